This is an optimization exercise on Yosys and OpenROAD, whose aim is small area, a short achievable clock period and few clock cycles per item, not a production implementation. At most, simulation tests tie the RTL to the original design; equivalence was not proved. The runs stand in the order in which they began. Some may have run side by side, so a run need not build on the results above it, and the first need not be the original design. Not every run is shown, and edits may drop behaviour that the tests do not exercise. For run 1, only the layout was checked, not whether the RTL still works.

===== config.mk =====
export PLATFORM = sky130hd
export DESIGN_NAME = kuznechik
export DESIGN_NICKNAME = kuznechik
export VERILOG_FILES = /design/flow/design.v
export SDC_FILE = /design/flow/constraint.sdc
export NUM_CORES = 4
export LEC_CHECK = 0
export CAP_MARGIN = 20
export CELL_PAD_IN_SITES_DETAIL_PLACEMENT = 1
export CELL_PAD_IN_SITES_GLOBAL_PLACEMENT = 2
export CORE_MARGIN = 2
export CORE_UTILIZATION = 25
export PLACE_DENSITY = 0.35
export SETUP_SLACK_MARGIN = 4
export SLEW_MARGIN = 20
export TNS_END_PERCENT = 100

===== constraint.sdc =====
create_clock -name core_clock -period 10.0 [get_ports {clk_i}]
set_input_delay 2.0000 -clock core_clock [delete_from_list [all_inputs] [get_ports {clk_i}]]
set_output_delay 2.0000 -clock core_clock [all_outputs]
set_load 0.01 [all_outputs]

===== design.v =====
module kuznechik(
    input  wire          clk_i,
    input  wire          resetn_i,
    input  wire          request_i,
    input  wire          ack_i,
    input  wire  [127:0] data_i,
    output reg           busy_o,
    output reg           valid_o,
    output wire  [127:0] data_o
);
  function automatic [7:0] sb(input [7:0] a);
    case (a)
      8'd0: sb = 8'hfc;
      8'd1: sb = 8'hee;
      8'd2: sb = 8'hdd;
      8'd3: sb = 8'h11;
      8'd4: sb = 8'hcf;
      8'd5: sb = 8'h6e;
      8'd6: sb = 8'h31;
      8'd7: sb = 8'h16;
      8'd8: sb = 8'hfb;
      8'd9: sb = 8'hc4;
      8'd10: sb = 8'hfa;
      8'd11: sb = 8'hda;
      8'd12: sb = 8'h23;
      8'd13: sb = 8'hc5;
      8'd14: sb = 8'h04;
      8'd15: sb = 8'h4d;
      8'd16: sb = 8'he9;
      8'd17: sb = 8'h77;
      8'd18: sb = 8'hf0;
      8'd19: sb = 8'hdb;
      8'd20: sb = 8'h93;
      8'd21: sb = 8'h2e;
      8'd22: sb = 8'h99;
      8'd23: sb = 8'hba;
      8'd24: sb = 8'h17;
      8'd25: sb = 8'h36;
      8'd26: sb = 8'hf1;
      8'd27: sb = 8'hbb;
      8'd28: sb = 8'h14;
      8'd29: sb = 8'hcd;
      8'd30: sb = 8'h5f;
      8'd31: sb = 8'hc1;
      8'd32: sb = 8'hf9;
      8'd33: sb = 8'h18;
      8'd34: sb = 8'h65;
      8'd35: sb = 8'h5a;
      8'd36: sb = 8'he2;
      8'd37: sb = 8'h5c;
      8'd38: sb = 8'hef;
      8'd39: sb = 8'h21;
      8'd40: sb = 8'h81;
      8'd41: sb = 8'h1c;
      8'd42: sb = 8'h3c;
      8'd43: sb = 8'h42;
      8'd44: sb = 8'h8b;
      8'd45: sb = 8'h01;
      8'd46: sb = 8'h8e;
      8'd47: sb = 8'h4f;
      8'd48: sb = 8'h05;
      8'd49: sb = 8'h84;
      8'd50: sb = 8'h02;
      8'd51: sb = 8'hae;
      8'd52: sb = 8'he3;
      8'd53: sb = 8'h6a;
      8'd54: sb = 8'h8f;
      8'd55: sb = 8'ha0;
      8'd56: sb = 8'h06;
      8'd57: sb = 8'h0b;
      8'd58: sb = 8'hed;
      8'd59: sb = 8'h98;
      8'd60: sb = 8'h7f;
      8'd61: sb = 8'hd4;
      8'd62: sb = 8'hd3;
      8'd63: sb = 8'h1f;
      8'd64: sb = 8'heb;
      8'd65: sb = 8'h34;
      8'd66: sb = 8'h2c;
      8'd67: sb = 8'h51;
      8'd68: sb = 8'hea;
      8'd69: sb = 8'hc8;
      8'd70: sb = 8'h48;
      8'd71: sb = 8'hab;
      8'd72: sb = 8'hf2;
      8'd73: sb = 8'h2a;
      8'd74: sb = 8'h68;
      8'd75: sb = 8'ha2;
      8'd76: sb = 8'hfd;
      8'd77: sb = 8'h3a;
      8'd78: sb = 8'hce;
      8'd79: sb = 8'hcc;
      8'd80: sb = 8'hb5;
      8'd81: sb = 8'h70;
      8'd82: sb = 8'h0e;
      8'd83: sb = 8'h56;
      8'd84: sb = 8'h08;
      8'd85: sb = 8'h0c;
      8'd86: sb = 8'h76;
      8'd87: sb = 8'h12;
      8'd88: sb = 8'hbf;
      8'd89: sb = 8'h72;
      8'd90: sb = 8'h13;
      8'd91: sb = 8'h47;
      8'd92: sb = 8'h9c;
      8'd93: sb = 8'hb7;
      8'd94: sb = 8'h5d;
      8'd95: sb = 8'h87;
      8'd96: sb = 8'h15;
      8'd97: sb = 8'ha1;
      8'd98: sb = 8'h96;
      8'd99: sb = 8'h29;
      8'd100: sb = 8'h10;
      8'd101: sb = 8'h7b;
      8'd102: sb = 8'h9a;
      8'd103: sb = 8'hc7;
      8'd104: sb = 8'hf3;
      8'd105: sb = 8'h91;
      8'd106: sb = 8'h78;
      8'd107: sb = 8'h6f;
      8'd108: sb = 8'h9d;
      8'd109: sb = 8'h9e;
      8'd110: sb = 8'hb2;
      8'd111: sb = 8'hb1;
      8'd112: sb = 8'h32;
      8'd113: sb = 8'h75;
      8'd114: sb = 8'h19;
      8'd115: sb = 8'h3d;
      8'd116: sb = 8'hff;
      8'd117: sb = 8'h35;
      8'd118: sb = 8'h8a;
      8'd119: sb = 8'h7e;
      8'd120: sb = 8'h6d;
      8'd121: sb = 8'h54;
      8'd122: sb = 8'hc6;
      8'd123: sb = 8'h80;
      8'd124: sb = 8'hc3;
      8'd125: sb = 8'hbd;
      8'd126: sb = 8'h0d;
      8'd127: sb = 8'h57;
      8'd128: sb = 8'hdf;
      8'd129: sb = 8'hf5;
      8'd130: sb = 8'h24;
      8'd131: sb = 8'ha9;
      8'd132: sb = 8'h3e;
      8'd133: sb = 8'ha8;
      8'd134: sb = 8'h43;
      8'd135: sb = 8'hc9;
      8'd136: sb = 8'hd7;
      8'd137: sb = 8'h79;
      8'd138: sb = 8'hd6;
      8'd139: sb = 8'hf6;
      8'd140: sb = 8'h7c;
      8'd141: sb = 8'h22;
      8'd142: sb = 8'hb9;
      8'd143: sb = 8'h03;
      8'd144: sb = 8'he0;
      8'd145: sb = 8'h0f;
      8'd146: sb = 8'hec;
      8'd147: sb = 8'hde;
      8'd148: sb = 8'h7a;
      8'd149: sb = 8'h94;
      8'd150: sb = 8'hb0;
      8'd151: sb = 8'hbc;
      8'd152: sb = 8'hdc;
      8'd153: sb = 8'he8;
      8'd154: sb = 8'h28;
      8'd155: sb = 8'h50;
      8'd156: sb = 8'h4e;
      8'd157: sb = 8'h33;
      8'd158: sb = 8'h0a;
      8'd159: sb = 8'h4a;
      8'd160: sb = 8'ha7;
      8'd161: sb = 8'h97;
      8'd162: sb = 8'h60;
      8'd163: sb = 8'h73;
      8'd164: sb = 8'h1e;
      8'd165: sb = 8'h00;
      8'd166: sb = 8'h62;
      8'd167: sb = 8'h44;
      8'd168: sb = 8'h1a;
      8'd169: sb = 8'hb8;
      8'd170: sb = 8'h38;
      8'd171: sb = 8'h82;
      8'd172: sb = 8'h64;
      8'd173: sb = 8'h9f;
      8'd174: sb = 8'h26;
      8'd175: sb = 8'h41;
      8'd176: sb = 8'had;
      8'd177: sb = 8'h45;
      8'd178: sb = 8'h46;
      8'd179: sb = 8'h92;
      8'd180: sb = 8'h27;
      8'd181: sb = 8'h5e;
      8'd182: sb = 8'h55;
      8'd183: sb = 8'h2f;
      8'd184: sb = 8'h8c;
      8'd185: sb = 8'ha3;
      8'd186: sb = 8'ha5;
      8'd187: sb = 8'h7d;
      8'd188: sb = 8'h69;
      8'd189: sb = 8'hd5;
      8'd190: sb = 8'h95;
      8'd191: sb = 8'h3b;
      8'd192: sb = 8'h07;
      8'd193: sb = 8'h58;
      8'd194: sb = 8'hb3;
      8'd195: sb = 8'h40;
      8'd196: sb = 8'h86;
      8'd197: sb = 8'hac;
      8'd198: sb = 8'h1d;
      8'd199: sb = 8'hf7;
      8'd200: sb = 8'h30;
      8'd201: sb = 8'h37;
      8'd202: sb = 8'h6b;
      8'd203: sb = 8'he4;
      8'd204: sb = 8'h88;
      8'd205: sb = 8'hd9;
      8'd206: sb = 8'he7;
      8'd207: sb = 8'h89;
      8'd208: sb = 8'he1;
      8'd209: sb = 8'h1b;
      8'd210: sb = 8'h83;
      8'd211: sb = 8'h49;
      8'd212: sb = 8'h4c;
      8'd213: sb = 8'h3f;
      8'd214: sb = 8'hf8;
      8'd215: sb = 8'hfe;
      8'd216: sb = 8'h8d;
      8'd217: sb = 8'h53;
      8'd218: sb = 8'haa;
      8'd219: sb = 8'h90;
      8'd220: sb = 8'hca;
      8'd221: sb = 8'hd8;
      8'd222: sb = 8'h85;
      8'd223: sb = 8'h61;
      8'd224: sb = 8'h20;
      8'd225: sb = 8'h71;
      8'd226: sb = 8'h67;
      8'd227: sb = 8'ha4;
      8'd228: sb = 8'h2d;
      8'd229: sb = 8'h2b;
      8'd230: sb = 8'h09;
      8'd231: sb = 8'h5b;
      8'd232: sb = 8'hcb;
      8'd233: sb = 8'h9b;
      8'd234: sb = 8'h25;
      8'd235: sb = 8'hd0;
      8'd236: sb = 8'hbe;
      8'd237: sb = 8'he5;
      8'd238: sb = 8'h6c;
      8'd239: sb = 8'h52;
      8'd240: sb = 8'h59;
      8'd241: sb = 8'ha6;
      8'd242: sb = 8'h74;
      8'd243: sb = 8'hd2;
      8'd244: sb = 8'he6;
      8'd245: sb = 8'hf4;
      8'd246: sb = 8'hb4;
      8'd247: sb = 8'hc0;
      8'd248: sb = 8'hd1;
      8'd249: sb = 8'h66;
      8'd250: sb = 8'haf;
      8'd251: sb = 8'hc2;
      8'd252: sb = 8'h39;
      8'd253: sb = 8'h4b;
      8'd254: sb = 8'h63;
      8'd255: sb = 8'hb6;
    endcase
  endfunction
  reg  [127:0] s;
  reg  [3:0]   rc;
  reg  [127:0] rk;
  always_comb begin
    case (rc)
      4'd1: rk = 128'hfedcba98765432100123456789abcdef;
      4'd2: rk = 128'hdb31485315694343228d6aef8cc78c44;
      4'd3: rk = 128'h3d4553d8e9cfec6815ebadc40a9ffd04;
      4'd4: rk = 128'h57646468c44a5e28d3e59246f429f1ac;
      4'd5: rk = 128'hbd079435165c6432b532e82834da581b;
      4'd6: rk = 128'h51e640757e8745de705727265a0098b1;
      4'd7: rk = 128'h5a7925017b9fdd3ed72a91a22286f984;
      4'd8: rk = 128'hbb44e25378c73123a5f32f73cdb6e517;
      default: rk = 128'hfedcba98765432100123456789abcdef;
    endcase
  end
  wire [127:0] ls;
  kuz_lin u_lin (.a(s), .y(ls));
  wire [127:0] x  = busy_o ? (ls ^ rk) : (data_i ^ 128'h8899aabbccddeeff0011223344556677);
  wire [127:0] sx;
  genvar gi;
  generate
    for (gi = 0; gi < 16; gi = gi + 1) begin : g_sbox
      assign sx[gi*8 +: 8] = sb(x[gi*8 +: 8]);
    end
  endgenerate
  assign data_o = ls ^ 128'h72e9dd7416bcf45b755dbaa88e4a4043;
  always_ff @(posedge clk_i or negedge resetn_i) begin
    if (!resetn_i) begin
      busy_o  <= 1'b0;
      valid_o <= 1'b0;
      rc      <= 4'd0;
    end else if (!busy_o) begin
      if (request_i) begin
        busy_o  <= 1'b1;
        valid_o <= 1'b0;
        rc      <= 4'd1;
      end else if (ack_i) begin
        valid_o <= 1'b0;
      end
    end else begin
      rc <= rc + 4'd1;
      if (rc == 4'd8) begin
        busy_o  <= 1'b0;
        valid_o <= 1'b1;
      end
    end
  end
  always_ff @(posedge clk_i) begin
    if (busy_o | request_i)
      s <= sx;
  end
endmodule
module kuz_lin(input wire [127:0] a, output wire [127:0] y);
  wire [2875:0] t;
  assign t[0] = a[15] ^ a[64];
  assign t[1] = a[28] ^ a[105];
  assign t[2] = a[29] ^ a[106];
  assign t[3] = a[10] ^ a[110];
  assign t[4] = a[45] ^ a[48];
  assign t[5] = a[14] ^ a[68];
  assign t[6] = a[71] ^ a[108];
  assign t[7] = a[25] ^ a[118];
  assign t[8] = a[13] ^ a[117];
  assign t[9] = a[27] ^ a[40];
  assign t[10] = a[1] ^ a[72];
  assign t[11] = a[2] ^ a[50];
  assign t[12] = a[30] ^ a[43];
  assign t[13] = a[51] ^ a[109];
  assign t[14] = a[66] ^ a[81];
  assign t[15] = a[41] ^ a[122];
  assign t[16] = a[31] ^ a[107];
  assign t[17] = a[49] ^ a[121];
  assign t[18] = a[26] ^ a[119];
  assign t[19] = a[83] ^ a[100];
  assign t[20] = a[65] ^ a[79];
  assign t[21] = a[24] ^ a[104];
  assign t[22] = a[44] ^ a[125];
  assign t[23] = a[73] ^ a[74];
  assign t[24] = a[61] ^ a[111];
  assign t[25] = a[23] ^ a[84];
  assign t[26] = a[62] ^ a[103];
  assign t[27] = a[67] ^ a[69];
  assign t[28] = a[22] ^ a[86];
  assign t[29] = a[70] ^ a[115];
  assign t[30] = a[21] ^ a[85];
  assign t[31] = a[113] ^ a[123];
  assign t[32] = a[116] ^ a[120];
  assign t[33] = a[89] ^ a[124];
  assign t[34] = a[52] ^ a[126];
  assign t[35] = a[18] ^ a[82];
  assign t[36] = a[7] ^ a[8];
  assign t[37] = a[46] ^ a[112];
  assign t[38] = a[76] ^ a[98];
  assign t[39] = a[53] ^ a[54];
  assign t[40] = a[12] ^ a[63];
  assign t[41] = a[0] ^ a[96];
  assign t[42] = a[75] ^ a[97];
  assign t[43] = a[11] ^ a[78];
  assign t[44] = a[5] ^ a[55];
  assign t[45] = a[101] ^ a[102];
  assign t[46] = a[42] ^ a[59];
  assign t[47] = a[20] ^ a[47];
  assign t[48] = a[87] ^ a[127];
  assign t[49] = a[4] ^ a[99];
  assign t[50] = a[6] ^ a[37];
  assign t[51] = a[3] ^ a[9];
  assign t[52] = a[32] ^ a[34];
  assign t[53] = a[88] ^ t[2];
  assign t[54] = a[57] ^ a[94];
  assign t[55] = a[39] ^ a[91];
  assign t[56] = a[16] ^ a[80];
  assign t[57] = a[17] ^ a[77];
  assign t[58] = a[56] ^ a[60];
  assign t[59] = a[58] ^ a[114];
  assign t[60] = a[36] ^ a[38];
  assign t[61] = a[33] ^ a[92];
  assign t[62] = a[95] ^ t[21];
  assign t[63] = a[19] ^ a[90];
  assign t[64] = a[35] ^ t[7];
  assign t[65] = t[0] ^ t[4];
  assign t[66] = t[9] ^ t[16];
  assign t[67] = a[93] ^ t[6];
  assign t[68] = t[1] ^ t[5];
  assign t[69] = t[3] ^ t[11];
  assign t[70] = t[10] ^ t[20];
  assign t[71] = t[12] ^ t[17];
  assign t[72] = t[24] ^ t[26];
  assign t[73] = t[23] ^ t[31];
  assign t[74] = t[13] ^ t[28];
  assign t[75] = t[22] ^ t[36];
  assign t[76] = a[121] ^ t[8];
  assign t[77] = t[14] ^ t[42];
  assign t[78] = t[15] ^ t[43];
  assign t[79] = a[33] ^ t[25];
  assign t[80] = t[18] ^ t[45];
  assign t[81] = t[19] ^ t[34];
  assign t[82] = t[33] ^ t[35];
  assign t[83] = a[95] ^ t[39];
  assign t[84] = a[71] ^ a[93];
  assign t[85] = t[38] ^ t[51];
  assign t[86] = t[27] ^ t[32];
  assign t[87] = a[59] ^ t[37];
  assign t[88] = a[108] ^ t[30];
  assign t[89] = a[44] ^ a[92];
  assign t[90] = t[29] ^ t[46];
  assign t[91] = t[9] ^ t[50];
  assign t[92] = t[8] ^ t[41];
  assign t[93] = a[104] ^ t[56];
  assign t[94] = t[48] ^ t[61];
  assign t[95] = a[22] ^ t[44];
  assign t[96] = a[74] ^ t[40];
  assign t[97] = a[14] ^ t[1];
  assign t[98] = a[67] ^ a[82];
  assign t[99] = a[19] ^ t[3];
  assign t[100] = a[32] ^ a[91];
  assign t[101] = a[29] ^ a[99];
  assign t[102] = a[60] ^ a[124];
  assign t[103] = a[48] ^ a[66];
  assign t[104] = a[3] ^ a[52];
  assign t[105] = a[119] ^ t[55];
  assign t[106] = a[27] ^ a[49];
  assign t[107] = a[78] ^ t[14];
  assign t[108] = a[122] ^ t[22];
  assign t[109] = a[100] ^ t[49];
  assign t[110] = a[75] ^ a[109];
  assign t[111] = a[118] ^ t[47];
  assign t[112] = a[94] ^ a[106];
  assign t[113] = a[12] ^ t[5];
  assign t[114] = a[76] ^ a[120];
  assign t[115] = a[113] ^ t[52];
  assign t[116] = a[51] ^ a[85];
  assign t[117] = a[31] ^ t[53];
  assign t[118] = a[88] ^ t[60];
  assign t[119] = a[9] ^ a[28];
  assign t[120] = a[64] ^ t[30];
  assign t[121] = a[6] ^ a[62];
  assign t[122] = a[61] ^ a[102];
  assign t[123] = a[46] ^ a[65];
  assign t[124] = a[54] ^ t[15];
  assign t[125] = a[87] ^ t[10];
  assign t[126] = a[26] ^ t[0];
  assign t[127] = a[7] ^ t[69];
  assign t[128] = a[5] ^ t[7];
  assign t[129] = a[38] ^ t[57];
  assign t[130] = a[72] ^ a[112];
  assign t[131] = a[37] ^ a[82];
  assign t[132] = a[69] ^ a[73];
  assign t[133] = t[23] ^ t[41];
  assign t[134] = a[86] ^ t[58];
  assign t[135] = a[125] ^ t[27];
  assign t[136] = a[96] ^ t[54];
  assign t[137] = a[30] ^ a[55];
  assign t[138] = a[103] ^ a[111];
  assign t[139] = a[11] ^ a[42];
  assign t[140] = a[23] ^ a[97];
  assign t[141] = a[35] ^ a[80];
  assign t[142] = a[68] ^ a[110];
  assign t[143] = a[58] ^ a[77];
  assign t[144] = a[53] ^ a[114];
  assign t[145] = a[117] ^ t[18];
  assign t[146] = a[4] ^ a[56];
  assign t[147] = a[25] ^ a[50];
  assign t[148] = a[84] ^ a[101];
  assign t[149] = a[39] ^ a[90];
  assign t[150] = a[41] ^ t[17];
  assign t[151] = t[6] ^ t[11];
  assign t[152] = a[21] ^ t[13];
  assign t[153] = a[36] ^ t[33];
  assign t[154] = a[123] ^ t[4];
  assign t[155] = a[80] ^ a[127];
  assign t[156] = t[32] ^ t[68];
  assign t[157] = a[13] ^ a[47];
  assign t[158] = a[43] ^ a[70];
  assign t[159] = a[40] ^ t[59];
  assign t[160] = a[29] ^ t[25];
  assign t[161] = a[63] ^ t[64];
  assign t[162] = a[76] ^ t[70];
  assign t[163] = a[126] ^ t[20];
  assign t[164] = a[17] ^ t[28];
  assign t[165] = a[85] ^ t[49];
  assign t[166] = a[107] ^ t[29];
  assign t[167] = a[19] ^ a[98];
  assign t[168] = t[31] ^ t[52];
  assign t[169] = a[24] ^ t[24];
  assign t[170] = a[1] ^ t[63];
  assign t[171] = a[8] ^ a[115];
  assign t[172] = a[0] ^ a[79];
  assign t[173] = a[10] ^ a[18];
  assign t[174] = a[2] ^ a[34];
  assign t[175] = a[45] ^ t[67];
  assign t[176] = a[116] ^ t[27];
  assign t[177] = t[12] ^ t[40];
  assign t[178] = a[15] ^ a[26];
  assign t[179] = a[53] ^ t[46];
  assign t[180] = a[103] ^ t[2];
  assign t[181] = a[20] ^ a[68];
  assign t[182] = t[37] ^ t[77];
  assign t[183] = a[113] ^ t[62];
  assign t[184] = t[36] ^ t[66];
  assign t[185] = a[89] ^ t[55];
  assign t[186] = t[19] ^ t[49];
  assign t[187] = a[83] ^ a[92];
  assign t[188] = a[81] ^ t[71];
  assign t[189] = t[16] ^ t[39];
  assign t[190] = a[111] ^ t[26];
  assign t[191] = a[110] ^ t[75];
  assign t[192] = a[101] ^ t[48];
  assign t[193] = t[42] ^ t[85];
  assign t[194] = a[30] ^ a[57];
  assign t[195] = a[16] ^ a[79];
  assign t[196] = a[105] ^ a[122];
  assign t[197] = t[0] ^ t[29];
  assign t[198] = a[116] ^ t[24];
  assign t[199] = a[87] ^ t[15];
  assign t[200] = a[3] ^ t[35];
  assign t[201] = a[41] ^ t[6];
  assign t[202] = t[11] ^ t[88];
  assign t[203] = a[52] ^ t[47];
  assign t[204] = a[0] ^ t[44];
  assign t[205] = t[50] ^ t[63];
  assign t[206] = a[60] ^ t[20];
  assign t[207] = a[0] ^ t[25];
  assign t[208] = t[14] ^ t[58];
  assign t[209] = a[27] ^ t[38];
  assign t[210] = t[70] ^ t[98];
  assign t[211] = a[70] ^ a[107];
  assign t[212] = a[25] ^ t[51];
  assign t[213] = t[17] ^ t[47];
  assign t[214] = a[91] ^ a[97];
  assign t[215] = a[54] ^ a[65];
  assign t[216] = a[112] ^ t[53];
  assign t[217] = a[90] ^ t[5];
  assign t[218] = a[117] ^ t[43];
  assign t[219] = a[69] ^ a[125];
  assign t[220] = a[127] ^ t[59];
  assign t[221] = t[34] ^ t[57];
  assign t[222] = a[13] ^ t[80];
  assign t[223] = t[13] ^ t[73];
  assign t[224] = a[102] ^ t[104];
  assign t[225] = a[84] ^ a[103];
  assign t[226] = t[10] ^ t[81];
  assign t[227] = a[45] ^ a[126];
  assign t[228] = a[119] ^ t[22];
  assign t[229] = a[88] ^ t[72];
  assign t[230] = a[86] ^ t[84];
  assign t[231] = t[48] ^ t[161];
  assign t[232] = a[35] ^ a[39];
  assign t[233] = a[38] ^ t[91];
  assign t[234] = a[93] ^ t[101];
  assign t[235] = a[74] ^ a[95];
  assign t[236] = a[2] ^ a[14];
  assign t[237] = t[33] ^ t[62];
  assign t[238] = a[20] ^ a[114];
  assign t[239] = a[23] ^ a[87];
  assign t[240] = a[22] ^ a[101];
  assign t[241] = t[66] ^ t[94];
  assign t[242] = a[47] ^ t[74];
  assign t[243] = a[11] ^ t[15];
  assign t[244] = a[5] ^ t[97];
  assign t[245] = t[39] ^ t[45];
  assign t[246] = a[56] ^ a[78];
  assign t[247] = a[36] ^ t[54];
  assign t[248] = a[96] ^ t[8];
  assign t[249] = a[15] ^ t[4];
  assign t[250] = a[18] ^ t[1];
  assign t[251] = t[69] ^ t[117];
  assign t[252] = a[61] ^ t[107];
  assign t[253] = a[8] ^ t[23];
  assign t[254] = a[51] ^ t[21];
  assign t[255] = a[6] ^ t[68];
  assign t[256] = a[100] ^ t[0];
  assign t[257] = t[12] ^ t[89];
  assign t[258] = a[55] ^ t[7];
  assign t[259] = a[66] ^ t[40];
  assign t[260] = a[94] ^ t[83];
  assign t[261] = a[49] ^ t[56];
  assign t[262] = a[9] ^ t[21];
  assign t[263] = a[94] ^ t[111];
  assign t[264] = a[92] ^ t[25];
  assign t[265] = t[19] ^ t[65];
  assign t[266] = a[15] ^ t[79];
  assign t[267] = a[42] ^ a[58];
  assign t[268] = a[12] ^ t[64];
  assign t[269] = a[48] ^ t[41];
  assign t[270] = a[104] ^ t[31];
  assign t[271] = a[115] ^ t[30];
  assign t[272] = a[70] ^ t[16];
  assign t[273] = a[50] ^ t[76];
  assign t[274] = a[20] ^ a[72];
  assign t[275] = a[16] ^ a[24];
  assign t[276] = a[81] ^ t[65];
  assign t[277] = a[46] ^ t[44];
  assign t[278] = a[57] ^ t[46];
  assign t[279] = a[32] ^ a[120];
  assign t[280] = a[95] ^ t[73];
  assign t[281] = a[36] ^ a[44];
  assign t[282] = a[78] ^ a[117];
  assign t[283] = a[83] ^ a[126];
  assign t[284] = a[89] ^ a[105];
  assign t[285] = a[93] ^ a[123];
  assign t[286] = a[62] ^ a[89];
  assign t[287] = t[3] ^ t[102];
  assign t[288] = a[114] ^ a[120];
  assign t[289] = a[109] ^ a[118];
  assign t[290] = t[60] ^ t[144];
  assign t[291] = a[33] ^ t[112];
  assign t[292] = a[5] ^ a[77];
  assign t[293] = a[43] ^ t[79];
  assign t[294] = a[13] ^ a[28];
  assign t[295] = a[1] ^ a[17];
  assign t[296] = a[124] ^ t[146];
  assign t[297] = a[31] ^ t[35];
  assign t[298] = t[2] ^ t[121];
  assign t[299] = a[118] ^ t[28];
  assign t[300] = a[15] ^ t[32];
  assign t[301] = a[75] ^ t[8];
  assign t[302] = a[73] ^ t[88];
  assign t[303] = a[10] ^ a[55];
  assign t[304] = a[37] ^ t[32];
  assign t[305] = a[34] ^ t[18];
  assign t[306] = a[75] ^ t[10];
  assign t[307] = a[63] ^ t[57];
  assign t[308] = t[80] ^ t[147];
  assign t[309] = a[67] ^ t[125];
  assign t[310] = a[37] ^ a[88];
  assign t[311] = a[11] ^ t[76];
  assign t[312] = a[7] ^ a[61];
  assign t[313] = a[12] ^ t[13];
  assign t[314] = a[22] ^ t[12];
  assign t[315] = a[127] ^ t[78];
  assign t[316] = a[52] ^ t[59];
  assign t[317] = a[60] ^ t[108];
  assign t[318] = a[72] ^ t[37];
  assign t[319] = a[3] ^ t[30];
  assign t[320] = t[53] ^ t[249];
  assign t[321] = a[54] ^ t[44];
  assign t[322] = a[125] ^ t[36];
  assign t[323] = a[9] ^ t[71];
  assign t[324] = t[38] ^ t[81];
  assign t[325] = t[31] ^ t[72];
  assign t[326] = a[90] ^ t[105];
  assign t[327] = a[43] ^ t[118];
  assign t[328] = a[6] ^ t[0];
  assign t[329] = a[67] ^ t[45];
  assign t[330] = t[50] ^ t[149];
  assign t[331] = a[112] ^ t[34];
  assign t[332] = t[1] ^ t[14];
  assign t[333] = a[63] ^ t[65];
  assign t[334] = a[53] ^ t[62];
  assign t[335] = a[83] ^ t[145];
  assign t[336] = a[99] ^ t[135];
  assign t[337] = a[14] ^ t[67];
  assign t[338] = a[1] ^ t[82];
  assign t[339] = a[35] ^ t[51];
  assign t[340] = a[50] ^ t[92];
  assign t[341] = a[45] ^ a[64];
  assign t[342] = a[51] ^ t[82];
  assign t[343] = t[100] ^ t[236];
  assign t[344] = t[35] ^ t[106];
  assign t[345] = t[82] ^ t[126];
  assign t[346] = a[19] ^ a[21];
  assign t[347] = a[121] ^ t[157];
  assign t[348] = a[41] ^ t[95];
  assign t[349] = a[80] ^ t[237];
  assign t[350] = a[39] ^ t[116];
  assign t[351] = a[69] ^ a[116];
  assign t[352] = a[59] ^ a[98];
  assign t[353] = a[115] ^ t[51];
  assign t[354] = a[71] ^ a[91];
  assign t[355] = a[46] ^ t[139];
  assign t[356] = a[108] ^ t[87];
  assign t[357] = t[55] ^ t[153];
  assign t[358] = a[24] ^ a[115];
  assign t[359] = t[17] ^ t[90];
  assign t[360] = a[10] ^ a[61];
  assign t[361] = t[109] ^ t[152];
  assign t[362] = t[99] ^ t[114];
  assign t[363] = a[18] ^ t[90];
  assign t[364] = a[29] ^ a[127];
  assign t[365] = a[28] ^ t[174];
  assign t[366] = a[17] ^ t[155];
  assign t[367] = a[47] ^ t[142];
  assign t[368] = a[74] ^ t[233];
  assign t[369] = t[96] ^ t[154];
  assign t[370] = a[38] ^ t[124];
  assign t[371] = a[31] ^ a[40];
  assign t[372] = a[21] ^ t[151];
  assign t[373] = t[9] ^ t[128];
  assign t[374] = a[51] ^ t[181];
  assign t[375] = a[9] ^ a[109];
  assign t[376] = a[121] ^ t[171];
  assign t[377] = a[102] ^ t[19];
  assign t[378] = a[77] ^ t[86];
  assign t[379] = t[2] ^ t[6];
  assign t[380] = a[36] ^ t[18];
  assign t[381] = t[37] ^ t[39];
  assign t[382] = t[93] ^ t[117];
  assign t[383] = a[58] ^ t[28];
  assign t[384] = t[79] ^ t[83];
  assign t[385] = t[113] ^ t[197];
  assign t[386] = a[4] ^ t[27];
  assign t[387] = a[4] ^ t[42];
  assign t[388] = a[87] ^ t[21];
  assign t[389] = a[88] ^ t[119];
  assign t[390] = t[57] ^ t[139];
  assign t[391] = a[97] ^ t[49];
  assign t[392] = a[12] ^ t[114];
  assign t[393] = t[47] ^ t[56];
  assign t[394] = a[26] ^ t[7];
  assign t[395] = a[107] ^ t[36];
  assign t[396] = a[111] ^ t[61];
  assign t[397] = a[119] ^ t[38];
  assign t[398] = a[27] ^ t[115];
  assign t[399] = a[8] ^ t[3];
  assign t[400] = a[73] ^ t[60];
  assign t[401] = a[123] ^ t[12];
  assign t[402] = t[26] ^ t[66];
  assign t[403] = t[54] ^ t[144];
  assign t[404] = t[40] ^ t[59];
  assign t[405] = t[99] ^ t[192];
  assign t[406] = a[40] ^ t[25];
  assign t[407] = t[68] ^ t[148];
  assign t[408] = a[111] ^ t[91];
  assign t[409] = a[48] ^ t[7];
  assign t[410] = a[64] ^ t[129];
  assign t[411] = a[86] ^ t[52];
  assign t[412] = a[34] ^ t[4];
  assign t[413] = a[7] ^ a[66];
  assign t[414] = t[20] ^ t[28];
  assign t[415] = a[96] ^ t[112];
  assign t[416] = t[74] ^ t[89];
  assign t[417] = a[99] ^ t[211];
  assign t[418] = t[43] ^ t[102];
  assign t[419] = a[31] ^ t[61];
  assign t[420] = a[94] ^ t[43];
  assign t[421] = a[58] ^ t[64];
  assign t[422] = a[30] ^ a[72];
  assign t[423] = a[122] ^ t[19];
  assign t[424] = t[103] ^ t[330];
  assign t[425] = a[48] ^ t[134];
  assign t[426] = a[75] ^ t[84];
  assign t[427] = a[59] ^ t[135];
  assign t[428] = a[46] ^ t[20];
  assign t[429] = a[54] ^ t[78];
  assign t[430] = t[87] ^ t[129];
  assign t[431] = t[123] ^ t[124];
  assign t[432] = a[39] ^ t[58];
  assign t[433] = t[58] ^ t[73];
  assign t[434] = a[57] ^ t[122];
  assign t[435] = a[49] ^ t[110];
  assign t[436] = a[23] ^ t[172];
  assign t[437] = a[45] ^ t[140];
  assign t[438] = a[26] ^ t[131];
  assign t[439] = a[112] ^ t[52];
  assign t[440] = t[120] ^ t[195];
  assign t[441] = a[62] ^ t[232];
  assign t[442] = a[36] ^ a[76];
  assign t[443] = t[38] ^ t[168];
  assign t[444] = a[110] ^ t[119];
  assign t[445] = t[164] ^ t[261];
  assign t[446] = a[114] ^ t[130];
  assign t[447] = a[81] ^ t[216];
  assign t[448] = a[25] ^ t[242];
  assign t[449] = t[42] ^ t[268];
  assign t[450] = t[109] ^ t[132];
  assign t[451] = t[158] ^ t[303];
  assign t[452] = a[81] ^ t[85];
  assign t[453] = t[4] ^ t[127];
  assign t[454] = t[46] ^ t[125];
  assign t[455] = a[63] ^ a[100];
  assign t[456] = a[71] ^ t[136];
  assign t[457] = t[103] ^ t[159];
  assign t[458] = a[84] ^ t[34];
  assign t[459] = a[110] ^ t[16];
  assign t[460] = a[92] ^ t[86];
  assign t[461] = t[40] ^ t[240];
  assign t[462] = a[25] ^ t[187];
  assign t[463] = t[251] ^ t[264];
  assign t[464] = t[37] ^ t[260];
  assign t[465] = a[18] ^ t[126];
  assign t[466] = t[63] ^ t[162];
  assign t[467] = a[47] ^ t[201];
  assign t[468] = t[90] ^ t[122];
  assign t[469] = t[35] ^ t[286];
  assign t[470] = a[48] ^ t[116];
  assign t[471] = a[106] ^ t[110];
  assign t[472] = t[160] ^ t[179];
  assign t[473] = a[58] ^ t[109];
  assign t[474] = t[56] ^ t[136];
  assign t[475] = a[123] ^ t[53];
  assign t[476] = t[133] ^ t[145];
  assign t[477] = a[2] ^ t[212];
  assign t[478] = a[98] ^ t[306];
  assign t[479] = a[30] ^ t[6];
  assign t[480] = a[107] ^ t[414];
  assign t[481] = a[10] ^ t[76];
  assign t[482] = a[71] ^ t[143];
  assign t[483] = a[87] ^ t[93];
  assign t[484] = a[116] ^ a[127];
  assign t[485] = a[42] ^ t[231];
  assign t[486] = t[98] ^ t[166];
  assign t[487] = a[97] ^ t[45];
  assign t[488] = a[84] ^ t[320];
  assign t[489] = t[110] ^ t[130];
  assign t[490] = a[54] ^ t[127];
  assign t[491] = a[8] ^ t[151];
  assign t[492] = t[104] ^ t[332];
  assign t[493] = a[42] ^ t[235];
  assign t[494] = t[1] ^ t[106];
  assign t[495] = t[75] ^ t[222];
  assign t[496] = a[62] ^ a[108];
  assign t[497] = a[98] ^ a[109];
  assign t[498] = t[193] ^ t[248];
  assign t[499] = t[131] ^ t[160];
  assign t[500] = a[49] ^ a[126];
  assign t[501] = a[69] ^ t[206];
  assign t[502] = a[3] ^ t[77];
  assign t[503] = a[105] ^ t[155];
  assign t[504] = a[32] ^ t[87];
  assign t[505] = a[57] ^ t[128];
  assign t[506] = a[79] ^ t[74];
  assign t[507] = a[85] ^ t[467];
  assign t[508] = a[23] ^ t[121];
  assign t[509] = t[53] ^ t[406];
  assign t[510] = t[54] ^ t[132];
  assign t[511] = t[162] ^ t[205];
  assign t[512] = a[16] ^ a[68];
  assign t[513] = t[165] ^ t[214];
  assign t[514] = t[95] ^ t[185];
  assign t[515] = t[50] ^ t[366];
  assign t[516] = t[26] ^ t[107];
  assign t[517] = t[247] ^ t[300];
  assign t[518] = a[43] ^ t[238];
  assign t[519] = a[4] ^ t[171];
  assign t[520] = a[79] ^ t[226];
  assign t[521] = t[40] ^ t[225];
  assign t[522] = t[134] ^ t[191];
  assign t[523] = t[62] ^ t[113];
  assign t[524] = t[188] ^ t[234];
  assign t[525] = a[117] ^ t[183];
  assign t[526] = t[137] ^ t[289];
  assign t[527] = a[99] ^ t[270];
  assign t[528] = t[167] ^ t[189];
  assign t[529] = a[52] ^ a[83];
  assign t[530] = t[75] ^ t[215];
  assign t[531] = a[104] ^ t[141];
  assign t[532] = a[56] ^ a[86];
  assign t[533] = t[138] ^ t[184];
  assign t[534] = t[182] ^ t[375];
  assign t[535] = a[14] ^ a[65];
  assign t[536] = t[86] ^ t[193];
  assign t[537] = t[70] ^ t[223];
  assign t[538] = t[148] ^ t[203];
  assign t[539] = t[29] ^ t[170];
  assign t[540] = t[100] ^ t[210];
  assign t[541] = t[14] ^ t[150];
  assign t[542] = t[78] ^ t[217];
  assign t[543] = t[34] ^ t[45];
  assign t[544] = a[108] ^ t[81];
  assign t[545] = t[165] ^ t[345];
  assign t[546] = a[114] ^ t[41];
  assign t[547] = a[13] ^ t[133];
  assign t[548] = a[41] ^ t[29];
  assign t[549] = a[27] ^ t[26];
  assign t[550] = t[39] ^ t[55];
  assign t[551] = t[94] ^ t[154];
  assign t[552] = t[18] ^ t[452];
  assign t[553] = t[29] ^ t[263];
  assign t[554] = a[45] ^ t[153];
  assign t[555] = t[91] ^ t[178];
  assign t[556] = a[19] ^ t[19];
  assign t[557] = t[31] ^ t[136];
  assign t[558] = a[127] ^ t[67];
  assign t[559] = t[18] ^ t[123];
  assign t[560] = a[93] ^ t[33];
  assign t[561] = a[102] ^ t[63];
  assign t[562] = a[19] ^ t[16];
  assign t[563] = t[43] ^ t[156];
  assign t[564] = a[31] ^ t[5];
  assign t[565] = a[78] ^ t[38];
  assign t[566] = t[3] ^ t[32];
  assign t[567] = a[85] ^ t[0];
  assign t[568] = a[60] ^ t[62];
  assign t[569] = a[66] ^ t[487];
  assign t[570] = t[13] ^ t[54];
  assign t[571] = a[45] ^ a[90];
  assign t[572] = a[105] ^ t[8];
  assign t[573] = a[38] ^ t[267];
  assign t[574] = a[32] ^ t[84];
  assign t[575] = t[190] ^ t[511];
  assign t[576] = a[43] ^ t[120];
  assign t[577] = t[67] ^ t[362];
  assign t[578] = a[70] ^ t[61];
  assign t[579] = a[107] ^ t[96];
  assign t[580] = a[69] ^ t[11];
  assign t[581] = a[12] ^ t[86];
  assign t[582] = t[208] ^ t[420];
  assign t[583] = t[71] ^ t[141];
  assign t[584] = t[97] ^ t[271];
  assign t[585] = t[194] ^ t[371];
  assign t[586] = a[84] ^ t[10];
  assign t[587] = a[16] ^ a[113];
  assign t[588] = a[4] ^ t[259];
  assign t[589] = a[34] ^ t[15];
  assign t[590] = t[107] ^ t[245];
  assign t[591] = a[91] ^ t[56];
  assign t[592] = t[27] ^ t[103];
  assign t[593] = a[11] ^ t[24];
  assign t[594] = a[3] ^ t[80];
  assign t[595] = t[155] ^ t[291];
  assign t[596] = a[44] ^ t[58];
  assign t[597] = a[55] ^ t[86];
  assign t[598] = a[18] ^ t[53];
  assign t[599] = t[16] ^ t[287];
  assign t[600] = t[22] ^ t[72];
  assign t[601] = a[124] ^ t[328];
  assign t[602] = a[105] ^ t[187];
  assign t[603] = a[110] ^ t[18];
  assign t[604] = a[35] ^ t[47];
  assign t[605] = a[40] ^ t[399];
  assign t[606] = a[5] ^ t[105];
  assign t[607] = a[17] ^ t[477];
  assign t[608] = a[97] ^ t[11];
  assign t[609] = a[27] ^ t[93];
  assign t[610] = a[103] ^ t[89];
  assign t[611] = t[48] ^ t[168];
  assign t[612] = t[217] ^ t[372];
  assign t[613] = t[176] ^ t[293];
  assign t[614] = t[62] ^ t[181];
  assign t[615] = a[90] ^ t[43];
  assign t[616] = a[7] ^ t[77];
  assign t[617] = a[17] ^ t[133];
  assign t[618] = t[145] ^ t[369];
  assign t[619] = a[108] ^ t[108];
  assign t[620] = t[34] ^ t[301];
  assign t[621] = t[230] ^ t[297];
  assign t[622] = a[51] ^ t[26];
  assign t[623] = a[11] ^ t[92];
  assign t[624] = t[72] ^ t[152];
  assign t[625] = a[74] ^ t[36];
  assign t[626] = t[105] ^ t[288];
  assign t[627] = a[120] ^ t[72];
  assign t[628] = t[99] ^ t[242];
  assign t[629] = a[74] ^ t[192];
  assign t[630] = a[105] ^ t[84];
  assign t[631] = a[7] ^ t[30];
  assign t[632] = a[77] ^ t[102];
  assign t[633] = a[13] ^ t[69];
  assign t[634] = t[71] ^ t[114];
  assign t[635] = t[24] ^ t[69];
  assign t[636] = t[64] ^ t[199];
  assign t[637] = a[37] ^ t[196];
  assign t[638] = a[56] ^ a[94];
  assign t[639] = t[167] ^ t[204];
  assign t[640] = t[106] ^ t[277];
  assign t[641] = t[175] ^ t[419];
  assign t[642] = a[100] ^ t[147];
  assign t[643] = t[197] ^ t[585];
  assign t[644] = t[100] ^ t[196];
  assign t[645] = a[73] ^ t[221];
  assign t[646] = t[122] ^ t[180];
  assign t[647] = a[20] ^ t[80];
  assign t[648] = t[430] ^ t[523];
  assign t[649] = a[5] ^ t[274];
  assign t[650] = t[3] ^ t[146];
  assign t[651] = t[55] ^ t[127];
  assign t[652] = a[76] ^ t[0];
  assign t[653] = a[50] ^ t[163];
  assign t[654] = a[22] ^ t[213];
  assign t[655] = a[18] ^ t[280];
  assign t[656] = a[72] ^ t[76];
  assign t[657] = a[57] ^ t[159];
  assign t[658] = a[100] ^ t[23];
  assign t[659] = a[101] ^ a[119];
  assign t[660] = a[64] ^ t[118];
  assign t[661] = a[6] ^ a[68];
  assign t[662] = a[90] ^ t[218];
  assign t[663] = t[313] ^ t[357];
  assign t[664] = a[26] ^ t[104];
  assign t[665] = a[73] ^ t[49];
  assign t[666] = t[108] ^ t[137];
  assign t[667] = a[66] ^ t[177];
  assign t[668] = a[37] ^ t[59];
  assign t[669] = t[285] ^ t[441];
  assign t[670] = t[31] ^ t[170];
  assign t[671] = a[24] ^ a[42];
  assign t[672] = t[159] ^ t[224];
  assign t[673] = t[273] ^ t[522];
  assign t[674] = a[120] ^ t[33];
  assign t[675] = t[217] ^ t[450];
  assign t[676] = t[47] ^ t[137];
  assign t[677] = t[200] ^ t[207];
  assign t[678] = a[9] ^ t[52];
  assign t[679] = t[342] ^ t[352];
  assign t[680] = a[70] ^ t[26];
  assign t[681] = t[118] ^ t[680];
  assign t[682] = t[89] ^ t[305];
  assign t[683] = t[169] ^ t[187];
  assign t[684] = a[55] ^ t[54];
  assign t[685] = t[266] ^ t[338];
  assign t[686] = a[127] ^ t[97];
  assign t[687] = t[253] ^ t[359];
  assign t[688] = a[113] ^ t[206];
  assign t[689] = t[34] ^ t[48];
  assign t[690] = a[2] ^ t[4];
  assign t[691] = t[1] ^ t[340];
  assign t[692] = a[11] ^ t[71];
  assign t[693] = t[158] ^ t[173];
  assign t[694] = a[56] ^ t[312];
  assign t[695] = t[44] ^ t[521];
  assign t[696] = a[1] ^ t[41];
  assign t[697] = a[63] ^ t[95];
  assign t[698] = t[10] ^ t[198];
  assign t[699] = t[128] ^ t[440];
  assign t[700] = a[23] ^ t[88];
  assign t[701] = a[125] ^ t[287];
  assign t[702] = t[257] ^ t[473];
  assign t[703] = t[24] ^ t[232];
  assign t[704] = t[166] ^ t[509];
  assign t[705] = a[27] ^ t[370];
  assign t[706] = a[32] ^ t[335];
  assign t[707] = a[44] ^ t[65];
  assign t[708] = t[78] ^ t[310];
  assign t[709] = t[220] ^ t[246];
  assign t[710] = t[78] ^ t[255];
  assign t[711] = a[67] ^ t[318];
  assign t[712] = a[22] ^ t[143];
  assign t[713] = t[37] ^ t[275];
  assign t[714] = a[113] ^ t[122];
  assign t[715] = t[5] ^ t[111];
  assign t[716] = a[112] ^ t[403];
  assign t[717] = a[91] ^ t[426];
  assign t[718] = t[156] ^ t[323];
  assign t[719] = t[57] ^ t[83];
  assign t[720] = a[43] ^ t[202];
  assign t[721] = t[95] ^ t[175];
  assign t[722] = t[93] ^ t[106];
  assign t[723] = a[92] ^ t[52];
  assign t[724] = a[82] ^ t[42];
  assign t[725] = a[58] ^ t[368];
  assign t[726] = a[65] ^ t[61];
  assign t[727] = a[61] ^ t[496];
  assign t[728] = t[169] ^ t[219];
  assign t[729] = t[400] ^ t[588];
  assign t[730] = t[35] ^ t[418];
  assign t[731] = a[88] ^ t[186];
  assign t[732] = t[178] ^ t[243];
  assign t[733] = t[174] ^ t[532];
  assign t[734] = t[114] ^ t[115];
  assign t[735] = a[72] ^ t[361];
  assign t[736] = a[88] ^ t[94];
  assign t[737] = t[33] ^ t[156];
  assign t[738] = t[45] ^ t[446];
  assign t[739] = t[2] ^ t[138];
  assign t[740] = t[182] ^ t[307];
  assign t[741] = a[33] ^ t[149];
  assign t[742] = a[73] ^ t[226];
  assign t[743] = t[130] ^ t[212];
  assign t[744] = t[141] ^ t[254];
  assign t[745] = a[122] ^ t[77];
  assign t[746] = a[89] ^ t[157];
  assign t[747] = t[560] ^ t[664];
  assign t[748] = a[62] ^ t[318];
  assign t[749] = a[66] ^ t[228];
  assign t[750] = t[464] ^ t[520];
  assign t[751] = a[80] ^ a[106];
  assign t[752] = t[46] ^ t[158];
  assign t[753] = a[51] ^ t[140];
  assign t[754] = t[143] ^ t[442];
  assign t[755] = t[323] ^ t[663];
  assign t[756] = a[104] ^ a[121];
  assign t[757] = t[229] ^ t[672];
  assign t[758] = a[1] ^ t[429];
  assign t[759] = t[296] ^ t[378];
  assign t[760] = t[92] ^ t[243];
  assign t[761] = a[64] ^ t[334];
  assign t[762] = t[409] ^ t[410];
  assign t[763] = t[8] ^ t[535];
  assign t[764] = a[123] ^ t[140];
  assign t[765] = a[93] ^ t[75];
  assign t[766] = t[98] ^ t[121];
  assign t[767] = t[138] ^ t[299];
  assign t[768] = t[211] ^ t[391];
  assign t[769] = a[50] ^ t[348];
  assign t[770] = t[252] ^ t[607];
  assign t[771] = t[283] ^ t[354];
  assign t[772] = a[116] ^ t[102];
  assign t[773] = a[9] ^ a[20];
  assign t[774] = a[38] ^ a[50];
  assign t[775] = t[344] ^ t[752];
  assign t[776] = a[118] ^ t[455];
  assign t[777] = a[32] ^ t[372];
  assign t[778] = t[12] ^ t[101];
  assign t[779] = t[74] ^ t[131];
  assign t[780] = a[6] ^ t[527];
  assign t[781] = t[222] ^ t[349];
  assign t[782] = t[64] ^ t[142];
  assign t[783] = t[123] ^ t[290];
  assign t[784] = t[468] ^ t[478];
  assign t[785] = t[28] ^ t[78];
  assign t[786] = t[150] ^ t[676];
  assign t[787] = a[11] ^ t[786];
  assign t[788] = t[239] ^ t[476];
  assign t[789] = t[219] ^ t[296];
  assign t[790] = a[27] ^ t[94];
  assign t[791] = t[44] ^ t[512];
  assign t[792] = a[34] ^ t[105];
  assign t[793] = t[32] ^ t[65];
  assign t[794] = t[79] ^ t[466];
  assign t[795] = t[103] ^ t[347];
  assign t[796] = t[140] ^ t[379];
  assign t[797] = t[60] ^ t[278];
  assign t[798] = t[184] ^ t[374];
  assign t[799] = t[244] ^ t[315];
  assign t[800] = t[373] ^ t[503];
  assign t[801] = a[87] ^ a[95];
  assign t[802] = a[16] ^ t[89];
  assign t[803] = t[19] ^ t[284];
  assign t[804] = t[50] ^ t[348];
  assign t[805] = a[71] ^ t[14];
  assign t[806] = t[66] ^ t[83];
  assign t[807] = a[112] ^ t[351];
  assign t[808] = a[102] ^ t[390];
  assign t[809] = a[102] ^ t[120];
  assign t[810] = t[281] ^ t[671];
  assign t[811] = t[70] ^ t[256];
  assign t[812] = t[117] ^ t[555];
  assign t[813] = t[258] ^ t[495];
  assign t[814] = a[85] ^ t[435];
  assign t[815] = t[121] ^ t[329];
  assign t[816] = t[352] ^ t[513];
  assign t[817] = a[95] ^ t[256];
  assign t[818] = t[190] ^ t[336];
  assign t[819] = a[10] ^ t[319];
  assign t[820] = t[115] ^ t[333];
  assign t[821] = t[132] ^ t[517];
  assign t[822] = t[411] ^ t[494];
  assign t[823] = t[37] ^ t[170];
  assign t[824] = t[283] ^ t[454];
  assign t[825] = t[134] ^ t[339];
  assign t[826] = a[24] ^ a[88];
  assign t[827] = t[402] ^ t[741];
  assign t[828] = t[17] ^ t[239];
  assign t[829] = a[31] ^ t[173];
  assign t[830] = t[85] ^ t[88];
  assign t[831] = t[125] ^ t[358];
  assign t[832] = t[285] ^ t[593];
  assign t[833] = a[0] ^ t[447];
  assign t[834] = t[66] ^ t[388];
  assign t[835] = t[259] ^ t[327];
  assign t[836] = t[292] ^ t[368];
  assign t[837] = a[81] ^ t[311];
  assign t[838] = t[492] ^ t[518];
  assign t[839] = t[329] ^ t[350];
  assign t[840] = t[363] ^ t[369];
  assign t[841] = a[126] ^ t[327];
  assign t[842] = t[415] ^ t[458];
  assign t[843] = t[216] ^ t[679];
  assign t[844] = t[292] ^ t[423];
  assign t[845] = t[214] ^ t[264];
  assign t[846] = t[113] ^ t[199];
  assign t[847] = t[483] ^ t[536];
  assign t[848] = t[279] ^ t[828];
  assign t[849] = t[96] ^ t[164];
  assign t[850] = a[91] ^ t[286];
  assign t[851] = t[474] ^ t[484];
  assign t[852] = a[8] ^ t[186];
  assign t[853] = a[123] ^ t[119];
  assign t[854] = a[44] ^ t[163];
  assign t[855] = a[56] ^ t[198];
  assign t[856] = t[298] ^ t[855];
  assign t[857] = t[163] ^ t[337];
  assign t[858] = a[68] ^ t[428];
  assign t[859] = a[118] ^ t[357];
  assign t[860] = a[38] ^ t[401];
  assign t[861] = t[231] ^ t[384];
  assign t[862] = a[46] ^ t[389];
  assign t[863] = t[13] ^ t[279];
  assign t[864] = t[150] ^ t[451];
  assign t[865] = t[195] ^ t[738];
  assign t[866] = a[61] ^ t[668];
  assign t[867] = t[202] ^ t[360];
  assign t[868] = t[241] ^ t[255];
  assign t[869] = t[183] ^ t[656];
  assign t[870] = t[209] ^ t[486];
  assign t[871] = a[65] ^ a[97];
  assign t[872] = a[32] ^ t[871];
  assign t[873] = a[77] ^ t[324];
  assign t[874] = a[4] ^ t[272];
  assign t[875] = t[204] ^ t[730];
  assign t[876] = t[18] ^ t[189];
  assign t[877] = a[90] ^ t[269];
  assign t[878] = t[85] ^ t[317];
  assign t[879] = t[101] ^ t[135];
  assign t[880] = t[120] ^ t[146];
  assign t[881] = t[254] ^ t[417];
  assign t[882] = t[60] ^ t[227];
  assign t[883] = t[144] ^ t[504];
  assign t[884] = t[157] ^ t[177];
  assign t[885] = t[119] ^ t[165];
  assign t[886] = t[12] ^ t[83];
  assign t[887] = a[80] ^ t[383];
  assign t[888] = t[188] ^ t[338];
  assign t[889] = t[139] ^ t[304];
  assign t[890] = t[205] ^ t[263];
  assign t[891] = t[162] ^ t[412];
  assign t[892] = t[416] ^ t[431];
  assign t[893] = a[30] ^ t[557];
  assign t[894] = t[111] ^ t[138];
  assign t[895] = t[221] ^ t[308];
  assign t[896] = t[385] ^ t[459];
  assign t[897] = a[25] ^ a[120];
  assign t[898] = t[624] ^ t[662];
  assign t[899] = t[267] ^ t[508];
  assign t[900] = t[142] ^ t[515];
  assign t[901] = t[50] ^ t[173];
  assign t[902] = a[116] ^ t[112];
  assign t[903] = a[21] ^ t[683];
  assign t[904] = t[110] ^ t[709];
  assign t[905] = a[106] ^ t[627];
  assign t[906] = t[36] ^ t[341];
  assign t[907] = a[52] ^ t[346];
  assign t[908] = t[200] ^ t[321];
  assign t[909] = t[87] ^ t[148];
  assign t[910] = t[238] ^ t[547];
  assign t[911] = t[480] ^ t[497];
  assign t[912] = t[269] ^ t[335];
  assign t[913] = t[233] ^ t[265];
  assign t[914] = t[173] ^ t[851];
  assign t[915] = a[14] ^ t[392];
  assign t[916] = t[191] ^ t[526];
  assign t[917] = t[126] ^ t[219];
  assign t[918] = a[37] ^ a[116];
  assign t[919] = t[274] ^ t[638];
  assign t[920] = t[918] ^ t[68];
  assign t[921] = t[180] ^ t[185];
  assign t[922] = t[197] ^ t[207];
  assign t[923] = t[258] ^ t[262];
  assign t[924] = t[380] ^ t[919];
  assign t[925] = t[188] ^ t[405];
  assign t[926] = t[544] ^ t[920];
  assign t[927] = t[921] ^ t[922];
  assign t[928] = t[923] ^ t[924];
  assign t[929] = t[892] ^ t[925];
  assign t[930] = t[926] ^ t[927];
  assign t[931] = t[928] ^ t[929];
  assign t[932] = t[930] ^ t[931];
  assign t[933] = a[47] ^ a[50];
  assign t[934] = a[51] ^ a[82];
  assign t[935] = a[117] ^ t[5];
  assign t[936] = t[933] ^ t[934];
  assign t[937] = t[120] ^ t[185];
  assign t[938] = t[355] ^ t[377];
  assign t[939] = t[510] ^ t[853];
  assign t[940] = t[935] ^ t[936];
  assign t[941] = t[175] ^ t[539];
  assign t[942] = t[541] ^ t[767];
  assign t[943] = t[806] ^ t[937];
  assign t[944] = t[938] ^ t[939];
  assign t[945] = t[940] ^ t[841];
  assign t[946] = t[941] ^ t[942];
  assign t[947] = t[943] ^ t[944];
  assign t[948] = t[945] ^ t[946];
  assign t[949] = t[947] ^ t[948];
  assign t[950] = a[15] ^ a[28];
  assign t[951] = a[103] ^ t[267];
  assign t[952] = t[529] ^ t[950];
  assign t[953] = t[451] ^ t[951];
  assign t[954] = t[952] ^ t[237];
  assign t[955] = t[263] ^ t[326];
  assign t[956] = t[491] ^ t[499];
  assign t[957] = t[581] ^ t[629];
  assign t[958] = t[953] ^ t[892];
  assign t[959] = t[954] ^ t[955];
  assign t[960] = t[956] ^ t[957];
  assign t[961] = t[958] ^ t[959];
  assign t[962] = t[960] ^ t[961];
  assign t[963] = a[52] ^ a[55];
  assign t[964] = a[70] ^ t[13];
  assign t[965] = t[571] ^ t[801];
  assign t[966] = t[963] ^ t[212];
  assign t[967] = t[367] ^ t[602];
  assign t[968] = t[964] ^ t[965];
  assign t[969] = t[311] ^ t[472];
  assign t[970] = t[717] ^ t[749];
  assign t[971] = t[809] ^ t[860];
  assign t[972] = t[966] ^ t[967];
  assign t[973] = t[968] ^ t[969];
  assign t[974] = t[970] ^ t[971];
  assign t[975] = t[972] ^ t[973];
  assign t[976] = t[974] ^ t[975];
  assign t[977] = a[8] ^ a[26];
  assign t[978] = a[31] ^ a[85];
  assign t[979] = a[122] ^ t[123];
  assign t[980] = t[341] ^ t[977];
  assign t[981] = t[978] ^ t[257];
  assign t[982] = t[287] ^ t[386];
  assign t[983] = t[550] ^ t[574];
  assign t[984] = t[979] ^ t[980];
  assign t[985] = t[767] ^ t[842];
  assign t[986] = t[915] ^ t[981];
  assign t[987] = t[982] ^ t[983];
  assign t[988] = t[984] ^ t[985];
  assign t[989] = t[986] ^ t[987];
  assign t[990] = t[988] ^ t[989];
  assign t[991] = a[9] ^ a[65];
  assign t[992] = a[77] ^ a[86];
  assign t[993] = t[991] ^ t[992];
  assign t[994] = t[272] ^ t[347];
  assign t[995] = t[437] ^ t[567];
  assign t[996] = t[791] ^ t[993];
  assign t[997] = t[749] ^ t[790];
  assign t[998] = t[832] ^ t[994];
  assign t[999] = t[995] ^ t[996];
  assign t[1000] = t[464] ^ t[997];
  assign t[1001] = t[998] ^ t[999];
  assign t[1002] = t[1000] ^ t[1001];
  assign t[1003] = a[95] ^ a[113];
  assign t[1004] = t[7] ^ t[167];
  assign t[1005] = t[240] ^ t[1003];
  assign t[1006] = t[176] ^ t[203];
  assign t[1007] = t[548] ^ t[630];
  assign t[1008] = t[1004] ^ t[1005];
  assign t[1009] = t[265] ^ t[509];
  assign t[1010] = t[516] ^ t[682];
  assign t[1011] = t[1006] ^ t[1007];
  assign t[1012] = t[1008] ^ t[900];
  assign t[1013] = t[1009] ^ t[1010];
  assign t[1014] = t[1011] ^ t[755];
  assign t[1015] = t[1012] ^ t[1013];
  assign t[1016] = t[1014] ^ t[1015];
  assign t[1017] = a[55] ^ a[80];
  assign t[1018] = t[35] ^ t[288];
  assign t[1019] = t[1017] ^ t[67];
  assign t[1020] = t[262] ^ t[550];
  assign t[1021] = t[561] ^ t[1018];
  assign t[1022] = t[265] ^ t[273];
  assign t[1023] = t[506] ^ t[584];
  assign t[1024] = t[879] ^ t[1019];
  assign t[1025] = t[1020] ^ t[1021];
  assign t[1026] = t[533] ^ t[841];
  assign t[1027] = t[1022] ^ t[1023];
  assign t[1028] = t[1024] ^ t[1025];
  assign t[1029] = t[485] ^ t[1026];
  assign t[1030] = t[1027] ^ t[1028];
  assign t[1031] = t[1029] ^ t[1030];
  assign t[1032] = a[9] ^ a[94];
  assign t[1033] = t[8] ^ t[38];
  assign t[1034] = t[141] ^ t[1032];
  assign t[1035] = t[299] ^ t[331];
  assign t[1036] = t[396] ^ t[561];
  assign t[1037] = t[753] ^ t[772];
  assign t[1038] = t[1033] ^ t[1034];
  assign t[1039] = t[359] ^ t[732];
  assign t[1040] = t[765] ^ t[1035];
  assign t[1041] = t[1036] ^ t[1037];
  assign t[1042] = t[1038] ^ t[251];
  assign t[1043] = t[540] ^ t[1039];
  assign t[1044] = t[1040] ^ t[1041];
  assign t[1045] = t[725] ^ t[1042];
  assign t[1046] = t[1043] ^ t[1044];
  assign t[1047] = t[1045] ^ t[1046];
  assign t[1048] = a[20] ^ a[39];
  assign t[1049] = a[44] ^ a[53];
  assign t[1050] = a[83] ^ a[96];
  assign t[1051] = a[99] ^ t[28];
  assign t[1052] = t[48] ^ t[98];
  assign t[1053] = t[294] ^ t[1048];
  assign t[1054] = t[1049] ^ t[1050];
  assign t[1055] = t[305] ^ t[482];
  assign t[1056] = t[1051] ^ t[1052];
  assign t[1057] = t[1053] ^ t[1054];
  assign t[1058] = t[280] ^ t[502];
  assign t[1059] = t[554] ^ t[583];
  assign t[1060] = t[646] ^ t[1055];
  assign t[1061] = t[1056] ^ t[1057];
  assign t[1062] = t[511] ^ t[896];
  assign t[1063] = t[1058] ^ t[1059];
  assign t[1064] = t[1060] ^ t[1061];
  assign t[1065] = t[1062] ^ t[1063];
  assign t[1066] = t[1064] ^ t[1065];
  assign t[1067] = a[35] ^ t[422];
  assign t[1068] = t[87] ^ t[118];
  assign t[1069] = t[190] ^ t[565];
  assign t[1070] = t[591] ^ t[1067];
  assign t[1071] = t[265] ^ t[499];
  assign t[1072] = t[530] ^ t[745];
  assign t[1073] = t[834] ^ t[1068];
  assign t[1074] = t[1069] ^ t[1070];
  assign t[1075] = t[612] ^ t[759];
  assign t[1076] = t[910] ^ t[1071];
  assign t[1077] = t[1072] ^ t[1073];
  assign t[1078] = t[1074] ^ t[1075];
  assign t[1079] = t[1076] ^ t[1077];
  assign t[1080] = t[1078] ^ t[1079];
  assign t[1081] = a[16] ^ a[47];
  assign t[1082] = a[60] ^ t[131];
  assign t[1083] = t[227] ^ t[282];
  assign t[1084] = t[1081] ^ t[118];
  assign t[1085] = t[150] ^ t[462];
  assign t[1086] = t[1082] ^ t[1083];
  assign t[1087] = t[336] ^ t[407];
  assign t[1088] = t[514] ^ t[643];
  assign t[1089] = t[830] ^ t[1084];
  assign t[1090] = t[1085] ^ t[1086];
  assign t[1091] = t[537] ^ t[740];
  assign t[1092] = t[1087] ^ t[1088];
  assign t[1093] = t[1089] ^ t[1090];
  assign t[1094] = t[1091] ^ t[1092];
  assign t[1095] = t[1093] ^ t[1094];
  assign t[1096] = a[42] ^ a[47];
  assign t[1097] = a[70] ^ t[15];
  assign t[1098] = t[1096] ^ t[93];
  assign t[1099] = t[129] ^ t[133];
  assign t[1100] = t[176] ^ t[299];
  assign t[1101] = t[574] ^ t[714];
  assign t[1102] = t[1097] ^ t[324];
  assign t[1103] = t[424] ^ t[858];
  assign t[1104] = t[1098] ^ t[1099];
  assign t[1105] = t[1100] ^ t[1101];
  assign t[1106] = t[545] ^ t[904];
  assign t[1107] = t[1102] ^ t[1103];
  assign t[1108] = t[1104] ^ t[1105];
  assign t[1109] = t[463] ^ t[1106];
  assign t[1110] = t[1107] ^ t[1108];
  assign t[1111] = t[1109] ^ t[1110];
  assign t[1112] = t[129] ^ t[218];
  assign t[1113] = t[230] ^ t[367];
  assign t[1114] = t[395] ^ t[401];
  assign t[1115] = t[470] ^ t[803];
  assign t[1116] = t[363] ^ t[502];
  assign t[1117] = t[606] ^ t[629];
  assign t[1118] = t[716] ^ t[722];
  assign t[1119] = t[1112] ^ t[1113];
  assign t[1120] = t[1114] ^ t[1115];
  assign t[1121] = t[818] ^ t[1116];
  assign t[1122] = t[1117] ^ t[1118];
  assign t[1123] = t[1119] ^ t[1120];
  assign t[1124] = t[794] ^ t[1121];
  assign t[1125] = t[1122] ^ t[1123];
  assign t[1126] = t[1124] ^ t[1125];
  assign t[1127] = a[29] ^ t[141];
  assign t[1128] = t[215] ^ t[67];
  assign t[1129] = t[76] ^ t[129];
  assign t[1130] = t[250] ^ t[350];
  assign t[1131] = t[461] ^ t[650];
  assign t[1132] = t[658] ^ t[1127];
  assign t[1133] = t[293] ^ t[398];
  assign t[1134] = t[454] ^ t[614];
  assign t[1135] = t[616] ^ t[708];
  assign t[1136] = t[917] ^ t[1128];
  assign t[1137] = t[1129] ^ t[1130];
  assign t[1138] = t[1131] ^ t[1132];
  assign t[1139] = t[1133] ^ t[1134];
  assign t[1140] = t[1135] ^ t[1136];
  assign t[1141] = t[1137] ^ t[1138];
  assign t[1142] = t[1139] ^ t[1140];
  assign t[1143] = t[1141] ^ t[1142];
  assign t[1144] = a[1] ^ a[31];
  assign t[1145] = a[59] ^ a[101];
  assign t[1146] = t[132] ^ t[147];
  assign t[1147] = t[282] ^ t[285];
  assign t[1148] = t[1144] ^ t[1145];
  assign t[1149] = t[77] ^ t[322];
  assign t[1150] = t[566] ^ t[723];
  assign t[1151] = t[1146] ^ t[1147];
  assign t[1152] = t[1148] ^ t[465];
  assign t[1153] = t[584] ^ t[657];
  assign t[1154] = t[877] ^ t[1149];
  assign t[1155] = t[1150] ^ t[1151];
  assign t[1156] = t[804] ^ t[1152];
  assign t[1157] = t[1153] ^ t[1154];
  assign t[1158] = t[1155] ^ t[755];
  assign t[1159] = t[1156] ^ t[1157];
  assign t[1160] = t[1158] ^ t[1159];
  assign t[1161] = t[21] ^ t[227];
  assign t[1162] = t[192] ^ t[291];
  assign t[1163] = t[350] ^ t[469];
  assign t[1164] = t[763] ^ t[1161];
  assign t[1165] = t[634] ^ t[635];
  assign t[1166] = t[670] ^ t[731];
  assign t[1167] = t[1162] ^ t[1163];
  assign t[1168] = t[1164] ^ t[449];
  assign t[1169] = t[883] ^ t[1165];
  assign t[1170] = t[1166] ^ t[1167];
  assign t[1171] = t[836] ^ t[1168];
  assign t[1172] = t[1169] ^ t[1170];
  assign t[1173] = t[1171] ^ t[1172];
  assign t[1174] = a[15] ^ a[65];
  assign t[1175] = t[122] ^ t[281];
  assign t[1176] = t[413] ^ t[1174];
  assign t[1177] = t[200] ^ t[604];
  assign t[1178] = t[1175] ^ t[1176];
  assign t[1179] = t[599] ^ t[708];
  assign t[1180] = t[822] ^ t[831];
  assign t[1181] = t[842] ^ t[886];
  assign t[1182] = t[1177] ^ t[1178];
  assign t[1183] = t[618] ^ t[816];
  assign t[1184] = t[1179] ^ t[1180];
  assign t[1185] = t[1181] ^ t[1182];
  assign t[1186] = t[1183] ^ t[1184];
  assign t[1187] = t[1185] ^ t[1186];
  assign t[1188] = a[60] ^ a[66];
  assign t[1189] = a[67] ^ a[86];
  assign t[1190] = t[172] ^ t[294];
  assign t[1191] = t[1188] ^ t[1189];
  assign t[1192] = t[53] ^ t[400];
  assign t[1193] = t[1190] ^ t[1191];
  assign t[1194] = t[202] ^ t[528];
  assign t[1195] = t[551] ^ t[600];
  assign t[1196] = t[640] ^ t[852];
  assign t[1197] = t[889] ^ t[1192];
  assign t[1198] = t[1193] ^ t[349];
  assign t[1199] = t[449] ^ t[1194];
  assign t[1200] = t[1195] ^ t[1196];
  assign t[1201] = t[1197] ^ t[1198];
  assign t[1202] = t[1199] ^ t[1200];
  assign t[1203] = t[1201] ^ t[1202];
  assign t[1204] = a[125] ^ t[47];
  assign t[1205] = t[74] ^ t[85];
  assign t[1206] = t[248] ^ t[305];
  assign t[1207] = t[321] ^ t[330];
  assign t[1208] = t[642] ^ t[674];
  assign t[1209] = t[713] ^ t[727];
  assign t[1210] = t[882] ^ t[1204];
  assign t[1211] = t[309] ^ t[407];
  assign t[1212] = t[579] ^ t[1205];
  assign t[1213] = t[1206] ^ t[1207];
  assign t[1214] = t[1208] ^ t[1209];
  assign t[1215] = t[1210] ^ t[524];
  assign t[1216] = t[1211] ^ t[1212];
  assign t[1217] = t[1213] ^ t[1214];
  assign t[1218] = t[1215] ^ t[1216];
  assign t[1219] = t[1217] ^ t[1218];
  assign t[1220] = a[113] ^ t[21];
  assign t[1221] = t[638] ^ t[129];
  assign t[1222] = t[347] ^ t[543];
  assign t[1223] = t[724] ^ t[863];
  assign t[1224] = t[1220] ^ t[666];
  assign t[1225] = t[700] ^ t[748];
  assign t[1226] = t[1221] ^ t[1222];
  assign t[1227] = t[1223] ^ t[231];
  assign t[1228] = t[651] ^ t[675];
  assign t[1229] = t[812] ^ t[1224];
  assign t[1230] = t[1225] ^ t[1226];
  assign t[1231] = t[1227] ^ t[1228];
  assign t[1232] = t[1229] ^ t[1230];
  assign t[1233] = t[1231] ^ t[1232];
  assign t[1234] = a[56] ^ a[69];
  assign t[1235] = a[110] ^ t[194];
  assign t[1236] = t[756] ^ t[1234];
  assign t[1237] = t[185] ^ t[290];
  assign t[1238] = t[578] ^ t[1235];
  assign t[1239] = t[1236] ^ t[324];
  assign t[1240] = t[333] ^ t[594];
  assign t[1241] = t[1237] ^ t[1238];
  assign t[1242] = t[448] ^ t[533];
  assign t[1243] = t[655] ^ t[799];
  assign t[1244] = t[1239] ^ t[1240];
  assign t[1245] = t[1241] ^ t[1242];
  assign t[1246] = t[1243] ^ t[1244];
  assign t[1247] = t[1245] ^ t[1246];
  assign t[1248] = a[8] ^ t[12];
  assign t[1249] = t[26] ^ t[116];
  assign t[1250] = t[160] ^ t[262];
  assign t[1251] = t[608] ^ t[1248];
  assign t[1252] = t[1249] ^ t[244];
  assign t[1253] = t[345] ^ t[370];
  assign t[1254] = t[421] ^ t[468];
  assign t[1255] = t[474] ^ t[481];
  assign t[1256] = t[734] ^ t[1250];
  assign t[1257] = t[1251] ^ t[520];
  assign t[1258] = t[641] ^ t[1252];
  assign t[1259] = t[1253] ^ t[1254];
  assign t[1260] = t[1255] ^ t[1256];
  assign t[1261] = t[1257] ^ t[1258];
  assign t[1262] = t[1259] ^ t[1260];
  assign t[1263] = t[1261] ^ t[1262];
  assign t[1264] = a[29] ^ t[23];
  assign t[1265] = t[284] ^ t[295];
  assign t[1266] = t[801] ^ t[115];
  assign t[1267] = t[118] ^ t[169];
  assign t[1268] = t[331] ^ t[435];
  assign t[1269] = t[603] ^ t[1264];
  assign t[1270] = t[1265] ^ t[276];
  assign t[1271] = t[340] ^ t[473];
  assign t[1272] = t[621] ^ t[695];
  assign t[1273] = t[889] ^ t[1266];
  assign t[1274] = t[1267] ^ t[1268];
  assign t[1275] = t[1269] ^ t[878];
  assign t[1276] = t[1270] ^ t[1271];
  assign t[1277] = t[1272] ^ t[1273];
  assign t[1278] = t[1274] ^ t[1275];
  assign t[1279] = t[1276] ^ t[1277];
  assign t[1280] = t[1278] ^ t[1279];
  assign t[1281] = a[20] ^ a[61];
  assign t[1282] = t[246] ^ t[1281];
  assign t[1283] = t[92] ^ t[164];
  assign t[1284] = t[417] ^ t[494];
  assign t[1285] = t[1282] ^ t[182];
  assign t[1286] = t[210] ^ t[736];
  assign t[1287] = t[747] ^ t[899];
  assign t[1288] = t[1283] ^ t[1284];
  assign t[1289] = t[820] ^ t[916];
  assign t[1290] = t[1285] ^ t[1286];
  assign t[1291] = t[1287] ^ t[1288];
  assign t[1292] = t[1289] ^ t[1290];
  assign t[1293] = t[1291] ^ t[1292];
  assign t[1294] = a[48] ^ t[81];
  assign t[1295] = t[164] ^ t[169];
  assign t[1296] = t[179] ^ t[257];
  assign t[1297] = t[272] ^ t[572];
  assign t[1298] = t[604] ^ t[665];
  assign t[1299] = t[684] ^ t[598];
  assign t[1300] = t[601] ^ t[1294];
  assign t[1301] = t[1295] ^ t[1296];
  assign t[1302] = t[1297] ^ t[1298];
  assign t[1303] = t[552] ^ t[612];
  assign t[1304] = t[904] ^ t[1299];
  assign t[1305] = t[1300] ^ t[1301];
  assign t[1306] = t[1302] ^ t[1303];
  assign t[1307] = t[1304] ^ t[1305];
  assign t[1308] = t[1306] ^ t[1307];
  assign t[1309] = a[49] ^ a[59];
  assign t[1310] = a[74] ^ a[115];
  assign t[1311] = t[751] ^ t[1309];
  assign t[1312] = t[1310] ^ t[65];
  assign t[1313] = t[75] ^ t[314];
  assign t[1314] = t[754] ^ t[850];
  assign t[1315] = t[1311] ^ t[337];
  assign t[1316] = t[405] ^ t[501];
  assign t[1317] = t[505] ^ t[677];
  assign t[1318] = t[806] ^ t[1312];
  assign t[1319] = t[1313] ^ t[1314];
  assign t[1320] = t[735] ^ t[1315];
  assign t[1321] = t[1316] ^ t[1317];
  assign t[1322] = t[1318] ^ t[1319];
  assign t[1323] = t[1320] ^ t[1321];
  assign t[1324] = t[1322] ^ t[1323];
  assign t[1325] = a[8] ^ a[23];
  assign t[1326] = t[41] ^ t[143];
  assign t[1327] = t[215] ^ t[1325];
  assign t[1328] = t[198] ^ t[205];
  assign t[1329] = t[444] ^ t[802];
  assign t[1330] = t[1326] ^ t[1327];
  assign t[1331] = t[333] ^ t[356];
  assign t[1332] = t[582] ^ t[647];
  assign t[1333] = t[814] ^ t[874];
  assign t[1334] = t[1328] ^ t[1329];
  assign t[1335] = t[1330] ^ t[742];
  assign t[1336] = t[769] ^ t[1331];
  assign t[1337] = t[1332] ^ t[1333];
  assign t[1338] = t[1334] ^ t[1335];
  assign t[1339] = t[1336] ^ t[1337];
  assign t[1340] = t[1338] ^ t[1339];
  assign t[1341] = a[6] ^ a[9];
  assign t[1342] = a[38] ^ a[57];
  assign t[1343] = t[282] ^ t[1341];
  assign t[1344] = t[1342] ^ t[134];
  assign t[1345] = t[152] ^ t[392];
  assign t[1346] = t[393] ^ t[1343];
  assign t[1347] = t[183] ^ t[229];
  assign t[1348] = t[472] ^ t[558];
  assign t[1349] = t[569] ^ t[617];
  assign t[1350] = t[640] ^ t[1344];
  assign t[1351] = t[1345] ^ t[1346];
  assign t[1352] = t[453] ^ t[540];
  assign t[1353] = t[1347] ^ t[1348];
  assign t[1354] = t[1349] ^ t[1350];
  assign t[1355] = t[1351] ^ t[1352];
  assign t[1356] = t[1353] ^ t[1354];
  assign t[1357] = t[1355] ^ t[1356];
  assign t[1358] = a[22] ^ a[83];
  assign t[1359] = a[98] ^ t[23];
  assign t[1360] = t[61] ^ t[661];
  assign t[1361] = t[1358] ^ t[250];
  assign t[1362] = t[409] ^ t[432];
  assign t[1363] = t[570] ^ t[746];
  assign t[1364] = t[1359] ^ t[1360];
  assign t[1365] = t[309] ^ t[440];
  assign t[1366] = t[692] ^ t[1361];
  assign t[1367] = t[1362] ^ t[1363];
  assign t[1368] = t[1364] ^ t[490];
  assign t[1369] = t[740] ^ t[757];
  assign t[1370] = t[1365] ^ t[1366];
  assign t[1371] = t[1367] ^ t[1368];
  assign t[1372] = t[1369] ^ t[1370];
  assign t[1373] = t[1371] ^ t[1372];
  assign t[1374] = t[14] ^ t[23];
  assign t[1375] = t[194] ^ t[195];
  assign t[1376] = t[313] ^ t[397];
  assign t[1377] = t[608] ^ t[1374];
  assign t[1378] = t[1375] ^ t[334];
  assign t[1379] = t[363] ^ t[760];
  assign t[1380] = t[789] ^ t[823];
  assign t[1381] = t[894] ^ t[1376];
  assign t[1382] = t[1377] ^ t[488];
  assign t[1383] = t[868] ^ t[1378];
  assign t[1384] = t[1379] ^ t[1380];
  assign t[1385] = t[1381] ^ t[1382];
  assign t[1386] = t[1383] ^ t[1384];
  assign t[1387] = t[1385] ^ t[1386];
  assign t[1388] = a[57] ^ t[41];
  assign t[1389] = t[167] ^ t[201];
  assign t[1390] = t[321] ^ t[343];
  assign t[1391] = t[508] ^ t[632];
  assign t[1392] = t[807] ^ t[1388];
  assign t[1393] = t[252] ^ t[576];
  assign t[1394] = t[790] ^ t[854];
  assign t[1395] = t[1389] ^ t[1390];
  assign t[1396] = t[1391] ^ t[1392];
  assign t[1397] = t[382] ^ t[448];
  assign t[1398] = t[618] ^ t[1393];
  assign t[1399] = t[1394] ^ t[1395];
  assign t[1400] = t[1396] ^ t[1397];
  assign t[1401] = t[1398] ^ t[1399];
  assign t[1402] = t[1400] ^ t[1401];
  assign t[1403] = a[33] ^ a[47];
  assign t[1404] = a[75] ^ a[79];
  assign t[1405] = a[118] ^ a[121];
  assign t[1406] = a[126] ^ t[54];
  assign t[1407] = t[246] ^ t[292];
  assign t[1408] = t[1403] ^ t[1404];
  assign t[1409] = t[1405] ^ t[80];
  assign t[1410] = t[82] ^ t[165];
  assign t[1411] = t[395] ^ t[446];
  assign t[1412] = t[678] ^ t[1406];
  assign t[1413] = t[1407] ^ t[1408];
  assign t[1414] = t[223] ^ t[728];
  assign t[1415] = t[846] ^ t[1409];
  assign t[1416] = t[1410] ^ t[1411];
  assign t[1417] = t[1412] ^ t[1413];
  assign t[1418] = t[488] ^ t[577];
  assign t[1419] = t[1414] ^ t[1415];
  assign t[1420] = t[1416] ^ t[1417];
  assign t[1421] = t[1418] ^ t[1419];
  assign t[1422] = t[1420] ^ t[1421];
  assign t[1423] = a[6] ^ a[13];
  assign t[1424] = a[26] ^ t[2];
  assign t[1425] = t[48] ^ t[422];
  assign t[1426] = t[571] ^ t[1423];
  assign t[1427] = t[186] ^ t[230];
  assign t[1428] = t[344] ^ t[355];
  assign t[1429] = t[548] ^ t[622];
  assign t[1430] = t[694] ^ t[1424];
  assign t[1431] = t[1425] ^ t[1426];
  assign t[1432] = t[421] ^ t[523];
  assign t[1433] = t[538] ^ t[1427];
  assign t[1434] = t[1428] ^ t[1429];
  assign t[1435] = t[1430] ^ t[1431];
  assign t[1436] = t[1432] ^ t[1433];
  assign t[1437] = t[1434] ^ t[1435];
  assign t[1438] = t[1436] ^ t[1437];
  assign t[1439] = a[52] ^ a[56];
  assign t[1440] = a[84] ^ t[354];
  assign t[1441] = t[1439] ^ t[179];
  assign t[1442] = t[556] ^ t[631];
  assign t[1443] = t[1440] ^ t[244];
  assign t[1444] = t[308] ^ t[748];
  assign t[1445] = t[834] ^ t[884];
  assign t[1446] = t[1441] ^ t[1442];
  assign t[1447] = t[821] ^ t[1443];
  assign t[1448] = t[1444] ^ t[1445];
  assign t[1449] = t[1446] ^ t[1447];
  assign t[1450] = t[1448] ^ t[1449];
  assign t[1451] = a[41] ^ a[57];
  assign t[1452] = a[63] ^ a[108];
  assign t[1453] = t[47] ^ t[58];
  assign t[1454] = t[158] ^ t[225];
  assign t[1455] = t[897] ^ t[1451];
  assign t[1456] = t[1452] ^ t[97];
  assign t[1457] = t[245] ^ t[253];
  assign t[1458] = t[383] ^ t[470];
  assign t[1459] = t[802] ^ t[1453];
  assign t[1460] = t[1454] ^ t[1455];
  assign t[1461] = t[1456] ^ t[1457];
  assign t[1462] = t[1458] ^ t[1459];
  assign t[1463] = t[1460] ^ t[812];
  assign t[1464] = t[869] ^ t[1461];
  assign t[1465] = t[1462] ^ t[1463];
  assign t[1466] = t[1464] ^ t[1465];
  assign t[1467] = a[89] ^ a[107];
  assign t[1468] = t[137] ^ t[1467];
  assign t[1469] = t[97] ^ t[230];
  assign t[1470] = t[262] ^ t[278];
  assign t[1471] = t[316] ^ t[394];
  assign t[1472] = t[489] ^ t[631];
  assign t[1473] = t[1468] ^ t[617];
  assign t[1474] = t[646] ^ t[707];
  assign t[1475] = t[848] ^ t[1469];
  assign t[1476] = t[1470] ^ t[1471];
  assign t[1477] = t[1472] ^ t[705];
  assign t[1478] = t[1473] ^ t[1474];
  assign t[1479] = t[1475] ^ t[1476];
  assign t[1480] = t[1477] ^ t[1478];
  assign t[1481] = t[1479] ^ t[1480];
  assign t[1482] = a[55] ^ a[94];
  assign t[1483] = a[96] ^ a[108];
  assign t[1484] = a[122] ^ t[3];
  assign t[1485] = t[42] ^ t[147];
  assign t[1486] = t[1482] ^ t[1483];
  assign t[1487] = t[179] ^ t[250];
  assign t[1488] = t[559] ^ t[1484];
  assign t[1489] = t[1485] ^ t[1486];
  assign t[1490] = t[320] ^ t[433];
  assign t[1491] = t[634] ^ t[831];
  assign t[1492] = t[887] ^ t[1487];
  assign t[1493] = t[1488] ^ t[1489];
  assign t[1494] = t[827] ^ t[1490];
  assign t[1495] = t[1491] ^ t[1492];
  assign t[1496] = t[1493] ^ t[1494];
  assign t[1497] = t[1495] ^ t[1496];
  assign t[1498] = a[79] ^ t[5];
  assign t[1499] = t[45] ^ t[84];
  assign t[1500] = t[227] ^ t[351];
  assign t[1501] = t[177] ^ t[228];
  assign t[1502] = t[261] ^ t[297];
  assign t[1503] = t[1498] ^ t[1499];
  assign t[1504] = t[1500] ^ t[183];
  assign t[1505] = t[266] ^ t[373];
  assign t[1506] = t[582] ^ t[862];
  assign t[1507] = t[1501] ^ t[1502];
  assign t[1508] = t[1503] ^ t[490];
  assign t[1509] = t[816] ^ t[1504];
  assign t[1510] = t[1505] ^ t[1506];
  assign t[1511] = t[1507] ^ t[1508];
  assign t[1512] = t[1509] ^ t[1510];
  assign t[1513] = t[1511] ^ t[1512];
  assign t[1514] = a[40] ^ a[103];
  assign t[1515] = a[124] ^ t[43];
  assign t[1516] = t[57] ^ t[148];
  assign t[1517] = t[279] ^ t[1514];
  assign t[1518] = t[67] ^ t[258];
  assign t[1519] = t[423] ^ t[471];
  assign t[1520] = t[1515] ^ t[1516];
  assign t[1521] = t[1517] ^ t[255];
  assign t[1522] = t[452] ^ t[711];
  assign t[1523] = t[736] ^ t[874];
  assign t[1524] = t[1518] ^ t[1519];
  assign t[1525] = t[1520] ^ t[655];
  assign t[1526] = t[1521] ^ t[1522];
  assign t[1527] = t[1523] ^ t[1524];
  assign t[1528] = t[673] ^ t[1525];
  assign t[1529] = t[1526] ^ t[1527];
  assign t[1530] = t[1528] ^ t[1529];
  assign t[1531] = a[39] ^ a[98];
  assign t[1532] = a[100] ^ a[102];
  assign t[1533] = t[1531] ^ t[1532];
  assign t[1534] = t[65] ^ t[99];
  assign t[1535] = t[247] ^ t[301];
  assign t[1536] = t[316] ^ t[381];
  assign t[1537] = t[386] ^ t[1533];
  assign t[1538] = t[477] ^ t[1534];
  assign t[1539] = t[1535] ^ t[1536];
  assign t[1540] = t[1537] ^ t[507];
  assign t[1541] = t[537] ^ t[868];
  assign t[1542] = t[875] ^ t[905];
  assign t[1543] = t[1538] ^ t[1539];
  assign t[1544] = t[1540] ^ t[1541];
  assign t[1545] = t[1542] ^ t[1543];
  assign t[1546] = t[1544] ^ t[1545];
  assign t[1547] = a[120] ^ t[9];
  assign t[1548] = t[19] ^ t[101];
  assign t[1549] = t[310] ^ t[773];
  assign t[1550] = t[247] ^ t[259];
  assign t[1551] = t[322] ^ t[394];
  assign t[1552] = t[439] ^ t[565];
  assign t[1553] = t[572] ^ t[1547];
  assign t[1554] = t[1548] ^ t[1549];
  assign t[1555] = t[359] ^ t[551];
  assign t[1556] = t[568] ^ t[621];
  assign t[1557] = t[839] ^ t[1550];
  assign t[1558] = t[1551] ^ t[1552];
  assign t[1559] = t[1553] ^ t[1554];
  assign t[1560] = t[1555] ^ t[1556];
  assign t[1561] = t[1557] ^ t[1558];
  assign t[1562] = t[1559] ^ t[1560];
  assign t[1563] = t[1561] ^ t[1562];
  assign t[1564] = a[37] ^ a[99];
  assign t[1565] = t[84] ^ t[143];
  assign t[1566] = t[172] ^ t[225];
  assign t[1567] = t[346] ^ t[360];
  assign t[1568] = t[774] ^ t[1564];
  assign t[1569] = t[81] ^ t[291];
  assign t[1570] = t[1565] ^ t[1566];
  assign t[1571] = t[1567] ^ t[1568];
  assign t[1572] = t[398] ^ t[425];
  assign t[1573] = t[636] ^ t[711];
  assign t[1574] = t[1569] ^ t[1570];
  assign t[1575] = t[1571] ^ t[718];
  assign t[1576] = t[1572] ^ t[1573];
  assign t[1577] = t[1574] ^ t[781];
  assign t[1578] = t[1575] ^ t[1576];
  assign t[1579] = t[1577] ^ t[1578];
  assign t[1580] = a[35] ^ t[46];
  assign t[1581] = t[116] ^ t[360];
  assign t[1582] = t[68] ^ t[93];
  assign t[1583] = t[108] ^ t[218];
  assign t[1584] = t[269] ^ t[290];
  assign t[1585] = t[510] ^ t[586];
  assign t[1586] = t[1580] ^ t[1581];
  assign t[1587] = t[308] ^ t[611];
  assign t[1588] = t[654] ^ t[817];
  assign t[1589] = t[1582] ^ t[1583];
  assign t[1590] = t[1584] ^ t[1585];
  assign t[1591] = t[1586] ^ t[447];
  assign t[1592] = t[827] ^ t[1587];
  assign t[1593] = t[1588] ^ t[1589];
  assign t[1594] = t[1590] ^ t[1591];
  assign t[1595] = t[1592] ^ t[1593];
  assign t[1596] = t[1594] ^ t[1595];
  assign t[1597] = a[11] ^ a[33];
  assign t[1598] = t[59] ^ t[131];
  assign t[1599] = t[178] ^ t[295];
  assign t[1600] = t[1597] ^ t[124];
  assign t[1601] = t[166] ^ t[177];
  assign t[1602] = t[437] ^ t[531];
  assign t[1603] = t[543] ^ t[622];
  assign t[1604] = t[1598] ^ t[1599];
  assign t[1605] = t[202] ^ t[280];
  assign t[1606] = t[501] ^ t[822];
  assign t[1607] = t[1600] ^ t[1601];
  assign t[1608] = t[1602] ^ t[1603];
  assign t[1609] = t[1604] ^ t[859];
  assign t[1610] = t[1605] ^ t[1606];
  assign t[1611] = t[1607] ^ t[1608];
  assign t[1612] = t[833] ^ t[1609];
  assign t[1613] = t[1610] ^ t[1611];
  assign t[1614] = t[1612] ^ t[1613];
  assign t[1615] = a[13] ^ a[46];
  assign t[1616] = a[83] ^ t[137];
  assign t[1617] = t[1615] ^ t[74];
  assign t[1618] = t[82] ^ t[96];
  assign t[1619] = t[168] ^ t[180];
  assign t[1620] = t[228] ^ t[290];
  assign t[1621] = t[304] ^ t[531];
  assign t[1622] = t[1616] ^ t[241];
  assign t[1623] = t[491] ^ t[492];
  assign t[1624] = t[877] ^ t[1617];
  assign t[1625] = t[1618] ^ t[1619];
  assign t[1626] = t[1620] ^ t[1621];
  assign t[1627] = t[784] ^ t[1622];
  assign t[1628] = t[1623] ^ t[1624];
  assign t[1629] = t[1625] ^ t[1626];
  assign t[1630] = t[1627] ^ t[1628];
  assign t[1631] = t[1629] ^ t[1630];
  assign t[1632] = a[25] ^ a[35];
  assign t[1633] = a[68] ^ a[115];
  assign t[1634] = t[1632] ^ t[1633];
  assign t[1635] = t[163] ^ t[277];
  assign t[1636] = t[377] ^ t[567];
  assign t[1637] = t[615] ^ t[1634];
  assign t[1638] = t[443] ^ t[728];
  assign t[1639] = t[845] ^ t[1635];
  assign t[1640] = t[1636] ^ t[1637];
  assign t[1641] = t[524] ^ t[1638];
  assign t[1642] = t[1639] ^ t[1640];
  assign t[1643] = t[725] ^ t[914];
  assign t[1644] = t[1641] ^ t[1642];
  assign t[1645] = t[1643] ^ t[1644];
  assign t[1646] = a[44] ^ a[106];
  assign t[1647] = t[9] ^ t[36];
  assign t[1648] = t[194] ^ t[1646];
  assign t[1649] = t[198] ^ t[204];
  assign t[1650] = t[458] ^ t[644];
  assign t[1651] = t[1647] ^ t[1648];
  assign t[1652] = t[175] ^ t[223];
  assign t[1653] = t[309] ^ t[465];
  assign t[1654] = t[590] ^ t[633];
  assign t[1655] = t[768] ^ t[825];
  assign t[1656] = t[1649] ^ t[1650];
  assign t[1657] = t[1651] ^ t[648];
  assign t[1658] = t[1652] ^ t[1653];
  assign t[1659] = t[1654] ^ t[1655];
  assign t[1660] = t[1656] ^ t[1657];
  assign t[1661] = t[1658] ^ t[1659];
  assign t[1662] = t[1660] ^ t[1661];
  assign t[1663] = t[63] ^ t[181];
  assign t[1664] = t[92] ^ t[322];
  assign t[1665] = t[479] ^ t[637];
  assign t[1666] = t[726] ^ t[863];
  assign t[1667] = t[1663] ^ t[325];
  assign t[1668] = t[450] ^ t[554];
  assign t[1669] = t[819] ^ t[1664];
  assign t[1670] = t[1665] ^ t[1666];
  assign t[1671] = t[704] ^ t[895];
  assign t[1672] = t[1667] ^ t[1668];
  assign t[1673] = t[1669] ^ t[1670];
  assign t[1674] = t[1671] ^ t[1672];
  assign t[1675] = t[1673] ^ t[1674];
  assign t[1676] = a[18] ^ a[66];
  assign t[1677] = a[119] ^ t[1676];
  assign t[1678] = t[99] ^ t[115];
  assign t[1679] = t[133] ^ t[234];
  assign t[1680] = t[307] ^ t[353];
  assign t[1681] = t[564] ^ t[906];
  assign t[1682] = t[1677] ^ t[273];
  assign t[1683] = t[698] ^ t[783];
  assign t[1684] = t[785] ^ t[845];
  assign t[1685] = t[1678] ^ t[1679];
  assign t[1686] = t[1680] ^ t[1681];
  assign t[1687] = t[800] ^ t[1682];
  assign t[1688] = t[1683] ^ t[1684];
  assign t[1689] = t[1685] ^ t[1686];
  assign t[1690] = t[1687] ^ t[1688];
  assign t[1691] = t[1689] ^ t[1690];
  assign t[1692] = a[30] ^ a[40];
  assign t[1693] = a[42] ^ a[114];
  assign t[1694] = t[112] ^ t[167];
  assign t[1695] = t[236] ^ t[1692];
  assign t[1696] = t[1693] ^ t[111];
  assign t[1697] = t[389] ^ t[396];
  assign t[1698] = t[470] ^ t[519];
  assign t[1699] = t[901] ^ t[1694];
  assign t[1700] = t[1695] ^ t[182];
  assign t[1701] = t[429] ^ t[581];
  assign t[1702] = t[669] ^ t[811];
  assign t[1703] = t[1696] ^ t[1697];
  assign t[1704] = t[1698] ^ t[1699];
  assign t[1705] = t[788] ^ t[1700];
  assign t[1706] = t[1701] ^ t[1702];
  assign t[1707] = t[1703] ^ t[1704];
  assign t[1708] = t[1705] ^ t[1706];
  assign t[1709] = t[1707] ^ t[1708];
  assign t[1710] = a[10] ^ t[139];
  assign t[1711] = t[659] ^ t[73];
  assign t[1712] = t[150] ^ t[234];
  assign t[1713] = t[300] ^ t[733];
  assign t[1714] = t[791] ^ t[907];
  assign t[1715] = t[1710] ^ t[184];
  assign t[1716] = t[210] ^ t[237];
  assign t[1717] = t[1711] ^ t[1712];
  assign t[1718] = t[1713] ^ t[1714];
  assign t[1719] = t[498] ^ t[553];
  assign t[1720] = t[835] ^ t[1715];
  assign t[1721] = t[1716] ^ t[1717];
  assign t[1722] = t[1718] ^ t[1719];
  assign t[1723] = t[1720] ^ t[1721];
  assign t[1724] = t[1722] ^ t[1723];
  assign t[1725] = a[20] ^ a[64];
  assign t[1726] = t[1725] ^ t[68];
  assign t[1727] = t[186] ^ t[199];
  assign t[1728] = t[228] ^ t[253];
  assign t[1729] = t[314] ^ t[268];
  assign t[1730] = t[424] ^ t[481];
  assign t[1731] = t[716] ^ t[808];
  assign t[1732] = t[1726] ^ t[1727];
  assign t[1733] = t[1728] ^ t[349];
  assign t[1734] = t[536] ^ t[777];
  assign t[1735] = t[1729] ^ t[1730];
  assign t[1736] = t[1731] ^ t[1732];
  assign t[1737] = t[1733] ^ t[1734];
  assign t[1738] = t[1735] ^ t[1736];
  assign t[1739] = t[1737] ^ t[1738];
  assign t[1740] = a[75] ^ t[17];
  assign t[1741] = t[27] ^ t[143];
  assign t[1742] = t[240] ^ t[92];
  assign t[1743] = t[128] ^ t[180];
  assign t[1744] = t[270] ^ t[493];
  assign t[1745] = t[615] ^ t[644];
  assign t[1746] = t[829] ^ t[882];
  assign t[1747] = t[1740] ^ t[1741];
  assign t[1748] = t[293] ^ t[385];
  assign t[1749] = t[530] ^ t[1742];
  assign t[1750] = t[1743] ^ t[1744];
  assign t[1751] = t[1745] ^ t[1746];
  assign t[1752] = t[1747] ^ t[552];
  assign t[1753] = t[735] ^ t[1748];
  assign t[1754] = t[1749] ^ t[1750];
  assign t[1755] = t[1751] ^ t[1752];
  assign t[1756] = t[1753] ^ t[1754];
  assign t[1757] = t[1755] ^ t[1756];
  assign t[1758] = a[12] ^ a[14];
  assign t[1759] = a[17] ^ t[7];
  assign t[1760] = t[32] ^ t[103];
  assign t[1761] = t[195] ^ t[364];
  assign t[1762] = t[442] ^ t[1758];
  assign t[1763] = t[328] ^ t[353];
  assign t[1764] = t[518] ^ t[586];
  assign t[1765] = t[724] ^ t[1759];
  assign t[1766] = t[1760] ^ t[1761];
  assign t[1767] = t[1762] ^ t[191];
  assign t[1768] = t[356] ^ t[398];
  assign t[1769] = t[514] ^ t[1763];
  assign t[1770] = t[1764] ^ t[1765];
  assign t[1771] = t[1766] ^ t[898];
  assign t[1772] = t[1767] ^ t[1768];
  assign t[1773] = t[1769] ^ t[1770];
  assign t[1774] = t[1771] ^ t[1772];
  assign t[1775] = t[1773] ^ t[1774];
  assign t[1776] = a[61] ^ t[100];
  assign t[1777] = t[151] ^ t[153];
  assign t[1778] = t[176] ^ t[250];
  assign t[1779] = t[328] ^ t[521];
  assign t[1780] = t[556] ^ t[1776];
  assign t[1781] = t[475] ^ t[654];
  assign t[1782] = t[782] ^ t[881];
  assign t[1783] = t[1777] ^ t[1778];
  assign t[1784] = t[1779] ^ t[1780];
  assign t[1785] = t[865] ^ t[878];
  assign t[1786] = t[1781] ^ t[1782];
  assign t[1787] = t[1783] ^ t[1784];
  assign t[1788] = t[1785] ^ t[1786];
  assign t[1789] = t[1787] ^ t[1788];
  assign t[1790] = a[5] ^ a[45];
  assign t[1791] = a[104] ^ t[100];
  assign t[1792] = t[146] ^ t[172];
  assign t[1793] = t[1790] ^ t[366];
  assign t[1794] = t[376] ^ t[489];
  assign t[1795] = t[658] ^ t[1791];
  assign t[1796] = t[1792] ^ t[345];
  assign t[1797] = t[619] ^ t[815];
  assign t[1798] = t[832] ^ t[1793];
  assign t[1799] = t[1794] ^ t[1795];
  assign t[1800] = t[838] ^ t[1796];
  assign t[1801] = t[1797] ^ t[1798];
  assign t[1802] = t[1799] ^ t[463];
  assign t[1803] = t[1800] ^ t[1801];
  assign t[1804] = t[1802] ^ t[1803];
  assign t[1805] = a[17] ^ a[91];
  assign t[1806] = a[103] ^ t[178];
  assign t[1807] = t[484] ^ t[587];
  assign t[1808] = t[756] ^ t[1805];
  assign t[1809] = t[81] ^ t[403];
  assign t[1810] = t[1806] ^ t[1807];
  assign t[1811] = t[1808] ^ t[667];
  assign t[1812] = t[862] ^ t[1809];
  assign t[1813] = t[1810] ^ t[798];
  assign t[1814] = t[867] ^ t[1811];
  assign t[1815] = t[1812] ^ t[794];
  assign t[1816] = t[1813] ^ t[1814];
  assign t[1817] = t[1815] ^ t[1816];
  assign t[1818] = a[29] ^ t[1];
  assign t[1819] = t[174] ^ t[220];
  assign t[1820] = t[353] ^ t[592];
  assign t[1821] = t[829] ^ t[850];
  assign t[1822] = t[1818] ^ t[302];
  assign t[1823] = t[416] ^ t[538];
  assign t[1824] = t[609] ^ t[719];
  assign t[1825] = t[760] ^ t[1819];
  assign t[1826] = t[1820] ^ t[1821];
  assign t[1827] = t[1822] ^ t[1823];
  assign t[1828] = t[1824] ^ t[1825];
  assign t[1829] = t[1826] ^ t[1827];
  assign t[1830] = t[1828] ^ t[1829];
  assign t[1831] = a[35] ^ a[92];
  assign t[1832] = a[93] ^ t[39];
  assign t[1833] = t[63] ^ t[140];
  assign t[1834] = t[1831] ^ t[224];
  assign t[1835] = t[526] ^ t[1832];
  assign t[1836] = t[1833] ^ t[309];
  assign t[1837] = t[445] ^ t[605];
  assign t[1838] = t[880] ^ t[1834];
  assign t[1839] = t[1835] ^ t[563];
  assign t[1840] = t[840] ^ t[1836];
  assign t[1841] = t[1837] ^ t[1838];
  assign t[1842] = t[833] ^ t[1839];
  assign t[1843] = t[1840] ^ t[1841];
  assign t[1844] = t[1842] ^ t[1843];
  assign t[1845] = a[4] ^ a[12];
  assign t[1846] = a[41] ^ a[119];
  assign t[1847] = t[11] ^ t[142];
  assign t[1848] = t[239] ^ t[773];
  assign t[1849] = t[1845] ^ t[1846];
  assign t[1850] = t[164] ^ t[277];
  assign t[1851] = t[739] ^ t[1847];
  assign t[1852] = t[1848] ^ t[1849];
  assign t[1853] = t[528] ^ t[623];
  assign t[1854] = t[688] ^ t[717];
  assign t[1855] = t[1850] ^ t[1851];
  assign t[1856] = t[1852] ^ t[821];
  assign t[1857] = t[888] ^ t[1853];
  assign t[1858] = t[1854] ^ t[1855];
  assign t[1859] = t[1856] ^ t[1857];
  assign t[1860] = t[1858] ^ t[1859];
  assign t[1861] = a[30] ^ a[99];
  assign t[1862] = t[1861] ^ t[125];
  assign t[1863] = t[272] ^ t[493];
  assign t[1864] = t[580] ^ t[753];
  assign t[1865] = t[457] ^ t[481];
  assign t[1866] = t[619] ^ t[908];
  assign t[1867] = t[915] ^ t[1862];
  assign t[1868] = t[1863] ^ t[1864];
  assign t[1869] = t[890] ^ t[903];
  assign t[1870] = t[1865] ^ t[1866];
  assign t[1871] = t[1867] ^ t[1868];
  assign t[1872] = t[1869] ^ t[1870];
  assign t[1873] = t[1871] ^ t[1872];
  assign t[1874] = a[70] ^ a[114];
  assign t[1875] = t[235] ^ t[500];
  assign t[1876] = t[1874] ^ t[99];
  assign t[1877] = t[436] ^ t[805];
  assign t[1878] = t[1875] ^ t[686];
  assign t[1879] = t[1876] ^ t[1877];
  assign t[1880] = t[495] ^ t[762];
  assign t[1881] = t[769] ^ t[903];
  assign t[1882] = t[1878] ^ t[1879];
  assign t[1883] = t[843] ^ t[1880];
  assign t[1884] = t[1881] ^ t[1882];
  assign t[1885] = t[1883] ^ t[1884];
  assign t[1886] = a[42] ^ a[122];
  assign t[1887] = a[126] ^ t[6];
  assign t[1888] = t[63] ^ t[240];
  assign t[1889] = t[1886] ^ t[71];
  assign t[1890] = t[610] ^ t[1887];
  assign t[1891] = t[1888] ^ t[244];
  assign t[1892] = t[599] ^ t[609];
  assign t[1893] = t[626] ^ t[731];
  assign t[1894] = t[1889] ^ t[1890];
  assign t[1895] = t[537] ^ t[1891];
  assign t[1896] = t[1892] ^ t[1893];
  assign t[1897] = t[1894] ^ t[770];
  assign t[1898] = t[1895] ^ t[1896];
  assign t[1899] = t[1897] ^ t[1898];
  assign t[1900] = t[158] ^ t[500];
  assign t[1901] = t[64] ^ t[115];
  assign t[1902] = t[185] ^ t[230];
  assign t[1903] = t[319] ^ t[374];
  assign t[1904] = t[434] ^ t[1900];
  assign t[1905] = t[241] ^ t[427];
  assign t[1906] = t[844] ^ t[1901];
  assign t[1907] = t[1902] ^ t[1903];
  assign t[1908] = t[1904] ^ t[466];
  assign t[1909] = t[488] ^ t[490];
  assign t[1910] = t[729] ^ t[1905];
  assign t[1911] = t[1906] ^ t[1907];
  assign t[1912] = t[1908] ^ t[1909];
  assign t[1913] = t[1910] ^ t[1911];
  assign t[1914] = t[1912] ^ t[1913];
  assign t[1915] = a[28] ^ t[96];
  assign t[1916] = t[136] ^ t[206];
  assign t[1917] = t[314] ^ t[316];
  assign t[1918] = t[325] ^ t[356];
  assign t[1919] = t[362] ^ t[1915];
  assign t[1920] = t[1916] ^ t[1917];
  assign t[1921] = t[382] ^ t[758];
  assign t[1922] = t[913] ^ t[1918];
  assign t[1923] = t[1919] ^ t[1920];
  assign t[1924] = t[813] ^ t[1921];
  assign t[1925] = t[1922] ^ t[1923];
  assign t[1926] = t[1924] ^ t[1925];
  assign t[1927] = a[115] ^ t[97];
  assign t[1928] = t[404] ^ t[432];
  assign t[1929] = t[690] ^ t[184];
  assign t[1930] = t[325] ^ t[410];
  assign t[1931] = t[472] ^ t[854];
  assign t[1932] = t[1927] ^ t[1928];
  assign t[1933] = t[534] ^ t[787];
  assign t[1934] = t[1929] ^ t[1930];
  assign t[1935] = t[1931] ^ t[1932];
  assign t[1936] = t[781] ^ t[1933];
  assign t[1937] = t[1934] ^ t[1935];
  assign t[1938] = t[1936] ^ t[1937];
  assign t[1939] = a[67] ^ t[147];
  assign t[1940] = t[149] ^ t[171];
  assign t[1941] = t[278] ^ t[344];
  assign t[1942] = t[546] ^ t[714];
  assign t[1943] = t[1939] ^ t[1940];
  assign t[1944] = t[431] ^ t[516];
  assign t[1945] = t[686] ^ t[701];
  assign t[1946] = t[793] ^ t[830];
  assign t[1947] = t[884] ^ t[1941];
  assign t[1948] = t[1942] ^ t[1943];
  assign t[1949] = t[382] ^ t[1944];
  assign t[1950] = t[1945] ^ t[1946];
  assign t[1951] = t[1947] ^ t[1948];
  assign t[1952] = t[1949] ^ t[1950];
  assign t[1953] = t[1951] ^ t[1952];
  assign t[1954] = a[89] ^ t[283];
  assign t[1955] = t[303] ^ t[358];
  assign t[1956] = t[126] ^ t[159];
  assign t[1957] = t[208] ^ t[307];
  assign t[1958] = t[355] ^ t[391];
  assign t[1959] = t[562] ^ t[1954];
  assign t[1960] = t[1955] ^ t[242];
  assign t[1961] = t[340] ^ t[475];
  assign t[1962] = t[600] ^ t[1956];
  assign t[1963] = t[1957] ^ t[1958];
  assign t[1964] = t[1959] ^ t[540];
  assign t[1965] = t[718] ^ t[1960];
  assign t[1966] = t[1961] ^ t[1962];
  assign t[1967] = t[1963] ^ t[1964];
  assign t[1968] = t[1965] ^ t[1966];
  assign t[1969] = t[1967] ^ t[1968];
  assign t[1970] = a[117] ^ t[69];
  assign t[1971] = t[86] ^ t[207];
  assign t[1972] = t[376] ^ t[393];
  assign t[1973] = t[727] ^ t[872];
  assign t[1974] = t[241] ^ t[505];
  assign t[1975] = t[542] ^ t[667];
  assign t[1976] = t[707] ^ t[1970];
  assign t[1977] = t[1971] ^ t[1972];
  assign t[1978] = t[1973] ^ t[742];
  assign t[1979] = t[1974] ^ t[1975];
  assign t[1980] = t[1976] ^ t[1977];
  assign t[1981] = t[843] ^ t[1978];
  assign t[1982] = t[1979] ^ t[1980];
  assign t[1983] = t[1981] ^ t[1982];
  assign t[1984] = a[109] ^ t[134];
  assign t[1985] = t[201] ^ t[209];
  assign t[1986] = t[298] ^ t[381];
  assign t[1987] = t[388] ^ t[566];
  assign t[1988] = t[625] ^ t[649];
  assign t[1989] = t[703] ^ t[853];
  assign t[1990] = t[797] ^ t[1984];
  assign t[1991] = t[1985] ^ t[1986];
  assign t[1992] = t[1987] ^ t[1988];
  assign t[1993] = t[1989] ^ t[702];
  assign t[1994] = t[837] ^ t[895];
  assign t[1995] = t[1990] ^ t[1991];
  assign t[1996] = t[1992] ^ t[1993];
  assign t[1997] = t[1994] ^ t[1995];
  assign t[1998] = t[1996] ^ t[1997];
  assign t[1999] = a[0] ^ a[53];
  assign t[2000] = t[11] ^ t[22];
  assign t[2001] = t[137] ^ t[826];
  assign t[2002] = t[1999] ^ t[213];
  assign t[2003] = t[218] ^ t[439];
  assign t[2004] = t[471] ^ t[573];
  assign t[2005] = t[578] ^ t[592];
  assign t[2006] = t[771] ^ t[2000];
  assign t[2007] = t[2001] ^ t[407];
  assign t[2008] = t[825] ^ t[2002];
  assign t[2009] = t[2003] ^ t[2004];
  assign t[2010] = t[2005] ^ t[2006];
  assign t[2011] = t[545] ^ t[2007];
  assign t[2012] = t[2008] ^ t[2009];
  assign t[2013] = t[2010] ^ t[575];
  assign t[2014] = t[2011] ^ t[2012];
  assign t[2015] = t[2013] ^ t[2014];
  assign t[2016] = a[76] ^ t[15];
  assign t[2017] = t[90] ^ t[365];
  assign t[2018] = t[381] ^ t[471];
  assign t[2019] = t[694] ^ t[763];
  assign t[2020] = t[2016] ^ t[302];
  assign t[2021] = t[445] ^ t[647];
  assign t[2022] = t[695] ^ t[2017];
  assign t[2023] = t[2018] ^ t[2019];
  assign t[2024] = t[893] ^ t[913];
  assign t[2025] = t[2020] ^ t[2021];
  assign t[2026] = t[2022] ^ t[2023];
  assign t[2027] = t[2024] ^ t[2025];
  assign t[2028] = t[2026] ^ t[2027];
  assign t[2029] = a[59] ^ t[177];
  assign t[2030] = t[412] ^ t[441];
  assign t[2031] = t[459] ^ t[772];
  assign t[2032] = t[491] ^ t[502];
  assign t[2033] = t[598] ^ t[844];
  assign t[2034] = t[866] ^ t[2029];
  assign t[2035] = t[2030] ^ t[2031];
  assign t[2036] = t[553] ^ t[761];
  assign t[2037] = t[788] ^ t[2032];
  assign t[2038] = t[2033] ^ t[2034];
  assign t[2039] = t[2035] ^ t[2036];
  assign t[2040] = t[2037] ^ t[2038];
  assign t[2041] = t[2039] ^ t[2040];
  assign t[2042] = a[78] ^ a[123];
  assign t[2043] = t[56] ^ t[58];
  assign t[2044] = t[106] ^ t[215];
  assign t[2045] = t[235] ^ t[284];
  assign t[2046] = t[2042] ^ t[152];
  assign t[2047] = t[228] ^ t[479];
  assign t[2048] = t[519] ^ t[562];
  assign t[2049] = t[766] ^ t[2043];
  assign t[2050] = t[2044] ^ t[2045];
  assign t[2051] = t[161] ^ t[660];
  assign t[2052] = t[698] ^ t[909];
  assign t[2053] = t[2046] ^ t[2047];
  assign t[2054] = t[2048] ^ t[2049];
  assign t[2055] = t[2050] ^ t[498];
  assign t[2056] = t[2051] ^ t[2052];
  assign t[2057] = t[2053] ^ t[2054];
  assign t[2058] = t[2055] ^ t[2056];
  assign t[2059] = t[2057] ^ t[2058];
  assign t[2060] = a[0] ^ a[109];
  assign t[2061] = t[38] ^ t[149];
  assign t[2062] = t[371] ^ t[496];
  assign t[2063] = t[751] ^ t[2060];
  assign t[2064] = t[77] ^ t[153];
  assign t[2065] = t[304] ^ t[434];
  assign t[2066] = t[2061] ^ t[2062];
  assign t[2067] = t[2063] ^ t[645];
  assign t[2068] = t[688] ^ t[697];
  assign t[2069] = t[715] ^ t[885];
  assign t[2070] = t[2064] ^ t[2065];
  assign t[2071] = t[2066] ^ t[453];
  assign t[2072] = t[706] ^ t[2067];
  assign t[2073] = t[2068] ^ t[2069];
  assign t[2074] = t[2070] ^ t[2071];
  assign t[2075] = t[2072] ^ t[2073];
  assign t[2076] = t[2074] ^ t[2075];
  assign t[2077] = a[53] ^ a[107];
  assign t[2078] = t[100] ^ t[532];
  assign t[2079] = t[2077] ^ t[200];
  assign t[2080] = t[220] ^ t[397];
  assign t[2081] = t[399] ^ t[696];
  assign t[2082] = t[713] ^ t[776];
  assign t[2083] = t[2078] ^ t[266];
  assign t[2084] = t[541] ^ t[879];
  assign t[2085] = t[2079] ^ t[2080];
  assign t[2086] = t[2081] ^ t[2082];
  assign t[2087] = t[898] ^ t[2083];
  assign t[2088] = t[2084] ^ t[2085];
  assign t[2089] = t[2086] ^ t[836];
  assign t[2090] = t[2087] ^ t[2088];
  assign t[2091] = t[2089] ^ t[2090];
  assign t[2092] = a[7] ^ a[19];
  assign t[2093] = t[11] ^ t[42];
  assign t[2094] = t[172] ^ t[194];
  assign t[2095] = t[2092] ^ t[90];
  assign t[2096] = t[105] ^ t[115];
  assign t[2097] = t[367] ^ t[396];
  assign t[2098] = t[461] ^ t[766];
  assign t[2099] = t[2093] ^ t[2094];
  assign t[2100] = t[483] ^ t[544];
  assign t[2101] = t[885] ^ t[2095];
  assign t[2102] = t[2096] ^ t[2097];
  assign t[2103] = t[2098] ^ t[2099];
  assign t[2104] = t[758] ^ t[762];
  assign t[2105] = t[2100] ^ t[2101];
  assign t[2106] = t[2102] ^ t[2103];
  assign t[2107] = t[2104] ^ t[2105];
  assign t[2108] = t[2106] ^ t[2107];
  assign t[2109] = t[29] ^ t[58];
  assign t[2110] = t[282] ^ t[587];
  assign t[2111] = t[67] ^ t[180];
  assign t[2112] = t[220] ^ t[254];
  assign t[2113] = t[314] ^ t[319];
  assign t[2114] = t[419] ^ t[436];
  assign t[2115] = t[510] ^ t[703];
  assign t[2116] = t[901] ^ t[2109];
  assign t[2117] = t[2110] ^ t[156];
  assign t[2118] = t[276] ^ t[478];
  assign t[2119] = t[504] ^ t[2111];
  assign t[2120] = t[2112] ^ t[2113];
  assign t[2121] = t[2114] ^ t[2115];
  assign t[2122] = t[2116] ^ t[705];
  assign t[2123] = t[2117] ^ t[2118];
  assign t[2124] = t[2119] ^ t[2120];
  assign t[2125] = t[2121] ^ t[2122];
  assign t[2126] = t[2123] ^ t[2124];
  assign t[2127] = t[2125] ^ t[2126];
  assign t[2128] = a[19] ^ a[29];
  assign t[2129] = a[82] ^ a[105];
  assign t[2130] = a[121] ^ t[4];
  assign t[2131] = t[50] ^ t[59];
  assign t[2132] = t[281] ^ t[2128];
  assign t[2133] = t[2129] ^ t[96];
  assign t[2134] = t[186] ^ t[203];
  assign t[2135] = t[243] ^ t[306];
  assign t[2136] = t[432] ^ t[807];
  assign t[2137] = t[2130] ^ t[2131];
  assign t[2138] = t[2132] ^ t[222];
  assign t[2139] = t[337] ^ t[384];
  assign t[2140] = t[402] ^ t[2133];
  assign t[2141] = t[2134] ^ t[2135];
  assign t[2142] = t[2136] ^ t[2137];
  assign t[2143] = t[699] ^ t[2138];
  assign t[2144] = t[2139] ^ t[2140];
  assign t[2145] = t[2141] ^ t[2142];
  assign t[2146] = t[2143] ^ t[2144];
  assign t[2147] = t[2145] ^ t[2146];
  assign t[2148] = a[48] ^ a[72];
  assign t[2149] = a[101] ^ t[5];
  assign t[2150] = t[2148] ^ t[78];
  assign t[2151] = t[253] ^ t[278];
  assign t[2152] = t[339] ^ t[404];
  assign t[2153] = t[602] ^ t[733];
  assign t[2154] = t[805] ^ t[2149];
  assign t[2155] = t[229] ^ t[499];
  assign t[2156] = t[814] ^ t[2150];
  assign t[2157] = t[2151] ^ t[2152];
  assign t[2158] = t[2153] ^ t[2154];
  assign t[2159] = t[859] ^ t[2155];
  assign t[2160] = t[2156] ^ t[2157];
  assign t[2161] = t[2158] ^ t[2159];
  assign t[2162] = t[2160] ^ t[2161];
  assign t[2163] = a[124] ^ t[239];
  assign t[2164] = t[289] ^ t[135];
  assign t[2165] = t[169] ^ t[180];
  assign t[2166] = t[208] ^ t[519];
  assign t[2167] = t[630] ^ t[652];
  assign t[2168] = t[2163] ^ t[542];
  assign t[2169] = t[633] ^ t[792];
  assign t[2170] = t[860] ^ t[2164];
  assign t[2171] = t[2165] ^ t[2166];
  assign t[2172] = t[2167] ^ t[865];
  assign t[2173] = t[2168] ^ t[2169];
  assign t[2174] = t[2170] ^ t[2171];
  assign t[2175] = t[2172] ^ t[2173];
  assign t[2176] = t[2174] ^ t[2175];
  assign t[2177] = a[73] ^ a[82];
  assign t[2178] = a[106] ^ a[124];
  assign t[2179] = t[22] ^ t[2177];
  assign t[2180] = t[2178] ^ t[163];
  assign t[2181] = t[2179] ^ t[229];
  assign t[2182] = t[460] ^ t[606];
  assign t[2183] = t[743] ^ t[744];
  assign t[2184] = t[808] ^ t[2180];
  assign t[2185] = t[893] ^ t[896];
  assign t[2186] = t[2181] ^ t[2182];
  assign t[2187] = t[2183] ^ t[2184];
  assign t[2188] = t[2185] ^ t[2186];
  assign t[2189] = t[2187] ^ t[2188];
  assign t[2190] = a[4] ^ t[16];
  assign t[2191] = t[32] ^ t[34];
  assign t[2192] = t[661] ^ t[107];
  assign t[2193] = t[133] ^ t[153];
  assign t[2194] = t[190] ^ t[404];
  assign t[2195] = t[462] ^ t[503];
  assign t[2196] = t[693] ^ t[872];
  assign t[2197] = t[2190] ^ t[2191];
  assign t[2198] = t[175] ^ t[917];
  assign t[2199] = t[2192] ^ t[2193];
  assign t[2200] = t[2194] ^ t[2195];
  assign t[2201] = t[2196] ^ t[2197];
  assign t[2202] = t[869] ^ t[2198];
  assign t[2203] = t[2199] ^ t[2200];
  assign t[2204] = t[2201] ^ t[2202];
  assign t[2205] = t[2203] ^ t[2204];
  assign t[2206] = a[63] ^ a[84];
  assign t[2207] = t[23] ^ t[27];
  assign t[2208] = t[497] ^ t[2206];
  assign t[2209] = t[108] ^ t[291];
  assign t[2210] = t[438] ^ t[2207];
  assign t[2211] = t[2208] ^ t[311];
  assign t[2212] = t[539] ^ t[616];
  assign t[2213] = t[2209] ^ t[2210];
  assign t[2214] = t[800] ^ t[857];
  assign t[2215] = t[883] ^ t[2211];
  assign t[2216] = t[2212] ^ t[2213];
  assign t[2217] = t[2214] ^ t[2215];
  assign t[2218] = t[2216] ^ t[2217];
  assign t[2219] = a[85] ^ t[235];
  assign t[2220] = t[111] ^ t[113];
  assign t[2221] = t[208] ^ t[365];
  assign t[2222] = t[489] ^ t[603];
  assign t[2223] = t[771] ^ t[2219];
  assign t[2224] = t[370] ^ t[595];
  assign t[2225] = t[793] ^ t[2220];
  assign t[2226] = t[2221] ^ t[2222];
  assign t[2227] = t[2223] ^ t[780];
  assign t[2228] = t[870] ^ t[2224];
  assign t[2229] = t[2225] ^ t[2226];
  assign t[2230] = t[2227] ^ t[2228];
  assign t[2231] = t[2229] ^ t[2230];
  assign t[2232] = a[0] ^ a[65];
  assign t[2233] = a[89] ^ t[103];
  assign t[2234] = t[289] ^ t[310];
  assign t[2235] = t[659] ^ t[2232];
  assign t[2236] = t[76] ^ t[87];
  assign t[2237] = t[96] ^ t[343];
  assign t[2238] = t[395] ^ t[444];
  assign t[2239] = t[549] ^ t[754];
  assign t[2240] = t[2233] ^ t[2234];
  assign t[2241] = t[2235] ^ t[315];
  assign t[2242] = t[527] ^ t[597];
  assign t[2243] = t[700] ^ t[817];
  assign t[2244] = t[2236] ^ t[2237];
  assign t[2245] = t[2238] ^ t[2239];
  assign t[2246] = t[2240] ^ t[2241];
  assign t[2247] = t[2242] ^ t[2243];
  assign t[2248] = t[2244] ^ t[2245];
  assign t[2249] = t[2246] ^ t[2247];
  assign t[2250] = t[2248] ^ t[2249];
  assign t[2251] = a[48] ^ t[19];
  assign t[2252] = t[365] ^ t[434];
  assign t[2253] = t[531] ^ t[712];
  assign t[2254] = t[2251] ^ t[210];
  assign t[2255] = t[266] ^ t[326];
  assign t[2256] = t[433] ^ t[605];
  assign t[2257] = t[681] ^ t[2252];
  assign t[2258] = t[2253] ^ t[507];
  assign t[2259] = t[837] ^ t[2254];
  assign t[2260] = t[2255] ^ t[2256];
  assign t[2261] = t[2257] ^ t[2258];
  assign t[2262] = t[2259] ^ t[2260];
  assign t[2263] = t[2261] ^ t[2262];
  assign t[2264] = a[28] ^ a[53];
  assign t[2265] = t[20] ^ t[116];
  assign t[2266] = t[2264] ^ t[176];
  assign t[2267] = t[208] ^ t[343];
  assign t[2268] = t[684] ^ t[2265];
  assign t[2269] = t[405] ^ t[445];
  assign t[2270] = t[732] ^ t[796];
  assign t[2271] = t[2266] ^ t[2267];
  assign t[2272] = t[2268] ^ t[525];
  assign t[2273] = t[702] ^ t[2269];
  assign t[2274] = t[2270] ^ t[2271];
  assign t[2275] = t[2272] ^ t[2273];
  assign t[2276] = t[2274] ^ t[2275];
  assign t[2277] = a[96] ^ t[15];
  assign t[2278] = t[130] ^ t[238];
  assign t[2279] = t[224] ^ t[270];
  assign t[2280] = t[313] ^ t[394];
  assign t[2281] = t[2277] ^ t[2278];
  assign t[2282] = t[156] ^ t[501];
  assign t[2283] = t[513] ^ t[528];
  assign t[2284] = t[595] ^ t[635];
  assign t[2285] = t[775] ^ t[2279];
  assign t[2286] = t[2280] ^ t[2281];
  assign t[2287] = t[721] ^ t[2282];
  assign t[2288] = t[2283] ^ t[2284];
  assign t[2289] = t[2285] ^ t[2286];
  assign t[2290] = t[2287] ^ t[2288];
  assign t[2291] = t[2289] ^ t[2290];
  assign t[2292] = a[110] ^ t[9];
  assign t[2293] = t[132] ^ t[275];
  assign t[2294] = t[152] ^ t[166];
  assign t[2295] = t[355] ^ t[2292];
  assign t[2296] = t[2293] ^ t[260];
  assign t[2297] = t[273] ^ t[325];
  assign t[2298] = t[425] ^ t[601];
  assign t[2299] = t[639] ^ t[682];
  assign t[2300] = t[796] ^ t[852];
  assign t[2301] = t[2294] ^ t[2295];
  assign t[2302] = t[838] ^ t[2296];
  assign t[2303] = t[2297] ^ t[2298];
  assign t[2304] = t[2299] ^ t[2300];
  assign t[2305] = t[2301] ^ t[2302];
  assign t[2306] = t[2303] ^ t[2304];
  assign t[2307] = t[2305] ^ t[2306];
  assign t[2308] = a[57] ^ a[98];
  assign t[2309] = a[124] ^ t[119];
  assign t[2310] = t[295] ^ t[535];
  assign t[2311] = t[2308] ^ t[96];
  assign t[2312] = t[546] ^ t[2309];
  assign t[2313] = t[2310] ^ t[191];
  assign t[2314] = t[361] ^ t[486];
  assign t[2315] = t[538] ^ t[636];
  assign t[2316] = t[722] ^ t[886];
  assign t[2317] = t[2311] ^ t[2312];
  assign t[2318] = t[721] ^ t[856];
  assign t[2319] = t[2313] ^ t[2314];
  assign t[2320] = t[2315] ^ t[2316];
  assign t[2321] = t[2317] ^ t[2318];
  assign t[2322] = t[2319] ^ t[2320];
  assign t[2323] = t[2321] ^ t[2322];
  assign t[2324] = a[111] ^ t[8];
  assign t[2325] = t[22] ^ t[101];
  assign t[2326] = t[295] ^ t[512];
  assign t[2327] = t[80] ^ t[81];
  assign t[2328] = t[154] ^ t[189];
  assign t[2329] = t[250] ^ t[271];
  assign t[2330] = t[479] ^ t[2324];
  assign t[2331] = t[2325] ^ t[2326];
  assign t[2332] = t[127] ^ t[517];
  assign t[2333] = t[697] ^ t[899];
  assign t[2334] = t[2327] ^ t[2328];
  assign t[2335] = t[2329] ^ t[2330];
  assign t[2336] = t[2331] ^ t[534];
  assign t[2337] = t[2332] ^ t[2333];
  assign t[2338] = t[2334] ^ t[2335];
  assign t[2339] = t[2336] ^ t[2337];
  assign t[2340] = t[2338] ^ t[2339];
  assign t[2341] = a[7] ^ a[58];
  assign t[2342] = a[64] ^ a[124];
  assign t[2343] = t[138] ^ t[227];
  assign t[2344] = t[236] ^ t[2341];
  assign t[2345] = t[2342] ^ t[209];
  assign t[2346] = t[245] ^ t[776];
  assign t[2347] = t[2343] ^ t[2344];
  assign t[2348] = t[117] ^ t[356];
  assign t[2349] = t[515] ^ t[597];
  assign t[2350] = t[677] ^ t[692];
  assign t[2351] = t[2345] ^ t[2346];
  assign t[2352] = t[2347] ^ t[525];
  assign t[2353] = t[628] ^ t[2348];
  assign t[2354] = t[2349] ^ t[2350];
  assign t[2355] = t[2351] ^ t[2352];
  assign t[2356] = t[2353] ^ t[2354];
  assign t[2357] = t[2355] ^ t[2356];
  assign t[2358] = t[7] ^ t[54];
  assign t[2359] = t[214] ^ t[150];
  assign t[2360] = t[151] ^ t[224];
  assign t[2361] = t[322] ^ t[393];
  assign t[2362] = t[693] ^ t[696];
  assign t[2363] = t[739] ^ t[803];
  assign t[2364] = t[2358] ^ t[457];
  assign t[2365] = t[460] ^ t[506];
  assign t[2366] = t[876] ^ t[2359];
  assign t[2367] = t[2360] ^ t[2361];
  assign t[2368] = t[2362] ^ t[2363];
  assign t[2369] = t[648] ^ t[2364];
  assign t[2370] = t[2365] ^ t[2366];
  assign t[2371] = t[2367] ^ t[2368];
  assign t[2372] = t[2369] ^ t[2370];
  assign t[2373] = t[2371] ^ t[2372];
  assign t[2374] = a[1] ^ a[54];
  assign t[2375] = t[9] ^ t[51];
  assign t[2376] = t[225] ^ t[246];
  assign t[2377] = t[2374] ^ t[68];
  assign t[2378] = t[90] ^ t[234];
  assign t[2379] = t[331] ^ t[642];
  assign t[2380] = t[2375] ^ t[2376];
  assign t[2381] = t[326] ^ t[576];
  assign t[2382] = t[795] ^ t[2377];
  assign t[2383] = t[2378] ^ t[2379];
  assign t[2384] = t[2380] ^ t[911];
  assign t[2385] = t[2381] ^ t[2382];
  assign t[2386] = t[2383] ^ t[914];
  assign t[2387] = t[2384] ^ t[2385];
  assign t[2388] = t[2386] ^ t[2387];
  assign t[2389] = a[53] ^ a[119];
  assign t[2390] = t[13] ^ t[29];
  assign t[2391] = t[141] ^ t[194];
  assign t[2392] = t[413] ^ t[500];
  assign t[2393] = t[2389] ^ t[169];
  assign t[2394] = t[199] ^ t[301];
  assign t[2395] = t[610] ^ t[678];
  assign t[2396] = t[690] ^ t[712];
  assign t[2397] = t[2390] ^ t[2391];
  assign t[2398] = t[2392] ^ t[302];
  assign t[2399] = t[715] ^ t[909];
  assign t[2400] = t[2393] ^ t[2394];
  assign t[2401] = t[2395] ^ t[2396];
  assign t[2402] = t[2397] ^ t[2398];
  assign t[2403] = t[2399] ^ t[2400];
  assign t[2404] = t[2401] ^ t[2402];
  assign t[2405] = t[2403] ^ t[2404];
  assign t[2406] = a[76] ^ t[67];
  assign t[2407] = t[72] ^ t[73];
  assign t[2408] = t[94] ^ t[207];
  assign t[2409] = t[374] ^ t[589];
  assign t[2410] = t[810] ^ t[127];
  assign t[2411] = t[378] ^ t[425];
  assign t[2412] = t[590] ^ t[620];
  assign t[2413] = t[643] ^ t[743];
  assign t[2414] = t[2406] ^ t[2407];
  assign t[2415] = t[2408] ^ t[2409];
  assign t[2416] = t[2410] ^ t[2411];
  assign t[2417] = t[2412] ^ t[2413];
  assign t[2418] = t[2414] ^ t[2415];
  assign t[2419] = t[2416] ^ t[2417];
  assign t[2420] = t[2418] ^ t[2419];
  assign t[2421] = t[30] ^ t[39];
  assign t[2422] = t[275] ^ t[136];
  assign t[2423] = t[218] ^ t[426];
  assign t[2424] = t[438] ^ t[564];
  assign t[2425] = t[2421] ^ t[223];
  assign t[2426] = t[864] ^ t[2422];
  assign t[2427] = t[2423] ^ t[2424];
  assign t[2428] = t[757] ^ t[759];
  assign t[2429] = t[891] ^ t[2425];
  assign t[2430] = t[2426] ^ t[2427];
  assign t[2431] = t[485] ^ t[2428];
  assign t[2432] = t[2429] ^ t[2430];
  assign t[2433] = t[2431] ^ t[2432];
  assign t[2434] = a[79] ^ t[22];
  assign t[2435] = t[33] ^ t[277];
  assign t[2436] = t[316] ^ t[387];
  assign t[2437] = t[549] ^ t[580];
  assign t[2438] = t[652] ^ t[2434];
  assign t[2439] = t[456] ^ t[719];
  assign t[2440] = t[782] ^ t[785];
  assign t[2441] = t[2435] ^ t[2436];
  assign t[2442] = t[2437] ^ t[2438];
  assign t[2443] = t[687] ^ t[706];
  assign t[2444] = t[835] ^ t[2439];
  assign t[2445] = t[2440] ^ t[2441];
  assign t[2446] = t[2442] ^ t[2443];
  assign t[2447] = t[2444] ^ t[2445];
  assign t[2448] = t[2446] ^ t[2447];
  assign t[2449] = a[28] ^ a[51];
  assign t[2450] = a[78] ^ a[88];
  assign t[2451] = a[118] ^ t[130];
  assign t[2452] = t[149] ^ t[2449];
  assign t[2453] = t[2450] ^ t[83];
  assign t[2454] = t[204] ^ t[380];
  assign t[2455] = t[482] ^ t[746];
  assign t[2456] = t[2451] ^ t[2452];
  assign t[2457] = t[293] ^ t[317];
  assign t[2458] = t[408] ^ t[653];
  assign t[2459] = t[2453] ^ t[2454];
  assign t[2460] = t[2455] ^ t[2456];
  assign t[2461] = t[840] ^ t[2457];
  assign t[2462] = t[2458] ^ t[2459];
  assign t[2463] = t[2460] ^ t[847];
  assign t[2464] = t[2461] ^ t[2462];
  assign t[2465] = t[2463] ^ t[2464];
  assign t[2466] = a[34] ^ a[54];
  assign t[2467] = t[116] ^ t[172];
  assign t[2468] = t[354] ^ t[364];
  assign t[2469] = t[2466] ^ t[91];
  assign t[2470] = t[397] ^ t[596];
  assign t[2471] = t[665] ^ t[906];
  assign t[2472] = t[2467] ^ t[2468];
  assign t[2473] = t[252] ^ t[430];
  assign t[2474] = t[620] ^ t[670];
  assign t[2475] = t[864] ^ t[2469];
  assign t[2476] = t[2470] ^ t[2471];
  assign t[2477] = t[2472] ^ t[737];
  assign t[2478] = t[2473] ^ t[2474];
  assign t[2479] = t[2475] ^ t[2476];
  assign t[2480] = t[2477] ^ t[2478];
  assign t[2481] = t[2479] ^ t[2480];
  assign t[2482] = a[68] ^ a[75];
  assign t[2483] = t[30] ^ t[148];
  assign t[2484] = t[294] ^ t[774];
  assign t[2485] = t[2482] ^ t[74];
  assign t[2486] = t[379] ^ t[689];
  assign t[2487] = t[2483] ^ t[2484];
  assign t[2488] = t[326] ^ t[457];
  assign t[2489] = t[734] ^ t[811];
  assign t[2490] = t[2485] ^ t[2486];
  assign t[2491] = t[2487] ^ t[687];
  assign t[2492] = t[818] ^ t[875];
  assign t[2493] = t[2488] ^ t[2489];
  assign t[2494] = t[2490] ^ t[2491];
  assign t[2495] = t[2492] ^ t[2493];
  assign t[2496] = t[2494] ^ t[2495];
  assign t[2497] = a[6] ^ a[46];
  assign t[2498] = t[6] ^ t[364];
  assign t[2499] = t[2497] ^ t[105];
  assign t[2500] = t[377] ^ t[907];
  assign t[2501] = t[2498] ^ t[579];
  assign t[2502] = t[657] ^ t[894];
  assign t[2503] = t[2499] ^ t[2500];
  assign t[2504] = t[613] ^ t[891];
  assign t[2505] = t[2501] ^ t[2502];
  assign t[2506] = t[2503] ^ t[673];
  assign t[2507] = t[2504] ^ t[2505];
  assign t[2508] = t[2506] ^ t[2507];
  assign t[2509] = a[46] ^ a[82];
  assign t[2510] = t[54] ^ t[60];
  assign t[2511] = t[63] ^ t[142];
  assign t[2512] = t[196] ^ t[375];
  assign t[2513] = t[2509] ^ t[65];
  assign t[2514] = t[145] ^ t[376];
  assign t[2515] = t[462] ^ t[689];
  assign t[2516] = t[2510] ^ t[2511];
  assign t[2517] = t[2512] ^ t[334];
  assign t[2518] = t[427] ^ t[443];
  assign t[2519] = t[887] ^ t[2513];
  assign t[2520] = t[2514] ^ t[2515];
  assign t[2521] = t[2516] ^ t[720];
  assign t[2522] = t[856] ^ t[2517];
  assign t[2523] = t[2518] ^ t[2519];
  assign t[2524] = t[2520] ^ t[2521];
  assign t[2525] = t[2522] ^ t[2523];
  assign t[2526] = t[2524] ^ t[2525];
  assign t[2527] = t[60] ^ t[61];
  assign t[2528] = t[104] ^ t[207];
  assign t[2529] = t[632] ^ t[2527];
  assign t[2530] = t[530] ^ t[626];
  assign t[2531] = t[744] ^ t[2528];
  assign t[2532] = t[2529] ^ t[524];
  assign t[2533] = t[820] ^ t[867];
  assign t[2534] = t[870] ^ t[890];
  assign t[2535] = t[2530] ^ t[2531];
  assign t[2536] = t[2532] ^ t[2533];
  assign t[2537] = t[2534] ^ t[2535];
  assign t[2538] = t[2536] ^ t[2537];
  assign t[2539] = a[0] ^ a[62];
  assign t[2540] = a[77] ^ a[116];
  assign t[2541] = t[17] ^ t[49];
  assign t[2542] = t[147] ^ t[312];
  assign t[2543] = t[2539] ^ t[2540];
  assign t[2544] = t[271] ^ t[332];
  assign t[2545] = t[339] ^ t[420];
  assign t[2546] = t[2541] ^ t[2542];
  assign t[2547] = t[2543] ^ t[226];
  assign t[2548] = t[614] ^ t[666];
  assign t[2549] = t[779] ^ t[783];
  assign t[2550] = t[792] ^ t[2544];
  assign t[2551] = t[2545] ^ t[2546];
  assign t[2552] = t[641] ^ t[2547];
  assign t[2553] = t[2548] ^ t[2549];
  assign t[2554] = t[2550] ^ t[2551];
  assign t[2555] = t[2552] ^ t[2553];
  assign t[2556] = t[2554] ^ t[2555];
  assign t[2557] = a[5] ^ a[21];
  assign t[2558] = t[52] ^ t[196];
  assign t[2559] = t[282] ^ t[341];
  assign t[2560] = t[358] ^ t[2557];
  assign t[2561] = t[176] ^ t[192];
  assign t[2562] = t[438] ^ t[2558];
  assign t[2563] = t[2559] ^ t[2560];
  assign t[2564] = t[669] ^ t[2561];
  assign t[2565] = t[2562] ^ t[2563];
  assign t[2566] = t[448] ^ t[729];
  assign t[2567] = t[2564] ^ t[2565];
  assign t[2568] = t[463] ^ t[750];
  assign t[2569] = t[2566] ^ t[2567];
  assign t[2570] = t[2568] ^ t[2569];
  assign t[2571] = a[2] ^ a[83];
  assign t[2572] = t[60] ^ t[211];
  assign t[2573] = t[275] ^ t[422];
  assign t[2574] = t[2571] ^ t[73];
  assign t[2575] = t[95] ^ t[367];
  assign t[2576] = t[428] ^ t[902];
  assign t[2577] = t[2572] ^ t[2573];
  assign t[2578] = t[408] ^ t[623];
  assign t[2579] = t[747] ^ t[839];
  assign t[2580] = t[2574] ^ t[2575];
  assign t[2581] = t[2576] ^ t[2577];
  assign t[2582] = t[2578] ^ t[2579];
  assign t[2583] = t[2580] ^ t[2581];
  assign t[2584] = t[861] ^ t[2582];
  assign t[2585] = t[2583] ^ t[2584];
  assign t[2586] = a[16] ^ a[28];
  assign t[2587] = t[25] ^ t[42];
  assign t[2588] = t[288] ^ t[295];
  assign t[2589] = t[2586] ^ t[113];
  assign t[2590] = t[224] ^ t[258];
  assign t[2591] = t[411] ^ t[2587];
  assign t[2592] = t[2588] ^ t[260];
  assign t[2593] = t[424] ^ t[476];
  assign t[2594] = t[660] ^ t[789];
  assign t[2595] = t[2589] ^ t[2590];
  assign t[2596] = t[2591] ^ t[507];
  assign t[2597] = t[533] ^ t[2592];
  assign t[2598] = t[2593] ^ t[2594];
  assign t[2599] = t[2595] ^ t[2596];
  assign t[2600] = t[2597] ^ t[2598];
  assign t[2601] = t[2599] ^ t[2600];
  assign t[2602] = a[21] ^ a[36];
  assign t[2603] = t[4] ^ t[529];
  assign t[2604] = t[2602] ^ t[124];
  assign t[2605] = t[168] ^ t[387];
  assign t[2606] = t[625] ^ t[726];
  assign t[2607] = t[902] ^ t[2603];
  assign t[2608] = t[229] ^ t[421];
  assign t[2609] = t[514] ^ t[775];
  assign t[2610] = t[823] ^ t[2604];
  assign t[2611] = t[2605] ^ t[2606];
  assign t[2612] = t[2607] ^ t[691];
  assign t[2613] = t[900] ^ t[2608];
  assign t[2614] = t[2609] ^ t[2610];
  assign t[2615] = t[2611] ^ t[2612];
  assign t[2616] = t[2613] ^ t[2614];
  assign t[2617] = t[2615] ^ t[2616];
  assign t[2618] = a[67] ^ a[91];
  assign t[2619] = a[107] ^ t[21];
  assign t[2620] = t[44] ^ t[2618];
  assign t[2621] = t[213] ^ t[271];
  assign t[2622] = t[331] ^ t[570];
  assign t[2623] = t[2619] ^ t[2620];
  assign t[2624] = t[156] ^ t[175];
  assign t[2625] = t[745] ^ t[866];
  assign t[2626] = t[2621] ^ t[2622];
  assign t[2627] = t[2623] ^ t[522];
  assign t[2628] = t[685] ^ t[2624];
  assign t[2629] = t[2625] ^ t[2626];
  assign t[2630] = t[485] ^ t[2627];
  assign t[2631] = t[2628] ^ t[2629];
  assign t[2632] = t[2630] ^ t[2631];
  assign t[2633] = t[23] ^ t[157];
  assign t[2634] = t[351] ^ t[413];
  assign t[2635] = t[529] ^ t[82];
  assign t[2636] = t[353] ^ t[437];
  assign t[2637] = t[596] ^ t[778];
  assign t[2638] = t[2633] ^ t[2634];
  assign t[2639] = t[161] ^ t[797];
  assign t[2640] = t[876] ^ t[2635];
  assign t[2641] = t[2636] ^ t[2637];
  assign t[2642] = t[2638] ^ t[777];
  assign t[2643] = t[799] ^ t[2639];
  assign t[2644] = t[2640] ^ t[2641];
  assign t[2645] = t[575] ^ t[2642];
  assign t[2646] = t[2643] ^ t[2644];
  assign t[2647] = t[2645] ^ t[2646];
  assign t[2648] = a[10] ^ a[123];
  assign t[2649] = t[55] ^ t[123];
  assign t[2650] = t[2648] ^ t[95];
  assign t[2651] = t[166] ^ t[203];
  assign t[2652] = t[209] ^ t[262];
  assign t[2653] = t[482] ^ t[2649];
  assign t[2654] = t[315] ^ t[361];
  assign t[2655] = t[427] ^ t[2650];
  assign t[2656] = t[2651] ^ t[2652];
  assign t[2657] = t[2653] ^ t[449];
  assign t[2658] = t[685] ^ t[691];
  assign t[2659] = t[905] ^ t[2654];
  assign t[2660] = t[2655] ^ t[2656];
  assign t[2661] = t[2657] ^ t[2658];
  assign t[2662] = t[2659] ^ t[2660];
  assign t[2663] = t[2661] ^ t[2662];
  assign t[2664] = a[2] ^ t[6];
  assign t[2665] = t[170] ^ t[179];
  assign t[2666] = t[298] ^ t[380];
  assign t[2667] = t[461] ^ t[723];
  assign t[2668] = t[764] ^ t[2664];
  assign t[2669] = t[701] ^ t[795];
  assign t[2670] = t[881] ^ t[2665];
  assign t[2671] = t[2666] ^ t[2667];
  assign t[2672] = t[2668] ^ t[563];
  assign t[2673] = t[699] ^ t[873];
  assign t[2674] = t[2669] ^ t[2670];
  assign t[2675] = t[2671] ^ t[2672];
  assign t[2676] = t[2673] ^ t[2674];
  assign t[2677] = t[2675] ^ t[2676];
  assign t[2678] = a[7] ^ t[2];
  assign t[2679] = t[24] ^ t[39];
  assign t[2680] = t[40] ^ t[196];
  assign t[2681] = t[274] ^ t[897];
  assign t[2682] = t[79] ^ t[91];
  assign t[2683] = t[221] ^ t[248];
  assign t[2684] = t[256] ^ t[343];
  assign t[2685] = t[418] ^ t[2678];
  assign t[2686] = t[2679] ^ t[2680];
  assign t[2687] = t[2681] ^ t[336];
  assign t[2688] = t[558] ^ t[583];
  assign t[2689] = t[594] ^ t[2682];
  assign t[2690] = t[2683] ^ t[2684];
  assign t[2691] = t[2685] ^ t[2686];
  assign t[2692] = t[911] ^ t[2687];
  assign t[2693] = t[2688] ^ t[2689];
  assign t[2694] = t[2690] ^ t[2691];
  assign t[2695] = t[2692] ^ t[2693];
  assign t[2696] = t[2694] ^ t[2695];
  assign t[2697] = a[3] ^ a[121];
  assign t[2698] = t[294] ^ t[2697];
  assign t[2699] = t[109] ^ t[113];
  assign t[2700] = t[245] ^ t[415];
  assign t[2701] = t[589] ^ t[764];
  assign t[2702] = t[2698] ^ t[241];
  assign t[2703] = t[252] ^ t[302];
  assign t[2704] = t[465] ^ t[653];
  assign t[2705] = t[681] ^ t[2699];
  assign t[2706] = t[2700] ^ t[2701];
  assign t[2707] = t[916] ^ t[2702];
  assign t[2708] = t[2703] ^ t[2704];
  assign t[2709] = t[2705] ^ t[2706];
  assign t[2710] = t[2707] ^ t[2708];
  assign t[2711] = t[2709] ^ t[2710];
  assign t[2712] = a[13] ^ a[15];
  assign t[2713] = a[119] ^ t[232];
  assign t[2714] = t[364] ^ t[455];
  assign t[2715] = t[2712] ^ t[66];
  assign t[2716] = t[124] ^ t[154];
  assign t[2717] = t[190] ^ t[386];
  assign t[2718] = t[439] ^ t[444];
  assign t[2719] = t[493] ^ t[674];
  assign t[2720] = t[2713] ^ t[2714];
  assign t[2721] = t[569] ^ t[639];
  assign t[2722] = t[779] ^ t[2715];
  assign t[2723] = t[2716] ^ t[2717];
  assign t[2724] = t[2718] ^ t[2719];
  assign t[2725] = t[2720] ^ t[857];
  assign t[2726] = t[2721] ^ t[2722];
  assign t[2727] = t[2723] ^ t[2724];
  assign t[2728] = t[2725] ^ t[2726];
  assign t[2729] = t[2727] ^ t[2728];
  assign t[2730] = a[33] ^ a[59];
  assign t[2731] = a[109] ^ t[29];
  assign t[2732] = t[43] ^ t[346];
  assign t[2733] = t[2730] ^ t[69];
  assign t[2734] = t[189] ^ t[213];
  assign t[2735] = t[249] ^ t[469];
  assign t[2736] = t[637] ^ t[2731];
  assign t[2737] = t[2732] ^ t[433];
  assign t[2738] = t[456] ^ t[858];
  assign t[2739] = t[2733] ^ t[2734];
  assign t[2740] = t[2735] ^ t[2736];
  assign t[2741] = t[2737] ^ t[2738];
  assign t[2742] = t[2739] ^ t[2740];
  assign t[2743] = t[813] ^ t[847];
  assign t[2744] = t[2741] ^ t[2742];
  assign t[2745] = t[2743] ^ t[2744];
  assign t[2746] = a[23] ^ a[78];
  assign t[2747] = t[123] ^ t[281];
  assign t[2748] = t[2746] ^ t[92];
  assign t[2749] = t[220] ^ t[365];
  assign t[2750] = t[469] ^ t[650];
  assign t[2751] = t[2747] ^ t[188];
  assign t[2752] = t[268] ^ t[475];
  assign t[2753] = t[645] ^ t[2748];
  assign t[2754] = t[2749] ^ t[2750];
  assign t[2755] = t[761] ^ t[784];
  assign t[2756] = t[798] ^ t[804];
  assign t[2757] = t[2751] ^ t[2752];
  assign t[2758] = t[2753] ^ t[2754];
  assign t[2759] = t[2755] ^ t[2756];
  assign t[2760] = t[2757] ^ t[2758];
  assign t[2761] = t[2759] ^ t[2760];
  assign t[2762] = a[96] ^ a[117];
  assign t[2763] = t[123] ^ t[288];
  assign t[2764] = t[2762] ^ t[72];
  assign t[2765] = t[75] ^ t[221];
  assign t[2766] = t[487] ^ t[2763];
  assign t[2767] = t[276] ^ t[342];
  assign t[2768] = t[443] ^ t[2764];
  assign t[2769] = t[2765] ^ t[2766];
  assign t[2770] = t[251] ^ t[675];
  assign t[2771] = t[787] ^ t[2767];
  assign t[2772] = t[2768] ^ t[2769];
  assign t[2773] = t[861] ^ t[2770];
  assign t[2774] = t[2771] ^ t[2772];
  assign t[2775] = t[2773] ^ t[2774];
  assign t[2776] = a[7] ^ t[591];
  assign t[2777] = t[649] ^ t[810];
  assign t[2778] = t[280] ^ t[362];
  assign t[2779] = t[846] ^ t[880];
  assign t[2780] = t[2776] ^ t[2777];
  assign t[2781] = t[704] ^ t[912];
  assign t[2782] = t[2778] ^ t[2779];
  assign t[2783] = t[2780] ^ t[770];
  assign t[2784] = t[2781] ^ t[2782];
  assign t[2785] = t[2783] ^ t[2784];
  assign t[2786] = a[8] ^ a[62];
  assign t[2787] = a[84] ^ t[178];
  assign t[2788] = t[2786] ^ t[93];
  assign t[2789] = t[154] ^ t[201];
  assign t[2790] = t[387] ^ t[390];
  assign t[2791] = t[2787] ^ t[408];
  assign t[2792] = t[460] ^ t[480];
  assign t[2793] = t[505] ^ t[819];
  assign t[2794] = t[2788] ^ t[2789];
  assign t[2795] = t[2790] ^ t[888];
  assign t[2796] = t[910] ^ t[2791];
  assign t[2797] = t[2792] ^ t[2793];
  assign t[2798] = t[2794] ^ t[2795];
  assign t[2799] = t[2796] ^ t[2797];
  assign t[2800] = t[2798] ^ t[2799];
  assign t[2801] = a[5] ^ a[24];
  assign t[2802] = t[56] ^ t[2801];
  assign t[2803] = t[209] ^ t[296];
  assign t[2804] = t[297] ^ t[573];
  assign t[2805] = t[2802] ^ t[539];
  assign t[2806] = t[765] ^ t[848];
  assign t[2807] = t[849] ^ t[2803];
  assign t[2808] = t[2804] ^ t[534];
  assign t[2809] = t[710] ^ t[720];
  assign t[2810] = t[912] ^ t[2805];
  assign t[2811] = t[2806] ^ t[2807];
  assign t[2812] = t[2808] ^ t[2809];
  assign t[2813] = t[2810] ^ t[2811];
  assign t[2814] = t[2812] ^ t[2813];
  assign t[2815] = a[12] ^ a[19];
  assign t[2816] = t[35] ^ t[57];
  assign t[2817] = t[294] ^ t[2815];
  assign t[2818] = t[108] ^ t[213];
  assign t[2819] = t[2816] ^ t[2817];
  assign t[2820] = t[193] ^ t[216];
  assign t[2821] = t[276] ^ t[373];
  assign t[2822] = t[456] ^ t[506];
  assign t[2823] = t[2818] ^ t[2819];
  assign t[2824] = t[613] ^ t[651];
  assign t[2825] = t[780] ^ t[824];
  assign t[2826] = t[2820] ^ t[2821];
  assign t[2827] = t[2822] ^ t[2823];
  assign t[2828] = t[2824] ^ t[2825];
  assign t[2829] = t[2826] ^ t[2827];
  assign t[2830] = t[2828] ^ t[2829];
  assign t[2831] = a[3] ^ a[19];
  assign t[2832] = a[49] ^ a[73];
  assign t[2833] = a[111] ^ t[274];
  assign t[2834] = t[2831] ^ t[2832];
  assign t[2835] = t[92] ^ t[120];
  assign t[2836] = t[159] ^ t[160];
  assign t[2837] = t[257] ^ t[559];
  assign t[2838] = t[2833] ^ t[2834];
  assign t[2839] = t[342] ^ t[568];
  assign t[2840] = t[611] ^ t[768];
  assign t[2841] = t[2835] ^ t[2836];
  assign t[2842] = t[2837] ^ t[2838];
  assign t[2843] = t[453] ^ t[710];
  assign t[2844] = t[873] ^ t[2839];
  assign t[2845] = t[2840] ^ t[2841];
  assign t[2846] = t[2842] ^ t[2843];
  assign t[2847] = t[2844] ^ t[2845];
  assign t[2848] = t[2846] ^ t[2847];
  assign t[2849] = a[68] ^ t[9];
  assign t[2850] = t[174] ^ t[284];
  assign t[2851] = t[376] ^ t[436];
  assign t[2852] = t[2849] ^ t[2850];
  assign t[2853] = t[516] ^ t[809];
  assign t[2854] = t[849] ^ t[908];
  assign t[2855] = t[2851] ^ t[2852];
  assign t[2856] = t[525] ^ t[577];
  assign t[2857] = t[824] ^ t[2853];
  assign t[2858] = t[2854] ^ t[2855];
  assign t[2859] = t[2856] ^ t[2857];
  assign t[2860] = t[2858] ^ t[2859];
  assign t[2861] = a[17] ^ a[33];
  assign t[2862] = a[50] ^ t[312];
  assign t[2863] = t[371] ^ t[826];
  assign t[2864] = t[2861] ^ t[168];
  assign t[2865] = t[261] ^ t[778];
  assign t[2866] = t[2862] ^ t[2863];
  assign t[2867] = t[276] ^ t[317];
  assign t[2868] = t[815] ^ t[2864];
  assign t[2869] = t[2865] ^ t[2866];
  assign t[2870] = t[498] ^ t[628];
  assign t[2871] = t[737] ^ t[2867];
  assign t[2872] = t[2868] ^ t[2869];
  assign t[2873] = t[750] ^ t[2870];
  assign t[2874] = t[2871] ^ t[2872];
  assign t[2875] = t[2873] ^ t[2874];
  assign y[0] = t[932];
  assign y[1] = t[949];
  assign y[2] = t[962];
  assign y[3] = t[976];
  assign y[4] = t[990];
  assign y[5] = t[1002];
  assign y[6] = t[1016];
  assign y[7] = t[1031];
  assign y[8] = t[1047];
  assign y[9] = t[1066];
  assign y[10] = t[1080];
  assign y[11] = t[1095];
  assign y[12] = t[1111];
  assign y[13] = t[1126];
  assign y[14] = t[1143];
  assign y[15] = t[1160];
  assign y[16] = t[1173];
  assign y[17] = t[1187];
  assign y[18] = t[1203];
  assign y[19] = t[1219];
  assign y[20] = t[1233];
  assign y[21] = t[1247];
  assign y[22] = t[1263];
  assign y[23] = t[1280];
  assign y[24] = t[1293];
  assign y[25] = t[1308];
  assign y[26] = t[1324];
  assign y[27] = t[1340];
  assign y[28] = t[1357];
  assign y[29] = t[1373];
  assign y[30] = t[1387];
  assign y[31] = t[1402];
  assign y[32] = t[1422];
  assign y[33] = t[1438];
  assign y[34] = t[1450];
  assign y[35] = t[1466];
  assign y[36] = t[1481];
  assign y[37] = t[1497];
  assign y[38] = t[1513];
  assign y[39] = t[1530];
  assign y[40] = t[1546];
  assign y[41] = t[1563];
  assign y[42] = t[1579];
  assign y[43] = t[1596];
  assign y[44] = t[1614];
  assign y[45] = t[1631];
  assign y[46] = t[1645];
  assign y[47] = t[1662];
  assign y[48] = t[1675];
  assign y[49] = t[1691];
  assign y[50] = t[1709];
  assign y[51] = t[1724];
  assign y[52] = t[1739];
  assign y[53] = t[1757];
  assign y[54] = t[1775];
  assign y[55] = t[1789];
  assign y[56] = t[1804];
  assign y[57] = t[1817];
  assign y[58] = t[1830];
  assign y[59] = t[1844];
  assign y[60] = t[1860];
  assign y[61] = t[1873];
  assign y[62] = t[1885];
  assign y[63] = t[1899];
  assign y[64] = t[1914];
  assign y[65] = t[1926];
  assign y[66] = t[1938];
  assign y[67] = t[1953];
  assign y[68] = t[1969];
  assign y[69] = t[1983];
  assign y[70] = t[1998];
  assign y[71] = t[2015];
  assign y[72] = t[2028];
  assign y[73] = t[2041];
  assign y[74] = t[2059];
  assign y[75] = t[2076];
  assign y[76] = t[2091];
  assign y[77] = t[2108];
  assign y[78] = t[2127];
  assign y[79] = t[2147];
  assign y[80] = t[2162];
  assign y[81] = t[2176];
  assign y[82] = t[2189];
  assign y[83] = t[2205];
  assign y[84] = t[2218];
  assign y[85] = t[2231];
  assign y[86] = t[2250];
  assign y[87] = t[2263];
  assign y[88] = t[2276];
  assign y[89] = t[2291];
  assign y[90] = t[2307];
  assign y[91] = t[2323];
  assign y[92] = t[2340];
  assign y[93] = t[2357];
  assign y[94] = t[2373];
  assign y[95] = t[2388];
  assign y[96] = t[2405];
  assign y[97] = t[2420];
  assign y[98] = t[2433];
  assign y[99] = t[2448];
  assign y[100] = t[2465];
  assign y[101] = t[2481];
  assign y[102] = t[2496];
  assign y[103] = t[2508];
  assign y[104] = t[2526];
  assign y[105] = t[2538];
  assign y[106] = t[2556];
  assign y[107] = t[2570];
  assign y[108] = t[2585];
  assign y[109] = t[2601];
  assign y[110] = t[2617];
  assign y[111] = t[2632];
  assign y[112] = t[2647];
  assign y[113] = t[2663];
  assign y[114] = t[2677];
  assign y[115] = t[2696];
  assign y[116] = t[2711];
  assign y[117] = t[2729];
  assign y[118] = t[2745];
  assign y[119] = t[2761];
  assign y[120] = t[2775];
  assign y[121] = t[2785];
  assign y[122] = t[2800];
  assign y[123] = t[2814];
  assign y[124] = t[2830];
  assign y[125] = t[2848];
  assign y[126] = t[2860];
  assign y[127] = t[2875];
endmodule

===== run.sh =====
#!/bin/bash
# synth_recipe.tcl (not shown) runs the flow's synth.tcl, then flattens the netlist and writes it again
# the make line also repeats each setting of config.mk as NAME=value (left out here)
make -C /OpenROAD-flow-scripts/flow DESIGN_CONFIG=/design/flow/config.mk WORK_HOME=/design/flow/orfs CLKGATE_MAP_FILE= SYNTH_SCRIPT=/design/flow/synth_recipe.tcl finish

==> run summary, run 1 <==
relative slew slack roughly 17%; Fmax ~160 MHz; WP data required roughly 8.0 ns; CP Max Fanout 6; Std-Cell Rows roughly 230; post-route ant nets 0; port buffer count around 260; routability cong. ~1.2; die span in y 617 µm; Cells after Synth approximately 12,000; TritonCTS clock tree done; post-synthesis sequential area ratio about 4.3%; Residual DRC 0; post-synth net total ~13,000; Crit path largest cell delay 0.67 ns; critical path arrival approximately 4.3 ns; vias in the first global route 112,000; met2 wire length 356 mm; minimum clock period 6.34 ns; met3 wire len 110 mm; initial antenna violation count 65; Post-synth EDFFs 128; Worst Max-Slew Pin Slew around 1.2 ns; area share of the largest cell type after synthesis ~16%; WL met1 approximately 330 mm; Crit path top cell by count buf_12; Final setup violation count 0; Setup TNS 0 ns; total CTS buffers 25; Slew Limit Fails 0; pin count of the biggest net entering global routing 80; Crit Path Class reg2out; TritonRoute pass-1 iters 9; RSZ-0062 raised after global routing yes; CP Launch Type register; clk root buf clkbuf_16; core area about 370,000 µm²; cts hold-fix bufs 0; Remaining Overflow, GRT 0; Hold/Removal Path Class reg2reg; CP cell instances buf_12 > buf_12 > xor2_4 > buf_12 > xor3_4 > xor2_2 > xnor3_1 > xnor3_2 > clkdlybuf4s50_1; ratio of cells with drive above 1 in the final layout a little over a quarter; area leader, netlist xnor3_1; Area growth, synth to finish 36.1%; final WL about 880 mm; first-pass GRT wire length roughly 1100 mm; hpwl dp approximately 640 mm; Final #Nets about 13,000; Initial Util 25.1%; die area 381,000 µm²; Synth Flop Type edfxtp_1; routed vias approximately 120k; clock latency (worst-skew pair) 0.68 ns; Synth area leaders xnor3_1 16%, xnor2_1 13%, a21oi_1 5.5%, o21ai_0 5.3%, nand2_1 4.7%; post-synth cell types between 100 and 150; status finished clean; Max H-tree Level 4; starting DRC count in detailed routing 18,700; Syn Std Cell Area roughly 94,000 µm²; Ports 262; Avg Cell Area, Syn about 7.6 µm²; asr flop ratio synth between 4 and 5%; routed length per placed instance 48.6 µm; highest routed metal layer met5; CP max stage cell edfxtp_1; Synth warnings 1; Clock Sinks around 130; max cap viols 0; top-count cell post-synth xnor2_1; post-route clock skew 0.0420 ns; Bufs on Longest Clock Path 3; Vias per Instance 6.73; clk slew on worst S/H paths ~0.09 ns; Tcrit/Tclk final 63.4%; Worst Setup End Kind output pin; final hold violation count 0; Tot GR Track Use 44.1%; Synth top cells by count 1,388 x xnor2_1, 1,188 x nand2_1, 1,127 x nor2_1; die width approximately 620 µm; register bit total from synthesis ~130
cell type report:
class / instances / area [µm²]
Clock inverter: 6 / 28.8
Timing Repair inverter: 1 / 5.00
Sequential cell: 134 / 4010
Antenna cell: 38 / 95.1
Clock buffer: 26 / 629
Multi-Input combinational cell: 10800 / 96200
Timing Repair Buffer: 1918 / 19900
Fill cell: 43300 / 247000
Inverter: 153 / 774
Tap cell: 4994 / 6250
per-layer routing:
| layer | global-route usage, % | vias to the layer above |
|---|---|---|
| met3 | 17.4 | 2471 |
| met5 | 2.58 | - |
| met1 | 54.0 | 62200 |
| met2 | 63.3 | 9661 |
| met4 | 29.4 | 44 |
| li1 | - | 47100 |
sequential cells by signal, summed over array words and instances, names as in the netlist:
name     count
busy_o       1
rc           4
valid_o      1
s          128
critical path, delay by kind of cell (launching register included):
kind | cells | cell delay, ns
XOR/XNOR | 5 | 1.80
buffers and inverters | 4 | 1.14
flip-flops | 1 | 0.67
stage by stage:
stage               cell area [µm²]  util [%]  std cells  hold slack, ns  setup WS [ns]
finish                       128000      34.1      18100           0.592           3.66
floorplan                     94000         -      12400           0.569           4.37
CTS                          122000      32.5      17700           0.581           3.72
global route                 128000      34.1      18000           0.673           3.74
global placement             104000      27.7      17100           0.546          0.638
detailed placement           105000      27.9      17100           0.560           1.38
cells by family after synthesis:
kind of cell	Yosys count	synth area share [%]
XOR/XNOR	2661	37.3
AO/OA/AOI/OAI	4303	30.3
buffers and inverters	1462	7.07
adder cells (fa/ha/maj)	224	2.98
AND/OR/NAND/NOR	3400	15.8
multiplexers	183	2.37
flip-flops	134	4.25
repair_timing:
action / in CTS / in global routing
resized for setup: 2101 / 750
setup endpoints to repair: 256 / 230
pin swaps: 334 / 237
cloned: 18 / 11
buffers inserted: 606 / 277
worst paths after layout:
kind,start,to,slack (ns),cells after the start
setup / recovery,s[118],data_o[69],3.66,9
hold / removal,valid_o,valid_o,0.59,2
setup reg to reg,s[121],s[55],3.81,21
hold reg to reg,valid_o,valid_o,0.59,2
max in group asynchronous,resetn_i,rc[2],7.80,1
min in group asynchronous,resetn_i,valid_o,1.72,1
layout by cell type, fill, tap and decap left out, types with 293 or more instances in the layout:
master | synthesis | routed
buf_4 | 116 | 1140
nor3_1 | 307 | 299
nand2_1 | 1188 | 1133
nand3_1 | 299 | 298
o211ai_1 | 293 | 293
xnor2_2 | 63 | 297
a21oi_1 | 1032 | 985
nor2_1 | 1127 | 1040
xnor3_1 | 667 | 385
xnor2_1 | 1388 | 894
o21ai_0 | 986 | 955
Power of run 1 is left out: the tool's default activity adds up to more than one toggle a clock period on the data nets, which glitch-free logic cannot reach.
## Run 2: large edit since run 1, in outline
design.v: 3330 -> 3501 lines; modules unchanged: 0
  kuznechik: edited, 323 -> 324 lines
  kuz_lin: edited, 3007 -> 3177 lines, shown in part
==> module kuznechik, changes in run 2 <==
@@ -283,8 +283,9 @@
       4'd8: rk = 128'hbb44e25378c73123a5f32f73cdb6e517;
-      default: rk = 128'hfedcba98765432100123456789abcdef;
+      4'd9: rk = 128'h72e9dd7416bcf45b755dbaa88e4a4043;
+      default: rk = 128'h0;
     endcase
   end
-  wire [127:0] ls;
-  kuz_lin u_lin (.a(s), .y(ls));
-  wire [127:0] x  = busy_o ? (ls ^ rk) : (data_i ^ 128'h8899aabbccddeeff0011223344556677);
+  wire [127:0] lk;
+  kuz_lin u_lin (.a(s), .k(rk), .y(lk));
+  wire [127:0] x  = busy_o ? lk : (data_i ^ 128'h8899aabbccddeeff0011223344556677);
   wire [127:0] sx;
@@ -296,3 +297,3 @@
   endgenerate
-  assign data_o = ls ^ 128'h72e9dd7416bcf45b755dbaa88e4a4043;
+  assign data_o = lk;
   always_ff @(posedge clk_i or negedge resetn_i) begin
==> module kuz_lin, changes in run 2, first 54 of 5992 lines <==
@@ -1,3 +1,3 @@
-module kuz_lin(input wire [127:0] a, output wire [127:0] y);
-  wire [2875:0] t;
+module kuz_lin(input wire [127:0] a, input wire [127:0] k, output wire [127:0] y);
+  wire [3045:0] t;
   assign t[0] = a[15] ^ a[64];
@@ -54,4 +54,4 @@
   assign t[51] = a[3] ^ a[9];
-  assign t[52] = a[32] ^ a[34];
-  assign t[53] = a[88] ^ t[2];
+  assign t[52] = a[88] ^ t[2];
+  assign t[53] = a[32] ^ a[34];
   assign t[54] = a[57] ^ a[94];
@@ -66,1015 +66,1015 @@
   assign t[63] = a[19] ^ a[90];
-  assign t[64] = a[35] ^ t[7];
-  assign t[65] = t[0] ^ t[4];
-  assign t[66] = t[9] ^ t[16];
-  assign t[67] = a[93] ^ t[6];
+  assign t[64] = a[35] ^ a[93];
+  assign t[65] = t[3] ^ t[11];
+  assign t[66] = t[0] ^ t[4];
+  assign t[67] = t[9] ^ t[16];
   assign t[68] = t[1] ^ t[5];
-  assign t[69] = t[3] ^ t[11];
-  assign t[70] = t[10] ^ t[20];
-  assign t[71] = t[12] ^ t[17];
+  assign t[69] = t[6] ^ t[13];
+  assign t[70] = t[7] ^ t[22];
+  assign t[71] = t[10] ^ t[20];
   assign t[72] = t[24] ^ t[26];
-  assign t[73] = t[23] ^ t[31];
-  assign t[74] = t[13] ^ t[28];
-  assign t[75] = t[22] ^ t[36];
-  assign t[76] = a[121] ^ t[8];
-  assign t[77] = t[14] ^ t[42];
-  assign t[78] = t[15] ^ t[43];
-  assign t[79] = a[33] ^ t[25];
-  assign t[80] = t[18] ^ t[45];
-  assign t[81] = t[19] ^ t[34];
-  assign t[82] = t[33] ^ t[35];
-  assign t[83] = a[95] ^ t[39];
-  assign t[84] = a[71] ^ a[93];
-  assign t[85] = t[38] ^ t[51];
-  assign t[86] = t[27] ^ t[32];
-  assign t[87] = a[59] ^ t[37];
-  assign t[88] = a[108] ^ t[30];
-  assign t[89] = a[44] ^ a[92];
-  assign t[90] = t[29] ^ t[46];
-  assign t[91] = t[9] ^ t[50];
+  assign t[73] = t[12] ^ t[17];
+  assign t[74] = t[23] ^ t[31];
+  assign t[75] = a[121] ^ t[8];
+  assign t[76] = t[18] ^ t[19];
==> run 2 against run 1 <==
Against the previous run: still clean; sequential share of layout area shrank 0.064 points; count of clock-buffer cells in the layout grew 1; first-iteration DRC count shrank 1.9%; setup slack gained 0.058 ns; via count grew 0.18%; critical path depth grew 11; synthesized area shrank 2.2%; global-route usage grew 0.49 points; clock skew shrank 0.0067 ns; synthesized cell count grew 0.78%; hold slack lost 0.040 ns; critical path type is now reg2reg; critical endpoint is now s[35].
==> run summary, run 2 <==
post-route ant nets 0 (unchanged); Synth Flop Type edfxtp_1 (unchanged); total CTS buffers 25 (unchanged); Remaining Overflow, GRT 0 (unchanged); TritonRoute pass-1 iters 6 (was 9); area share of the largest cell type after synthesis 14.8% (was 16.0%); RSZ-0062 raised after global routing yes (unchanged); WP data required 10.38 ns (was 8.00 ns); Slew Limit Fails 0 (unchanged); pin count of the biggest net entering global routing 81 (was 80); Avg Cell Area, Syn 7.37 µm² (was 7.60 µm²); Ports 262 (unchanged); routed length per placed instance 47.7 µm (was 48.6 µm); post-synth cell types 106 (was 109); Worst Max-Slew Pin Slew 1.18 ns (was 1.24 ns); final WL 870 mm (was 878 mm); Setup TNS 0 ns (unchanged); Vias per Instance 6.67 (was 6.73); Tot GR Track Use 44.6% (was 44.1%); Final setup violation count 0 (unchanged); most frequent cells in the layout 1,283 x buf_4, 1,261 x nand2_1, 1,145 x nor2_1 (was 1,140 x buf_4, 1,133 x nand2_1, 1,040 x nor2_1); most common cell after layout, fill and taps aside buf_4 (unchanged); TritonCTS clock tree done (unchanged); Critical Path End s[35] (was data_o[69]); final hold violation count 0 (unchanged); CP startpoint s[24] (was s[118]); minimum clock period 6.28 ns (was 6.34 ns); R2R setup slack 3.72 ns (was 3.81 ns); Synth area leaders xnor2_1 15%, xnor3_1 14%, a21oi_1 5.5%, nand2_1 5.3%, o21ai_0 5.3% (was xnor3_1 16%, xnor2_1 13%, a21oi_1 5.5%, o21ai_0 5.3%, nand2_1 4.7%); area leader, netlist xnor2_1 (was xnor3_1); reg2reg start s[24] (was s[121]); post-synth net total 12,800 (was 12,700); CP Max Fanout 25 (was 6); Post-synth EDFFs 128 (unchanged); clk slew on worst S/H paths 0.08 ns (was 0.09 ns); max reg flops 128 (unchanged); clock latency (worst-skew pair) 0.63 ns (was 0.68 ns); register bit total from synthesis 134 (unchanged); filler instances 42,100 (was 43,300); core area 366,000 µm² (was 375,000 µm²); die span in y 610 µm (was 617 µm); Syn Std Cell Area 91,900 µm² (was 94,000 µm²); die area 372,000 µm² (was 381,000 µm²); Cells after Synth 12,500 (was 12,400); Reg2Reg Capture Point s[35] (was s[55]); port buffer count 261 (unchanged); Biggest register s (unchanged); Final #Nets 13,700 (was 13,400); Tcrit/Tclk final 62.8% (was 63.4%); clk root buf clkbuf_16 (unchanged); asr flop ratio synth 4.48% (unchanged); die width 610 µm (was 617 µm); Area growth, synth to finish 41.9% (was 36.1%); Max H-tree Level 4 (unchanged); initial antenna violation count 62 (was 65); hpwl dp 634 mm (was 644 mm); status finished clean (unchanged); Crit Path Class reg2reg (was reg2out); Bufs on Longest Clock Path 3 (unchanged); Worst Setup End Kind register (was output pin); first-pass GRT wire length 1130 mm (was 1140 mm); starting DRC count in detailed routing 18,300 (was 18,700); CP Launch Type register (unchanged); Top Registers s x128, rc x4 (unchanged); Fmax 159 MHz (was 158 MHz); FF-to-FF path depth 20 (was 21); vias in the first global route 113,000 (was 112,000); top-count cell post-synth xnor2_1 (unchanged); ratio of cells with drive above 1 in the final layout 29.1% (was 27.2%); routability cong. 1.18 (was 1.19); Clock Sinks 134 (unchanged); relative slew slack 20.9% (was 17.1%); Initial Util 25.1% (about the same); Hold/Removal Path Class reg2reg (unchanged); Synth top cells by count 1,555 x xnor2_1, 1,298 x nand2_1, 1,223 x nor2_1 (was 1,388 x xnor2_1, 1,188 x nand2_1, 1,127 x nor2_1); max cap viols 0 (unchanged); critical path arrival 6.66 ns (was 4.34 ns); Std-Cell Rows 222 (was 225); post-synthesis sequential area ratio 4.35% (was 4.25%); Synth warnings 1 (unchanged); Residual DRC 0 (unchanged); routed vias 122,000 (was 121,000); post-route clock skew 0.0353 ns (was 0.0420 ns)
[run 2: what timing repair did]
item                                     CTS  global route
gates resized for setup                 2392           754
endpoints found under the setup margin   256           229
pin swaps                                558           324
cloned                                     4            10
setup buffers                            849           333
hold buffers                               0             0
[run 2: metal layers]
layer / GRT usage [%] / wire length, µm / vias up
met3: 20.0 / 114000 / 2590
met1: 53.2 / 325000 / 62000
met4: 30.8 / 77400 / 48
met2: 63.5 / 352000 / 9728
li1: - / - / 47300
met5: 1.07 / 1740 / -
[run 2: critical path, cell delays in order, from the launching register on]
cell      delay [ns]
edfxtp_1        0.44
buf_4           0.20
buf_4           0.20
xnor2_4         0.61
buf_4           0.29
xnor3_1         0.36
xnor2_2         0.31
xnor3_1         0.33
xnor3_2         0.49
buf_4           0.16
mux2i_2         0.07
buf_4           0.28
ha_1            0.24
buf_4           0.21
nor2_1          0.70
nor3_1          0.11
nor3_1          0.18
a21oi_1         0.07
o221ai_1        0.24
o32ai_1         0.20
a311o_1         0.32
[run 2: through the flow]
stage               utilization [%]  hold WS [ns]  area [µm²]  cells  setup slack [ns]
global route                   35.6         0.601      130000  18200              3.75
global placement               27.6         0.541      101000  17000              1.30
CTS                            33.8         0.562      124000  17900              3.73
detailed placement             27.8         0.546      102000  17000              1.53
finish                         35.7         0.552      130000  18200              3.72
floorplan                         -         0.566       91900  12500              4.23
[run 2: worst min-delay path by stage]
| stage | start | endpoint | slack [ns] | cells after the start |
|---|---|---|---|---|
| 3_3_place_gp | valid_o | valid_o | 0.54 | 2 |
| 2_1_floorplan | valid_o | valid_o | 0.57 | 2 |
| 6_report | valid_o | valid_o | 0.55 | 2 |
| 3_5_place_dp | valid_o | valid_o | 0.55 | 2 |
| 5_1_grt | valid_o | valid_o | 0.60 | 2 |
| 4_1_cts | valid_o | valid_o | 0.56 | 2 |
[run 2: cells by family after synthesis]
group / synth area share [%]
AOI/OAI and AO/OA: 29.7
and+or+nand+nor: 16.9
xor gates and xnor gates: 36.6
buffers and inverters: 7.01
adders and majority gates: 3.12
muxes: 2.37
DFF: 4.35
[run 2: final cells by class]
type | instances | area [µm²] | area share, %
flip-flops and latches | 134 | 4000 | 3.07
well taps | 4816 | 6030 | 4.62
repair buffers | 2144 | 22300 | 17.1
inverters | 179 | 813 | 0.623
clock buffers | 27 | 643 | 0.493
multi-input cells | 10900 | 96500 | 74.0
clock inverters | 5 | 25.0 | 0.0192
diodes | 44 | 110 | 0.0844
Testbench counts for the RTL of run 2, summed over its fixed seeds: cycles 2,304, blocks 256.
Power of run 2 is left out for the same reason.
==> run 3: changes to the inputs <==
==> flow/run.sh (new file) <==
#!/bin/bash
set -o pipefail
cp standard.sh standard.sh.txt 2>/dev/null
export BUFFER_PORTS_ARGS="-buffer_cell sky130_fd_sc_hd__buf_4"
bash standard.sh > standard.log 2>&1
==> standard.sh (new file) <==
#!/bin/bash
# synth_recipe.tcl (not shown) runs the flow's synth.tcl, then flattens the netlist and writes it again
# the make line also repeats each setting of config.mk as NAME=value (left out here)
make -C /OpenROAD-flow-scripts/flow DESIGN_CONFIG=/design/flow/config.mk WORK_HOME=/design/flow/orfs CLKGATE_MAP_FILE= SYNTH_SCRIPT=/design/flow/synth_recipe.tcl "${@:-finish}"
removed: run.sh
==> run 3 against run 2 <==
Against the previous run: still clean on timing, DRC and antenna; synthesized cell count unchanged; non-clock buffer count is 444 lower; sequential share of layout area grew 0.26 points; synthesized area unchanged; fmax rose by 0.62%; global-route usage shrank 1.3 points; critical endpoint is now s[114].
==> run summary, run 3 <==
die span in y 610 µm (unchanged); Ports 262 (unchanged); clk slew on worst S/H paths 0.08 ns (about the same); RSZ-0062 raised after global routing yes (unchanged); Initial Util 25.1% (unchanged); Hold WS 0.556 ns (was 0.552 ns); vias in the first global route 110,000 (was 113,000); die width 610 µm (unchanged); Worst Max-Slew Pin Slew 1.20 ns (was 1.18 ns); CP max stage cell xnor3_1 (was nor2_1); core area 366,000 µm² (unchanged); top-count cell post-synth xnor2_1 (unchanged); routed length per placed instance 47.4 µm (was 47.7 µm); status finished clean (unchanged); CP startpoint s[64] (was s[24]); post-synth cell types 106 (unchanged); most frequent cells in the layout 1,267 x nand2_1, 1,257 x buf_4, 1,151 x nor2_1 (was 1,283 x buf_4, 1,261 x nand2_1, 1,145 x nor2_1); hpwl dp 626 mm (was 634 mm); TritonCTS clock tree done (unchanged); area share of the largest cell type after synthesis 14.8% (unchanged); Synth area leaders xnor2_1 15%, xnor3_1 14%, a21oi_1 5.5%, nand2_1 5.3%, o21ai_0 5.3% (unchanged); routed vias 118,000 (was 122,000); Crit Path Class reg2reg (unchanged); Slew Limit Fails 0 (unchanged); Final #Nets 13,300 (was 13,700); Tot GR Track Use 43.4% (was 44.6%); Crit path largest cell delay 0.51 ns (was 0.70 ns); Cells after Synth 12,500 (unchanged); pin count of the biggest net entering global routing 76 (was 81); final instance area 120,000 µm² (was 130,000 µm²); CP cell instances buf_12 > buf_4 > xnor2_2 > xnor3_1 > xnor2_4 > buf_12 > buf_4 > xnor3_1 > xnor3_2 > mux2i_4 > buf_6 > inv_4 > buf_4 > nor2_4 > nor2_2 > a221oi_2 > nor3_1 > a2111oi_2 > a211oi_1 > a311o_1 (was buf_4 > buf_4 > xnor2_4 > buf_4 > xnor3_1 > xnor2_2 > xnor3_1 > xnor3_2 > buf_4 > mux2i_2 > buf_4 > ha_1 > buf_4 > nor2_1 > nor3_1 > nor3_1 > a21oi_1 > o221ai_1 > o32ai_1 > a311o_1); max cap viols 0 (unchanged); clock latency (worst-skew pair) 0.64 ns (was 0.63 ns); cts hold-fix bufs 0 (unchanged); Max H-tree Level 4 (unchanged); Remaining Overflow, GRT 0 (unchanged); total CTS buffers 21 (was 25); Hold/Removal Path Class reg2reg (unchanged); CP delay by family, top buffers and inverters (was XOR/XNOR gates); Clock Sinks 134 (unchanged); routability cong. 1.15 (was 1.18); Vias per Instance 6.61 (was 6.67); final WL 843 mm (was 870 mm); clk root buf clkbuf_16 (unchanged); Setup TNS 0 ns (unchanged); Bufs on Longest Clock Path 3 (unchanged); die area 372,000 µm² (unchanged); Final Worst Setup Slack 3.76 ns (was 3.72 ns); minimum clock period 6.24 ns (was 6.28 ns); ratio of cells with drive above 1 in the final layout 25.2% (was 29.1%); Post-synth EDFFs 128 (unchanged); area of placed instances 101,000 µm² (was 102,000 µm²); Area growth, synth to finish 31.1% (was 41.9%); Synth Flop Type edfxtp_1 (unchanged); critical path arrival 6.61 ns (was 6.66 ns); Std-Cell Rows 222 (unchanged); CP bufs+invs 7 (was 6); Hold Crit Start valid_o (unchanged); starting DRC count in detailed routing 17,300 (was 18,300); post-route clock skew 0.0398 ns (was 0.0353 ns); Top Registers s x128, rc x4 (unchanged); Fmax 160 MHz (was 159 MHz); Syn Std Cell Area 91,900 µm² (unchanged); Residual DRC 0 (unchanged); initial antenna violation count 48 (was 62); Synth top cells by count 1,555 x xnor2_1, 1,298 x nand2_1, 1,223 x nor2_1 (unchanged); register bit total from synthesis 134 (unchanged); asr flop ratio synth 4.48% (unchanged); Worst Setup End Kind register (unchanged); Tcrit/Tclk final 62.4% (was 62.8%); pre-CTS setup slack 1.57 ns (was 1.53 ns); reg2reg start s[64] (was s[24]); most common cell after layout, fill and taps aside nand2_1 (was buf_4); port buffer count 261 (unchanged); final hold violation count 0 (unchanged); CP Launch Type register (unchanged); Biggest register s (unchanged); TritonRoute pass-1 iters 7 (was 6); WP data required 10.37 ns (was 10.38 ns); relative slew slack 19.6% (was 20.9%); post-route ant nets 0 (unchanged); CP Max Fanout 33 (was 25); max reg flops 128 (unchanged); Crit path top cell by count buf_4 (unchanged); first-pass GRT wire length 1100 mm (was 1130 mm); Synth warnings 1 (unchanged); area leader, netlist xnor2_1 (unchanged); Avg Cell Area, Syn 7.37 µm² (unchanged); post-synth net total 12,800 (unchanged); Final setup violation count 0 (unchanged); post-synthesis sequential area ratio 4.35% (unchanged)
-- run 3: cell count changes in the layout (fill, tap and decap cells not counted), sizes merged --
| cell | before | now |
|---|---|---|
| clkdlybuf4s15 | 14 | 0 |
| diode | 44 | 27 |
| bufinv | 0 | 3 |
| a21o | 63 | 64 |
| clkdlybuf4s50 | 137 | 0 |
| a21oi | 1016 | 1013 |
| dlymetal6s2s | 15 | 0 |
| buf | 1890 | 1689 |
| dlygate4sd2 | 59 | 0 |
| clkbuf | 54 | 32 |
| o21bai | 20 | 19 |
| mux2i | 129 | 132 |
| clkinvlp | 23 | 25 |
-- run 3: cell type report --
type / instances / area, µm²
Multi-Input combinational cell: 10900 / 92000
Timing Repair Buffer: 1700 / 16900
Tap cell: 4816 / 6030
Antenna cell: 27 / 67.6
Clock buffer: 23 / 543
Clock inverter: 10 / 129
Inverter: 179 / 821
Fill cell: 42900 / 245000
Sequential cell: 134 / 4010
-- run 3: per-stage QoR --
stage,std cells,utilization (%)
after detailed placement,17000,27.7
after global routing,17800,32.9
after floorplan,12500,-
final,17800,32.9
after global placement,17000,27.5
after CTS,17500,31.6
-- run 3: worst register-to-register path, delay by kind of cell (launching register included) --
family,cells,cell delay (ns)
multiplexers,1,0.20
flip-flops,1,0.38
AND/OR/NAND/NOR,3,0.59
buffers and inverters,7,1.83
XOR/XNOR,5,1.90
AO/OA/AOI/OAI,4,1.10
-- run 3: metal layers --
metal	global-route usage (%)	wire length [µm]	vias to the layer above
met5	0.555	953	-
met4	27.5	68900	44
met2	63.6	349000	8687
met1	53.5	324000	60200
met3	15.6	100000	2173
li1	-	-	46500
-- run 3: cell families after synthesis --
logic type,synth area share [%]
AND/OR/NAND/NOR,16.9
flip-flops,4.35
adder cells (fa/ha/maj),3.12
AO/OA/AOI/OAI,29.7
multiplexers,2.37
XOR/XNOR,36.6
buffers and inverters,7.01
-- run 3: final timing paths --
path	cells past startpoint	end	slack (ns)
min in group asynchronous	1	valid_o	1.18
worst max register to register	20	s[114]	3.76
max in group asynchronous	1	rc[1]	8.66
worst min register to register	2	valid_o	0.56
worst min-delay path	2	valid_o	0.56
worst max-delay path	20	s[114]	3.76
-- run 3: timing repair --
action	4_1_cts	5_1_grt
buffers inserted	487	229
hold endpoints to repair	0	0
gates resized for setup	1509	507
gates cloned	8	6
pin swaps	272	187
setup endpoints to repair	256	222
Power of run 3 is left out for the same reason.
==> run 4: changes to the inputs <==
--- a/config.mk
+++ b/config.mk
@@ -13,3 +13,3 @@
 export PLACE_DENSITY = 0.35
-export SETUP_SLACK_MARGIN = 4
+export SETUP_SLACK_MARGIN = 3.5
 export SLEW_MARGIN = 20
==> run 4 against run 3 <==
Against the previous run: hold slack barely moved; sequential share of layout area grew 0.33 points; first-iteration DRC count shrank 0.39%; synthesized area did not move; via count fell by 2.2%; register-to-register slack got worse by 0.51 ns; critical path type is now reg2out.
==> run summary, run 4 <==
Post-synth EDFFs 128 (unchanged); Remaining Overflow, GRT 0 (unchanged); Final #Nets 12,800 (was 13,300); routed vias 115,000 (was 118,000); post-synth cell types 106 (unchanged); Layout Utilization 29.9% (was 32.9%); Slew Limit Fails 0 (unchanged); FF-to-FF path depth 18 (was 20); first-pass GRT wire length 1080 mm (was 1100 mm); Hold/Removal Path Class reg2reg (unchanged); Worst Setup End Kind output pin (was register); Top Registers s x128, rc x4 (unchanged); Cells after Synth 12,500 (unchanged); core area 366,000 µm² (unchanged); most common cell after layout, fill and taps aside xnor2_1 (was nand2_1); Tcrit/Tclk final 68.3% (was 62.4%); critical path arrival 4.83 ns (was 6.61 ns); TritonCTS clock tree done (unchanged); max reg flops 128 (unchanged); multi-input logic area 87,200 µm² (was 92,000 µm²); Synth Flop Type edfxtp_1 (unchanged); ratio of cells with drive above 1 in the final layout 18.0% (was 25.2%); status finished clean (unchanged); routed length per placed instance 48.0 µm (was 47.4 µm); Crit Path Class reg2out (was reg2reg); Final setup violation count 0 (unchanged); Hold Path Depth 2 (unchanged); post-synthesis sequential area ratio 4.35% (unchanged); final hold violation count 0 (unchanged); CP Launch Type register (unchanged); pin count of the biggest net entering global routing 84 (was 76); minimum clock period 6.83 ns (was 6.24 ns); Bufs on Longest Clock Path 3 (unchanged); Std-Cell Rows 222 (unchanged); post-route ant nets 0 (unchanged); port buffer count 261 (unchanged); Synth top cells by count 1,555 x xnor2_1, 1,298 x nand2_1, 1,223 x nor2_1 (unchanged); clk root buf clkbuf_16 (unchanged); Biggest register s (unchanged); initial antenna violation count 47 (was 48); die area 372,000 µm² (unchanged); register bit total from synthesis 134 (unchanged); Max H-tree Level 4 (unchanged); top-count cell post-synth xnor2_1 (unchanged); non-filler cells, final 17,300 (was 17,800); Synth warnings 1 (unchanged); Seq. cell area 4010 µm² (about the same); post-route clock skew 0.0350 ns (was 0.0398 ns); Vias per Instance 6.64 (was 6.61); Tot GR Track Use 42.8% (was 43.4%); most frequent cells in the layout 1,292 x xnor2_1, 1,288 x nand2_1, 1,189 x nor2_1 (was 1,267 x nand2_1, 1,257 x buf_4, 1,151 x nor2_1); clk slew on worst S/H paths 0.08 ns (about the same); clock latency (worst-skew pair) 0.67 ns (was 0.64 ns); Avg Cell Area, Syn 7.37 µm² (unchanged); post-synth net total 12,800 (unchanged); Synth area leaders xnor2_1 15%, xnor3_1 14%, a21oi_1 5.5%, nand2_1 5.3%, o21ai_0 5.3% (unchanged); Worst Max-Slew Pin Slew 1.36 ns (was 1.20 ns); final WL 831 mm (was 843 mm); Area growth, synth to finish 19.2% (was 31.1%); RSZ-0062 raised after global routing yes (unchanged); Initial Util 25.1% (unchanged); Fmax 146 MHz (was 160 MHz); starting DRC count in detailed routing 17,200 (was 17,300); Residual DRC 0 (unchanged); die width 610 µm (unchanged); routability cong. 1.15 (unchanged); relative slew slack 8.62% (was 19.6%); Hold WS 0.557 ns (was 0.556 ns); max cap viols 0 (unchanged); TritonRoute pass-1 iters 6 (was 7); Syn Std Cell Area 91,900 µm² (unchanged); filler instances 43,600 (was 42,900); Setup TNS 0 ns (unchanged); area leader, netlist xnor2_1 (unchanged); die span in y 610 µm (unchanged); WP data required 8.00 ns (was 10.37 ns); CP Max Fanout 13 (was 33); cts hold-fix bufs 0 (unchanged); area share of the largest cell type after synthesis 14.8% (unchanged); asr flop ratio synth 4.48% (unchanged); Clock Sinks 134 (unchanged); total CTS buffers 21 (unchanged); hpwl dp 626 mm (unchanged); Ports 262 (unchanged); Placed Cells incl. Taps 17,000 (unchanged); vias in the first global route 108,000 (was 110,000)
run 4: cell counts after synthesis:
Identical to the previous run, type by type.
run 4: metal layers:
layer  wire, µm  GRT usage [%]  vias up
met5        623          0.530        -
met4      64900           26.5       34
met3      95500           14.8     1892
met2     345000           62.8     8350
met1     325000           53.2    59300
li1           -              -    45500
run 4: final timing paths:
path,end,start,slack [ns]
max in group asynchronous,rc[3],resetn_i,8.70
worst max-delay path,data_o[63],s[108],3.17
min in group asynchronous,valid_o,resetn_i,1.14
worst min-delay path,valid_o,valid_o,0.56
worst max register to register,s[70],s[12],3.25
worst min register to register,valid_o,valid_o,0.56
run 4: logic make-up (layout without fill, tap and decap cells):
kind of cell               count (synthesis)  after routing  synth area share (%)
AOI/OAI and AO/OA                       4159           4161                  29.7
xor gates and xnor gates                2724           2724                  36.6
adders and majority gates                229            229                  3.12
buffers and inverters                   1442           1439                  7.01
DFF                                      134            134                  4.35
muxes                                    182            189                  2.37
other                                      0             33                     0
and+or+nand+nor                         3593           3593                  16.9
run 4: cell type report:
cell class	instances	share of cell area [%]
diodes	33	0.0754
clock buffers	23	0.496
clock inverters	10	0.118
inverters	179	0.688
multi-input cells	10900	79.6
flip-flops and latches	134	3.66
well taps	4816	5.50
repair buffers	1227	9.83
run 4: through the flow:
| step | cell area [µm²] | setup WS, ns |
|---|---|---|
| 2_1_floorplan | 91900 | 4.23 |
| 3_3_place_gp | 101000 | 1.10 |
| 3_5_place_dp | 101000 | 1.57 |
| 4_1_cts | 107000 | 3.31 |
| 5_1_grt | 109000 | 3.24 |
| 6_report | 110000 | 3.17 |
run 4: worst max-delay path, stage by stage, from the launching register on:
cell	delay (ns)
edfxtp_1	0.39
clkbuf_8	0.29
xnor2_4	0.22
buf_8	0.33
xor2_4	0.29
buf_4	0.24
buf_12	0.18
xor2_1	0.41
xnor2_1	0.35
xnor2_2	0.48
xnor2_1	0.19
xnor2_2	0.45
buf_4	0.21
run 4: repair_timing:
action,4_1_cts,5_1_grt
resized for setup,630,217
cloned,7,2
setup endpoints to repair,255,170
buffers inserted,172,75
pin swaps,38,28
Power of run 4 is left out for the same reason.
==> run 5: changes to the inputs <==
--- a/config.mk
+++ b/config.mk
@@ -13,3 +13,3 @@
 export PLACE_DENSITY = 0.35
-export SETUP_SLACK_MARGIN = 3.5
+export SETUP_SLACK_MARGIN = 3
 export SLEW_MARGIN = 20
==> run 5 against run 4 <==
Against the previous run: wire length down 0.76%; global-route usage is 0.27 points lower; hold slack worse by 0.0012 ns; final cell count decreased by 0.93%; non-clock buffer count is 145 lower; synthesized cell count is the same; largest cell class unchanged.
==> run summary, run 5 <==
relative slew slack 10.7% (was 8.62%); TritonRoute pass-1 iters 6 (unchanged); vias in the first global route 107,000 (was 108,000); post-route clock skew 0.0360 ns (was 0.0350 ns); final instance area 105,000 µm² (was 110,000 µm²); max reg flops 128 (unchanged); Residual DRC 0 (unchanged); Seq. cell area 4010 µm² (unchanged); Cells after Synth 12,500 (unchanged); Synth Flop Type edfxtp_1 (unchanged); critical path arrival 7.66 ns (was 4.83 ns); post-synthesis sequential area ratio 4.35% (unchanged); TritonCTS clock tree done (unchanged); Top Registers s x128, rc x4 (unchanged); FF-to-FF path depth 17 (was 18); Bufs on Longest Clock Path 3 (unchanged); Ports 262 (unchanged); Area growth, synth to finish 14.5% (was 19.2%); Post-synth EDFFs 128 (unchanged); most frequent cells in the layout 1,409 x xnor2_1, 1,291 x nand2_1, 1,206 x nor2_1 (was 1,292 x xnor2_1, 1,288 x nand2_1, 1,189 x nor2_1); final WL 825 mm (was 831 mm); Avg Cell Area, Syn 7.37 µm² (unchanged); RSZ-0062 raised after global routing yes (unchanged); filler instances 43,900 (was 43,600); core area 366,000 µm² (unchanged); CP startpoint s[64] (was s[108]); area share of the largest cell type after synthesis 14.8% (unchanged); Synth area leaders xnor2_1 15%, xnor3_1 14%, a21oi_1 5.5%, nand2_1 5.3%, o21ai_0 5.3% (unchanged); Placed Cells incl. Taps 17,000 (unchanged); cts hold-fix bufs 0 (unchanged); Synth top cells by count 1,555 x xnor2_1, 1,298 x nand2_1, 1,223 x nor2_1 (unchanged); Final setup violation count 0 (unchanged); Remaining Overflow, GRT 0 (unchanged); post-synth cell types 106 (unchanged); die span in y 610 µm (unchanged); post-route ant nets 0 (unchanged); Std-Cell Rows 222 (unchanged); Reg2Reg Capture Point s[70] (unchanged); clock latency (worst-skew pair) 0.64 ns (was 0.67 ns); Setup TNS 0 ns (unchanged); total CTS buffers 21 (unchanged); pin count of the biggest net entering global routing 84 (unchanged); hpwl dp 626 mm (unchanged); Critical Path End s[70] (was data_o[63]); Final #Nets 12,700 (was 12,800); first-pass GRT wire length 1080 mm (about the same); port buffer count 261 (unchanged); Worst Setup End Kind register (was output pin); Biggest register s (unchanged); area leader, netlist xnor2_1 (unchanged); Worst Max-Slew Pin Slew 1.33 ns (was 1.36 ns); die area 372,000 µm² (unchanged); CP Max Fanout 17 (was 13); ratio of cells with drive above 1 in the final layout 14.7% (was 18.0%); Tcrit/Tclk final 73.2% (was 68.3%); register bit total from synthesis 134 (unchanged); most common cell after layout, fill and taps aside xnor2_1 (unchanged); Hold/Removal Path Class reg2reg (unchanged); minimum clock period 7.32 ns (was 6.83 ns); WP data required 10.34 ns (was 8.00 ns); reg2reg start s[64] (was s[12]); post-synth net total 12,800 (unchanged); starting DRC count in detailed routing 17,600 (was 17,200); clk slew on worst S/H paths 0.07 ns (was 0.08 ns); clk root buf clkbuf_16 (unchanged); Initial Util 25.1% (unchanged); Syn Std Cell Area 91,900 µm² (unchanged); Vias per Instance 6.63 (was 6.64); Slew Limit Fails 0 (unchanged); Max H-tree Level 4 (unchanged); routed length per placed instance 48.1 µm (was 48.0 µm); routed vias 114,000 (was 115,000); CP Launch Type register (unchanged); max cap viols 0 (unchanged); multi-input logic area 84,700 µm² (was 87,200 µm²); non-filler cells, final 17,200 (was 17,300); top-count cell post-synth xnor2_1 (unchanged); R2R setup slack 2.68 ns (was 3.25 ns); die width 610 µm (unchanged); Synth warnings 1 (unchanged); asr flop ratio synth 4.48% (unchanged); status finished clean (unchanged); routability cong. 1.15 (unchanged); Crit Path Class reg2reg (was reg2out); initial antenna violation count 52 (was 47); Clock Sinks 134 (unchanged); final hold violation count 0 (unchanged); Tot GR Track Use 42.5% (was 42.8%); area of placed instances 101,000 µm² (unchanged); Fmax 137 MHz (was 146 MHz)
==> run 5: cell counts after synthesis <==
Identical to the previous run, type by type.
==> run 5: critical path, cell delays in order (launching register included) <==
cell and delay (ns):
edfxtp_1 0.85, xnor2_2 0.18, buf_4 0.50, buf_4 0.36, xnor2_1 0.10, buf_4 0.21
xnor2_1 0.84, xnor2_2 0.36, xnor2_1 0.26, xnor3_1 0.41, mux2_2 0.53, ha_2 0.71
nand2b_2 0.41, nand3_1 0.29, o21ai_0 0.20, a221o_1 0.18, nand4_1 0.16, a211o_1 0.41
==> run 5: timing repair <==
item	in CTS	in global routing
endpoints found under the setup margin	221	125
setup buffers	61	41
gates resized for setup	223	125
pin swaps	6	9
gates cloned	1	2
==> run 5: per-stage QoR <==
stage | setup WS [ns] | hold WS [ns] | utilization (%)
6_report | 2.68 | 0.555 | 28.8
5_1_grt | 2.82 | 0.594 | 28.7
4_1_cts | 2.78 | 0.570 | 28.4
3_5_place_dp | 1.57 | 0.552 | 27.7
3_3_place_gp | 1.10 | 0.546 | 27.5
2_1_floorplan | 4.23 | 0.566 | -
==> run 5: cells by family (layout without fill, tap and decap cells) <==
group	Yosys count	in the layout	share of synthesized area (%)
adder cells (fa/ha/maj)	229	229	3.12
multiplexers	182	185	2.37
buffers and inverters	1442	1294	7.01
AO/OA/AOI/OAI	4159	4159	29.7
flip-flops	134	134	4.35
XOR/XNOR	2724	2724	36.6
other	0	23	0
AND/OR/NAND/NOR	3593	3593	16.9
==> run 5: layer usage <==
metal  GRT usage, %  wire (µm)  up-vias
met5          0.181        327        -
met4           26.5      65200       48
met3           14.1      93100     1911
met2           62.5     342000     8122
met1           53.2     324000    58500
li1               -          -    45200
==> run 5: cell type report <==
class | count | share of cell area, %
clock buffer | 23 | 0.516
tap | 4816 | 5.73
sequential | 134 | 3.81
clock inverter | 10 | 0.123
antenna | 23 | 0.0547
inverter | 179 | 0.672
timing repair buffer | 1082 | 8.54
multi-input combinational | 10900 | 80.6
==> run 5: worst min path at each step <==
stage / start / end / cells past startpoint
detailed placement: valid_o / valid_o / 2
CTS: valid_o / valid_o / 2
global placement: valid_o / valid_o / 2
floorplan: valid_o / valid_o / 2
global route: valid_o / valid_o / 2
finish: valid_o / valid_o / 2
Power of run 5 is left out for the same reason.

## afterwards: timing with drivers on the ports
Ports are ideal in the flow. The routed layouts listed here were re-timed in OpenROAD. Step 1 (the two cells are an assumption about what drives the block):
set clk [get_ports {clk_i}]
set_driving_cell -lib_cell sky130_fd_sc_hd__clkbuf_16 $clk
set_driving_cell -lib_cell sky130_fd_sc_hd__buf_2 [delete_from_list [all_inputs] $clk]
Step 2 also shifts input and output timing later by t, the mid clock arrival at the registers, as if the neighbouring blocks saw the same clock. a / b / c = no drivers / after step 1 / after step 2; a / b = the first two.
run	t (ns)	setup WS [ns]	hold slack, ns	worst register clock-pin slew, ns	worst slew at a driven data input, ns
run 1	0.759	3.662 / 3.565 / 3.805	0.592 / 0.592 / 0.592	0.10 / 0.10	0.14
run 2	0.720	3.721 / 3.621 / 3.721	0.552 / 0.552 / 0.552	0.09 / 0.09	0.15
run 3	0.743	3.760 / 3.679 / 3.760	0.556 / 0.556 / 0.556	0.09 / 0.09	0.15
run 4	0.740	3.172 / 3.086 / 3.245	0.557 / 0.557 / 0.557	0.09 / 0.09	0.16
run 5	0.735	2.683 / 2.574 / 2.683	0.555 / 0.555 / 0.555	0.09 / 0.09	0.15
After both steps every run listed still meets setup and hold.
